Background: an optimization exercise with open tools, aiming at small area. Do not read the settings as production practice.
Where RTL was checked, it was by simulation tests only, not by an equivalence proof against the original.
The runs stand in the order in which they began. Some may have run side by side, so a run need not build on the results above it, and the first need not be the original design.
Some runs may be left out. An edit can pass the tests and still lose a function that they never use.
No functional check of the RTL was part of run 3.
The clock cells of runs 9 and 11 to 14 come from the design's own scripts or RTL, not from TritonCTS.
No driver is modelled on the clock port, so clock power and skew are understated where the tree is cut down; a real chip needs a root buffer or a tree.
Power is estimated from default activity; no workload was simulated.

$ cat flow/config.mk
export PLATFORM = sky130hd
export DESIGN_NAME = FP_MUL
export DESIGN_NICKNAME = FP_MUL
export VERILOG_FILES = /design/flow/design.v
export SDC_FILE = /design/flow/constraint.sdc
export NUM_CORES = 8
export LEC_CHECK = 0
export CAP_MARGIN = 20
export CORE_MARGIN = 2
export CORE_UTILIZATION = 40
export SLEW_MARGIN = 20
$ cat flow/constraint.sdc
create_clock -name core_clock -period 10.0 [get_ports {CLK}]
set_input_delay 2.0000 -clock core_clock [delete_from_list [all_inputs] [get_ports {CLK}]]
set_output_delay 2.0000 -clock core_clock [all_outputs]
set_load 0.01 [all_outputs]
$ cat flow/design.v
`timescale 1ns/10ps
module FP_MUL(CLK, RESET, ENABLE, DATA_IN, DATA_OUT, READY);
input        CLK;
input        RESET;
input        ENABLE;
input  [7:0] DATA_IN;
output [7:0] DATA_OUT;
output       READY;
reg  [5:0]  cnt;
reg  [63:0] A_reg;
reg  [63:0] B_reg;
reg  [55:0] X;
reg         bp;
reg         p105;
wire ld_a    = (cnt >= 6'd1)  && (cnt <= 6'd8);
wire ld_b    = (cnt >= 6'd9)  && (cnt <= 6'd16);
wire compute = (cnt >= 6'd17) && (cnt <= 6'd43);
wire first   = (cnt == 6'd17);
wire last    = (cnt == 6'd43);
wire rnd     = (cnt == 6'd44);
always @(posedge CLK or posedge RESET)
	if (RESET)
		cnt <= 6'd0;
	else if (cnt == 6'd57)
		cnt <= 6'd0;
	else
		cnt <= cnt + 6'd1;
always @(posedge CLK)
	if (ld_a)
		A_reg <= {DATA_IN, A_reg[63:8]};
always @(posedge CLK)
	if (ld_b)
		B_reg <= {DATA_IN, B_reg[63:8]};
	else
		B_reg[51:0] <= {X[1:0], B_reg[51:2]};
always @(posedge CLK)
	bp <= B_reg[1];
wire b1  = last ? 1'b0 : B_reg[1];
wire b0  = last ? 1'b1 : B_reg[0];
wire bm1 = first ? 1'b0 : bp;
wire one = compute & (b0 ^ bm1);
wire two = compute & ((b1 & ~b0 & ~bm1) | (~b1 & b0 & bm1));
wire neg = compute & b1 & ~(b0 & bm1);
wire [53:0] ma  = {1'b0, 1'b1, A_reg[51:0]};
wire [53:0] sel = ({54{one}} & ma) | ({54{two}} & {ma[52:0], 1'b0});
wire [55:0] pp  = {neg, neg, sel ^ {54{neg}}};
wire cr  = X[1] & X[0] & (X[53] | B_reg[51]);
wire cin = neg | (rnd & cr);
wire [55:0] xs = {X[55], X[55], X[55:2]};
wire [56:0] c;
wire [55:0] s;
assign c[0] = cin;
genvar k;
generate
	for (k = 0; k < 56; k = k + 1) begin : g_add
		assign s[k]   = xs[k] ^ pp[k] ^ c[k];
		assign c[k+1] = (xs[k] & pp[k]) | (xs[k] & c[k]) | (pp[k] & c[k]);
	end
endgenerate
always @(posedge CLK or posedge RESET)
	if (RESET)
		X <= 56'd0;
	else
		X <= s;
always @(posedge CLK)
	if (rnd)
		p105 <= X[53];
wire [107:0] R  = {X, B_reg[51:0]};
wire [2:0]   j  = cnt[2:0] - 3'd1;      
wire [10:0]  E  = A_reg[62:52] + B_reg[62:52] + 11'h401 + {10'd0, p105};
wire         sg = A_reg[63] ^ B_reg[63];
reg [8:0] w;
always @*
	case (j)
		3'd1: w = R[88 +: 9];
		3'd2: w = R[78 +: 9];
		3'd3: w = R[68 +: 9];
		3'd4: w = R[58 +: 9];
		3'd5: w = R[48 +: 9];
		3'd6: w = R[38 +: 9];
		default: w = R[28 +: 9];
	endcase
wire [7:0] fb = p105 ? w[8:1] : w[7:0];
wire [1:0] lo = p105 ? {R[30], R[29] ^ R[28]}
                     : {R[29] ^ (R[28] & R[27]), R[28] ^ R[27]};
reg [7:0] dout;
always @*
	case (j)
		3'd0: dout = {sg, E[10:4]};
		3'd1: dout = {E[3:0], fb[3:0]};
		3'd7: dout = {fb[7:2], lo};
		default: dout = fb;
	endcase
assign READY    = (cnt >= 6'd49) && (cnt <= 6'd56);
assign DATA_OUT = dout;
endmodule
$ cat flow/run.sh
#!/bin/bash
# synth_recipe.tcl (not shown) runs the flow's synth.tcl, then flattens the netlist and writes it again
# the make line also repeats each setting of config.mk as NAME=value (left out here)
make -C /OpenROAD-flow-scripts/flow DESIGN_CONFIG=/design/flow/config.mk WORK_HOME=/design/flow/orfs CLKGATE_MAP_FILE= SYNTH_SCRIPT=/design/flow/synth_recipe.tcl finish
==> impl_metrics.csv, run 1 <==
group,metric,value,unit
worst_setup_path,reg2reg_depth,66,
routing,drt-wirelength-per-cell,17.9,um
logic_synthesis,syn_area_per_cell,12.4,um^2
place,io_buffers,18,
place,gp_routability_congestion,0.856,
timing,slew_viol_final,0,
timing,period_share,2.09,
worst_setup_path,crit_fanout,3,
die,start_util,0.409,
logic_synthesis,netlist_area,9960,um^2
power,irDropWorstVdd,0.0961,mV
logic_synthesis,ys.flop_type,"edfxtp_1",
place,dpl-instance-area,11200,um^2
hold_path,hold_path_end,"bp",
routing,ant_nets,0,
clocking,cts_root_buf,"clkbuf_16",
worst_setup_path,cp_slowest_stage_delay,0.39,ns
worst_setup_path,cp_common_cell,"fa_2",
clocking,clock-sinks,192,
job,max_cap_viol_count,0,
logic_synthesis,seq_area_frac_synth,0.494,
die,core,24400,um^2
clocking,htreeDepth,4,
logic_synthesis,ys_ff_latch,192,
place,dpl_worst_slack,-10.91,ns
hold_path,worstHoldPathCells,0,
cells_and_area,area_growth,18.9,%
timing,worstMarginPinSlew,0.985,ns
worst_setup_path,critPathKind,"flip-flop to flip-flop",
worst_setup_path,path_buf_inv,5,
routing,drcViolationCount,0,
worst_setup_path,end_kind,"flip-flop",
die,num_rows,57,
logic_synthesis,synth_fp_nets,897,
clocking,cts_tree,"built",
routing,drt_iter0_markers,414,
hold_path,min_from,"B_reg[1]",
die,dieArea,26200,um^2
die,die_width,162,um
worst_setup_path,ff2ff_setup_slack,-10.86,ns
timing,period_minus_slack,20.86,ns
clocking,clkLatencyLatePin,0.44,ns
die,ios,20,
logic_synthesis,synthCells,801,
worst_setup_path,timing.rr.end,"X[54]",
die,die_h,162,um
worst_setup_path,worstPathArrival,21.18,ns
global_routing,grt_first_pass_wirelength,35500,um
global_routing,groute.usage.overall,0.177,
hold_path,hp-class,"flip-flop to flip-flop",
worst_setup_path,path_depth,66,
worst_setup_path,required,10.32,ns
timing,fmax,47.9,MHz
logic_synthesis,ys_warn_count,1,
worst_setup_path,critical-path-top-delay-family,"adder cells",
logic_synthesis,yosysTopAreaCellShare,0.232,
clocking,cts.clk_slew.worst_paths,0.08,ns
timing,setup_violations,33,
cells_and_area,drive_gt1_frac,0.316,
routing,drt_pass1_iterations,5,
logic_synthesis,synth_cell_types,63,
timing,slew_headroom,0.343,
logic_synthesis,synth_area_leaders,"edfxtp_1 (23%), dfrtp_1 (16%), fa_1 (11%)",
power,power.leakage,4.63,nW
global_routing,overflow,0,
routing,totalWireLength,22000,um
logic_synthesis,synth_edf_count,77,
timing,rsz0062_at_grt,"true",
global_routing,grt_pass1_vias,6491,
outcome,violations,"setup timing",
place,dp_hpwl,15900,um
cells_and_area,nets,988,
power,cellPowerDensity,214,nW/um^2
cells_and_area,antenna_cells,0,
outcome,status,"failed layout checks",
timing,setup_slack,-10.86,ns
global_routing,antenna_found_initial,0,
timing,hold_ws,0.374,ns
clocking,clockBufferDepth,2,
global_routing,grt_max_degree,65,
worst_setup_path,r2r-start,"cnt[1]",
timing,clock_skew,0.0135,ns
clocking,hold_buffers,0,
logic_synthesis,async_flop_share,0.323,
clocking,cts_inserted_buffers,17,
worst_setup_path,slowest_stage,"dfrtp_1",
routing,vias_per_cell,5.12,
timing,hold_violations,0,
worst_setup_path,cp-start-kind,"flip-flop",
routing,via_count,6293,
logic_synthesis,synth_top_cell_by_area,"edfxtp_1",
cells_and_area,fin_area,11900,um^2
-- per-stage QoR --
step | std cells | utilization | TNS, ns | power, mW
floorplan | 801 | - | -187.47 | 1.56
global placement | 1194 | 0.459 | -180.82 | 1.81
detailed placement | 1194 | 0.459 | -189.62 | 1.82
CTS | 1229 | 0.486 | -190.07 | 2.55
global route | 1229 | 0.486 | -201.33 | 2.69
finish | 1229 | 0.486 | -189.22 | 2.54
-- report_power, final --
group          switching, mW  internal (mW)  total, mW
clock network          0.337          0.361      0.698
registers              0.142           1.04       1.19
logic                  0.329          0.323      0.652
total                  0.808           1.73       2.54
-- cells in the final DEF, fill, tap and decap left out, drive strengths merged, types with 3 or more instances in the layout --
| cell | count |
|---|---|
| edfxtp | 77 |
| ha | 28 |
| nor2b | 4 |
| buf | 95 |
| a22oi | 15 |
| nor2 | 21 |
| mux2 | 61 |
| nand2 | 21 |
| a21o | 3 |
| dfxtp | 53 |
| clkdlybuf4s50 | 18 |
| a221o | 3 |
| nor3b | 4 |
| nand4 | 3 |
| clkbuf | 17 |
| nand3 | 10 |
| a211oi | 5 |
| nor3 | 12 |
| xnor2 | 60 |
| a32oi | 54 |
| inv | 133 |
| o211ai | 4 |
| o21ai | 8 |
| clkinv | 5 |
| mux2i | 3 |
| fa | 57 |
| nand2b | 5 |
| a31oi | 5 |
| dfrtp | 62 |
| xor2 | 8 |
| a21oi | 15 |
-- worst max path at each step --
stage / startpoint / endpoint / slack [ns]
6_report: cnt[1] / X[54] / -10.86
5_1_grt: cnt[1] / X[54] / -11.36
4_1_cts: cnt[1] / X[54] / -10.91
3_5_place_dp: cnt[1] / X[54] / -10.91
3_3_place_gp: cnt[1] / X[54] / -10.55
2_1_floorplan: cnt[5] / X[54] / -10.73
-- Yosys cell counts, types with 2 or more instances --
library cell	instances
a211oi_1	5
a21o_1	3
a21oi_1	15
a221o_1	3
a222oi_1	2
a22oi_1	15
a31oi_1	5
a32oi_1	54
buf_1	4
buf_2	19
buf_6	6
clkbuf_1	12
dfrtp_1	62
dfxtp_1	53
edfxtp_1	77
fa_1	57
ha_1	28
inv_1	124
mux2_2	61
mux2i_1	2
nand2_1	20
nand2b_1	5
nand3_1	10
nand3b_1	2
nand4_1	3
nor2_1	20
nor2b_1	4
nor3_1	12
nor3b_1	3
nor4_1	2
o2111ai_1	2
o211ai_1	4
o21ai_0	8
o31a_1	2
o31ai_1	2
o41ai_1	2
xnor2_1	60
xor2_1	8
-- cell families after synthesis --
logic type / after synthesis / synth area share
AO/OA/AOI/OAI: 136 / 0.107
XOR/XNOR: 68 / 0.0598
adder cells (fa/ha/maj): 85 / 0.150
buffers and inverters: 166 / 0.0694
flip-flops: 192 / 0.494
multiplexers: 64 / 0.0732
AND/OR/NAND/NOR: 90 / 0.0462
-- final cells by class --
type	instances	area [um^2]
fill	2172	12500
sequential	192	4920
multi-input combinational	443	4550
timing repair buffer	113	893
inverter	125	469
clock buffer	17	425
tap	324	405
clock inverter	15	184
-- metal layers --
layer | share of wire | track usage | routed length [um] | vias to the layer above
met5 | 0 | 0 | 0 | -
met4 | 0.011 | 0.0358 | 240 | 0
met3 | 0.032 | 0.0314 | 697 | 17
met2 | 0.50 | 0.294 | 10900 | 103
met1 | 0.46 | 0.244 | 10200 | 3187
li1 | - | - | - | 2986
-- worst reg2reg max path: cells and delay by family, from the launching register on --
kind / cells / cell delay, ns
buffers and inverters: 5 / 0.38
adders and majority gates: 57 / 19.23
DFF: 1 / 0.39
and+or+nand+nor: 3 / 0.35
AOI/OAI and AO/OA: 1 / 0.37
-- timing repair --
action	4_1_cts	5_1_grt
setup buffers	3	0
endpoints found under the setup margin	33	34
pin swaps	1	0
gates resized for setup	12	16
==> run 2: changes to the inputs <==
--- a/flow/design.v
+++ b/flow/design.v
@@ -47,16 +47,7 @@
 wire cr  = X[1] & X[0] & (X[53] | B_reg[51]);
 wire cin = neg | (rnd & cr);
 wire [55:0] xs = {X[55], X[55], X[55:2]};
-wire [56:0] c;
-wire [55:0] s;
-assign c[0] = cin;
-genvar k;
-generate
-	for (k = 0; k < 56; k = k + 1) begin : g_add
-		assign s[k]   = xs[k] ^ pp[k] ^ c[k];
-		assign c[k+1] = (xs[k] & pp[k]) | (xs[k] & c[k]) | (pp[k] & c[k]);
-	end
-endgenerate
+wire [55:0] s = xs + pp + {55'd0, cin};
 always @(posedge CLK or posedge RESET)
 	if (RESET)
 		X <= 56'd0;
==> run 2 against run 1 <==
- the run now finishes clean
- clock power decreased by 5.3%
- critical path type is now flip-flop to output port
- critical path depth decreased by 52
- highest routed layer unchanged
- largest power group unchanged
- die area increased by 14%
- largest cell class is now multi-input gates
==> impl_metrics.csv, run 2 <==
group,metric,value,unit
outcome,status,"no timing/DRC/antenna violations",
global_routing,grt_pass1_vias,8346,
worst_setup_path,ff2ff_setup_slack,3.48,ns
cells_and_area,final_common_cell,"nand2_1",
clocking,hold_buffers,0,
place,dp_hpwl,20800,um
logic_synthesis,netlist_area,11400,um^2
hold_path,hold_path_end,"bp",
timing,slew_headroom,0.410,
die,die_width,173,um
clocking,cts-resized-gates,0,
logic_synthesis,ys_warn_count,1,
routing,ant_nets,0,
worst_setup_path,timing.rr.end,"X[54]",
logic_synthesis,seq_area_frac_synth,0.432,
timing,hold_violations,0,
routing,drcViolationCount,0,
place,io_buffers,18,
timing,worstMarginPinSlew,0.885,ns
logic_synthesis,synth_fp_nets,1292,
cells_and_area,antenna_cells,0,
clocking,cts_inserted_buffers,17,
timing,slew_viol_final,0,
routing,totalWireLength,27800,um
die,core,27900,um^2
die,start_util,0.408,
cells_and_area,nets,1279,
die,dieArea,29900,um^2
logic_synthesis,synth_cell_types,74,
logic_synthesis,netlist_top_cells_count,"nand2_1 (216), xnor2_1 (95), ha_1 (86), edfxtp_1 (77), a21oi_1 (76)",
die,num_rows,61,
hold_path,min_from,"B_reg[1]",
power,cellPowerDensity,208,nW/um^2
timing,fmax,153,MHz
power,power.leakage,5.07,nW
logic_synthesis,synthCells,1192,
global_routing,antenna_found_initial,0,
worst_setup_path,end_kind,"output port",
timing,rsz0062_at_grt,"false",
logic_synthesis,syn_area_per_cell,9.56,um^2
hold_path,worstHoldPathCells,0,
worst_setup_path,slowest_stage,"edfxtp_1",
timing,clock_skew,0.0212,ns
routing,via_count,8703,
die,die_h,173,um
clocking,htreeDepth,4,
cells_and_area,final_cell_mix,"nand2_1 (216), xnor2_1 (95), ha_1 (86)",
worst_setup_path,cp_common_cell,"ha_1",
timing,hold_ws,0.389,ns
timing,setup_violations,0,
logic_synthesis,synth_edf_count,77,
global_routing,groute.usage.overall,0.188,
routing,drt_iter0_markers,723,
routing,drt_pass1_iterations,8,
cells_and_area,area_growth,9.36,%
place,dp.cells,1537,
clocking,postCtsSetupBuffers,0,
worst_setup_path,path_cells,"clkinv_1, ha_1, inv_1, ha_1, fa_1, a21o_1, a21oi_1, nor2b_1, o21a_1, o41a_1, a31oi_1, xnor2_1, o21ai_0, clkdlybuf4s50_1",
die,ios,20,
global_routing,overflow,0,
cells_and_area,instances_no_fill,1570,
clocking,clockBufferDepth,2,
global_routing,grt_first_pass_wirelength,44700,um
worst_setup_path,r2r-start,"cnt[1]",
logic_synthesis,yosysMostFrequentCell,"nand2_1",
clocking,cts.clk_slew.worst_paths,0.07,ns
worst_setup_path,reg2reg_depth,19,
logic_synthesis,ys.flop_type,"edfxtp_1",
logic_synthesis,yosysTopAreaCellShare,0.203,
cells_and_area,multi_input_area,6140,um^2
logic_synthesis,synth_area_leaders,"edfxtp_1 (20%), dfrtp_1 (14%), ha_1 (9.4%)",
timing,period_minus_slack,6.52,ns
cells_and_area,seq_area,4920,um^2
worst_setup_path,crit_fanout,12,
hold_path,hp-class,"flip-flop to flip-flop",
worst_setup_path,critPathKind,"flip-flop to output port",
routing,drt-wirelength-per-cell,17.7,um
clocking,cts_root_buf,"clkbuf_16",
cells_and_area,fillers,2718,
logic_synthesis,ys_ff_latch,192,
worst_setup_path,worstPathArrival,4.52,ns
timing,period_share,0.652,
worst_setup_path,required,8.00,ns
logic_synthesis,async_flop_share,0.323,
cells_and_area,drive_gt1_frac,0.0520,
place,gp_routability_congestion,0.864,
clocking,clock-sinks,192,
routing,vias_per_cell,5.54,
worst_setup_path,cp-start-kind,"flip-flop",
global_routing,grt_max_degree,65,
power,irDropWorstVdd,0.145,mV
timing,setup_tns,0,ns
job,max_cap_viol_count,0,
clocking,clkLatencyLatePin,0.45,ns
worst_setup_path,cp_slowest_stage_delay,0.62,ns
logic_synthesis,synth_top_cell_by_area,"edfxtp_1",
clocking,cts_tree,"built",
run 2: cell types whose count changed after synthesis, sizes merged, moves of 52 or more:
cell / delta
a21oi: +63
a32oi: -54
fa: -54
ha: +58
inv: -93
mux2: -55
nand2: +195
o21ai: +52
run 2: critical path, delay by kind of cell, from the launching register on:
| kind | cells | cell delay (ns) |
|---|---|---|
| adder cells (fa/ha/maj) | 3 | 0.96 |
| flip-flops | 1 | 0.62 |
| buffers and inverters | 3 | 0.97 |
| AO/OA/AOI/OAI | 6 | 1.32 |
| XOR/XNOR | 1 | 0.11 |
| AND/OR/NAND/NOR | 1 | 0.09 |
run 2: cells by family (layout without fill, tap and decap cells):
logic type | after synthesis | count (layout) | synth area share
buffers and inverters | 90 | 90 | 0.0314
AOI/OAI and AO/OA | 320 | 320 | 0.192
xor gates and xnor gates | 120 | 120 | 0.0922
DFF | 192 | 192 | 0.432
and+or+nand+nor | 369 | 369 | 0.141
adders and majority gates | 89 | 89 | 0.0997
muxes | 12 | 12 | 0.0112
run 2: worst max path at each step:
stage / startpoint / to / slack [ns] / depth (start not counted)
finish: p105 / DATA_OUT[6] / 3.48 / 14
global route: cnt[1] / X[46] / 2.91 / 19
CTS: p105 / DATA_OUT[6] / 3.47 / 14
detailed placement: cnt[1] / X[54] / 3.62 / 19
global placement: cnt[1] / X[54] / 3.70 / 19
floorplan: cnt[0] / A_reg[0] / 1.39 / 5
run 2: stage by stage:
| stage | utilization | setup slack [ns] | area, um^2 | power [mW] |
|---|---|---|---|---|
| 2_1_floorplan | - | 1.39 | 11400 | 1.70 |
| 3_3_place_gp | 0.425 | 3.70 | 11900 | 1.92 |
| 3_5_place_dp | 0.425 | 3.62 | 11900 | 1.93 |
| 4_1_cts | 0.445 | 3.47 | 12400 | 2.60 |
| 5_1_grt | 0.446 | 2.91 | 12500 | 2.75 |
| 6_report | 0.446 | 3.48 | 12500 | 2.59 |
run 2: cell type report:
| class | count | share of cell area |
|---|---|---|
| flip-flops and latches | 192 | 0.395 |
| repair buffers | 24 | 0.0191 |
| multi-input cells | 910 | 0.493 |
| clock inverters | 13 | 0.0101 |
| inverters | 34 | 0.0103 |
| clock buffers | 19 | 0.0347 |
| well taps | 378 | 0.0379 |
run 2: where the power goes:
part | switching, mW | total, mW | internal (mW)
Clock | 0.332 | 0.661 | 0.329
Combinational | 0.400 | 0.682 | 0.282
Sequential | 0.206 | 1.25 | 1.04
Total | 0.938 | 2.59 | 1.65
run 2: routing by layer:
metal / part of all wire / global-route usage
met4: 0.016 / 0.0491
met1: 0.47 / 0.257
met5: 0 / 0
met2: 0.47 / 0.304
met3: 0.048 / 0.0383
==> run 3: changes to the inputs <==
==> flow/design.v (replaced) <==
`timescale 1ns/10ps
module FP_MUL(CLK, RESET, ENABLE, DATA_IN, DATA_OUT, READY);
input        CLK;
input        RESET;
input        ENABLE;
input  [7:0] DATA_IN;
output [7:0] DATA_OUT;
output       READY;
reg  [5:0]  cnt;
reg  [63:0] A_reg;
reg  [63:0] B_reg;
reg  [52:0] Xn;           
reg         p105;
reg         one, two, neg;    
reg         cb1, cb2;         
wire [52:0] X = ~Xn;
wire ld_a = (cnt >= 6'd1)  && (cnt <= 6'd8);
wire ld_b = (cnt >= 6'd9)  && (cnt <= 6'd16);
wire rnd  = (cnt == 6'd44);
always @(posedge CLK or posedge RESET)
	if (RESET)
		cnt <= 6'd0;
	else if (cnt == 6'd57)
		cnt <= 6'd0;
	else
		cnt <= cnt + 6'd1;
always @(posedge CLK)
	if (ld_a)
		A_reg <= {DATA_IN, A_reg[63:8]};
reg b1, b0, bm, dv;
always @* begin
	b1 = B_reg[3];
	b0 = B_reg[2];
	bm = B_reg[1];
	dv = (cnt >= 6'd16) && (cnt <= 6'd42);
	if (cnt == 6'd16) begin
		b1 = B_reg[9];
		b0 = B_reg[8];
		bm = 1'b0;
	end
	if (cnt == 6'd42) begin
		b1 = 1'b0;
		b0 = 1'b1;
	end
end
always @(posedge CLK) begin
	one <= dv & (b0 ^ bm);
	two <= dv & ((b1 & ~b0 & ~bm) | (~b1 & b0 & bm));
	neg <= dv & b1 & ~(b0 & bm);
end
wire [53:0] ma  = {1'b0, 1'b1, A_reg[51:0]};
wire [53:0] sel = ({54{one}} & ma) | ({54{two}} & {ma[52:0], 1'b0});
wire [54:0] pp  = {neg, sel ^ {54{neg}}};
localparam M1 = 20;
localparam M2 = 38;
wire [54:0] xs = {X[52], X[52], X[52:0]};
wire k1x   = cb1 & (&X[M2-3:M1-2]);
wire c51   = (&X[50:M2-1]) & ((cb2 & k1x) | ((cb2 | k1x) & X[M2-2]));
wire p105n = X[51] ^ c51;
wire cr  = B_reg[51] & B_reg[50] & (p105n | B_reg[49]);
wire cin = neg | (rnd & cr);
wire [55:0] c;
wire [54:0] s;
wire e0a, k0a, h0a, e1a, k1a, h1a;
wire e0b, k0b, h0b, e1b, k1b, h1b;
assign c[0] = cin;
genvar k;
generate
	for (k = 0; k < 55; k = k + 1) begin : g_add
		if (k != M1-2 && k != M1-1 && k != M2-2 && k != M2-1) begin : g_fa
			assign s[k]   = xs[k] ^ pp[k] ^ c[k];
			assign c[k+1] = (xs[k] & pp[k]) | (xs[k] & c[k]) | (pp[k] & c[k]);
		end
	end
endgenerate
assign e0a = xs[M1-2] ^ pp[M1-2] ^ cb1;
assign k0a = (xs[M1-2] & pp[M1-2]) | (xs[M1-2] & cb1) | (pp[M1-2] & cb1);
assign s[M1-2] = e0a ^ c[M1-2];
assign h0a = e0a & c[M1-2];
assign e1a = xs[M1-1] ^ pp[M1-1] ^ k0a;
assign k1a = (xs[M1-1] & pp[M1-1]) | (xs[M1-1] & k0a) | (pp[M1-1] & k0a);
assign s[M1-1] = e1a ^ h0a;
assign h1a = e1a & h0a;
assign c[M1] = k1a;
assign c[M1-1] = 1'b0;
assign e0b = xs[M2-2] ^ pp[M2-2] ^ cb2;
assign k0b = (xs[M2-2] & pp[M2-2]) | (xs[M2-2] & cb2) | (pp[M2-2] & cb2);
assign s[M2-2] = e0b ^ c[M2-2];
assign h0b = e0b & c[M2-2];
assign e1b = xs[M2-1] ^ pp[M2-1] ^ k0b;
assign k1b = (xs[M2-1] & pp[M2-1]) | (xs[M2-1] & k0b) | (pp[M2-1] & k0b);
assign s[M2-1] = e1b ^ h0b;
assign h1b = e1b & h0b;
assign c[M2] = k1b;
assign c[M2-1] = 1'b0;
always @(posedge CLK or posedge RESET)
	if (RESET) begin
		cb1 <= 1'b0;
		cb2 <= 1'b0;
	end else begin
		cb1 <= h1a;
		cb2 <= h1b;
	end
always @(posedge CLK or posedge RESET)
	if (RESET)
		Xn[52:34] <= {19{1'b1}};
	else
		Xn[52:34] <= ~s[54:36];
always @(posedge CLK)
	Xn[33:0] <= ~s[35:2];
always @(posedge CLK)
	if (ld_b)
		B_reg <= {DATA_IN, B_reg[63:8]};
	else
		B_reg[51:0] <= {s[1:0], B_reg[51:2]};
always @(posedge CLK)
	if (rnd)
		p105 <= p105n;
wire [104:0] R  = {X, B_reg[51:0]};
wire [2:0]   j  = cnt[2:0] - 3'd1;      
wire [10:0]  E  = A_reg[62:52] + B_reg[62:52] + 11'h401 + {10'd0, p105};
wire         sg = A_reg[63] ^ B_reg[63];
reg [8:0] w;
always @*
	case (j)
		3'd1: w = R[86 +: 9];
		3'd2: w = R[76 +: 9];
		3'd3: w = R[66 +: 9];
		3'd4: w = R[56 +: 9];
		3'd5: w = R[46 +: 9];
		3'd6: w = R[36 +: 9];
		default: w = R[26 +: 9];
	endcase
wire [7:0] fb = p105 ? w[8:1] : w[7:0];
wire [1:0] lo = p105 ? {R[28], R[27] ^ R[26]}
                     : {R[27] ^ (R[26] & R[25]), R[26] ^ R[25]};
reg [7:0] dout;
always @*
	case (j)
		3'd0: dout = {sg, E[10:4]};
		3'd1: dout = {E[3:0], fb[3:0]};
		3'd7: dout = {fb[7:2], lo};
		default: dout = fb;
	endcase
assign READY    = (cnt >= 6'd49) && (cnt <= 6'd56);
assign DATA_OUT = dout;
endmodule
==> flow/flow/run.sh (new file) <==
#!/bin/bash
# Standard layout, unchanged (used to inspect the work folder).
bash standard.sh > standard.log 2>&1
==> flow/standard.sh (new file) <==
#!/bin/bash
# synth_recipe.tcl (not shown) runs the flow's synth.tcl, then flattens the netlist and writes it again
# the make line also repeats each setting of config.mk as NAME=value (left out here)
make -C /OpenROAD-flow-scripts/flow DESIGN_CONFIG=/design/flow/config.mk WORK_HOME=/design/flow/orfs CLKGATE_MAP_FILE= SYNTH_SCRIPT=/design/flow/synth_recipe.tcl "${@:-finish}"
removed: flow/run.sh
==> run 3 against run 2 <==
- cell area shrank 15%
- critical path depth is 15 higher
- synthesized area down 17%
- synthesized cell count shrank 38%
- sequential cell count unchanged
- hold slack better by 0.063 ns
- still clean
- sequential share of layout area up 5.7 points
==> impl_metrics.csv, run 3 <==
group,metric,value,unit
logic_synthesis,synth_area_leaders,"edfxtp_1 (24%), dfxtp_1 (19%), fa_1 (12%)",
global_routing,overflow,0,
timing,slew_viol_final,0,
routing,drt_pass1_iterations,5,
worst_setup_path,crit_fanout,9,
clocking,cts-resized-gates,0,
logic_synthesis,synth_cell_types,58,
hold_path,hp-class,"flip-flop to flip-flop",
clocking,cts.clk_slew.worst_paths,0.08,ns
die,num_rows,56,
cells_and_area,antenna_cells,0,
global_routing,antenna_found_initial,0,
cells_and_area,seq_area,4770,um^2
routing,drt-wirelength-per-cell,18.8,um
timing,setup_violations,0,
power,power.share.clock,0.298,
logic_synthesis,netlist_top_cells_count,"dfxtp_1 (88), edfxtp_1 (77), xor2_1 (59), fa_1 (55), a22oi_1 (54)",
clocking,postCtsSetupBuffers,0,
die,ios,20,
timing,worstMarginPinSlew,0.755,ns
worst_setup_path,cp-start-kind,"flip-flop",
timing,setup_tns,0,ns
place,gp_routability_congestion,0.954,
power,totalPowerFinal,2.25,mW
power,power.leakage,3.73,nW
logic_synthesis,ys.flop_type,"dfxtp_1",
power,cellPowerDensity,213,nW/um^2
hold_path,worstHoldPathCells,0,
clocking,hold_buffers,0,
cells_and_area,largest_register_ffs,64,
clocking,cts_tree,"built",
die,start_util,0.406,
cells_and_area,area_growth,11.2,%
timing,period_share,0.934,
worst_setup_path,cp_slowest_stage_delay,0.61,ns
place,io_buffers,18,
clocking,cts_root_buf,"clkbuf_16",
global_routing,grt_first_pass_wirelength,32900,um
timing,period_minus_slack,9.34,ns
logic_synthesis,ys_ff_latch,192,
cells_and_area,final_common_cell,"dfxtp_1",
die,die_h,158,um
clocking,clockBufferDepth,2,
logic_synthesis,syn_area_per_cell,12.8,um^2
place,dp.cells,1047,
cells_and_area,drive_gt1_frac,0.161,
routing,drcViolationCount,0,
cells_and_area,fillers,2159,
routing,drt_iter0_markers,522,
worst_setup_path,timing.rr.end,"Xn[17]",
worst_setup_path,end_kind,"flip-flop",
global_routing,groute.usage.overall,0.175,
logic_synthesis,synth_top_cell_by_area,"edfxtp_1",
timing,slew_headroom,0.497,
worst_setup_path,critPathKind,"flip-flop to flip-flop",
worst_setup_path,r2r-start,"cnt[0]",
logic_synthesis,async_flop_share,0.141,
place,dp_hpwl,15200,um
worst_setup_path,cp_common_cell,"fa_1",
clocking,clkLatencyLatePin,0.44,ns
logic_synthesis,yosysMostFrequentCell,"dfxtp_1",
timing,rsz0062_at_grt,"false",
timing,clock_skew,0.0128,ns
timing,setup_slack,0.656,ns
logic_synthesis,synth_fp_nets,836,
timing,fmax,107,MHz
cells_and_area,nets,844,
cells_and_area,multi_input_area,4400,um^2
worst_setup_path,worstPathArrival,9.73,ns
clocking,cts_inserted_buffers,17,
global_routing,grt_max_degree,53,
outcome,status,"no timing/DRC/antenna violations",
worst_setup_path,crit_start,"cnt[0]",
power,pwr-share-comb,0.134,
logic_synthesis,synthCells,739,
power,irDropWorstVdd,0.127,mV
logic_synthesis,seq_area_frac_synth,0.503,
die,die_width,158,um
global_routing,grt_pass1_vias,5980,
worst_setup_path,crit_end,"Xn[17]",
logic_synthesis,netlist_area,9490,um^2
clocking,clock-sinks,192,
worst_setup_path,slowest_stage,"nor4_1",
routing,totalWireLength,20300,um
logic_synthesis,synth_edf_count,77,
power,sequentialPowerShare,0.569,
power,p_sw,0.652,mW
job,max_cap_viol_count,0,
routing,via_count,5806,
clocking,htreeDepth,4,
worst_setup_path,ff2ff_setup_slack,0.66,ns
cells_and_area,instances_no_fill,1079,
routing,ant_nets,0,
logic_synthesis,yosysTopAreaCellShare,0.244,
worst_setup_path,required,10.38,ns
timing,hold_violations,0,
die,dieArea,25000,um^2
place,dpl_worst_slack,0.791,ns
logic_synthesis,ys_warn_count,1,
die,core,23400,um^2
cells_and_area,final_cell_mix,"dfxtp_1 (87), edfxtp_1 (77), xor2_1 (59)",
power,swShare,0.289,
worst_setup_path,reg2reg_depth,29,
routing,vias_per_cell,5.38,
power,p_int,1.60,mW
## run 3: worst min path at each step
| stage | startpoint | slack, ns | end |
|---|---|---|---|
| after floorplan | A_reg[52] | 0.43 | A_reg[44] |
| after global routing | B_reg[7] | 0.47 | B_reg[5] |
| final | B_reg[60] | 0.45 | B_reg[52] |
| after CTS | B_reg[60] | 0.46 | B_reg[52] |
| after detailed placement | B_reg[5] | 0.45 | B_reg[3] |
| after global placement | B_reg[6] | 0.44 | B_reg[4] |
## run 3: cell families (layout without fill, tap and decap cells)
logic type      Yosys count  count (layout)  synth area share
compound gates          147             147             0.111
xor+xnor                 75              75            0.0720
fa+ha+maj                86              86             0.157
buf+inv                  80             101            0.0345
flops                   192             192             0.503
mux                      60              60            0.0712
simple gates             99              99            0.0513
## run 3: area by class of cell
| class | instances | share of cell area |
|---|---|---|
| Clock buffer | 23 | 0.0485 |
| Clock inverter | 9 | 0.00640 |
| Inverter | 41 | 0.0146 |
| Multi-Input combinational cell | 467 | 0.416 |
| Sequential cell | 192 | 0.452 |
| Tap cell | 319 | 0.0378 |
| Timing Repair Buffer | 28 | 0.0242 |
## run 3: power by group through the flow
stage,Clock (mW),Combinational (mW),Sequential [mW]
after CTS,0.685,0.307,1.29
after global routing,0.714,0.347,1.32
final,0.671,0.302,1.28
after floorplan,0,0.224,1.21
after detailed placement,0,0.302,1.30
after global placement,0,0.285,1.29
## run 3: metrics by stage
| step | utilization | hold slack [ns] | cell area [um^2] |
|---|---|---|---|
| 2_1_floorplan | - | 0.426 | 9490 |
| 3_3_place_gp | 0.426 | 0.439 | 9980 |
| 3_5_place_dp | 0.426 | 0.447 | 9980 |
| 4_1_cts | 0.451 | 0.456 | 10600 |
| 5_1_grt | 0.451 | 0.471 | 10600 |
| 6_report | 0.451 | 0.452 | 10600 |
## run 3: critical path: cells and delay by family (launching register included)
kind,cells,cell delay [ns]
adder cells (fa/ha/maj),21,6.90
AND/OR/NAND/NOR,2,1.21
flip-flops,1,0.48
AO/OA/AOI/OAI,1,0.16
buffers and inverters,5,0.53
## run 3: per-layer routing
metal | share of wire | global-route usage | vias to the layer above
li1 | - | - | 2694
met1 | 0.44 | 0.235 | 2914
met2 | 0.50 | 0.287 | 174
met3 | 0.055 | 0.0389 | 24
met4 | 0.014 | 0.0476 | 0
met5 | 0 | 0 | -
==> run 4: changes to the inputs <==
==> flow/design.v (replaced) <==
`timescale 1ns/10ps
module FP_MUL(CLK, RESET, ENABLE, DATA_IN, DATA_OUT, READY);
input        CLK;
input        RESET;
input        ENABLE;
input  [7:0] DATA_IN;
output [7:0] DATA_OUT;
output       READY;
reg  [5:0]  cnt;
reg  [63:0] A_reg;
reg  [63:0] B_reg;
reg  [52:0] Xn;           
reg         p105;
reg         one, two, neg;    
reg  [2:0]  cb;               
wire [52:0] X = ~Xn;
wire ld_a = (cnt >= 6'd1)  && (cnt <= 6'd8);
wire ld_b = (cnt >= 6'd9)  && (cnt <= 6'd16);
reg  rnd;                     
always @(posedge CLK or posedge RESET)
	if (RESET)
		cnt <= 6'd0;
	else if (cnt == 6'd57)
		cnt <= 6'd0;
	else
		cnt <= cnt + 6'd1;
always @(posedge CLK)
	if (ld_a)
		A_reg <= {DATA_IN, A_reg[63:8]};
reg b1, b0, bm, dv;
always @* begin
	b1 = B_reg[3];
	b0 = B_reg[2];
	bm = B_reg[1];
	dv = (cnt >= 6'd16) && (cnt <= 6'd42);
	if (cnt == 6'd16) begin
		b1 = B_reg[9];
		b0 = B_reg[8];
		bm = 1'b0;
	end
	if (cnt == 6'd42) begin
		b1 = 1'b0;
		b0 = 1'b1;
	end
end
always @(posedge CLK) begin
	rnd <= (cnt == 6'd43);
	one <= dv & (b0 ^ bm);
	two <= dv & ((b1 & ~b0 & ~bm) | (~b1 & b0 & bm));
	neg <= dv & b1 & ~(b0 & bm);
end
wire [53:0] ma  = {1'b0, 1'b1, A_reg[51:0]};
wire [53:0] sel = ({54{one}} & ma) | ({54{two}} & {ma[52:0], 1'b0});
wire [54:0] pp  = {neg, sel ^ {54{neg}}};
localparam NC = 3;
localparam [8*NC-1:0] CUT = {8'd40, 8'd26, 8'd12};
wire [54:0] xs = {X[52], X[52], X[52:0]};
function is_cut_bit;    
	input integer k;
	integer q;
	begin
		is_cut_bit = 1'b0;
		for (q = 0; q < NC; q = q + 1)
			if (k == CUT[8*q +: 8] - 2 || k == CUT[8*q +: 8] - 1)
				is_cut_bit = 1'b1;
	end
endfunction
wire [NC:0] kx;
assign kx[0] = 1'b0;
genvar k, q;
generate
	for (q = 0; q < NC; q = q + 1) begin : g_la
		localparam integer P  = CUT[8*q +: 8] - 2;
		localparam integer HI = (q == NC - 1) ? 50 : CUT[8*(q+1) +: 8] - 3;
		assign kx[q+1] = (&X[HI:P+1]) & ((cb[q] & kx[q]) | ((cb[q] | kx[q]) & X[P]));
	end
endgenerate
wire p105n = X[51] ^ kx[NC];
wire cr  = B_reg[51] & B_reg[50] & (p105n | B_reg[49]);
wire cin = neg | (rnd & cr);
wire [55:0] c;
wire [54:0] s;
wire [NC-1:0] hc;
assign c[0] = cin;
generate
	for (k = 0; k < 55; k = k + 1) begin : g_add
		if (!is_cut_bit(k)) begin : g_fa
			assign s[k]   = xs[k] ^ pp[k] ^ c[k];
			assign c[k+1] = (xs[k] & pp[k]) | (xs[k] & c[k]) | (pp[k] & c[k]);
		end
	end
	for (q = 0; q < NC; q = q + 1) begin : g_cut
		localparam integer M = CUT[8*q +: 8];
		wire e0, k0, h0, e1, k1;
		assign e0 = xs[M-2] ^ pp[M-2] ^ cb[q];
		assign k0 = (xs[M-2] & pp[M-2]) | (xs[M-2] & cb[q]) | (pp[M-2] & cb[q]);
		assign s[M-2] = e0 ^ c[M-2];
		assign h0 = e0 & c[M-2];
		assign e1 = xs[M-1] ^ pp[M-1] ^ k0;
		assign k1 = (xs[M-1] & pp[M-1]) | (xs[M-1] & k0) | (pp[M-1] & k0);
		assign s[M-1] = e1 ^ h0;
		assign hc[q] = e1 & h0;
		assign c[M] = k1;
		assign c[M-1] = 1'b0;
	end
endgenerate
always @(posedge CLK or posedge RESET)
	if (RESET)
		cb <= {NC{1'b0}};
	else
		cb <= hc;
always @(posedge CLK or posedge RESET)
	if (RESET)
		Xn[52:34] <= {19{1'b1}};
	else
		Xn[52:34] <= ~s[54:36];
always @(posedge CLK)
	Xn[33:0] <= ~s[35:2];
always @(posedge CLK)
	if (ld_b)
		B_reg <= {DATA_IN, B_reg[63:8]};
	else
		B_reg[51:0] <= {s[1:0], B_reg[51:2]};
always @(posedge CLK)
	if (rnd)
		p105 <= p105n;
wire [104:0] R  = {X, B_reg[51:0]};
wire [10:0] ea = A_reg[62:52];
wire [10:0] eb = B_reg[62:52];
wire [11:0] ec;
wire [10:0] et;
wire [11:0] ei;
wire [10:0] E;
assign ec[0] = 1'b1;
assign ei[0] = p105;
generate
	for (k = 0; k < 11; k = k + 1) begin : g_exp
		assign et[k]   = ea[k] ^ eb[k] ^ ec[k];
		assign ec[k+1] = (ea[k] & eb[k]) | (ea[k] & ec[k]) | (eb[k] & ec[k]);
		assign E[k]    = et[k] ^ ei[k] ^ (k == 10);
		assign ei[k+1] = et[k] & ei[k];
	end
endgenerate
wire         sg = A_reg[63] ^ B_reg[63];
wire [7:0] bs;
generate
	for (k = 0; k < 8; k = k + 1) begin : g_bs
		assign bs[k] = (cnt[2:0] == ((k + 1) % 8));
	end
endgenerate
wire [8:0] w = ({9{bs[1]}} & R[86 +: 9]) | ({9{bs[2]}} & R[76 +: 9])
             | ({9{bs[3]}} & R[66 +: 9]) | ({9{bs[4]}} & R[56 +: 9])
             | ({9{bs[5]}} & R[46 +: 9]) | ({9{bs[6]}} & R[36 +: 9])
             | ({9{bs[7]}} & R[26 +: 9]);
wire [7:0] fb = p105 ? w[8:1] : w[7:0];
wire [1:0] lo = p105 ? {R[28], R[27] ^ R[26]}
                     : {R[27] ^ (R[26] & R[25]), R[26] ^ R[25]};
wire [7:0] dout = ({8{bs[0]}} & {sg, E[10:4]})
                | ({8{bs[1]}} & {E[3:0], fb[3:0]})
                | ({8{bs[2] | bs[3] | bs[4] | bs[5] | bs[6]}} & fb)
                | ({8{bs[7]}} & {fb[7:2], lo});
assign READY    = (cnt[5:3] == 3'd6 && cnt[2:0] != 3'd0) || cnt == 6'd56;
assign DATA_OUT = dout;
endmodule
==> flow/flow/run.sh (replaced) <==
#!/bin/bash
# Layout flow: the standard ORFS flow (standard.sh) with
#  - synthesis by flow/synth.tcl: the standard script, no ABC pass before
#    the full adders are extracted (-noabc), final ABC mapping by
#    flow/area.abc (area-oriented);
#  - clock tree without dummy loads, built from clkbuf_8;
#  - ports buffered with buf_1;
#  - power recovery (downsizing of cells off the critical paths).
# Each tool's output is in flow.log and in ORFS's own logs under orfs/logs.
set -euo pipefail
W=$PWD
export FLOW_ABC_SCRIPT=$W/flow/area.abc
export SYNTH_ARGS=-noabc
export CTS_ARGS="-sink_clustering_enable -repair_clock_nets -dont_use_dummy_load -buf_list sky130_fd_sc_hd__clkbuf_8"
export BUFFER_PORTS_ARGS="-buffer_cell sky130_fd_sc_hd__buf_1"
export RECOVER_POWER=100
sed -e "s|SYNTH_SCRIPT=[^ ]*|SYNTH_SCRIPT=$W/flow/synth.tcl|" standard.sh > flow_standard.sh
bash flow_standard.sh > flow.log 2>&1
==> flow/flow/area.abc (new file) <==
&get -n
&st
&dch -f
&nf -R 1000 -p
&put
==> flow/flow/synth.tcl (new file) <==
proc synth {args} { yosys synth -nofsm -noshare {*}$args }
proc abc {args} {
  set i [lsearch -exact $args -script]
  if {$i >= 0} { lset args [expr {$i + 1}] $::env(FLOW_ABC_SCRIPT) }
  yosys abc {*}$args
}
source $::env(SCRIPTS_DIR)/synth.tcl
# left out here: clear keep_hierarchy, flatten, clean up, hide names made inside functions, write 1_2_yosys.v
--- a/flow/config.mk
+++ b/flow/config.mk
@@ -7,5 +7,5 @@
 export LEC_CHECK = 0
 export CAP_MARGIN = 20
 export CORE_MARGIN = 2
-export CORE_UTILIZATION = 40
+export CORE_UTILIZATION = 70
 export SLEW_MARGIN = 20
==> run 4 against run 3 <==
- the layout now fails its checks (capacitance limit, slew limit)
- register-to-register slack improved by 1.1 ns
- non-clock buffer count fell by 5
- clock power fell by 43%
- sequential power barely moved
- via count fell by 10%
- count of clock-buffer cells in the layout fell by 6
- sequential share of layout area rose by 5.4 points
- critical path depth fell by 8
- largest cell class unchanged
- critical path type unchanged
- die area fell by 45%
- final cell count fell by 22%
==> impl_metrics.csv, run 4 <==
group,metric,value,unit
outcome,status,"failed layout checks",
outcome,violations,"capacitance limit, slew limit",
logic_synthesis,synth_cell_types,48,
clocking,cts_root_buf,"clkbuf_8",
place,dp_hpwl,12700,um
logic_synthesis,yosysTopAreaCellShare,0.258,
routing,drcViolationCount,0,
routing,totalWireLength,17600,um
timing,clock_skew,0.0191,ns
power,p_int,1.34,mW
job,max_cap_viol_count,2,
timing,period_minus_slack,8.26,ns
clocking,clock-sinks,194,
worst_setup_path,critPathKind,"flip-flop to flip-flop",
routing,ant_nets,0,
global_routing,grt_first_pass_wirelength,28100,um
die,core,12600,um^2
die,die_width,117,um
routing,via_count,5199,
worst_setup_path,required,10.42,ns
global_routing,overflow,0,
routing,drt_iter0_markers,462,
global_routing,antenna_found_initial,0,
die,ios,20,
clocking,cts_tree,"built",
worst_setup_path,crit_fanout,51,
logic_synthesis,ys.flop_type,"dfxtp_1",
timing,setup_tns,0,ns
worst_setup_path,worstPathArrival,8.68,ns
timing,fmax,121,MHz
worst_setup_path,slowest_stage,"buf_4",
worst_setup_path,cp_slowest_stage_delay,0.50,ns
logic_synthesis,ys_warn_count,1,
worst_setup_path,path_buf_inv,3,
die,die_h,117,um
clocking,cts.clk_slew.worst_paths,0.08,ns
global_routing,groute.usage.overall,0.284,
cells_and_area,final_common_cell,"dfxtp_1",
clocking,postCtsSetupBuffers,0,
power,irDropWorstVdd,0.141,mV
routing,vias_per_cell,6.14,
cells_and_area,drive_gt1_frac,0.0637,
logic_synthesis,synth_area_leaders,"edfxtp_1 (26%), dfxtp_1 (20%), fa_1 (14%)",
power,power.leakage,3.19,nW
hold_path,hp-class,"flip-flop to flip-flop",
die,dieArea,13700,um^2
routing,drt-wirelength-per-cell,20.7,um
clocking,cts-resized-gates,0,
worst_setup_path,cp-start-kind,"flip-flop",
clocking,clockBufferDepth,2,
logic_synthesis,synthCells,635,
timing,slew_headroom,-1.34,
cells_and_area,antenna_cells,0,
power,pwr-share-comb,0.111,
power,cellPowerDensity,198,nW/um^2
clocking,hold_buffers,0,
power,swShare,0.286,
cells_and_area,fin_util,0.757,
logic_synthesis,yosysMostFrequentCell,"dfxtp_1",
worst_setup_path,path_cells,"buf_4, a22oi_1, xor2_1, fa_1, fa_1, fa_1, fa_1, fa_1, fa_1, fa_1, fa_1, fa_1, fa_1, fa_1, fa_1, fa_1, fa_1, clkinv_1, ha_1, ha_1, clkinv_1",
timing,slew_viol_final,132,
timing,period_share,0.826,
logic_synthesis,netlist_top_cells_count,"dfxtp_1 (89), edfxtp_1 (77), fa_1 (63), a22oi_1 (57), xor2_1 (57)",
logic_synthesis,netlist_area,8950,um^2
cells_and_area,nets,776,
worst_setup_path,cp_common_cell,"fa_1",
timing,setup_violations,0,
place,io_buffers,18,
worst_setup_path,end_kind,"flip-flop",
power,power.share.clock,0.205,
die,start_util,0.712,
clocking,htreeDepth,4,
global_routing,grt_max_degree,67,
logic_synthesis,ys_ff_latch,194,
logic_synthesis,async_flop_share,0.144,
routing,drt_pass1_iterations,6,
logic_synthesis,syn_area_per_cell,14.1,um^2
timing,worstMarginPinSlew,3.51,ns
cells_and_area,largest_register_ffs,64,
logic_synthesis,seq_area_frac_synth,0.538,
logic_synthesis,synth_top_cell_by_area,"edfxtp_1",
worst_setup_path,critical-path-top-delay-family,"adder cells",
cells_and_area,final_cell_mix,"dfxtp_1 (87), edfxtp_1 (77), fa_1 (63)",
place,gp_routability_congestion,0.908,
cells_and_area,area_growth,6.33,%
clocking,clkLatencyLatePin,0.47,ns
global_routing,grt_pass1_vias,5281,
die,num_rows,41,
power,p_sw,0.539,mW
power,sequentialPowerShare,0.684,
timing,hold_violations,0,
logic_synthesis,synth_edf_count,77,
logic_synthesis,synth_fp_nets,734,
clocking,cts_inserted_buffers,17,
timing,rsz0062_at_grt,"false",
-- run 4: changes by cell type in the layout (fill, tap and decap cells not counted), moves of 7 or more --
cell | before | now
inv_1 | 39 | 1
buf_4 | 10 | 3
a211oi_1 | 10 | 2
clkdlybuf4s50_1 | 18 | 0
mux2_1 | 0 | 49
mux2_2 | 53 | 0
nor2_1 | 29 | 22
nor3_1 | 10 | 3
xnor2_1 | 14 | 7
fa_1 | 55 | 63
buf_1 | 0 | 18
clkinv_1 | 1 | 25
clkbuf_16 | 19 | 0
clkbuf_8 | 2 | 17
-- run 4: worst paths after layout --
check                         start  depth (start not counted)       end  slack [ns]
max                             one                         21    Xn[23]        1.74
min                        B_reg[4]                          1  B_reg[2]        0.44
max reg2reg                     one                         21    Xn[23]        1.74
min reg2reg                B_reg[4]                          1  B_reg[2]        0.44
max in group asynchronous     RESET                          2    cnt[5]        7.56
min in group asynchronous     RESET                          2     cb[2]        1.77
-- run 4: cell families (layout without fill, tap and decap cells) --
kind of cell,after synthesis,in the layout,synth area share
muxes,53,53,0.0661
buffers and inverters,26,66,0.0109
DFF,194,194,0.538
adders and majority gates,90,90,0.178
AOI/OAI and AO/OA,122,122,0.0955
and+or+nand+nor,86,86,0.0482
xor gates and xnor gates,64,64,0.0626
-- run 4: final cells by class --
type                            instances  area [um^2]
Tap cell                              172          215
Fill cell                             841         3050
Timing Repair Buffer                   23         97.6
Sequential cell                       194         4820
Clock buffer                           17          234
Multi-Input combinational cell        415         4050
Inverter                               26         97.6
-- run 4: through the flow --
| step | worst slack [ns] | hold slack [ns] | power (mW) | area (um^2) | instances |
|---|---|---|---|---|---|
| 6_report | 1.74 | 0.438 | 1.88 | 9520 | 847 |
| 5_1_grt | 1.41 | 0.452 | 1.99 | 9520 | 847 |
| 4_1_cts | 1.68 | 0.445 | 1.89 | 9520 | 847 |
| 3_5_place_dp | 1.71 | 0.423 | 1.52 | 9290 | 830 |
| 3_3_place_gp | 1.88 | 0.415 | 1.48 | 9290 | 830 |
| 2_1_floorplan | 0.557 | 0.411 | 1.38 | 8950 | 635 |
-- run 4: per-layer routing --
layer | wire length, um | track usage | vias up | share of wire
li1 | - | - | 2392 | -
met1 | 7540 | 0.388 | 2629 | 0.43
met4 | 352 | 0.101 | 0 | 0.020
met5 | 0 | 0 | - | 0
met2 | 8810 | 0.458 | 145 | 0.50
met3 | 868 | 0.0602 | 33 | 0.049
-- run 4: power groups by stage --
stage	Sequential [mW]	Clock, mW	Combinational (mW)
2_1_floorplan	1.22	0	0.157
3_3_place_gp	1.29	0	0.189
3_5_place_dp	1.31	0	0.209
4_1_cts	1.29	0.388	0.213
5_1_grt	1.32	0.420	0.244
6_report	1.29	0.385	0.210
==> run 5: changes to the inputs <==
--- a/flow/flow/run.sh
+++ b/flow/flow/run.sh
@@ -5,7 +5,6 @@
 #    flow/area.abc (area-oriented);
 #  - clock tree without dummy loads, built from clkbuf_8;
 #  - ports buffered with buf_1;
-#  - power recovery (downsizing of cells off the critical paths).
 # Each tool's output is in flow.log and in ORFS's own logs under orfs/logs.
 set -euo pipefail
 W=$PWD
@@ -13,6 +12,5 @@
 export SYNTH_ARGS=-noabc
 export CTS_ARGS="-sink_clustering_enable -repair_clock_nets -dont_use_dummy_load -buf_list sky130_fd_sc_hd__clkbuf_8"
 export BUFFER_PORTS_ARGS="-buffer_cell sky130_fd_sc_hd__buf_1"
-export RECOVER_POWER=100
 sed -e "s|SYNTH_SCRIPT=[^ ]*|SYNTH_SCRIPT=$W/flow/synth.tcl|" standard.sh > flow_standard.sh
 bash flow_standard.sh > flow.log 2>&1
==> run 5 against run 4 <==
- now clean on timing, DRC and antenna
- die area stayed put
- fmax barely moved
- cell area barely moved
- count of clock-buffer cells in the layout did not move
- synthesized area did not move
- routed wire length hardly changed
- critical path depth did not move
- sequential power about the same
- core utilization grew 0.060 points
- non-clock buffer count is the same
- critical endpoint unchanged
==> impl_metrics.csv, run 5 <==
group,metric,value,unit
power,pwr-share-comb,0.111,
timing,period_share,0.827,
outcome,status,"no timing/DRC/antenna violations",
logic_synthesis,synth_area_leaders,"edfxtp_1 (26%), dfxtp_1 (20%), fa_1 (14%)",
power,p_int,1.34,mW
power,cellPowerDensity,198,nW/um^2
timing,clock_skew,0.0185,ns
clocking,clock-sinks,194,
timing,setup_tns,0,ns
power,p_sw,0.540,mW
logic_synthesis,synth_fp_nets,734,
worst_setup_path,required,10.42,ns
timing,worstMarginPinSlew,0.872,ns
worst_setup_path,crit_fanout,51,
clocking,cts_tree,"built",
die,dieArea,13700,um^2
hold_path,hp-class,"flip-flop to flip-flop",
timing,slew_viol_final,0,
worst_setup_path,critPathKind,"flip-flop to flip-flop",
routing,top_layer_used,"met4",
clocking,postCtsSetupBuffers,0,
timing,hold_violations,0,
worst_setup_path,end_kind,"flip-flop",
routing,ant_nets,0,
logic_synthesis,synth_cell_types,48,
power,power.share.clock,0.205,
logic_synthesis,syn_area_per_cell,14.1,um^2
place,io_buffers,18,
routing,drt_iter0_markers,467,
cells_and_area,antenna_cells,0,
die,die_width,117,um
timing,slew_headroom,0.417,
global_routing,grt_max_degree,67,
job,max_cap_viol_count,0,
die,start_util,0.712,
worst_setup_path,worstPathArrival,8.69,ns
clocking,cts_root_buf,"clkbuf_8",
routing,routed-wl-met2,8790,um
global_routing,overflow,0,
logic_synthesis,ys.flop_type,"dfxtp_1",
die,die_h,117,um
clocking,clockBufferDepth,2,
timing,rsz0062_at_grt,"false",
routing,totalWireLength,17600,um
logic_synthesis,synthCells,635,
cells_and_area,fin_util,0.758,
routing,drt_pass1_iterations,5,
timing,fmax,121,MHz
place,dpl_worst_slack,1.71,ns
die,ios,20,
cells_and_area,final_common_cell,"dfxtp_1",
global_routing,grt_first_pass_wirelength,28100,um
routing,wirelength_met1,7480,um
clocking,cts-resized-gates,0,
routing,via_count,5202,
routing,met3WireLength,934,um
routing,drcViolationCount,0,
clocking,hold_buffers,0,
power,sequentialPowerShare,0.684,
power,power.leakage,3.19,nW
cells_and_area,area_growth,6.42,%
logic_synthesis,synth_top_cell_by_area,"edfxtp_1",
routing,vias_per_cell,6.14,
logic_synthesis,yosysTopAreaCellShare,0.258,
routing,drt-wirelength-per-cell,20.8,um
place,dp_hpwl,12700,um
die,num_rows,41,
global_routing,grt_pass1_vias,5281,
logic_synthesis,netlist_area,8950,um^2
clocking,clkLatencyLatePin,0.47,ns
cells_and_area,drive_gt1_frac,0.0681,
logic_synthesis,netlist_top_cells_count,"dfxtp_1 (89), edfxtp_1 (77), fa_1 (63), a22oi_1 (57), xor2_1 (57)",
clocking,cts_inserted_buffers,17,
logic_synthesis,seq_area_frac_synth,0.538,
power,irDropWorstVdd,0.141,mV
die,core,12600,um^2
logic_synthesis,yosysMostFrequentCell,"dfxtp_1",
cells_and_area,final_cell_mix,"dfxtp_1 (87), edfxtp_1 (77), fa_1 (63)",
timing,hold_ws,0.438,ns
timing,setup_violations,0,
cells_and_area,fin_area,9520,um^2
timing,period_minus_slack,8.27,ns
logic_synthesis,ys_ff_latch,194,
worst_setup_path,cp-start-kind,"flip-flop",
cells_and_area,largest_register_ffs,64,
place,dpl-instance-area,9290,um^2
global_routing,antenna_found_initial,0,
timing,setup_slack,1.73,ns
power,swShare,0.286,
logic_synthesis,synth_edf_count,77,
place,gp_routability_congestion,0.908,
logic_synthesis,ys_warn_count,1,
cells_and_area,nets,776,
global_routing,groute.usage.overall,0.284,
logic_synthesis,async_flop_share,0.144,
clocking,cts.clk_slew.worst_paths,0.08,ns
clocking,htreeDepth,4,
==> run 5: power by group through the flow <==
stage                     logic, mW  registers, mW  clock network [mW]
final                         0.210           1.29               0.386
after floorplan               0.157           1.22                   0
after detailed placement      0.209           1.31                   0
after CTS                     0.213           1.29               0.388
after global placement        0.189           1.29                   0
after global routing          0.244           1.32               0.420
==> run 5: worst paths after layout <==
check | startpoint | endpoint | slack [ns] | cells past startpoint
min in group asynchronous | RESET | cb[2] | 1.57 | 2
worst min-delay path | B_reg[4] | B_reg[2] | 0.44 | 1
worst max-delay path | one | Xn[23] | 1.73 | 21
worst max register to register | one | Xn[23] | 1.73 | 21
max in group asynchronous | RESET | cnt[1] | 8.02 | 2
worst min register to register | B_reg[4] | B_reg[2] | 0.44 | 1
==> run 5: kinds of logic (layout without fill, tap and decap cells) <==
| family | Yosys count | in the layout | share of synthesized area |
|---|---|---|---|
| buffers and inverters | 26 | 66 | 0.0109 |
| adder cells (fa/ha/maj) | 90 | 90 | 0.178 |
| AND/OR/NAND/NOR | 86 | 86 | 0.0482 |
| AO/OA/AOI/OAI | 122 | 122 | 0.0955 |
| multiplexers | 53 | 53 | 0.0661 |
| flip-flops | 194 | 194 | 0.538 |
| XOR/XNOR | 64 | 64 | 0.0626 |
==> run 5: stage by stage <==
stage | total power [mW] | cells
after floorplan | 1.38 | 635
after global placement | 1.48 | 830
after detailed placement | 1.52 | 830
after CTS | 1.89 | 847
after global routing | 1.99 | 847
final | 1.88 | 847
==> run 5: per-layer routing <==
metal,vias up,track usage
met5,-,0
met4,0,0.101
met3,35,0.0602
met2,155,0.458
met1,2620,0.388
li1,2392,-
==> run 5: cell type report <==
class                      count  area [um^2]
sequential                   194         4820
multi-input combinational    415         4050
fill                         838         3050
clock buffer                  17          234
tap                          172          215
timing repair buffer          23          105
inverter                      26         97.6
==> run 5: critical path: stages (launching register included) <==
cell,delay [ns]
dfxtp_1,0.46
buf_4,0.50
a22oi_1,0.22
xor2_1,0.20
fa_1,0.42
fa_1,0.39
fa_1,0.42
fa_1,0.46
fa_1,0.46
fa_1,0.46
fa_1,0.46
fa_1,0.46
fa_1,0.47
fa_1,0.48
fa_1,0.46
fa_1,0.48
fa_1,0.47
fa_1,0.43
clkinv_1,0.06
ha_1,0.16
ha_1,0.23
clkinv_1,0.04
==> run 6: changes to the inputs <==
--- a/flow/design.v
+++ b/flow/design.v
@@ -8,14 +8,15 @@
 output       READY;
 reg  [5:0]  cnt;
 reg  [63:0] A_reg;
-reg  [63:0] B_reg;
+reg  [55:0] B_reg;
 reg  [52:0] Xn;           
 reg         p105;
 reg         one, two, neg;    
 reg  [2:0]  cb;               
 wire [52:0] X = ~Xn;
 wire ld_a = (cnt >= 6'd1)  && (cnt <= 6'd8);
-wire ld_b = (cnt >= 6'd9)  && (cnt <= 6'd16);
+wire ld_b = (cnt >= 6'd9)  && (cnt <= 6'd15);
+wire ld_e = (cnt == 6'd16);
 reg  rnd;                     
 always @(posedge CLK or posedge RESET)
 	if (RESET)
@@ -24,27 +25,40 @@
 		cnt <= 6'd0;
 	else
 		cnt <= cnt + 6'd1;
+wire [10:0] eb  = {DATA_IN[6:0], B_reg[55:52]};
+wire [11:0] ec;
+wire [10:0] es;
+assign ec[0] = 1'b1;
+genvar k, q;
+generate
+	for (k = 0; k < 11; k = k + 1) begin : g_exp
+		assign es[k]   = A_reg[52+k] ^ eb[k] ^ ec[k];
+		assign ec[k+1] = (A_reg[52+k] & eb[k]) | (A_reg[52+k] & ec[k]) | (eb[k] & ec[k]);
+	end
+endgenerate
 always @(posedge CLK)
 	if (ld_a)
 		A_reg <= {DATA_IN, A_reg[63:8]};
+	else if (ld_e)
+		A_reg[63:52] <= {A_reg[63] ^ DATA_IN[7], ~es[10], es[9:0]};
 reg b1, b0, bm, dv;
 always @* begin
 	b1 = B_reg[3];
 	b0 = B_reg[2];
 	bm = B_reg[1];
-	dv = (cnt >= 6'd16) && (cnt <= 6'd42);
-	if (cnt == 6'd16) begin
+	dv = (cnt >= 6'd15) && (cnt <= 6'd41);
+	if (cnt == 6'd15) begin
 		b1 = B_reg[9];
 		b0 = B_reg[8];
 		bm = 1'b0;
 	end
-	if (cnt == 6'd42) begin
+	if (cnt == 6'd41) begin
 		b1 = 1'b0;
 		b0 = 1'b1;
 	end
 end
 always @(posedge CLK) begin
-	rnd <= (cnt == 6'd43);
+	rnd <= (cnt == 6'd42);
 	one <= dv & (b0 ^ bm);
 	two <= dv & ((b1 & ~b0 & ~bm) | (~b1 & b0 & bm));
 	neg <= dv & b1 & ~(b0 & bm);
@@ -67,7 +81,6 @@
 endfunction
 wire [NC:0] kx;
 assign kx[0] = 1'b0;
-genvar k, q;
 generate
 	for (q = 0; q < NC; q = q + 1) begin : g_la
 		localparam integer P  = CUT[8*q +: 8] - 2;
@@ -111,50 +124,45 @@
 		cb <= hc;
 always @(posedge CLK or posedge RESET)
 	if (RESET)
-		Xn[52:34] <= {19{1'b1}};
+		Xn[52:32] <= {21{1'b1}};
 	else
-		Xn[52:34] <= ~s[54:36];
+		Xn[52:32] <= ~s[54:34];
 always @(posedge CLK)
-	Xn[33:0] <= ~s[35:2];
+	Xn[31:0] <= ~s[33:2];
 always @(posedge CLK)
 	if (ld_b)
-		B_reg <= {DATA_IN, B_reg[63:8]};
+		B_reg[51:0] <= {DATA_IN[3:0], B_reg[55:8]};
 	else
 		B_reg[51:0] <= {s[1:0], B_reg[51:2]};
+always @(posedge CLK)
+	B_reg[55:52] <= DATA_IN[7:4];
 always @(posedge CLK)
 	if (rnd)
 		p105 <= p105n;
 wire [104:0] R  = {X, B_reg[51:0]};
-wire [10:0] ea = A_reg[62:52];
-wire [10:0] eb = B_reg[62:52];
-wire [11:0] ec;
-wire [10:0] et;
 wire [11:0] ei;
 wire [10:0] E;
-assign ec[0] = 1'b1;
 assign ei[0] = p105;
 generate
-	for (k = 0; k < 11; k = k + 1) begin : g_exp
-		assign et[k]   = ea[k] ^ eb[k] ^ ec[k];
-		assign ec[k+1] = (ea[k] & eb[k]) | (ea[k] & ec[k]) | (eb[k] & ec[k]);
-		assign E[k]    = et[k] ^ ei[k] ^ (k == 10);
-		assign ei[k+1] = et[k] & ei[k];
+	for (k = 0; k < 11; k = k + 1) begin : g_inc
+		assign E[k]    = A_reg[52+k] ^ ei[k];
+		assign ei[k+1] = A_reg[52+k] & ei[k];
 	end
 endgenerate
-wire         sg = A_reg[63] ^ B_reg[63];
+wire         sg = A_reg[63];
 wire [7:0] bs;
 generate
 	for (k = 0; k < 8; k = k + 1) begin : g_bs
 		assign bs[k] = (cnt[2:0] == ((k + 1) % 8));
 	end
 endgenerate
-wire [8:0] w = ({9{bs[1]}} & R[86 +: 9]) | ({9{bs[2]}} & R[76 +: 9])
-             | ({9{bs[3]}} & R[66 +: 9]) | ({9{bs[4]}} & R[56 +: 9])
-             | ({9{bs[5]}} & R[46 +: 9]) | ({9{bs[6]}} & R[36 +: 9])
-             | ({9{bs[7]}} & R[26 +: 9]);
+wire [8:0] w = ({9{bs[1]}} & R[84 +: 9]) | ({9{bs[2]}} & R[74 +: 9])
+             | ({9{bs[3]}} & R[64 +: 9]) | ({9{bs[4]}} & R[54 +: 9])
+             | ({9{bs[5]}} & R[44 +: 9]) | ({9{bs[6]}} & R[34 +: 9])
+             | ({9{bs[7]}} & R[24 +: 9]);
 wire [7:0] fb = p105 ? w[8:1] : w[7:0];
-wire [1:0] lo = p105 ? {R[28], R[27] ^ R[26]}
-                     : {R[27] ^ (R[26] & R[25]), R[26] ^ R[25]};
+wire [1:0] lo = p105 ? {R[26], R[25] ^ R[24]}
+                     : {R[25] ^ (R[24] & R[23]), R[24] ^ R[23]};
 wire [7:0] dout = ({8{bs[0]}} & {sg, E[10:4]})
                 | ({8{bs[1]}} & {E[3:0], fb[3:0]})
                 | ({8{bs[2] | bs[3] | bs[4] | bs[5] | bs[6]}} & fb)
==> run 6 against run 5 <==
- still clean on timing, DRC and antenna
- global-route usage rose by 0.84 points
- critical path depth shrank 3
- worst setup slack improved by 0.029 ns
- clock skew rose by 0.0043 ns
- register-to-register slack better by 0.03 ns
- synthesized area is 1.8% lower
- power shrank 1.9%
- count of clock-buffer cells in the layout unchanged
- fmax up 0.36%
- sequential cell count shrank 8
- routed wire length rose by 0.59%
- sequential share of layout area is 2.0 points lower
- critical path type unchanged
==> impl_metrics.csv, run 6 <==
group,metric,value,unit
cells_and_area,fillers,790,
logic_synthesis,synth_fp_nets,734,
global_routing,grt_first_pass_wirelength,28700,um
power,power.leakage,3.20,nW
die,start_util,0.726,
timing,setup_tns,0,ns
worst_setup_path,path_buf_inv,2,
die,dieArea,13500,um^2
hold_path,hp-class,"flip-flop to flip-flop",
routing,via_count,5286,
place,dp.cells,828,
power,irDropWorstVdd,0.177,mV
cells_and_area,nets,778,
clocking,clkLatencyLatePin,0.46,ns
job,max_cap_viol_count,0,
timing,fmax,121,MHz
logic_synthesis,synth_top_cell_by_area,"edfxtp_1",
worst_setup_path,critical-path-top-delay-family,"adder cells",
routing,drt_pass1_iterations,5,
logic_synthesis,synth_edf_count,65,
logic_synthesis,async_flop_share,0.161,
cells_and_area,antenna_cells,0,
routing,drcViolationCount,0,
timing,slew_viol_final,0,
timing,clock_skew,0.0229,ns
worst_setup_path,required,10.38,ns
global_routing,grt_pass1_vias,5350,
logic_synthesis,ys_ff_latch,186,
clocking,cts_inserted_buffers,17,
place,gp_routability_congestion,0.952,
cells_and_area,fin_area,9360,um^2
cells_and_area,drive_gt1_frac,0.0709,
timing,hold_violations,0,
clocking,cts-resized-gates,0,
cells_and_area,largest_register_ffs,64,
power,totalPowerFinal,1.85,mW
clocking,postCtsSetupBuffers,0,
timing,period_share,0.824,
timing,setup_violations,0,
logic_synthesis,netlist_area,8790,um^2
worst_setup_path,cp_slowest_stage_delay,0.48,ns
global_routing,grt_max_degree,58,
logic_synthesis,syn_area_per_cell,13.8,um^2
logic_synthesis,synthCells,635,
global_routing,overflow,0,
worst_setup_path,crit_fanout,30,
global_routing,antenna_found_initial,0,
worst_setup_path,slowest_stage,"buf_4",
routing,drt_iter0_markers,579,
die,die_h,116,um
cells_and_area,instances_no_fill,845,
worst_setup_path,path_cells,"buf_4, buf_4, xor2_1, fa_1, fa_1, fa_1, fa_1, fa_1, fa_1, fa_1, fa_1, fa_1, fa_1, fa_1, fa_1, fa_1, fa_1, xnor2_1",
routing,ant_nets,0,
power,cellPowerDensity,197,nW/um^2
worst_setup_path,critPathKind,"flip-flop to flip-flop",
logic_synthesis,ys_warn_count,1,
place,dpl-instance-area,9130,um^2
routing,totalWireLength,17700,um
logic_synthesis,yosysTopAreaCellShare,0.222,
logic_synthesis,ys.flop_type,"dfxtp_1",
logic_synthesis,yosysMostFrequentCell,"dfxtp_1",
place,io_buffers,18,
clocking,clockBufferDepth,2,
outcome,status,"no timing/DRC/antenna violations",
timing,slew_headroom,0.378,
timing,period_minus_slack,8.24,ns
cells_and_area,final_common_cell,"dfxtp_1",
logic_synthesis,synth_cell_types,48,
routing,vias_per_cell,6.26,
logic_synthesis,synth_area_leaders,"edfxtp_1 (22%), dfxtp_1 (21%), fa_1 (14%)",
clocking,cts.clk_slew.worst_paths,0.08,ns
clocking,cts_tree,"built",
logic_synthesis,seq_area_frac_synth,0.518,
cells_and_area,fin_util,0.773,
cells_and_area,area_growth,6.52,%
logic_synthesis,netlist_top_cells_count,"dfxtp_1 (91), edfxtp_1 (65), fa_1 (63), xor2_1 (59)",
clocking,cts_root_buf,"clkbuf_8",
worst_setup_path,cp-start-kind,"flip-flop",
die,num_rows,40,
worst_setup_path,worstPathArrival,8.62,ns
worst_setup_path,cp_common_cell,"fa_1",
cells_and_area,final_cell_mix,"dfxtp_1 (90), edfxtp_1 (65), fa_1 (63)",
place,dp_hpwl,13200,um
timing,rsz0062_at_grt,"false",
clocking,htreeDepth,4,
die,core,12100,um^2
routing,drt-wirelength-per-cell,20.9,um
clocking,clock-sinks,186,
die,ios,20,
clocking,hold_buffers,0,
die,die_width,116,um
timing,worstMarginPinSlew,0.910,ns
global_routing,groute.usage.overall,0.292,
worst_setup_path,end_kind,"flip-flop",
-- run 6: cell count changes after synthesis, moves of 4 or more --
cell	delta
o211ai_1	+4
edfxtp_1	-12
a221oi_1	+4
nand3_1	+4
mux2_1	+8
o221ai_1	-4
a21oi_1	-11
a221o_1	-4
-- run 6: area by class of cell --
cell class	count	area, um^2	area share
Tap cell	168	210	0.0224
Multi-Input combinational cell	422	4140	0.442
Timing Repair Buffer	25	128	0.0136
Sequential cell	186	4550	0.486
Clock buffer	17	234	0.0250
Inverter	27	101	0.0108
-- run 6: metrics by stage --
stage / hold WS, ns / setup WS (ns)
floorplan: 0.411 / 0.557
global placement: 0.415 / 1.85
detailed placement: 0.428 / 1.69
CTS: 0.449 / 1.67
global route: 0.458 / 1.36
finish: 0.440 / 1.76
-- run 6: layer usage --
metal	wire, um	GRT usage	up-vias
met1	7780	0.414	2693
met2	8600	0.459	169
met5	0	0	-
li1	-	-	2403
met4	269	0.0730	0
met3	1030	0.0769	21
-- run 6: cells by family after synthesis --
group           after synthesis  share of synthesized area
flops                       186                      0.518
xor+xnor                     64                     0.0638
compound gates              114                     0.0949
simple gates                 92                     0.0521
mux                          62                     0.0787
fa+ha+maj                    90                      0.181
buf+inv                      27                     0.0115
-- run 6: path summary, 6_finish.rpt --
kind                            startpoint        to  slack (ns)  cells after the start
worst max-delay path                   neg    Xn[52]        1.76                     18
worst min-delay path              B_reg[5]  B_reg[3]        0.44                      1
worst max register to register         neg    Xn[52]        1.76                     18
worst min register to register    B_reg[5]  B_reg[3]        0.44                      1
max in group asynchronous            RESET    Xn[47]        7.92                      3
min in group asynchronous            RESET    cnt[0]        1.50                      2
-- run 6: power breakdown --
| part | switching [mW] | internal, mW | leakage (nW) |
|---|---|---|---|
| Combinational | 0.0986 | 0.123 | 1.39 |
| Clock | 0.223 | 0.150 | 0.122 |
| Sequential | 0.213 | 1.04 | 1.68 |
| Total | 0.535 | 1.31 | 3.20 |
==> run 7: changes to the inputs <==
==> flow/design.v (replaced) <==
`timescale 1ns/10ps
module FP_MUL(CLK, RESET, ENABLE, DATA_IN, DATA_OUT, READY);
input        CLK;
input        RESET;
input        ENABLE;
input  [7:0] DATA_IN;
output [7:0] DATA_OUT;
output       READY;
reg  [5:0]  cnt;
reg  [63:0] A_reg;
reg  [39:0] B_reg;
reg         bp;           
reg  [52:0] Xn;           
reg         p105;
reg  [2:0]  cb;           
reg         ec4;          
wire [52:0] X = ~Xn;
genvar k, q;
always @(posedge CLK or posedge RESET)
	if (RESET)
		cnt <= 6'd0;
	else if (cnt == 6'd57)
		cnt <= 6'd0;
	else
		cnt <= cnt + 6'd1;
wire ld_a = (cnt >= 6'd1) && (cnt <= 6'd8);
wire ld_l = (cnt == 6'd15);       
wire ld_h = (cnt == 6'd16);       
wire rnd  = (cnt == 6'd37);
reg one, two, neg;
reg b1, b0, bm, dv;
always @* begin
	b1 = B_reg[3];
	b0 = B_reg[2];
	bm = B_reg[1];
	dv = (cnt >= 6'd9) && (cnt <= 6'd35);
	if (cnt == 6'd9) begin
		b1 = DATA_IN[1];
		b0 = DATA_IN[0];
		bm = 1'b0;
	end
	if (cnt == 6'd35) begin
		b1 = 1'b0;
		b0 = 1'b1;
	end
end
always @(posedge CLK) begin
	one <= dv & (b0 ^ bm);
	two <= dv & ((b1 & ~b0 & ~bm) | (~b1 & b0 & bm));
	neg <= dv & b1 & ~(b0 & bm);
end
wire [53:0] ma  = {1'b0, 1'b1, A_reg[51:0]};
wire [53:0] sel = ({54{one}} & ma) | ({54{two}} & {ma[52:0], 1'b0});
wire [54:0] pp  = {neg, sel ^ {54{neg}}};
localparam NC = 3;
localparam [8*NC-1:0] CUT = {8'd40, 8'd26, 8'd12};
wire [54:0] xs = {X[52], X[52], X[52:0]};
function is_cut_bit;    
	input integer k;
	integer q;
	begin
		is_cut_bit = 1'b0;
		for (q = 0; q < NC; q = q + 1)
			if (k == CUT[8*q +: 8] - 2 || k == CUT[8*q +: 8] - 1)
				is_cut_bit = 1'b1;
	end
endfunction
wire [NC:0] kx;
assign kx[0] = 1'b0;
generate
	for (q = 0; q < NC; q = q + 1) begin : g_la
		localparam integer P  = CUT[8*q +: 8] - 2;
		localparam integer HI = (q == NC - 1) ? 50 : CUT[8*(q+1) +: 8] - 3;
		assign kx[q+1] = (&X[HI:P+1]) & ((cb[q] & kx[q]) | ((cb[q] | kx[q]) & X[P]));
	end
endgenerate
wire p105n = X[51] ^ kx[NC];
wire        ex_a = ld_l | ld_h | rnd;
wire [10:0] eb   = {DATA_IN[6:0], DATA_IN[7:4]} & {11{ld_l | ld_h}};
wire [11:0] ec;
wire [10:0] es;
assign ec[0] = ld_l | p105n;
generate
	for (k = 0; k < 11; k = k + 1) begin : g_exp
		wire ci = (k == 4) ? (ld_h ? ec4 : ec[4]) : ec[k];
		assign es[k]   = A_reg[52+k] ^ eb[k] ^ ci;
		assign ec[k+1] = (A_reg[52+k] & eb[k]) | (A_reg[52+k] & ci) | (eb[k] & ci);
	end
endgenerate
always @(posedge CLK)
	ec4 <= ec[4];
always @(posedge CLK)
	if (ld_a)
		A_reg <= {DATA_IN, A_reg[63:8]};
	else if (ex_a) begin
		if (!ld_h)
			A_reg[55:52] <= es[3:0];
		if (!ld_l)
			A_reg[62:56] <= {es[10] ^ ld_h, es[9:4]};
		if (ld_h)
			A_reg[63] <= A_reg[63] ^ DATA_IN[7];
	end
wire cr  = B_reg[39] & B_reg[38] & (p105n | B_reg[37]);
wire cin = neg | (rnd & cr);
wire [55:0] c;
wire [54:0] s;
wire [NC-1:0] hc;
assign c[0] = cin;
generate
	for (k = 0; k < 55; k = k + 1) begin : g_add
		if (!is_cut_bit(k)) begin : g_fa
			assign s[k]   = xs[k] ^ pp[k] ^ c[k];
			assign c[k+1] = (xs[k] & pp[k]) | (xs[k] & c[k]) | (pp[k] & c[k]);
		end
	end
	for (q = 0; q < NC; q = q + 1) begin : g_cut
		localparam integer M = CUT[8*q +: 8];
		wire e0, k0, h0, e1, k1;
		assign e0 = xs[M-2] ^ pp[M-2] ^ cb[q];
		assign k0 = (xs[M-2] & pp[M-2]) | (xs[M-2] & cb[q]) | (pp[M-2] & cb[q]);
		assign s[M-2] = e0 ^ c[M-2];
		assign h0 = e0 & c[M-2];
		assign e1 = xs[M-1] ^ pp[M-1] ^ k0;
		assign k1 = (xs[M-1] & pp[M-1]) | (xs[M-1] & k0) | (pp[M-1] & k0);
		assign s[M-1] = e1 ^ h0;
		assign hc[q] = e1 & h0;
		assign c[M] = k1;
		assign c[M-1] = 1'b0;
	end
endgenerate
always @(posedge CLK)
	if (cnt == 6'd0)
		cb <= {NC{1'b0}};
	else
		cb <= hc;
always @(posedge CLK)
	if (cnt == 6'd0)
		Xn[52:18] <= {35{1'b1}};
	else
		Xn[52:18] <= ~s[54:20];
always @(posedge CLK)
	Xn[17:0] <= ~s[19:2];
wire [41:0] bsh = {s[1:0], B_reg[39:0]};
generate
	for (k = 0; k < 40; k = k + 1) begin : g_b
		localparam integer KH = k / 6;
		localparam integer KL = (k % 6 <= 1 && k >= 6) ? KH - 1 : KH;
		wire ldh = (cnt == 9 + KH);
		wire ldl = (cnt == 9 + KL);
		always @(posedge CLK)
			if (ldh)
				B_reg[k] <= DATA_IN[k - 6 * KH];
			else if (ldl)
				B_reg[k] <= DATA_IN[k - 6 * KL];
			else
				B_reg[k] <= bsh[k + 2];
	end
endgenerate
always @(posedge CLK)
	bp <= B_reg[1];
always @(posedge CLK)
	if (rnd)
		p105 <= p105n;
wire [93:0] R  = {X, B_reg, bp};
wire [10:0] E  = A_reg[62:52];
wire        sg = A_reg[63];
wire [7:0] bs;
generate
	for (k = 0; k < 8; k = k + 1) begin : g_bs
		assign bs[k] = (cnt[2:0] == ((k + 1) % 8));
	end
endgenerate
wire [8:0] w = ({9{bs[1]}} & R[61 +: 9]) | ({9{bs[2]}} & R[51 +: 9])
             | ({9{bs[3]}} & R[41 +: 9]) | ({9{bs[4]}} & R[31 +: 9])
             | ({9{bs[5]}} & R[21 +: 9]) | ({9{bs[6]}} & R[11 +: 9])
             | ({9{bs[7]}} & R[1 +: 9]);
wire [7:0] fb = p105 ? w[8:1] : w[7:0];
wire [1:0] lo = p105 ? {R[3], R[2] ^ R[1]}
                     : {R[2] ^ (R[1] & R[0]), R[1] ^ R[0]};
wire [7:0] dout = ({8{bs[0]}} & {sg, E[10:4]})
                | ({8{bs[1]}} & {E[3:0], fb[3:0]})
                | ({8{bs[2] | bs[3] | bs[4] | bs[5] | bs[6]}} & fb)
                | ({8{bs[7]}} & {fb[7:2], lo});
assign READY    = (cnt[5:3] == 3'd6 && cnt[2:0] != 3'd0) || cnt == 6'd56;
assign DATA_OUT = dout;
endmodule
--- a/flow/config.mk
+++ b/flow/config.mk
@@ -7,5 +7,5 @@
 export LEC_CHECK = 0
 export CAP_MARGIN = 20
 export CORE_MARGIN = 2
-export CORE_UTILIZATION = 70
+export CORE_UTILIZATION = 65
 export SLEW_MARGIN = 20
==> run 7 against run 6 <==
- sequential share of layout area is 3.3 points lower
- synthesized cell count increased by 8.0%
- power fell by 6.9%
- hold slack got worse by 0.012 ns
- global-route usage is 1.0 points lower
- core utilization shrank 5.8 points
- combinational power is 12% higher
- still clean on timing, DRC and antenna
- first-iteration DRC count grew 21%
- via count increased by 6.1%
- register-to-register slack got worse by 0.096 ns
==> impl_metrics.csv, run 7 <==
group,metric,value,unit
timing,period_minus_slack,8.34,ns
cells_and_area,nets,818,
clocking,postCtsSetupBuffers,0,
die,die_h,119,um
timing,clock_skew,0.0137,ns
timing,setup_tns,0,ns
place,gp_routability_congestion,0.859,
die,core,12700,um^2
timing,worstMarginPinSlew,0.903,ns
logic_synthesis,synth_fp_nets,775,
routing,drt-wirelength-per-cell,20.8,um
logic_synthesis,synth_area_leaders,"dfxtp_1 (24%), edfxtp_1 (23%), fa_1 (15%)",
place,io_buffers,18,
worst_setup_path,required,10.33,ns
clocking,cts_root_buf,"clkbuf_8",
outcome,status,"no timing/DRC/antenna violations",
routing,via_count,5609,
routing,drt_iter0_markers,700,
timing,rsz0062_at_grt,"false",
timing,slew_viol_final,0,
logic_synthesis,yosysMostFrequentCell,"dfxtp_1",
place,dpl_worst_slack,1.63,ns
die,dieArea,14000,um^2
cells_and_area,drive_gt1_frac,0.0358,
routing,drcViolationCount,0,
power,totalPowerFinal,1.72,mW
cells_and_area,fillers,956,
logic_synthesis,synth_cell_types,42,
worst_setup_path,r2r-start,"one",
worst_setup_path,worstPathArrival,8.67,ns
routing,totalWireLength,18700,um
hold_path,min_from,"B_reg[19]",
routing,vias_per_cell,6.24,
cells_and_area,final_common_cell,"dfxtp_1",
clocking,clockBufferDepth,2,
timing,setup_slack,1.66,ns
worst_setup_path,crit_start,"one",
clocking,cts-resized-gates,0,
timing,slew_headroom,0.396,
logic_synthesis,ys_ff_latch,172,
clocking,cts_inserted_buffers,17,
die,ios,20,
timing,hold_violations,0,
job,max_cap_viol_count,0,
logic_synthesis,ys_warn_count,1,
worst_setup_path,crit_fanout,52,
logic_synthesis,synth_top_cell_by_area,"dfxtp_1",
global_routing,groute.usage.overall,0.282,
routing,ant_nets,0,
power,power.leakage,3.12,nW
clocking,cts.clk_slew.worst_paths,0.08,ns
power,cellPowerDensity,189,nW/um^2
cells_and_area,largest_register_ffs,64,
timing,period_share,0.834,
power,irDropWorstVdd,0.128,mV
clocking,hold_buffers,0,
global_routing,grt_pass1_vias,5555,
clocking,clock-sinks,172,
die,die_width,119,um
worst_setup_path,critPathKind,"flip-flop to flip-flop",
global_routing,antenna_found_initial,0,
worst_setup_path,cp-start-kind,"flip-flop",
global_routing,grt_first_pass_wirelength,30100,um
place,dpl-instance-area,8870,um^2
logic_synthesis,yosysTopAreaCellShare,0.237,
die,num_rows,41,
logic_synthesis,synthCells,686,
place,dp_hpwl,13400,um
clocking,htreeDepth,4,
cells_and_area,fin_area,9100,um^2
global_routing,overflow,0,
logic_synthesis,syn_area_per_cell,12.4,um^2
hold_path,hp-class,"flip-flop to flip-flop",
logic_synthesis,synth_edf_count,65,
logic_synthesis,netlist_area,8520,um^2
global_routing,grt_max_degree,68,
die,start_util,0.670,
clocking,clkLatencyLatePin,0.46,ns
logic_synthesis,seq_area_frac_synth,0.484,
cells_and_area,instances_no_fill,899,
worst_setup_path,end_kind,"flip-flop",
logic_synthesis,netlist_top_cells_count,"dfxtp_1 (101), edfxtp_1 (65), fa_1 (64), a22oi_1 (60), xor2_1 (55)",
timing,setup_violations,0,
clocking,cts_tree,"built",
cells_and_area,antenna_cells,0,
logic_synthesis,async_flop_share,0.0349,
logic_synthesis,ys.flop_type,"dfxtp_1",
cells_and_area,area_growth,6.77,%
timing,fmax,120,MHz
place,dp.cells,882,
cells_and_area,final_cell_mix,"dfxtp_1 (99), edfxtp_1 (65), fa_1 (64)",
routing,drt_pass1_iterations,5,
run 7: cell types whose count changed after synthesis, sizes merged, moves of 6 or more:
cell / previous run / this run
a21oi: 6 / 21
clkinv: 27 / 21
dfstp: 21 / 0
dfxtp: 91 / 101
ha: 25 / 14
mux2: 57 / 33
mux2i: 5 / 15
nand2: 24 / 38
nand2b: 6 / 37
nor2: 23 / 37
nor2b: 6 / 16
nor3: 2 / 8
run 7: power by group:
part           switching [mW]  internal, mW
clock network           0.213         0.150
logic                   0.110         0.139
registers               0.180         0.930
total                   0.502          1.22
run 7: worst max-delay path, stage by stage, from the launching register on:
cell and delay, ns:
dfxtp_1 0.33, buf_4 0.45, a22oi_1 0.19, xor2_1 0.21, fa_1 0.42, fa_1 0.40, fa_1 0.46, fa_1 0.46
fa_1 0.46, fa_1 0.46, fa_1 0.46, fa_1 0.46, fa_1 0.47, fa_1 0.47, fa_1 0.46, fa_1 0.46
fa_1 0.46, fa_1 0.46, fa_1 0.44, xnor2_1 0.15, nand2_1 0.06
run 7: area by class of cell:
class,instances,area [um^2],area share
Tap cell,172,215,0.0236
Inverter,21,78.8,0.00866
Multi-Input combinational cell,493,4330,0.476
Timing Repair Buffer,24,113,0.0124
Clock buffer,17,234,0.0257
Sequential cell,172,4130,0.453
run 7: per-stage QoR:
stage                      util  hold slack (ns)
after floorplan               -            0.387
after global placement    0.697            0.401
after detailed placement  0.697            0.405
after CTS                 0.715            0.423
after global routing      0.715            0.447
final                     0.715            0.428
run 7: metal layers:
metal,GRT usage,wire [um],up-vias
met1,0.407,8240,2810
met2,0.434,9020,225
met5,0,0,-
met4,0.0871,349,0
met3,0.0574,1080,27
li1,-,-,2547
run 7: final timing paths:
path / end / slack [ns] / depth (start not counted)
min: B_reg[17] / 0.43 / 1
max reg2reg: Xn[52] / 1.66 / 20
min in group asynchronous: cnt[1] / 1.39 / 2
max in group asynchronous: cnt[2] / 8.46 / 2
max: Xn[52] / 1.66 / 20
min reg2reg: B_reg[17] / 0.43 / 1
run 7: logic make-up after synthesis:
group	after synthesis	share of synthesized area
DFF	172	0.484
adders and majority gates	80	0.173
buffers and inverters	21	0.00925
muxes	48	0.0612
and+or+nand+nor	176	0.106
xor gates and xnor gates	63	0.0647
AOI/OAI and AO/OA	126	0.101
==> run 8: changes to the inputs <==
--- a/flow/design.v
+++ b/flow/design.v
@@ -10,11 +10,12 @@
 reg  [63:0] A_reg;
 reg  [39:0] B_reg;
 reg         bp;           
-reg  [52:0] Xn;           
+reg  [52:20] Xt;          
+reg  [19:0] Xl;           
 reg         p105;
 reg  [2:0]  cb;           
 reg         ec4;          
-wire [52:0] X = ~Xn;
+wire [52:0] X = {Xt, Xl};
 genvar k, q;
 always @(posedge CLK or posedge RESET)
 	if (RESET)
@@ -133,13 +134,13 @@
 		cb <= {NC{1'b0}};
 	else
 		cb <= hc;
+always @(posedge CLK or posedge RESET)
+	if (RESET)
+		Xt <= 33'd0;
+	else
+		Xt <= s[54:22];
 always @(posedge CLK)
-	if (cnt == 6'd0)
-		Xn[52:18] <= {35{1'b1}};
-	else
-		Xn[52:18] <= ~s[54:20];
-always @(posedge CLK)
-	Xn[17:0] <= ~s[19:2];
+	Xl <= s[21:2];
 wire [41:0] bsh = {s[1:0], B_reg[39:0]};
 generate
 	for (k = 0; k < 40; k = k + 1) begin : g_b
==> flow/flow/area.abc (replaced) <==
&get -n
&st
&dch -f
&nf -R 1000 -p -C 32 -F 8 -A 8
&put
==> run 8 against run 7 <==
- still clean
- routed wire length down 2.4%
- synthesized area fell by 1.6%
- sequential power barely moved
- critical path depth unchanged
- hold slack improved by 0.0077 ns
- die area decreased by 1.6%
==> impl_metrics.csv, run 8 <==
group,metric,value,unit
place,dp_hpwl,13300,um
cells_and_area,fillers,920,
power,power.leakage,3.29,nW
outcome,status,"no timing/DRC/antenna violations",
worst_setup_path,cp_common_cell,"fa_1",
routing,vias_per_cell,6.45,
routing,totalWireLength,18300,um
die,num_rows,41,
die,die_h,118,um
global_routing,grt_first_pass_wirelength,30100,um
routing,drt_iter0_markers,565,
clocking,cts_root_buf,"clkbuf_8",
global_routing,antenna_found_initial,0,
worst_setup_path,r2r-start,"one",
routing,drt_pass1_iterations,5,
worst_setup_path,worstPathArrival,8.79,ns
die,dieArea,13800,um^2
worst_setup_path,path_cells,"a22oi_1, xnor2_1, fa_1, fa_1, fa_1, fa_1, fa_1, fa_1, fa_1, fa_1, fa_1, fa_1, fa_1, fa_1, fa_1, fa_1, fa_1, fa_1, xnor2_1, xnor2_1",
clocking,cts.clk_slew.worst_paths,0.08,ns
clocking,cts-resized-gates,0,
worst_setup_path,cp_slowest_stage_delay,0.86,ns
logic_synthesis,synth_edf_count,65,
logic_synthesis,synth_cell_types,41,
worst_setup_path,cp-start-kind,"flip-flop",
clocking,clock-sinks,172,
logic_synthesis,synth_area_leaders,"edfxtp_1 (23%), dfxtp_1 (16%), fa_1 (15%)",
logic_synthesis,yosysTopAreaCellShare,0.233,
worst_setup_path,slowest_stage,"dfxtp_1",
cells_and_area,final_cell_mix,"dfxtp_1 (66), a22oi_1 (66), edfxtp_1 (65)",
hold_path,min_from,"B_reg[29]",
die,core,12600,um^2
clocking,cts_inserted_buffers,17,
timing,slew_headroom,0.431,
power,irDropWorstVdd,0.179,mV
logic_synthesis,synthCells,609,
global_routing,overflow,0,
routing,drcViolationCount,0,
place,gp_routability_congestion,0.930,
timing,period_minus_slack,8.44,ns
worst_setup_path,required,10.34,ns
power,totalPowerFinal,1.68,mW
cells_and_area,seq_area,4290,um^2
timing,rsz0062_at_grt,"false",
cells_and_area,multi_input_area,4080,um^2
timing,hold_violations,0,
timing,worstMarginPinSlew,0.854,ns
die,ios,20,
worst_setup_path,reg2reg_depth,20,
clocking,postCtsSetupBuffers,0,
timing,setup_violations,0,
place,io_buffers,18,
timing,fmax,118,MHz
cells_and_area,largest_register_ffs,64,
worst_setup_path,end_kind,"flip-flop",
logic_synthesis,ys.flop_type,"dfxtp_1",
cells_and_area,antenna_cells,0,
cells_and_area,area_growth,6.67,%
logic_synthesis,netlist_top_cells_count,"dfxtp_1 (68), a22oi_1 (66), edfxtp_1 (65), fa_1 (64), xnor2_1 (61)",
hold_path,hold_path_end,"B_reg[27]",
cells_and_area,nets,740,
global_routing,groute.usage.overall,0.285,
global_routing,grt_max_degree,68,
timing,setup_tns,0,ns
hold_path,worstHoldPathCells,1,
clocking,htreeDepth,4,
clocking,clockBufferDepth,2,
worst_setup_path,crit_fanout,24,
clocking,clkLatencyLatePin,0.46,ns
timing,slew_viol_final,0,
clocking,cts_tree,"built",
logic_synthesis,yosysMostFrequentCell,"dfxtp_1",
worst_setup_path,ff2ff_setup_slack,1.56,ns
global_routing,grt_pass1_vias,5588,
hold_path,hp-class,"flip-flop to flip-flop",
logic_synthesis,ys_ff_latch,172,
routing,ant_nets,0,
logic_synthesis,synth_fp_nets,698,
worst_setup_path,critPathKind,"flip-flop to flip-flop",
logic_synthesis,ys_warn_count,1,
die,die_width,118,um
die,start_util,0.664,
timing,period_share,0.844,
logic_synthesis,netlist_area,8380,um^2
clocking,hold_buffers,0,
routing,drt-wirelength-per-cell,22.2,um
routing,via_count,5298,
logic_synthesis,async_flop_share,0.227,
power,cellPowerDensity,188,nW/um^2
worst_setup_path,timing.rr.end,"Xt[52]",
logic_synthesis,seq_area_frac_synth,0.512,
cells_and_area,fin_util,0.709,
cells_and_area,drive_gt1_frac,0.0401,
logic_synthesis,syn_area_per_cell,13.8,um^2
logic_synthesis,synth_top_cell_by_area,"edfxtp_1",
timing,clock_skew,0.0201,ns
job,max_cap_viol_count,0,
run 8: cell count changes in the layout (fill, tap and decap cells not counted), moves of 18 or more:
| cell | change |
|---|---|
| dfrtp_1 | +33 |
| xnor2_1 | +53 |
| dfxtp_1 | -33 |
| xor2_1 | -52 |
| nor2_1 | -18 |
| nand2b_1 | -32 |
run 8: logic make-up after synthesis:
kind of cell / Yosys count / synth area share
fa+ha+maj: 78 / 0.174
buf+inv: 6 / 0.00269
flops: 172 / 0.512
compound gates: 119 / 0.103
mux: 52 / 0.0679
xor+xnor: 64 / 0.0669
simple gates: 118 / 0.0745
run 8: worst max path at each step:
stage | from | end | slack (ns) | cells after the start
finish | one | Xt[52] | 1.56 | 20
CTS | one | Xt[52] | 1.53 | 20
global placement | one | Xt[52] | 1.77 | 20
global route | one | Xt[52] | 1.17 | 20
floorplan | neg | Xt[52] | 0.68 | 19
detailed placement | one | Xt[52] | 1.56 | 20
run 8: per-stage QoR:
step / hold slack (ns) / cells / worst slack, ns / cell area (um^2)
2_1_floorplan: 0.383 / 609 / 0.685 / 8380
3_3_place_gp: 0.421 / 804 / 1.77 / 8710
3_5_place_dp: 0.420 / 804 / 1.56 / 8710
4_1_cts: 0.439 / 821 / 1.53 / 8940
5_1_grt: 0.476 / 821 / 1.17 / 8940
6_report: 0.435 / 821 / 1.56 / 8940
run 8: critical path, delay by kind of cell, from the launching register on:
family,cells,cell delay [ns]
xor gates and xnor gates,3,0.50
DFF,1,0.86
adders and majority gates,16,6.72
AOI/OAI and AO/OA,1,0.23
run 8: power breakdown:
group / internal [mW] / leakage (nW) / switching (mW)
Combinational: 0.108 / 1.56 / 0.0939
Sequential: 0.928 / 1.61 / 0.188
Clock: 0.150 / 0.122 / 0.215
run 8: per-layer routing:
metal	global-route usage	share of wire	vias to the layer above
li1	-	-	2354
met1	0.394	0.43	2735
met2	0.461	0.50	190
met3	0.0610	0.057	19
met4	0.0858	0.011	0
met5	0	0	-
run 8: cell type report:
cell class,instances,share of cell area
multi-input cells,431,0.456
inverters,6,0.00252
repair buffers,23,0.0118
well taps,172,0.0241
flip-flops and latches,172,0.480
clock buffers,17,0.0262
==> run 9: changes to the inputs <==
==> flow/flow/run.sh (replaced) <==
#!/bin/bash
# Layout flow: the standard ORFS flow (standard.sh) with
#  - synthesis by flow/synth.tcl: the standard script, no ABC pass before
#    the full adders are extracted (-noabc), final ABC mapping by
#    flow/area.abc (area-oriented);
#  - clock tree: CTS (no dummy loads, clkbuf_8), then replaced by
#    flow/clktree.tcl with a root clkbuf_8 driving 7 clkbuf_16, each
#    driving one cluster of the registers' clock pins;
#  - ports buffered with buf_1;
# Each tool's output is in flow.log and in ORFS's own logs under orfs/logs.
set -euo pipefail
W=$PWD
export FLOW_ABC_SCRIPT=$W/flow/area.abc
export SYNTH_ARGS=-noabc
export CTS_ARGS="-sink_clustering_enable -repair_clock_nets -dont_use_dummy_load -buf_list sky130_fd_sc_hd__clkbuf_8"
export BUFFER_PORTS_ARGS="-buffer_cell sky130_fd_sc_hd__buf_1"
export POST_CTS_TCL=$W/flow/clktree.tcl
export CLK_NB=7 CLK_BUF=sky130_fd_sc_hd__clkbuf_16 CLK_ROOT=sky130_fd_sc_hd__clkbuf_8
sed -e "s|SYNTH_SCRIPT=[^ ]*|SYNTH_SCRIPT=$W/flow/synth.tcl|" standard.sh > flow_standard.sh
bash flow_standard.sh > flow.log 2>&1
==> flow/flow/clktree.tcl (new file) <==
# Clock tree: replaces the tree that CTS built with CLK_NB buffers
# (CLK_BUF), each driving the clock pins of one cluster of registers
# (k-means on their placement), driven from the clock port through one
# root buffer (CLK_ROOT).
namespace eval ct {
  variable sinks {}
  variable bufs {}
  proc walk {net} {
    variable sinks
    variable bufs
    foreach it [$net getITerms] {
      if {[$it isOutputSignal]} continue
      set inst [$it getInst]
      set m [[$inst getMaster] getName]
      if {[string match "sky130_fd_sc_hd__clkbuf_*" $m]} {
        lappend bufs $inst
        foreach o [$inst getITerms] {
          if {[$o isOutputSignal] && [$o getNet] ne "NULL"} { walk [$o getNet] }
        }
      } else {
        lappend sinks $it
      }
    }
  }
  proc run {nb buf root} {
    variable sinks
    variable bufs
    set sinks {}
    set bufs {}
    set block [ord::get_db_block]
    set db [ord::get_db]
    set clknet [[$block findBTerm CLK] getNet]
    walk $clknet
    puts "clktree: [llength $sinks] sinks, [llength $bufs] CTS buffers removed"
    foreach it $sinks { $it disconnect }
    foreach inst $bufs {
      foreach o [$inst getITerms] {
        set n [$o getNet]
        if {$n eq "NULL"} continue
        $o disconnect
        if {[$o isOutputSignal]} { odb::dbNet_destroy $n }
      }
      odb::dbInst_destroy $inst
    }
    set pts {}
    foreach it $sinks {
      set bb [[$it getInst] getBBox]
      lappend pts [list [expr {([$bb xMin] + [$bb xMax]) / 2.0}] [expr {([$bb yMin] + [$bb yMax]) / 2.0}]]
    }
    set n [llength $pts]
    set cx 0.0; set cy 0.0
    foreach p $pts { set cx [expr {$cx + [lindex $p 0]}]; set cy [expr {$cy + [lindex $p 1]}] }
    set cx [expr {$cx / $n}]; set cy [expr {$cy / $n}]
    set cs {}
    for {set k 0} {$k < $nb} {incr k} {
      set a [expr {2 * 3.14159265 * ($k + 0.5) / $nb}]
      lappend cs [list [expr {$cx + 20000 * cos($a)}] [expr {$cy + 20000 * sin($a)}]]
    }
    for {set iter 0} {$iter < 100} {incr iter} {
      set asg {}
      foreach p $pts {
        set best 0; set bd 1e30
        for {set k 0} {$k < $nb} {incr k} {
          set c [lindex $cs $k]
          set d [expr {pow([lindex $p 0] - [lindex $c 0], 2) + pow([lindex $p 1] - [lindex $c 1], 2)}]
          if {$d < $bd} { set bd $d; set best $k }
        }
        lappend asg $best
      }
      set ncs {}
      for {set k 0} {$k < $nb} {incr k} {
        set sx 0.0; set sy 0.0; set m 0
        foreach p $pts a $asg {
          if {$a == $k} { set sx [expr {$sx + [lindex $p 0]}]; set sy [expr {$sy + [lindex $p 1]}]; incr m }
        }
        if {$m > 0} { lappend ncs [list [expr {$sx / $m}] [expr {$sy / $m}]] } else { lappend ncs [lindex $cs $k] }
      }
      set cs $ncs
    }
    set rinst [odb::dbInst_create $block [$db findMaster $root] "clkbuf_root"]
    set rnet [odb::dbNet_create $block "clknet_root"]
    $rnet setSigType CLOCK
    $rinst setLocation [expr {int($cx)}] [expr {int($cy)}]
    $rinst setPlacementStatus PLACED
    foreach it [$rinst getITerms] {
      if {[[$it getMTerm] getName] eq "A"} { $it connect $clknet }
      if {[[$it getMTerm] getName] eq "X"} { $it connect $rnet }
    }
    set master [$db findMaster $buf]
    for {set k 0} {$k < $nb} {incr k} {
      set inst [odb::dbInst_create $block $master "clkbuf_leaf_$k"]
      set net [odb::dbNet_create $block "clknet_leaf_$k"]
      $net setSigType CLOCK
      set c [lindex $cs $k]
      $inst setLocation [expr {int([lindex $c 0])}] [expr {int([lindex $c 1])}]
      $inst setPlacementStatus PLACED
      foreach it [$inst getITerms] {
        if {[[$it getMTerm] getName] eq "A"} { $it connect $rnet }
        if {[[$it getMTerm] getName] eq "X"} { $it connect $net }
      }
      set cnt 0
      foreach it $sinks a $asg { if {$a == $k} { $it connect $net; incr cnt } }
      puts "clktree: leaf $k drives $cnt clock pins"
    }
    global_connect
    detailed_placement
    check_placement -verbose
    estimate_parasitics -placement
  }
}
ct::run $::env(CLK_NB) $::env(CLK_BUF) $::env(CLK_ROOT)
==> run 9 against run 8 <==
- cell area down 0.50%
- final cell count down 1.1%
- sequential power about the same
- register-to-register slack about the same
- via count down 1.3%
- critical path depth unchanged
- clock power down 7.4%
- largest power group unchanged
- highest routed layer unchanged
==> impl_metrics.csv, run 9 <==
group,metric,value,unit
timing,hold_violations,0,
timing,slew_viol_final,0,
die,ios,20,
logic_synthesis,syn_area_per_cell,13.8,um^2
timing,setup_violations,0,
global_routing,grt_first_pass_wirelength,29900,um
timing,worstMarginPinSlew,0.855,ns
power,power.share.clock,0.204,
logic_synthesis,synthCells,609,
global_routing,overflow,0,
routing,via_count,5229,
outcome,status,"no timing/DRC/antenna violations",
routing,drt_pass1_iterations,8,
clocking,clkLatencyLatePin,0.45,ns
routing,drcViolationCount,0,
timing,rsz0062_at_grt,"false",
cells_and_area,final_cell_mix,"dfxtp_1 (66), a22oi_1 (66), edfxtp_1 (65)",
power,cellPowerDensity,186,nW/um^2
logic_synthesis,yosysTopAreaCellShare,0.233,
timing,slew_headroom,0.430,
power,totalPowerFinal,1.65,mW
cells_and_area,area_growth,6.13,%
timing,clock_skew,0.0255,ns
power,p_int,1.17,mW
worst_setup_path,cp-start-kind,"flip-flop",
routing,totalWireLength,18100,um
logic_synthesis,ys.flop_type,"dfxtp_1",
power,p_sw,0.484,mW
place,dp.cells,804,
routing,vias_per_cell,6.44,
clocking,clock-sinks,172,
timing,period_share,0.845,
global_routing,antenna_found_initial,0,
logic_synthesis,synth_edf_count,65,
worst_setup_path,crit_fanout,24,
die,num_rows,41,
cells_and_area,drive_gt1_frac,0.0266,
global_routing,groute.usage.overall,0.272,
power,sequentialPowerShare,0.674,
place,dp_hpwl,13300,um
timing,hold_ws,0.441,ns
cells_and_area,largest_register_ffs,64,
timing,fmax,118,MHz
logic_synthesis,seq_area_frac_synth,0.512,
routing,drt-wirelength-per-cell,22.3,um
power,swShare,0.293,
logic_synthesis,synth_fp_nets,698,
die,core,12600,um^2
cells_and_area,nets,731,
place,dpl-instance-area,8710,um^2
worst_setup_path,end_kind,"flip-flop",
timing,setup_slack,1.55,ns
cells_and_area,fin_util,0.705,
logic_synthesis,netlist_area,8380,um^2
timing,setup_tns,0,ns
power,power.leakage,3.26,nW
hold_path,hp-class,"flip-flop to flip-flop",
logic_synthesis,ys_warn_count,1,
timing,period_minus_slack,8.45,ns
clocking,cts.clk_slew.worst_paths,0.11,ns
power,irDropWorstVdd,0.126,mV
die,start_util,0.664,
worst_setup_path,critPathKind,"flip-flop to flip-flop",
logic_synthesis,netlist_top_cells_count,"dfxtp_1 (68), a22oi_1 (66), edfxtp_1 (65), fa_1 (64), xnor2_1 (61)",
place,gp_routability_congestion,0.930,
routing,ant_nets,0,
die,die_width,118,um
job,max_cap_viol_count,0,
die,dieArea,13800,um^2
place,io_buffers,18,
global_routing,grt_pass1_vias,5510,
place,dpl_worst_slack,1.56,ns
power,pwr-share-comb,0.122,
worst_setup_path,worstPathArrival,8.77,ns
cells_and_area,antenna_cells,0,
logic_synthesis,synth_cell_types,41,
logic_synthesis,synth_top_cell_by_area,"edfxtp_1",
cells_and_area,fin_area,8900,um^2
die,die_h,118,um
cells_and_area,instances_no_fill,812,
logic_synthesis,yosysMostFrequentCell,"dfxtp_1",
routing,drt_iter0_markers,600,
logic_synthesis,ys_ff_latch,172,
logic_synthesis,async_flop_share,0.227,
worst_setup_path,required,10.32,ns
global_routing,grt_max_degree,68,
logic_synthesis,synth_area_leaders,"edfxtp_1 (23%), dfxtp_1 (16%), fa_1 (15%)",
-- run 9: cell counts after synthesis --
No cell type changed its count.
-- run 9: worst paths after layout --
kind | endpoint | cells after the start | slack [ns] | from
max in group asynchronous | Xt[26] | 3 | 7.97 | RESET
worst min register to register | B_reg[27] | 1 | 0.44 | B_reg[29]
worst max-delay path | Xt[52] | 20 | 1.55 | one
worst min-delay path | B_reg[27] | 1 | 0.44 | B_reg[29]
worst max register to register | Xt[52] | 20 | 1.55 | one
min in group asynchronous | Xt[42] | 3 | 1.63 | RESET
-- run 9: metal layers --
layer | vias up | track usage | part of all wire
li1 | 2338 | - | -
met1 | 2688 | 0.388 | 0.43
met2 | 175 | 0.460 | 0.50
met3 | 28 | 0.0315 | 0.060
met4 | 0 | 0.0550 | 0.019
met5 | - | 0 | 0
-- run 9: layout make-up --
| class | instances | area, um^2 |
|---|---|---|
| multi-input combinational | 431 | 4080 |
| buffer | 8 | 189 |
| inverter | 6 | 22.5 |
| fill | 917 | 3720 |
| timing repair buffer | 23 | 105 |
| tap | 172 | 215 |
| sequential | 172 | 4290 |
-- run 9: power by group through the flow --
stage                     Combinational (mW)  Clock (mW)  Sequential, mW
final                                  0.202       0.338            1.11
after floorplan                        0.142           0            1.06
after global placement                 0.182           0            1.12
after global routing                   0.236       0.368            1.14
after detailed placement               0.202           0            1.13
-- run 9: critical path, stage by stage, from the launching register on --
cell and delay, ns:
dfxtp_1 0.86, a22oi_1 0.23, xnor2_1 0.20, fa_1 0.41
fa_1 0.39, fa_1 0.40, fa_1 0.43, fa_1 0.43
fa_1 0.43, fa_1 0.42, fa_1 0.43, fa_1 0.42
fa_1 0.43, fa_1 0.43, fa_1 0.42, fa_1 0.42
fa_1 0.42, fa_1 0.43, fa_1 0.41, xnor2_1 0.14
xnor2_1 0.15
-- run 9: logic make-up (layout without fill, tap and decap cells) --
logic type,count (synthesis),after routing,synth area share
AO/OA/AOI/OAI,119,119,0.103
XOR/XNOR,64,64,0.0669
adder cells (fa/ha/maj),78,78,0.174
buffers and inverters,6,37,0.00269
flip-flops,172,172,0.512
multiplexers,52,52,0.0679
AND/OR/NAND/NOR,118,118,0.0745
==> run 10: changes to the inputs <==
--- a/flow/design.v
+++ b/flow/design.v
@@ -129,8 +129,8 @@
 		assign c[M-1] = 1'b0;
 	end
 endgenerate
-always @(posedge CLK)
-	if (cnt == 6'd0)
+always @(posedge CLK or posedge RESET)
+	if (RESET)
 		cb <= {NC{1'b0}};
 	else
 		cb <= hc;
==> flow/run.sh (new file) <==
#!/bin/bash
# synth_recipe.tcl (not shown) runs the flow's synth.tcl, then flattens the netlist and writes it again
# the make line also repeats each setting of config.mk as NAME=value (left out here)
make -C /OpenROAD-flow-scripts/flow DESIGN_CONFIG=/design/flow/config.mk WORK_HOME=/design/flow/orfs CLKGATE_MAP_FILE= SYNTH_SCRIPT=/design/flow/synth_recipe.tcl finish
--- a/flow/config.mk
+++ b/flow/config.mk
@@ -8,4 +8,5 @@
 export CAP_MARGIN = 20
 export CORE_MARGIN = 2
 export CORE_UTILIZATION = 65
+export CTS_BUF_LIST = sky130_fd_sc_hd__clkbuf_8
 export SLEW_MARGIN = 20
removed: flow/flow/run.sh
removed: flow/flow/area.abc
removed: flow/flow/clktree.tcl
removed: flow/flow/synth.tcl
removed: flow/standard.sh
==> run 10 against run 9 <==
- hold slack improved by 0.0069 ns
- power up 21%
- critical path depth up 1
- fmax increased by 3.7%
- core utilization rose by 1.0 points
- highest routed layer unchanged
- sequential cell count stayed put
- sequential share of layout area fell by 4.7 points
- routed wire length grew 13%
- first-iteration DRC count is 18% higher
- global-route usage rose by 2.4 points
- worst setup slack better by 0.30 ns
==> impl_metrics.csv, run 10 <==
group,metric,value,unit
clocking,clkLatencyLatePin,0.48,ns
clocking,cts-resized-gates,0,
die,start_util,0.664,
clocking,cts_root_buf,"clkbuf_8",
logic_synthesis,yosysTopAreaCellShare,0.213,
logic_synthesis,synth_mux_area_frac,0.0653,
logic_synthesis,seq_area_frac_synth,0.469,
worst_setup_path,cp_slowest_stage_delay,0.76,ns
cells_and_area,final_common_cell,"inv_1",
global_routing,groute.usage.overall,0.296,
cells_and_area,final_cell_mix,"inv_1 (117), edfxtp_1 (65), fa_1 (64)",
power,irDropWorstVdd,0.153,mV
die,core,13800,um^2
cells_and_area,nets,869,
timing,period_share,0.815,
job,max_cap_viol_count,0,
worst_setup_path,cp_common_cell,"fa_1",
logic_synthesis,yosysMostFrequentCell,"inv_1",
logic_synthesis,syn_area_per_cell,11.8,um^2
place,gp_routability_congestion,0.936,
logic_synthesis,netlist_top_cells_count,"inv_1 (117), dfxtp_1 (65), edfxtp_1 (65), fa_1 (64), a22oi_1 (61)",
logic_synthesis,synth_fp_nets,868,
timing,period_minus_slack,8.15,ns
worst_setup_path,ff2ff_setup_slack,1.85,ns
worst_setup_path,timing.rr.end,"Xt[52]",
logic_synthesis,synth_fa_ha_area_frac,0.159,
timing,hold_violations,0,
clocking,htreeDepth,4,
routing,vias_per_cell,6.09,
clocking,clock-sinks,172,
worst_setup_path,worstPathArrival,8.48,ns
logic_synthesis,netlist_area,9180,um^2
timing,worstMarginPinSlew,1.07,ns
logic_synthesis,synth-compound-area-share,0.111,
logic_synthesis,synth-simple-area-share,0.0677,
global_routing,antenna_found_initial,0,
clocking,hold_buffers,0,
routing,totalWireLength,20500,um
global_routing,grt_first_pass_wirelength,32500,um
logic_synthesis,ys.flop_type,"edfxtp_1",
clocking,cts_inserted_buffers,17,
timing,clock_skew,0.0156,ns
timing,fmax,123,MHz
routing,drt_iter0_markers,706,
logic_synthesis,synth_xor_xnor_area_share,0.0611,
worst_setup_path,critPathKind,"flip-flop to flip-flop",
logic_synthesis,synth_area_leaders,"edfxtp_1 (21%), dfxtp_1 (14%), fa_1 (14%)",
die,die_width,123,um
clocking,clockBufferDepth,2,
cells_and_area,antenna_cells,0,
logic_synthesis,synth_cell_types,62,
logic_synthesis,ys_warn_count,1,
timing,setup_violations,0,
die,dieArea,15100,um^2
die,num_rows,43,
routing,via_count,5927,
worst_setup_path,r2r-start,"one",
timing,slew_headroom,0.290,
global_routing,grt_max_degree,68,
cells_and_area,fillers,993,
hold_path,min_from,"B_reg[1]",
hold_path,hold_path_end,"bp",
logic_synthesis,synth_edf_count,65,
routing,drcViolationCount,0,
cells_and_area,area_growth,7.73,%
cells_and_area,drive_gt1_frac,0.113,
clocking,postCtsSetupBuffers,0,
global_routing,grt_pass1_vias,6047,
logic_synthesis,synth_top_cell_by_area,"edfxtp_1",
timing,setup_tns,0,ns
worst_setup_path,end_kind,"flip-flop",
worst_setup_path,required,10.33,ns
global_routing,overflow,0,
place,io_buffers,18,
power,cellPowerDensity,202,nW/um^2
worst_setup_path,path_cells,"buf_12, a22oi_1, xor2_1, fa_1, fa_1, fa_1, fa_1, fa_1, fa_1, fa_1, fa_1, fa_1, fa_1, fa_1, fa_1, fa_1, fa_1, fa_1, fa_1, xor2_1, xnor2_1",
timing,rsz0062_at_grt,"false",
timing,hold_ws,0.448,ns
worst_setup_path,cp-start-kind,"flip-flop",
outcome,status,"no timing/DRC/antenna violations",
die,ios,20,
cells_and_area,largest_register_ffs,64,
hold_path,hp-class,"flip-flop to flip-flop",
clocking,cts_tree,"built",
routing,drt_pass1_iterations,6,
place,dp_hpwl,14700,um
die,die_h,123,um
hold_path,worstHoldPathCells,0,
logic_synthesis,synth_top_family_by_area,"adder cells",
routing,drt-wirelength-per-cell,21.0,um
logic_synthesis,synthCells,779,
worst_setup_path,reg2reg_depth,21,
worst_setup_path,crit_fanout,42,
routing,ant_nets,0,
timing,slew_viol_final,0,
worst_setup_path,slowest_stage,"dfxtp_1",
logic_synthesis,ys_ff_latch,172,
logic_synthesis,async_flop_share,0.244,
clocking,cts.clk_slew.worst_paths,0.10,ns
power,power.leakage,3.90,nW
## run 10: kinds of logic (layout without fill, tap and decap cells)
kind of cell,count (synthesis),count (layout)
simple gates,113,113
fa+ha+maj,78,78
compound gates,139,139
buf+inv,158,172
xor+xnor,64,64
mux,55,55
flops,172,172
## run 10: worst max path at each step
stage / cells past startpoint / slack (ns) / start / end
after global placement: 21 / 2.03 / one / Xt[52]
after global routing: 21 / 1.56 / one / Xt[52]
final: 21 / 1.85 / one / Xt[52]
after detailed placement: 21 / 1.88 / one / Xt[52]
after floorplan: 21 / 2.40 / neg / Xt[52]
after CTS: 21 / 1.85 / one / Xt[52]
## run 10: metal layers
metal | routed length [um] | vias up | global-route usage
met3 | 1400 | 40 | 0.0799
met5 | 0 | - | 0
li1 | - | 2670 | -
met1 | 8730 | 2980 | 0.407
met4 | 568 | 0 | 0.112
met2 | 9780 | 237 | 0.454
## run 10: cell type report
cell class,count,area (um^2),area share
Inverter,117,440,0.0445
Clock buffer,17,234,0.0237
Timing Repair Buffer,23,230,0.0233
Clock inverter,15,195,0.0197
Multi-Input combinational cell,449,4260,0.431
Sequential cell,172,4310,0.435
Tap cell,180,225,0.0228
## run 10: critical path, delay by kind of cell (launching register included)
kind	cells	cell delay [ns]
AOI/OAI and AO/OA	1	0.13
xor gates and xnor gates	3	0.47
adders and majority gates	16	6.30
buffers and inverters	1	0.30
DFF	1	0.76
## run 10: stage by stage
step	cell area [um^2]	std cells	power (mW)	setup slack, ns	utilization
3_3_place_gp	9460	941	1.45	2.03	0.684
2_1_floorplan	9180	779	1.32	2.40	-
6_report	9890	973	2.00	1.85	0.715
3_5_place_dp	9460	941	1.47	1.88	0.684
5_1_grt	9890	973	2.12	1.56	0.715
4_1_cts	9890	973	2.01	1.85	0.715
## run 10: power breakdown
group          switching [mW]  internal, mW  total [mW]
Sequential              0.158         0.927        1.09
Clock                   0.267         0.272       0.539
Combinational           0.205         0.170       0.375
Total                   0.630          1.37        2.00
==> run 11: changes to the inputs <==
--- a/flow/design.v
+++ b/flow/design.v
@@ -28,28 +28,15 @@
 wire ld_l = (cnt == 6'd15);       
 wire ld_h = (cnt == 6'd16);       
 wire rnd  = (cnt == 6'd37);
-reg one, two, neg;
-reg b1, b0, bm, dv;
-always @* begin
-	b1 = B_reg[3];
-	b0 = B_reg[2];
-	bm = B_reg[1];
-	dv = (cnt >= 6'd9) && (cnt <= 6'd35);
-	if (cnt == 6'd9) begin
-		b1 = DATA_IN[1];
-		b0 = DATA_IN[0];
-		bm = 1'b0;
-	end
-	if (cnt == 6'd35) begin
-		b1 = 1'b0;
-		b0 = 1'b1;
-	end
-end
-always @(posedge CLK) begin
-	one <= dv & (b0 ^ bm);
-	two <= dv & ((b1 & ~b0 & ~bm) | (~b1 & b0 & bm));
-	neg <= dv & b1 & ~(b0 & bm);
-end
+reg dv;
+always @(posedge CLK)
+	dv <= (cnt >= 6'd9) && (cnt <= 6'd35);
+wire b1  = B_reg[1];
+wire b0  = B_reg[0];
+wire bm  = bp;
+wire one = dv & (b0 ^ bm);
+wire two = dv & ((b1 & ~b0 & ~bm) | (~b1 & b0 & bm));
+wire neg = dv & b1 & ~(b0 & bm);
 wire [53:0] ma  = {1'b0, 1'b1, A_reg[51:0]};
 wire [53:0] sel = ({54{one}} & ma) | ({54{two}} & {ma[52:0], 1'b0});
 wire [54:0] pp  = {neg, sel ^ {54{neg}}};
@@ -141,7 +128,8 @@
 		Xt <= s[54:22];
 always @(posedge CLK)
 	Xl <= s[21:2];
-wire [41:0] bsh = {s[1:0], B_reg[39:0]};
+wire [1:0]  btop = (cnt == 6'd16) ? 2'b01 : s[1:0];
+wire [41:0] bsh = {btop, B_reg[39:0]};
 generate
 	for (k = 0; k < 40; k = k + 1) begin : g_b
 		localparam integer KH = k / 6;
@@ -158,7 +146,7 @@
 	end
 endgenerate
 always @(posedge CLK)
-	bp <= B_reg[1];
+	bp <= B_reg[1] & (cnt != 6'd9);
 always @(posedge CLK)
 	if (rnd)
 		p105 <= p105n;
==> flow/flow/run.sh (new file) <==
#!/bin/bash
# Layout flow: the standard ORFS flow (standard.sh) with
#  - synthesis by flow/synth.tcl: the standard script, no ABC pass before
#    the full adders are extracted (-noabc), final ABC mapping by
#    flow/area.abc (area-oriented);
#  - clock tree: CTS (no dummy loads, clkbuf_8), then replaced by
#    flow/clktree.tcl with a root clkbuf_8 driving 7 (more if needed for
#    the clock-pin slew) clkbuf_16, each driving one cluster of the
#    registers' clock pins;
#  - ports buffered with buf_1;
# Each tool's output is in flow.log and in ORFS's own logs under orfs/logs.
set -euo pipefail
W=$PWD
export FLOW_ABC_SCRIPT=$W/flow/area.abc
export SYNTH_ARGS=-noabc
export CTS_ARGS="-sink_clustering_enable -repair_clock_nets -dont_use_dummy_load -buf_list sky130_fd_sc_hd__clkbuf_8"
export BUFFER_PORTS_ARGS="-buffer_cell sky130_fd_sc_hd__buf_1"
export POST_CTS_TCL=$W/flow/clktree.tcl
export CLK_NB=7 CLK_BUF=sky130_fd_sc_hd__clkbuf_16 CLK_ROOT=sky130_fd_sc_hd__clkbuf_8 CLK_SLEW_PS=105
sed -e "s|SYNTH_SCRIPT=[^ ]*|SYNTH_SCRIPT=$W/flow/synth.tcl|" standard.sh > flow_standard.sh
bash flow_standard.sh > flow.log 2>&1
==> flow/flow/area.abc (new file) <==
&get -n
&st
&dch -f
&nf -R 1000 -p -C 32 -F 8 -A 8
&put
==> flow/flow/clktree.tcl (new file) <==
# Clock tree: replaces the tree that CTS built with a root buffer (CLK_ROOT)
# driven by the clock port and NB leaf buffers (CLK_BUF), each driving the
# clock pins of one cluster of registers (k-means on their placement).  NB
# starts at CLK_NB and grows until the estimated clock-pin slew is at most
# CLK_SLEW_PS.
namespace eval ct {
  variable sinks {}
  variable bufs {}
  proc walk {net} {
    variable sinks
    variable bufs
    foreach it [$net getITerms] {
      if {[$it isOutputSignal]} continue
      set inst [$it getInst]
      set m [[$inst getMaster] getName]
      if {[string match "sky130_fd_sc_hd__clkbuf_*" $m]} {
        lappend bufs $inst
        foreach o [$inst getITerms] {
          if {[$o isOutputSignal] && [$o getNet] ne "NULL"} { walk [$o getNet] }
        }
      } else {
        lappend sinks $it
      }
    }
  }
  proc teardown {clknet} {
    variable sinks
    variable bufs
    set sinks {}
    set bufs {}
    walk $clknet
    foreach it $sinks { $it disconnect }
    foreach inst $bufs {
      foreach o [$inst getITerms] {
        set n [$o getNet]
        if {$n eq "NULL"} continue
        $o disconnect
        if {[$o isOutputSignal]} { odb::dbNet_destroy $n }
      }
      odb::dbInst_destroy $inst
    }
  }
  proc kmeans1 {pts nb seed} {
    set n [llength $pts]
    expr {srand($seed)}
    set cs {}
    for {set k 0} {$k < $nb} {incr k} { lappend cs [lindex $pts [expr {int(rand() * $n)}]] }
    for {set iter 0} {$iter < 60} {incr iter} {
      set asg {}
      foreach p $pts {
        set best 0; set bd 1e30
        for {set k 0} {$k < $nb} {incr k} {
          set c [lindex $cs $k]
          set d [expr {pow([lindex $p 0] - [lindex $c 0], 2) + pow([lindex $p 1] - [lindex $c 1], 2)}]
          if {$d < $bd} { set bd $d; set best $k }
        }
        lappend asg $best
      }
      set ncs {}
      for {set k 0} {$k < $nb} {incr k} {
        set sx 0.0; set sy 0.0; set m 0
        foreach p $pts a $asg {
          if {$a == $k} { set sx [expr {$sx + [lindex $p 0]}]; set sy [expr {$sy + [lindex $p 1]}]; incr m }
        }
        if {$m > 0} { lappend ncs [list [expr {$sx / $m}] [expr {$sy / $m}]] } else { lappend ncs [lindex $pts [expr {int(rand() * $n)}]] }
      }
      set cs $ncs
    }
    set worst 0.0
    for {set k 0} {$k < $nb} {incr k} {
      set c [lindex $cs $k]; set sd 0.0
      foreach p $pts a $asg { if {$a == $k} { set sd [expr {$sd + abs([lindex $p 0] - [lindex $c 0]) + abs([lindex $p 1] - [lindex $c 1])}] } }
      if {$sd > $worst} { set worst $sd }
    }
    return [list $worst $cs $asg]
  }
  proc kmeans {pts nb} {
    set n [llength $pts]
    set cx 0.0; set cy 0.0
    foreach p $pts { set cx [expr {$cx + [lindex $p 0]}]; set cy [expr {$cy + [lindex $p 1]}] }
    set cx [expr {$cx / $n}]; set cy [expr {$cy / $n}]
    set best {}
    for {set seed 1} {$seed <= 40} {incr seed} {
      set r [kmeans1 $pts $nb $seed]
      if {$best eq {} || [lindex $r 0] < [lindex $best 0]} { set best $r }
    }
    
    return [list $cx $cy [lindex $best 1] [lindex $best 2]]
  }
  proc build {clknet pts sinkl nb buf root} {
    set block [ord::get_db_block]
    set db [ord::get_db]
    lassign [kmeans $pts $nb] cx cy cs asg
    set rinst [odb::dbInst_create $block [$db findMaster $root] "clkbuf_root"]
    set rnet [odb::dbNet_create $block "clknet_root"]
    $rnet setSigType CLOCK
    $rinst setLocation [expr {int($cx)}] [expr {int($cy)}]
    $rinst setPlacementStatus PLACED
    foreach it [$rinst getITerms] {
      if {[[$it getMTerm] getName] eq "A"} { $it connect $clknet }
      if {[[$it getMTerm] getName] eq "X"} { $it connect $rnet }
    }
    set master [$db findMaster $buf]
    for {set k 0} {$k < $nb} {incr k} {
      set inst [odb::dbInst_create $block $master "clkbuf_leaf_$k"]
      set net [odb::dbNet_create $block "clknet_leaf_$k"]
      $net setSigType CLOCK
      set c [lindex $cs $k]
      $inst setLocation [expr {int([lindex $c 0])}] [expr {int([lindex $c 1])}]
      $inst setPlacementStatus PLACED
      foreach it [$inst getITerms] {
        if {[[$it getMTerm] getName] eq "A"} { $it connect $rnet }
        if {[[$it getMTerm] getName] eq "X"} { $it connect $net }
      }
      set cnt 0
      foreach it $sinkl a $asg { if {$a == $k} { $it connect $net; incr cnt } }
      puts "clktree: leaf $k drives $cnt clock pins"
    }
    global_connect
    detailed_placement
    estimate_parasitics -placement
    set mx 0
    foreach pin [all_registers -clock_pins -edge_triggered] {
      foreach e {rise fall} {
        foreach a {min max} {
          set s [get_property $pin slew_${a}_$e]
          set ps [expr {[sta::time_ui_sta $s] * 1e12}]
          if {$ps > $mx} { set mx $ps }
        }
      }
    }
    return $mx
  }
  proc run {nb buf root limit} {
    variable sinks
    set block [ord::get_db_block]
    set clknet [[$block findBTerm CLK] getNet]
    teardown $clknet
    set sinkl $sinks
    puts "clktree: [llength $sinkl] clock pins"
    set pts {}
    foreach it $sinkl {
      set bb [[$it getInst] getBBox]
      lappend pts [list [expr {([$bb xMin] + [$bb xMax]) / 2.0}] [expr {([$bb yMin] + [$bb yMax]) / 2.0}]]
    }
    while {1} {
      set slew [build $clknet $pts $sinkl $nb $buf $root]
      puts "clktree: $nb leaves, estimated clock-pin slew $slew ps"
      if {$slew <= $limit || $nb >= 16} break
      teardown $clknet
      incr nb
    }
    check_placement -verbose
  }
}
ct::run $::env(CLK_NB) $::env(CLK_BUF) $::env(CLK_ROOT) $::env(CLK_SLEW_PS)
==> flow/flow/synth.tcl (new file) <==
proc synth {args} { yosys synth -nofsm -noshare {*}$args }
proc abc {args} {
  set i [lsearch -exact $args -script]
  if {$i >= 0} { lset args [expr {$i + 1}] $::env(FLOW_ABC_SCRIPT) }
  yosys abc {*}$args
}
source $::env(SCRIPTS_DIR)/synth.tcl
# left out here: clear keep_hierarchy, flatten, clean up, hide names made inside functions, write 1_2_yosys.v
==> flow/standard.sh (new file) <==
#!/bin/bash
# synth_recipe.tcl (not shown) runs the flow's synth.tcl, then flattens the netlist and writes it again
# the make line also repeats each setting of config.mk as NAME=value (left out here)
make -C /OpenROAD-flow-scripts/flow DESIGN_CONFIG=/design/flow/config.mk WORK_HOME=/design/flow/orfs CLKGATE_MAP_FILE= SYNTH_SCRIPT=/design/flow/synth_recipe.tcl "${@:-finish}"
--- a/flow/config.mk
+++ b/flow/config.mk
@@ -7,6 +7,6 @@
 export LEC_CHECK = 0
 export CAP_MARGIN = 20
 export CORE_MARGIN = 2
-export CORE_UTILIZATION = 65
-export CTS_BUF_LIST = sky130_fd_sc_hd__clkbuf_8
+export CORE_UTILIZATION = 75
+export PLACE_DENSITY = 0.9
 export SLEW_MARGIN = 20
removed: flow/run.sh
==> run 11 against run 10 <==
- still clean
- final cell count down 20%
- routed wire length down 2.1%
- via count down 7.2%
- register-to-register slack worse by 0.85 ns
- sequential power up 4%
- critical endpoint unchanged
- largest power group unchanged
==> impl_metrics.csv, run 11 <==
group,metric,value,unit
outcome,status,"no timing/DRC/antenna violations",
timing,hold_ws,0.448,ns
timing,slew_headroom,0.277,
logic_synthesis,ys_ff_latch,170,
power,power.share.clock,0.198,
cells_and_area,drive_gt1_frac,0.0282,
logic_synthesis,netlist_area,8350,um^2
timing,slew_viol_final,0,
logic_synthesis,async_flop_share,0.247,
logic_synthesis,synth_area_leaders,"edfxtp_1 (23%), fa_1 (15%), dfxtp_1 (15%)",
clocking,clock-sinks,170,
power,p_int,1.17,mW
global_routing,overflow,0,
logic_synthesis,seq_area_frac_synth,0.511,
worst_setup_path,cp-start-kind,"flip-flop",
timing,clock_skew,0.00983,ns
timing,period_share,0.900,
power,sequentialPowerShare,0.665,
cells_and_area,final_common_cell,"edfxtp_1",
timing,setup_violations,0,
logic_synthesis,ys_warn_count,1,
job,max_cap_viol_count,0,
logic_synthesis,synth_cell_types,36,
worst_setup_path,worstPathArrival,9.28,ns
routing,totalWireLength,20000,um
logic_synthesis,yosysMostFrequentCell,"edfxtp_1",
logic_synthesis,synth_edf_count,65,
cells_and_area,antenna_cells,0,
routing,vias_per_cell,7.06,
worst_setup_path,path_depth,25,
power,irDropWorstVdd,0.172,mV
timing,worstMarginPinSlew,1.08,ns
worst_setup_path,end_kind,"flip-flop",
worst_setup_path,cp_common_cell,"fa_1",
timing,period_minus_slack,9.00,ns
logic_synthesis,synth_fp_nets,699,
die,dieArea,12000,um^2
cells_and_area,final_cell_mix,"edfxtp_1 (65), dfxtp_1 (63), a22oi_1 (63)",
place,gp_routability_congestion,0.949,
worst_setup_path,cp_slowest_stage_delay,0.47,ns
clocking,cts.clk_slew.worst_paths,0.10,ns
worst_setup_path,crit_fanout,53,
power,p_sw,0.524,mW
hold_path,hp-class,"flip-flop to flip-flop",
worst_setup_path,critPathKind,"flip-flop to flip-flop",
timing,fmax,111,MHz
global_routing,grt_first_pass_wirelength,31700,um
timing,setup_tns,0,ns
die,num_rows,38,
die,core,10800,um^2
power,pwr-share-comb,0.138,
place,io_buffers,18,
die,start_util,0.770,
routing,drt_iter0_markers,683,
timing,rsz0062_at_grt,"false",
logic_synthesis,syn_area_per_cell,13.7,um^2
hold_path,worstHoldPathCells,1,
logic_synthesis,synthCells,608,
clocking,clkLatencyLatePin,0.43,ns
routing,drt_pass1_iterations,8,
die,ios,20,
global_routing,grt_pass1_vias,5897,
logic_synthesis,yosysTopAreaCellShare,0.234,
worst_setup_path,reg2reg_depth,25,
worst_setup_path,critical-path-top-delay-family,"adder cells",
routing,via_count,5500,
timing,hold_violations,0,
worst_setup_path,required,10.28,ns
power,swShare,0.309,
cells_and_area,area_growth,5.98,%
global_routing,groute.usage.overall,0.358,
cells_and_area,largest_register_ffs,64,
global_routing,antenna_found_initial,0,
cells_and_area,fin_util,0.816,
logic_synthesis,ys.flop_type,"edfxtp_1",
place,dpl_worst_slack,1.01,ns
place,dp_hpwl,13800,um
routing,drcViolationCount,0,
timing,setup_slack,1.00,ns
power,cellPowerDensity,192,nW/um^2
routing,drt-wirelength-per-cell,25.7,um
routing,ant_nets,0,
die,die_h,110,um
power,power.leakage,3.27,nW
logic_synthesis,synth_top_cell_by_area,"edfxtp_1",
worst_setup_path,path_buf_inv,2,
global_routing,grt_max_degree,68,
logic_synthesis,netlist_top_cells_count,"edfxtp_1 (65), fa_1 (64), a22oi_1 (63), dfxtp_1 (63), xor2_1 (55)",
cells_and_area,nets,732,
worst_setup_path,slowest_stage,"dfxtp_1",
die,die_width,110,um
[run 11: cell count changes after synthesis, moves of 13 or more]
cell,change
mux2_1,+39
buf_2,-13
clkbuf_1,-21
mux2_2,-39
and2_0,+13
inv_1,-117
[run 11: path summary, 6_finish.rpt]
path,from,to,slack (ns)
worst max-delay path,B_reg[1],Xt[52],1.00
worst min-delay path,B_reg[29],B_reg[27],0.45
worst max register to register,B_reg[1],Xt[52],1.00
worst min register to register,B_reg[29],B_reg[27],0.45
max in group asynchronous,RESET,Xt[20],7.94
min in group asynchronous,RESET,Xt[32],1.68
[run 11: stage by stage]
step | cell area (um^2) | std cells | power [mW]
detailed placement | 8660 | 771 | 1.35
global route | 8850 | 779 | 1.76
global placement | 8660 | 771 | 1.30
finish | 8850 | 779 | 1.70
floorplan | 8360 | 608 | 1.20
[run 11: metal layers]
layer	track usage	vias to the layer above	wire, um
met3	0.0729	71	1790
met2	0.589	339	9900
met4	0.157	0	950
met5	0	-	0
li1	-	2318	-
met1	0.465	2772	7400
[run 11: logic make-up (layout without fill, tap and decap cells)]
kind of cell / count (synthesis) / after routing / synth area share
XOR/XNOR: 64 / 64 / 0.0671
AND/OR/NAND/NOR: 112 / 112 / 0.0688
adder cells (fa/ha/maj): 80 / 80 / 0.177
multiplexers: 52 / 52 / 0.0682
buffers and inverters: 8 / 39 / 0.00360
AO/OA/AOI/OAI: 122 / 122 / 0.104
flip-flops: 170 / 170 / 0.511
[run 11: layout make-up]
class	instances	area (um^2)
plain buffers	8	189
multi-input cells	430	4080
repair buffers	23	105
inverters	8	30.0
well taps	140	175
flip-flops and latches	170	4260
fillers	579	1990
[run 11: power by group through the flow]
stage	registers [mW]	clock network, mW	logic, mW
after global routing	1.15	0.354	0.256
final	1.13	0.335	0.234
after detailed placement	1.13	0	0.220
after floorplan	1.06	0	0.144
after global placement	1.12	0	0.183
==> run 12: changes to the inputs <==
--- a/flow/flow/run.sh
+++ b/flow/flow/run.sh
@@ -4,7 +4,7 @@
 #    the full adders are extracted (-noabc), final ABC mapping by
 #    flow/area.abc (area-oriented);
 #  - clock tree: CTS (no dummy loads, clkbuf_8), then replaced by
-#    flow/clktree.tcl with a root clkbuf_8 driving 7 (more if needed for
+#    flow/clktree.tcl with a root clkbuf_2 driving 6 (more if needed for
 #    the clock-pin slew) clkbuf_16, each driving one cluster of the
 #    registers' clock pins;
 #  - ports buffered with buf_1;
@@ -16,6 +16,6 @@
 export CTS_ARGS="-sink_clustering_enable -repair_clock_nets -dont_use_dummy_load -buf_list sky130_fd_sc_hd__clkbuf_8"
 export BUFFER_PORTS_ARGS="-buffer_cell sky130_fd_sc_hd__buf_1"
 export POST_CTS_TCL=$W/flow/clktree.tcl
-export CLK_NB=7 CLK_BUF=sky130_fd_sc_hd__clkbuf_16 CLK_ROOT=sky130_fd_sc_hd__clkbuf_8 CLK_SLEW_PS=105
+export CLK_NB=6 CLK_BUF=sky130_fd_sc_hd__clkbuf_16 CLK_ROOT=sky130_fd_sc_hd__clkbuf_2 CLK_SLEW_PS=105
 sed -e "s|SYNTH_SCRIPT=[^ ]*|SYNTH_SCRIPT=$W/flow/synth.tcl|" standard.sh > flow_standard.sh
 bash flow_standard.sh > flow.log 2>&1
==> run 12 against run 11 <==
- final cell count stayed put
- critical endpoint unchanged
- worst setup slack worse by 0.026 ns
- sequential share of layout area barely moved
- routed wire length grew 2.8%
- critical path depth unchanged
- cell area about the same
- fmax is 0.29% lower
==> impl_metrics.csv, run 12 <==
group,metric,value,unit
outcome,status,"no timing/DRC/antenna violations",
worst_setup_path,cp-start-kind,"flip-flop",
die,num_rows,38,
logic_synthesis,synth_top_family_by_area,"adder cells",
clocking,clkLatencyLatePin,0.75,ns
global_routing,grt_first_pass_wirelength,32700,um
worst_setup_path,cp_slowest_stage_delay,0.47,ns
logic_synthesis,synth_area_leaders,"edfxtp_1 (23%), fa_1 (15%), dfxtp_1 (15%)",
power,cellPowerDensity,192,nW/um^2
routing,drcViolationCount,0,
logic_synthesis,synth-simple-area-share,0.0688,
global_routing,overflow,0,
timing,slew_viol_final,0,
worst_setup_path,slowest_stage,"dfxtp_1",
logic_synthesis,async_flop_share,0.247,
place,gp_routability_congestion,0.949,
worst_setup_path,crit_fanout,53,
timing,setup_slack,0.976,ns
timing,setup_violations,0,
worst_setup_path,critPathKind,"flip-flop to flip-flop",
die,dieArea,12000,um^2
power,power.leakage,3.27,nW
worst_setup_path,cp_common_cell,"fa_1",
cells_and_area,largest_register_ffs,64,
timing,rsz0062_at_grt,"false",
routing,drt-wirelength-per-cell,26.5,um
logic_synthesis,synthCells,608,
cells_and_area,area_growth,5.88,%
timing,slew_headroom,0.309,
worst_setup_path,worstPathArrival,9.63,ns
place,io_buffers,18,
timing,hold_violations,0,
cells_and_area,nets,732,
global_routing,groute.usage.overall,0.370,
timing,setup_tns,0,ns
global_routing,grt_pass1_vias,5930,
cells_and_area,final_common_cell,"edfxtp_1",
routing,totalWireLength,20600,um
logic_synthesis,ys_warn_count,1,
timing,period_minus_slack,9.02,ns
logic_synthesis,netlist_area,8350,um^2
job,max_cap_viol_count,0,
logic_synthesis,ys_ff_latch,170,
die,die_width,110,um
logic_synthesis,netlist_top_cells_count,"edfxtp_1 (65), fa_1 (64), a22oi_1 (63), dfxtp_1 (63), xor2_1 (55)",
cells_and_area,antenna_cells,0,
clocking,clock-sinks,170,
die,ios,20,
routing,ant_nets,0,
timing,fmax,111,MHz
place,dp_hpwl,13800,um
worst_setup_path,required,10.61,ns
global_routing,grt_max_degree,68,
place,dpl_worst_slack,1.01,ns
worst_setup_path,path_buf_inv,2,
routing,via_count,5591,
routing,drt_pass1_iterations,7,
logic_synthesis,synth_xor_xnor_area_share,0.0671,
logic_synthesis,synth_fp_nets,699,
logic_synthesis,synth_edf_count,65,
routing,drt_iter0_markers,726,
logic_synthesis,synth_mux_area_frac,0.0682,
power,totalPowerFinal,1.70,mW
cells_and_area,final_cell_mix,"edfxtp_1 (65), dfxtp_1 (63), a22oi_1 (63)",
logic_synthesis,synth_fa_ha_area_frac,0.177,
die,die_h,110,um
logic_synthesis,syn_area_per_cell,13.7,um^2
logic_synthesis,yosysMostFrequentCell,"edfxtp_1",
die,core,10800,um^2
cells_and_area,drive_gt1_frac,0.0282,
worst_setup_path,critical-path-top-delay-family,"adder cells",
global_routing,antenna_found_initial,0,
hold_path,hp-class,"flip-flop to flip-flop",
clocking,cts.clk_slew.worst_paths,0.10,ns
timing,worstMarginPinSlew,1.03,ns
die,start_util,0.770,
power,irDropWorstVdd,0.172,mV
routing,vias_per_cell,7.18,
logic_synthesis,synth_cell_types,36,
timing,clock_skew,0.0113,ns
timing,period_share,0.902,
logic_synthesis,synth-compound-area-share,0.104,
worst_setup_path,end_kind,"flip-flop",
logic_synthesis,ys.flop_type,"edfxtp_1",
logic_synthesis,seq_area_frac_synth,0.511,
logic_synthesis,synth_top_cell_by_area,"edfxtp_1",
worst_setup_path,ff2ff_setup_slack,0.98,ns
logic_synthesis,yosysTopAreaCellShare,0.234,
run 12: per-layer routing:
layer | GRT usage | share of wire | wire [um] | up-vias
li1 | - | - | - | 2320
met1 | 0.480 | 0.36 | 7460 | 2787
met2 | 0.614 | 0.49 | 10100 | 387
met3 | 0.0729 | 0.093 | 1920 | 97
met4 | 0.157 | 0.053 | 1090 | 0
met5 | 0 | 0 | 0 | -
run 12: report_power, final:
group / switching [mW] / internal, mW / leakage [nW]
clock network: 0.208 / 0.125 / 0.0904
registers: 0.210 / 0.919 / 1.61
logic: 0.116 / 0.119 / 1.56
run 12: area by class of cell:
class                           instances  area, um^2
Tap cell                              140         175
Fill cell                             571        2000
Timing Repair Buffer                   23         105
Buffer                                  8         180
Multi-Input combinational cell        430        4080
Sequential cell                       170        4260
Inverter                                8        30.0
run 12: final timing paths:
path	startpoint	endpoint	cells past startpoint
max in group asynchronous	RESET	cb[1]	3
min	B_reg[29]	B_reg[27]	1
min reg2reg	B_reg[29]	B_reg[27]	1
min in group asynchronous	RESET	Xt[34]	3
max reg2reg	B_reg[1]	Xt[52]	25
max	B_reg[1]	Xt[52]	25
run 12: cells by family after synthesis:
family,Yosys count
compound gates,122
xor+xnor,64
fa+ha+maj,80
buf+inv,8
flops,170
mux,52
simple gates,112
run 12: worst reg2reg max path: cells and delay by family (launching register included):
family	cells	cell delay [ns]
AOI/OAI and AO/OA	2	0.59
buffers and inverters	2	0.45
xor gates and xnor gates	3	0.43
adders and majority gates	17	6.90
DFF	1	0.47
and+or+nand+nor	1	0.04
run 12: stage by stage:
stage / instances / hold slack (ns) / instance area [um^2] / util
finish: 779 / 0.450 / 8840 / 0.815
floorplan: 608 / 0.410 / 8360 / -
detailed placement: 771 / 0.427 / 8660 / 0.799
global route: 779 / 0.457 / 8840 / 0.815
global placement: 771 / 0.413 / 8660 / 0.799
==> run 13: changes to the inputs <==
--- a/flow/design.v
+++ b/flow/design.v
@@ -24,7 +24,6 @@
 		cnt <= 6'd0;
 	else
 		cnt <= cnt + 6'd1;
-wire ld_a = (cnt >= 6'd1) && (cnt <= 6'd8);
 wire ld_l = (cnt == 6'd15);       
 wire ld_h = (cnt == 6'd16);       
 wire rnd  = (cnt == 6'd37);
@@ -63,31 +62,34 @@
 	end
 endgenerate
 wire p105n = X[51] ^ kx[NC];
-wire        ex_a = ld_l | ld_h | rnd;
-wire [10:0] eb   = {DATA_IN[6:0], DATA_IN[7:4]} & {11{ld_l | ld_h}};
+wire        ld_f = (cnt >= 6'd1) && (cnt <= 6'd7);    
+wire        ld_s = (cnt == 6'd8);                     
+wire        ex_l = ld_f | ld_l | rnd;                 
+wire        ex_h = ld_s | ld_h | rnd;                 
+wire [10:0] ea   = A_reg[62:52] & {{7{~ld_s}}, {4{~ld_f}}};
+wire [10:0] eb   = {DATA_IN[6:0] & {7{ld_s | ld_h}}, DATA_IN[7:4] & {4{ld_f | ld_l}}};
 wire [11:0] ec;
 wire [10:0] es;
-assign ec[0] = ld_l | p105n;
+assign ec[0] = ld_l | (rnd & p105n);
 generate
 	for (k = 0; k < 11; k = k + 1) begin : g_exp
-		wire ci = (k == 4) ? (ld_h ? ec4 : ec[4]) : ec[k];
-		assign es[k]   = A_reg[52+k] ^ eb[k] ^ ci;
-		assign ec[k+1] = (A_reg[52+k] & eb[k]) | (A_reg[52+k] & ci) | (eb[k] & ci);
+		wire ci = (k == 4) ? (ld_h ? ec4 : (ec[4] & ~ld_s)) : ec[k];
+		assign es[k]   = ea[k] ^ eb[k] ^ ci;
+		assign ec[k+1] = (ea[k] & eb[k]) | (ea[k] & ci) | (eb[k] & ci);
 	end
 endgenerate
 always @(posedge CLK)
 	ec4 <= ec[4];
-always @(posedge CLK)
-	if (ld_a)
-		A_reg <= {DATA_IN, A_reg[63:8]};
-	else if (ex_a) begin
-		if (!ld_h)
-			A_reg[55:52] <= es[3:0];
-		if (!ld_l)
-			A_reg[62:56] <= {es[10] ^ ld_h, es[9:4]};
-		if (ld_h)
-			A_reg[63] <= A_reg[63] ^ DATA_IN[7];
-	end
+always @(posedge CLK) begin
+	if (ld_f)
+		A_reg[51:0] <= {DATA_IN[3:0], A_reg[55:8]};
+	if (ex_l)
+		A_reg[55:52] <= es[3:0];
+	if (ex_h)
+		A_reg[62:56] <= {es[10] ^ ld_h, es[9:4]};
+	if (ld_s | ld_h)
+		A_reg[63] <= (A_reg[63] & ld_h) ^ DATA_IN[7];
+end
 wire cr  = B_reg[39] & B_reg[38] & (p105n | B_reg[37]);
 wire cin = neg | (rnd & cr);
 wire [55:0] c;
==> run 13 against run 12 <==
- synthesized area fell by 0.46%
- critical endpoint unchanged
- core utilization shrank 0.22 points
- first-iteration DRC count is 10% lower
- largest power group unchanged
- die area fell by 0.45%
- critical path type unchanged
- combinational power fell by 8%
- fmax is 0.54% higher
- via count is 4.5% lower
- final cell count is 0.77% higher
- still clean
- cell area fell by 0.27%
- sequential share of layout area grew 0.13 points
- sequential power barely moved
==> impl_metrics.csv, run 13 <==
group,metric,value,unit
timing,worstMarginPinSlew,0.930,ns
cells_and_area,final_common_cell,"edfxtp_1",
power,irDropWorstVdd,0.195,mV
cells_and_area,multi_input_area,4030,um^2
cells_and_area,largest_register_ffs,64,
worst_setup_path,cp-start-kind,"flip-flop",
routing,drcViolationCount,0,
routing,totalWireLength,18900,um
die,ios,20,
die,die_width,109,um
clocking,clkLatencyLatePin,0.72,ns
routing,via_count,5341,
cells_and_area,drive_gt1_frac,0.0310,
power,p_int,1.15,mW
timing,fmax,111,MHz
timing,period_minus_slack,8.98,ns
global_routing,groute.usage.overall,0.342,
global_routing,grt_max_degree,56,
timing,slew_viol_final,0,
timing,hold_violations,0,
routing,ant_nets,0,
logic_synthesis,ys_warn_count,1,
hold_path,hp-class,"flip-flop to flip-flop",
outcome,status,"no timing/DRC/antenna violations",
die,dieArea,11900,um^2
logic_synthesis,synth_fp_nets,702,
timing,clock_skew,0.0215,ns
logic_synthesis,yosysMostFrequentCell,"edfxtp_1",
place,dpl_worst_slack,1.11,ns
worst_setup_path,crit_fanout,27,
routing,drt_pass1_iterations,6,
logic_synthesis,yosysTopAreaCellShare,0.235,
cells_and_area,nets,737,
logic_synthesis,synth_cell_types,37,
worst_setup_path,reg2reg_depth,23,
worst_setup_path,slowest_stage,"nor2_4",
place,dpl-instance-area,8630,um^2
logic_synthesis,synth_area_leaders,"edfxtp_1 (23%), fa_1 (15%), dfxtp_1 (15%)",
logic_synthesis,synth_edf_count,65,
timing,rsz0062_at_grt,"false",
worst_setup_path,end_kind,"flip-flop",
place,gp_routability_congestion,0.933,
hold_path,worstHoldPathCells,1,
logic_synthesis,seq_area_frac_synth,0.513,
die,start_util,0.767,
clocking,clock-sinks,170,
logic_synthesis,ys.flop_type,"edfxtp_1",
place,dp_hpwl,13600,um
hold_path,hold_path_end,"B_reg[17]",
worst_setup_path,cp_slowest_stage_delay,0.53,ns
place,io_buffers,18,
timing,slew_headroom,0.371,
cells_and_area,fin_util,0.813,
timing,period_share,0.898,
cells_and_area,final_cell_mix,"edfxtp_1 (65), dfxtp_1 (63), fa_1 (61)",
worst_setup_path,ff2ff_setup_slack,1.02,ns
worst_setup_path,worstPathArrival,9.55,ns
power,sequentialPowerShare,0.673,
worst_setup_path,timing.rr.end,"Xt[52]",
logic_synthesis,synth_top_cell_by_area,"edfxtp_1",
routing,vias_per_cell,6.80,
power,power.leakage,3.28,nW
worst_setup_path,required,10.57,ns
timing,setup_slack,1.02,ns
logic_synthesis,netlist_top_cells_count,"edfxtp_1 (65), fa_1 (64), dfxtp_1 (63), a22oi_1 (56), xor2_1 (56)",
cells_and_area,fin_area,8810,um^2
die,die_h,109,um
power,power.share.clock,0.196,
routing,drt_iter0_markers,650,
die,num_rows,38,
worst_setup_path,cp_common_cell,"fa_1",
timing,setup_violations,0,
global_routing,grt_first_pass_wirelength,30400,um
power,pwr-share-comb,0.131,
global_routing,grt_pass1_vias,5701,
global_routing,antenna_found_initial,0,
cells_and_area,area_growth,6.08,%
logic_synthesis,synthCells,612,
global_routing,overflow,0,
power,swShare,0.301,
hold_path,min_from,"B_reg[19]",
logic_synthesis,async_flop_share,0.247,
worst_setup_path,r2r-start,"B_reg[0]",
cells_and_area,seq_area,4260,um^2
timing,setup_tns,0,ns
clocking,cts.clk_slew.worst_paths,0.11,ns
cells_and_area,fillers,585,
cells_and_area,antenna_cells,0,
power,cellPowerDensity,187,nW/um^2
logic_synthesis,syn_area_per_cell,13.6,um^2
logic_synthesis,netlist_area,8310,um^2
routing,drt-wirelength-per-cell,24.1,um
job,max_cap_viol_count,0,
logic_synthesis,ys_ff_latch,170,
worst_setup_path,critPathKind,"flip-flop to flip-flop",
die,core,10800,um^2
worst_setup_path,path_cells,"ha_1, o21ai_0, nor2_4, buf_4, a22oi_1, xor2_1, fa_1, fa_2, fa_2, fa_1, fa_1, fa_1, fa_1, fa_1, fa_1, fa_1, fa_1, fa_1, fa_1, fa_1, fa_1, xor2_1, xnor2_1",
power,p_sw,0.497,mW
[run 13: changes by cell type after synthesis, sizes merged, moves of 4 or more]
cell    before  now
a222oi      11   15
a22oi       63   56
and2        13   22
clkinv       8   13
mux2        39   28
nand2       30   36
nor2b        6   10
o21ai       19   15
[run 13: worst max-delay path by stage]
stage / depth (start not counted) / start / slack (ns) / end
2_1_floorplan: 21 / B_reg[0] / 0.005 / Xt[52]
3_3_place_gp: 23 / B_reg[0] / 1.41 / Xt[52]
3_5_place_dp: 24 / B_reg[1] / 1.11 / Xt[52]
5_1_grt: 23 / B_reg[0] / 0.63 / Xt[52]
6_report: 23 / B_reg[0] / 1.02 / Xt[52]
[run 13: cells by family (layout without fill, tap and decap cells)]
kind of cell,after synthesis,count (layout),synth area share
compound gates,116,116,0.101
xor+xnor,63,63,0.0664
fa+ha+maj,79,79,0.177
buf+inv,13,46,0.00587
flops,170,170,0.513
mux,43,43,0.0560
simple gates,128,128,0.0806
[run 13: power by group through the flow]
stage               logic (mW)  clock network (mW)  registers [mW]
floorplan                0.139                   0            1.06
global placement         0.180                   0            1.11
detailed placement       0.207                   0            1.12
global route             0.244               0.344            1.14
finish                   0.216               0.323            1.11
[run 13: cell type report]
cell class / count / share of cell area
repair buffers: 25 / 0.0136
flip-flops and latches: 170 / 0.484
plain buffers: 8 / 0.0204
multi-input cells: 429 / 0.457
well taps: 140 / 0.0199
inverters: 13 / 0.00554
[run 13: critical path, delay by kind of cell (launching register included)]
kind                       cells  cell delay (ns)
buffers and inverters          1             0.41
DFF                            1             0.48
AOI/OAI and AO/OA              2             0.33
and+or+nand+nor                1             0.53
xor gates and xnor gates       3             0.50
adders and majority gates     16             6.58
[run 13: per-layer routing]
| layer | GRT usage | vias up | part of all wire |
|---|---|---|---|
| met1 | 0.459 | 2672 | 0.37 |
| li1 | - | 2322 | - |
| met2 | 0.569 | 282 | 0.50 |
| met5 | 0 | - | 0 |
| met3 | 0.0574 | 65 | 0.088 |
| met4 | 0.128 | 0 | 0.038 |
[run 13: through the flow]
| step | std cells | hold slack (ns) | total power, mW |
|---|---|---|---|
| 2_1_floorplan | 612 | 0.410 | 1.20 |
| 3_3_place_gp | 777 | 0.418 | 1.29 |
| 3_5_place_dp | 777 | 0.428 | 1.33 |
| 5_1_grt | 785 | 0.465 | 1.72 |
| 6_report | 785 | 0.458 | 1.65 |
==> run 14: changes to the inputs <==
--- a/flow/design.v
+++ b/flow/design.v
@@ -17,7 +17,7 @@
 reg         ec4;          
 wire [52:0] X = {Xt, Xl};
 genvar k, q;
-always @(posedge CLK or posedge RESET)
+always @(posedge CLK)
 	if (RESET)
 		cnt <= 6'd0;
 	else if (cnt == 6'd57)
@@ -29,7 +29,7 @@
 wire rnd  = (cnt == 6'd37);
 reg dv;
 always @(posedge CLK)
-	dv <= (cnt >= 6'd9) && (cnt <= 6'd35);
+	dv <= !RESET && (cnt >= 6'd9) && (cnt <= 6'd35);
 wire b1  = B_reg[1];
 wire b0  = B_reg[0];
 wire bm  = bp;
==> run 14 against run 13 <==
- worst setup slack improved by 0.22 ns
- synthesized area decreased by 0.47%
- via count rose by 2.2%
- die area shrank 0.45%
- clock power is 8.0% higher
- core utilization grew 0.25 points
- sequential power increased by 9%
- sequential cell count did not move
- first-iteration DRC count down 5.4%
- global-route usage fell by 0.14 points
==> impl_metrics.csv, run 14 <==
group,metric,value,unit
outcome,status,"no timing/DRC/antenna violations",
cells_and_area,area_growth,6.44,%
timing,slew_headroom,0.442,
worst_setup_path,cp_slowest_stage_delay,0.46,ns
place,dpl-instance-area,8600,um^2
timing,setup_violations,0,
die,dieArea,11900,um^2
logic_synthesis,ys.flop_type,"dfxtp_1",
logic_synthesis,synth_edf_count,65,
die,core,10800,um^2
timing,worstMarginPinSlew,0.836,ns
logic_synthesis,seq_area_frac_synth,0.512,
power,cellPowerDensity,212,nW/um^2
place,dpl_worst_slack,1.34,ns
worst_setup_path,slowest_stage,"dfxtp_1",
logic_synthesis,yosysMostFrequentCell,"dfxtp_1",
worst_setup_path,cp-start-kind,"flip-flop",
routing,drcViolationCount,0,
worst_setup_path,crit_fanout,52,
cells_and_area,final_cell_mix,"dfxtp_1 (69), edfxtp_1 (65), fa_1 (61)",
cells_and_area,nets,736,
global_routing,grt_pass1_vias,5485,
cells_and_area,largest_register_ffs,64,
clocking,cts.clk_slew.worst_paths,0.10,ns
logic_synthesis,ys_ff_latch,170,
routing,totalWireLength,19300,um
worst_setup_path,critPathKind,"flip-flop to flip-flop",
power,irDropWorstVdd,0.199,mV
worst_setup_path,required,10.66,ns
place,gp_routability_congestion,0.973,
timing,period_minus_slack,8.76,ns
logic_synthesis,yosysTopAreaCellShare,0.236,
power,power.leakage,3.43,nW
global_routing,overflow,0,
logic_synthesis,synth_fp_nets,700,
routing,ant_nets,0,
worst_setup_path,worstPathArrival,9.41,ns
clocking,clock-sinks,170,
die,die_width,109,um
logic_synthesis,synth_top_cell_by_area,"edfxtp_1",
routing,drt_iter0_markers,615,
timing,clock_skew,0.0214,ns
global_routing,antenna_found_initial,1,
cells_and_area,fin_area,8800,um^2
logic_synthesis,netlist_area,8270,um^2
logic_synthesis,synth_area_leaders,"edfxtp_1 (24%), dfxtp_1 (17%), fa_1 (15%)",
routing,vias_per_cell,6.95,
worst_setup_path,cp_common_cell,"fa_1",
timing,hold_violations,0,
place,io_buffers,18,
worst_setup_path,path_cells,"clkinv_1, ha_1, o21ai_0, nor2_4, buf_4, a22oi_1, xor2_1, fa_1, fa_2, fa_2, fa_1, fa_1, fa_1, fa_1, fa_1, fa_1, fa_1, fa_1, fa_1, fa_1, fa_1, fa_1, xor2_1, xnor2_1",
routing,via_count,5457,
global_routing,grt_first_pass_wirelength,29700,um
routing,drt-wirelength-per-cell,24.5,um
cells_and_area,fin_util,0.816,
worst_setup_path,end_kind,"flip-flop",
logic_synthesis,async_flop_share,0.212,
die,die_h,109,um
die,num_rows,38,
logic_synthesis,syn_area_per_cell,13.6,um^2
timing,setup_tns,0,ns
cells_and_area,instances_no_fill,785,
cells_and_area,drive_gt1_frac,0.0326,
die,start_util,0.766,
logic_synthesis,synthCells,610,
routing,drt_pass1_iterations,9,
worst_setup_path,path_buf_inv,2,
die,ios,20,
logic_synthesis,netlist_top_cells_count,"dfxtp_1 (69), edfxtp_1 (65), fa_1 (64), xor2_1 (58), a22oi_1 (57)",
timing,slew_viol_final,0,
timing,rsz0062_at_grt,"false",
logic_synthesis,synth_cell_types,37,
place,dp_hpwl,13300,um
logic_synthesis,ys_warn_count,1,
clocking,clkLatencyLatePin,0.80,ns
timing,fmax,114,MHz
global_routing,groute.usage.overall,0.341,
cells_and_area,final_common_cell,"dfxtp_1",
place,dp.cells,775,
global_routing,grt_max_degree,53,
hold_path,hp-class,"flip-flop to flip-flop",
timing,setup_slack,1.24,ns
timing,period_share,0.876,
job,max_cap_viol_count,0,
worst_setup_path,critical-path-top-delay-family,"adder cells",
[run 14: cell types whose count changed in the layout (fill, tap and decap cells not counted), sizes merged, moves of 3 or more]
cell    before  now
a31oi        2    5
clkinv      13   17
dfrtp       42   36
dfxtp       63   69
nand2       36   29
nand2b       2    5
[run 14: per-stage QoR]
stage | hold WS (ns) | power [mW]
3_5_place_dp | 0.432 | 1.51
3_3_place_gp | 0.420 | 1.47
6_report | 0.451 | 1.87
5_1_grt | 0.479 | 1.95
2_1_floorplan | 0.410 | 1.34
[run 14: final cells by class]
| class | instances | area [um^2] |
|---|---|---|
| Sequential cell | 170 | 4230 |
| Multi-Input combinational cell | 423 | 4000 |
| Fill cell | 565 | 1990 |
| Buffer | 9 | 205 |
| Tap cell | 140 | 175 |
| Timing Repair Buffer | 25 | 120 |
| Inverter | 17 | 63.8 |
| Antenna cell | 1 | 2.50 |
[run 14: final timing paths]
kind / start / to / slack (ns) / cells after the start
hold reg to reg: B_reg[19] / B_reg[17] / 0.45 / 1
setup / recovery: B_reg[1] / Xt[52] / 1.24 / 24
hold / removal: B_reg[19] / B_reg[17] / 0.45 / 1
setup reg to reg: B_reg[1] / Xt[52] / 1.24 / 24
min in group asynchronous: RESET / Xt[21] / 1.31 / 3
max in group asynchronous: RESET / Xt[25] / 8.33 / 3
[run 14: per-layer routing]
metal / up-vias / routed length [um] / track usage
li1: 2325 / - / -
met5: - / 0 / 0
met3: 69 / 1910 / 0.0849
met4: 0 / 839 / 0.141
met1: 2771 / 7100 / 0.451
met2: 292 / 9410 / 0.545
[run 14: cells by family (layout without fill, tap and decap cells)]
family          after synthesis  count (layout)  share of synthesized area
flops                       170             170                      0.512
compound gates              121             121                      0.107
simple gates                118             118                     0.0740
fa+ha+maj                    79              79                      0.178
xor+xnor                     64              64                     0.0678
mux                          41              41                     0.0536
buf+inv                      17              51                    0.00772
other cells                   0               1                          0
[run 14: worst reg2reg max path, stage by stage, from the launching register on]
cell	delay (ns)
dfxtp_1	0.46
clkinv_1	0.14
ha_1	0.22
o21ai_0	0.31
nor2_4	0.08
buf_4	0.31
a22oi_1	0.28
xor2_1	0.13
fa_1	0.43
fa_2	0.36
fa_2	0.37
fa_1	0.42
fa_1	0.43
fa_1	0.43
fa_1	0.46
fa_1	0.43
fa_1	0.45
fa_1	0.45
fa_1	0.45
fa_1	0.43
fa_1	0.43
fa_1	0.43
fa_1	0.44
xor2_1	0.17
xnor2_1	0.13
[run 14: power by group]
part | leakage (nW) | internal [mW] | switching [mW]
clock | 0.103 | 0.142 | 0.208
combinational | 1.65 | 0.143 | 0.169
sequential | 1.68 | 0.982 | 0.226

-- afterwards: timing with drivers on the ports --
In the flow no input, the clock included, has a driving cell. The finished layouts below were timed again as built, in two steps.
Step 1 assumes that a clkbuf_16 drives the clock port and a buf_2 every other input.
Step 2 times the ports against the registers' clock, not the clock port: input delays grow and output delays shrink by t, the midpoint of the rising clock arrivals with the driver on.
Slacks: ideal / step 1 / step 2; pairs: ideal / step 1.
| run | t (ns) | slack for setup (ns) | clock arrival spread, ns |
|---|---|---|---|
| run 1 | 0.480 | -10.863 / -10.863 / -10.863 | 0.015 / 0.015 |
| run 2 | 0.486 | 3.478 / 3.430 / 3.484 | 0.021 / 0.021 |
| run 3 | 0.483 | 0.656 / 0.656 / 0.656 | 0.014 / 0.014 |
| run 4 | 0.500 | 1.735 / 1.735 / 1.735 | 0.020 / 0.020 |
| run 5 | 0.502 | 1.731 / 1.731 / 1.731 | 0.018 / 0.019 |
| run 6 | 0.489 | 1.760 / 1.760 / 1.760 | 0.023 / 0.023 |
| run 7 | 0.493 | 1.664 / 1.664 / 1.664 | 0.014 / 0.015 |
| run 8 | 0.490 | 1.555 / 1.555 / 1.555 | 0.020 / 0.020 |
| run 9 | 0.472 | 1.551 / 1.551 / 1.551 | 0.025 / 0.026 |
| run 10 | 0.514 | 1.854 / 1.854 / 1.854 | 0.016 / 0.016 |
| run 11 | 0.459 | 1.002 / 1.002 / 1.002 | 0.011 / 0.011 |
| run 12 | 0.774 | 0.976 / 0.976 / 0.976 | 0.011 / 0.011 |
| run 13 | 0.738 | 1.024 / 1.024 / 1.024 | 0.022 / 0.022 |
| run 14 | 0.816 | 1.242 / 1.242 / 1.242 | 0.023 / 0.024 |
